Source: an optimization exercise on an open RTL-to-GDS flow (aim: small area). Production flows keep margins and buffers that such runs may drop.
Only simulation tests tie the RTL to the original design; equivalence was not proved.
The runs stand in the order in which they began. Some may have run side by side, so a run need not build on the results above it, and the first need not be the original design.
The series may have gaps, and a smaller design here may also do less where the tests do not look.
The clock cells of runs 8 to 12 come from the design's own scripts or RTL, not from TritonCTS.
The clock input has no modelled driver; a real chip could not lean on it and would need a root buffer or a full tree.

==> flow/design.v <==
module RateDivider(d, r, clock, Clear_b, ParLoad, Enable, pulse, rise, fall);
	input [27:0] d, r;
	input clock;
	input Clear_b;
	input ParLoad;
	input Enable;
	output pulse;
	output rise;
	output fall;
	reg [27:0] q;  
	reg [27:0] q_next;
	always @(*)
	begin
		q_next = q;
		if (Clear_b == 1'b0)  
			q_next = 28'b0000000000000000000000000000;  
		else if (Enable == 1'b1)
		begin
			if (ParLoad == 1'b0 || q == 28'b0000000000000000000000000000)  
				q_next = d;  
			else
				q_next = q - 1'b1;  
		end
	end
	always @(posedge clock)  
		q <= q_next;
	assign pulse = (q < r) ? 1'b1 : 1'b0;
	wire pulse_next = (q_next < r) ? 1'b1 : 1'b0;
	assign rise = !pulse && pulse_next;
	assign fall = pulse && !pulse_next;
endmodule
module SevenSegDecoder(e, m);
    input [3:0] e;
    output [6:0] m;
	 wire a, b, c, d;
	 assign a = e[0];
	 assign b = e[1];
	 assign c = e[2];
	 assign d = e[3];
    assign m[0] = ~((~a | b | c | d) & (a | b | ~c | d) & (~a | ~b | c | ~d) & (~a | b | ~c | ~d));
    assign m[1] = ~((~a | ~b | ~d) & (a | ~b | ~c) & (a | ~c | ~d) & (~a | b | ~c | d));
    assign m[2] = ~(( ~b | ~c | ~d) & (a | ~c | ~d) & (a | ~b | c | d)) ;
    assign m[3] = ~((~a | ~b | ~c) & (~a | b |c) & (a | b| ~c | d)& (a | ~b |c|~d)) ;
    assign m[4] = ~((~a | d) & (~a | b | c) & (b | ~c | d)) ;
    assign m[5] = ~((~a | c | d) & (~b | c | d) & (~a | ~b | d) & (~a | b | ~c | ~d)) ;
    assign m[6] = ~((b | c | d) & (~a | ~b | ~c | d) & (a | b | ~c | ~d)) ;
endmodule
module check_touched(
	input [7:0] bird_xleft, bird_xright, bird_ytop, bird_ybottom, wall_xleft, wall_xright, wall_topy, wall_bottomy,
	output touched
);
	wire in_the_hole, touched_top_bottom;
	assign in_the_hole = (bird_xright >= wall_xleft) && (bird_xleft <= wall_xright);
	assign touched_top_bottom  = (bird_ytop <= wall_topy) || (bird_ybottom >= wall_bottomy);
	assign touched = in_the_hole && touched_top_bottom;
endmodule
module draw_rect(
	input [7:0] start_x,
	input [7:0] start_y,
	input [7:0] width,
	input [7:0] height,
	input clk,
	input resetn,
	input clk_en,
	input enable,
	output [7:0] x_out,
	output [7:0] y_out,
	output finished_draw
    );
	reg [7:0] draw_x, draw_y;
	reg finished_draw_reg;
	always @(posedge clk)
	begin
		if (resetn == 1'b0)
		begin
			draw_x <= 8'b00000000;
			draw_y <= 8'b00000000;
			finished_draw_reg <= 1'b0;
		end
		else if (clk_en == 1'b1)
		begin
			if (enable == 1'b1 && !finished_draw_reg)
			begin
				if (draw_x < width - 1)
					draw_x <= draw_x + 1;
				else if (draw_y < height - 1) 
				begin
					draw_x <= 8'b0;
					draw_y <= draw_y + 1;
				end
				else
					finished_draw_reg <= 1'b1;
			end
			else if (enable == 1'b0)
			begin
				draw_x <= 8'b00000000;
				draw_y <= 8'b00000000;
				finished_draw_reg <= 1'b0;
			end
		end
	end
	assign x_out = start_x + draw_x;
	assign y_out = start_y + draw_y;
	assign finished_draw = finished_draw_reg;
endmodule
module wall_height_generator(clk, resetn, clk_en, out);
    input clk;
    input resetn;
    input clk_en;
	 output wire [7:0] out;
	 reg [7:0] random_number;
	 reg [3:0] current;
    localparam a = 4'b0000, b = 4'b0001, c = 4'b0010, d = 4'b0011, e = 4'b0100, f = 4'b0101, g = 4'b0110, h = 4'b0111, i = 4'b1000, j = 4'b1001, k = 4'b1010;
    always@(posedge clk)
    begin: state_table
        if (resetn == 1'b0) begin
            random_number <= 8'b00100000;
            current <= a;
        end
        else if (clk_en == 1'b1)
        case(current)
            a: begin
                random_number <= 8'b00110010;
                current <= b;
            end
            b : begin 
                random_number <= 8'b00111100;
                current <= c;
            end
            c: begin
					random_number <= 8'b00101000;
                current <= d;
				end
				d: begin
				random_number <= 8'b00000110;
                current <= e;
				end
				e: begin
				random_number <= 8'b00011110;
                current <= f;
				end
				f: begin
				random_number <= 8'b00010000;
                current <= g;
				end
				g:begin
				random_number <= 8'b00001010;
                current <= h;
				end
				h:begin
				random_number <= 8'b00011010;
                current <= i;
				end
				i:begin
				random_number <= 8'b00100100;
                current <= j;
				end
				j:begin
				random_number <= 8'b00000000;
                current <= k;
				end
				k:begin
				random_number <= 8'b00110111;
                current <= a;
				end
				default: ;
        endcase
    end
	 assign out = random_number;
endmodule
module control_bird(clk, resetn, clk_en, flag, press_key, touched, current_out);
        input clk;
        input resetn;
        input clk_en;
        input press_key;
        input touched;
        input flag;  
        output [4:0] current_out;
        reg [3:0] afterDraw, current;
        localparam B_START = 5'b00000, B_RAISING = 5'b00001, B_FALLING = 5'b00010, B_STOP = 5'b00011, B_DRAW = 5'b00100, B_DEL = 5'b01111, B_UPDATE = 5'b01110, B_UPDATE_VY = 5'b01011; 
			reg [19:0]counter;
        always@(posedge clk)
        begin: state_table
                if (resetn == 1'b0) begin
                        afterDraw <= B_START;
                        current <= B_START;
                        counter <= 20'b00000000000000000000;
                end
                else if (clk_en == 1'b1)
                case(current)
                        B_START: begin
                                afterDraw <= press_key ? B_RAISING : B_START;
                                current <= B_DRAW;
                        end
                        B_RAISING: begin
                                if (touched) afterDraw <= B_STOP;
                                else afterDraw  <= flag ? B_FALLING : B_RAISING;
                                current <= B_DRAW;
                        end
                        B_FALLING: begin
                                if (touched) afterDraw <= B_STOP;
                                else begin 
										  afterDraw  <= press_key ? B_RAISING : B_FALLING;
										  end
                                current <= B_DRAW;
                        end
                        B_STOP: begin
									current <= B_START;
                        end
								B_DRAW: begin
									if(counter < 20'b00000000000000001000)
										counter <= counter + 1'b1;
									else
									begin
										counter <= 1'b0;
										current <= B_DEL;
									end
								end
                        B_DEL: current <= B_UPDATE;
								B_UPDATE: current <= B_UPDATE_VY;
								B_UPDATE_VY: current <= afterDraw;
                        default current <= B_START;
                endcase
        end
	assign current_out = current;
endmodule
module control_wall(go, touched, clk, resetn, clk_en, current_out);
    input go;
    input touched;
    input clk;
    input resetn;
    input clk_en;
    output [4:0] current_out;
    localparam W_READY = 5'b00101, W_MOVE = 5'b00110, W_STOP = 5'b00111, W_DRAW = 5'b01000, W_DEL = 5'b01001, W_UPDATE = 5'b01010, W_DRAW_B = 5'b01101, W_DEL_B = 5'b01100;
    reg [3:0] afterDraw, current;
    always@(posedge clk)
    begin: state_table
        if (resetn == 1'b0) begin
            afterDraw <= W_READY;
            current <= W_READY;
        end
        else if (clk_en == 1'b1)
        case(current)
            W_READY: begin
                afterDraw <= go ? W_MOVE : W_READY;  
                current <= W_DRAW;
            end
            W_MOVE : begin 
                afterDraw <= touched ? W_STOP : W_MOVE;  
                current <= W_DRAW;
            end
            W_STOP: begin
					current <= W_READY;
            end
				W_DRAW: current <= W_DEL;
            W_DEL: current <= W_DRAW_B;
				W_DRAW_B: current <= W_DEL_B;
				W_DEL_B: current <= W_UPDATE;
				W_UPDATE: current <=  afterDraw;
            default current <= W_READY;
        endcase
    end
	 assign current_out = current;
endmodule
module control(clk, resetn, clk_en, touched, flag, collision, go, cur_state_out, bird_curr, wall_curr);
	input clk;
	input resetn;
	input clk_en;
	input touched;
	input flag;
	input collision;
	input go;
	output [4:0] cur_state_out;
	output [4:0] bird_curr, wall_curr;
	reg [3:0] cur_par_state;
	reg gogo;
	wire [4:0] bird_state_out, wall_state_out;
	always@(posedge clk)
	begin
		if (resetn == 1'b0) gogo <= 1'b0;
		else if (clk_en == 1'b1 && go == 1'b0) gogo <= 1'b1;
	end
	control_bird bird_controller(
		.clk(clk),
		.resetn(resetn),
		.clk_en(clk_en && cur_par_state == 4'b0001),
		.flag(flag),
		.press_key(gogo),
		.touched(collision),
		.current_out(bird_state_out));
	control_wall wall_controller(
		.go(gogo),
		.touched(collision),
		.clk(clk),
		.resetn(resetn),
		.clk_en(clk_en && cur_par_state == 4'b0000),
		.current_out(wall_state_out));
	always@(posedge clk)
        begin: state_table
        if (resetn == 1'b0)
			cur_par_state <= 4'b0000;
        else if (clk_en == 1'b1)
        case(cur_par_state)
			4'b0000: begin
				cur_par_state <= 4'b0001;
			end
			4'b0001: begin 
				cur_par_state <= 4'b0000;
			end
			default: ;
        endcase
        end
	assign bird_curr = bird_state_out;
	assign wall_curr = wall_state_out;
	assign cur_state_out = cur_par_state == 4'b0000 ? bird_state_out : wall_state_out;
endmodule
module datapath_bird(input clk, input resetn, input clk_en, input jump, input [4:0] cur_state, input collision, output [7:0] y_out);
	localparam BIRD_VY_SPEED = 8'b00000100;  
	localparam BIRD_VY_JUMP = 8'b00001010;  
	localparam GRAVITY = 8'b0000001000;
	localparam BIRD_Y_START = 8'b01000000;
	localparam BIRD_VY_START = 8'b00001000;
	localparam UPDATE_BIRD_Y = 5'b01110;
	localparam UPDATE_BIRD_VY = 5'b01011;
	reg [7:0] bird_vy; 
	reg [7:0] bird_y;
	reg raising, stopped;
	wire pulse_y, pulse_vy, tick_y, tick_vy;
	RateDivider rd0(
		.d(28'b0000000000000000000001111111),
		.r(28'b000000000000000000000000010),
		.clock(clk),
		.Clear_b(resetn),
		.ParLoad(1'b1),
		.Enable(clk_en && cur_state == UPDATE_BIRD_Y),
		.pulse(pulse_y),
		.rise(tick_y),
		.fall()
	);
	RateDivider rd1(
		.d(28'b0000000000000000000000111111),
		.r(28'b000000000000000000000000010),
		.clock(clk),
		.Clear_b(resetn),
		.ParLoad(1'b1),
		.Enable(clk_en && cur_state == UPDATE_BIRD_VY),
		.pulse(pulse_vy),
		.rise(tick_vy),
		.fall()
	);
	reg [20:0] counter;
	always @(posedge clk)
	begin
		if (resetn == 1'b0)
		begin
			bird_y <= BIRD_Y_START;
			counter <= 1'b0;
		end
		else if (tick_y == 1'b1)
		begin
		if(collision && counter == 1'b0)
			counter <= 1'b1;
		else if (counter > 1'b0 && counter < 10'b0001000000)
			counter <= counter + 1'b1;
		else if (counter >= 10'b0001000000)
		begin
			bird_y <= BIRD_Y_START;
			counter <= 1'b0;
		end
		else if(raising && !stopped && bird_y >= bird_vy)
			bird_y <= bird_y - bird_vy; 
		else if(!raising && !stopped)
			bird_y <= bird_y + bird_vy;
		end
	end
	always @(posedge clk)
	begin
		if (resetn == 1'b0)
		begin
			bird_vy <= BIRD_VY_START;
			raising <= 1'b1;
			stopped <= 1'b0;
		end
		else if (tick_vy == 1'b1)
		begin
		if(collision)
			bird_vy <= BIRD_VY_START;
		else if(!raising && jump)
		begin
			raising <= 1'b1;
			bird_vy <= 8'b00001000;
			stopped <= 1'b0;
		end
		else if(raising && bird_y < bird_vy) begin  
			bird_vy <= 1'b0;
			raising <= 1'b0;
		end
		else if(!raising && bird_y + bird_vy > 8'b01101100) begin  
			bird_vy <= 1'b0;
			stopped <= 1'b1;
		end
		else if (raising && bird_vy - 1'b1 > 1'b0) 
			bird_vy <= bird_vy - 3'b001;
		else if (raising && bird_vy - 1'b1 == 1'b0)
			raising <= 1'b0;
		else if (!raising)  
			bird_vy <= bird_vy + 1'b1;
		end
	end
	assign y_out = bird_y;
endmodule
module datapath_wall(input clk, input resetn, input clk_en, input [4:0] cur_state, output [7:0] x_out, input collision, output [7:0] y_out, output [7:0] score_out);
	localparam WALL_X_SPEED = 8'b00000001; 
	localparam WALL_HEIGHT = 8'b01111000; 
	localparam WALL_START = 1'b0; 
	localparam WALL_RESET = 8'b10100000; 
	localparam HOLE_Y = 8'b00100000;
	wire [7:0] wall_top_hole_y;
	reg [7:0] wall_x;
	reg [7:0] hole_y;
	reg [7:0] score;
	localparam UPDATE_WALL = 5'b01010;
	wire pulse_x, tick_x;
	RateDivider rd2(
		.d(28'b0000000000000000000000001111),
		.r(28'b000000000000000000000000010),
		.clock(clk),
		.Clear_b(resetn),
		.ParLoad(1'b1),
		.Enable(clk_en && cur_state == UPDATE_WALL),
		.pulse(pulse_x),
		.rise(tick_x),
		.fall()
	);
	reg [20:0] counter;
	always @(posedge clk)
	begin
		if (resetn == 1'b0)
		begin
			wall_x <= WALL_RESET;
			hole_y <= HOLE_Y;
			score <= 1'b0;
			counter <= 1'b0;
		end
		else if (tick_x == 1'b1)
		begin
		if(collision && counter == 1'b0)
			counter <= 1'b1;
		else if (counter > 1'b0 && counter < 10'b0001000000)
			counter <= counter + 1'b1;
		else if (counter >= 10'b0001000000)
		begin
			wall_x <= WALL_RESET;
			score <= 1'b0;
			counter <= 1'b0;
		end
		else if(WALL_X_SPEED < wall_x)
			wall_x <= wall_x - WALL_X_SPEED;
		else
		begin
			wall_x <= WALL_RESET;
			hole_y <= wall_top_hole_y;
			score <= score + 1'b1;
		end
		end
  	end
	assign x_out = wall_x;
	assign y_out = hole_y;
	assign score_out = score;
	wall_height_generator whg(
		.clk(clk),
		.resetn(resetn),
		.clk_en(tick_x),
		.out(wall_top_hole_y)
	);
endmodule
module datapath(
		input clk,
		input resetn,
		input clk_en,
		input [4:0] cur_state,
		input jump,
		output [7:0] x_out,
		output [7:0] y_out,
		output [2:0] colour_out,
		output [7:0] score_out,
		output collision,
		output finished_draw,
		output plot
	);
	localparam DRAW_BIRD = 5'b00100;
	localparam DEL_BIRD = 5'b01111;
	localparam UPDATE_BIRD_Y = 5'b10101;
	localparam DRAW_WALL_TOP = 5'b01101;
	localparam DEL_WALL_TOP = 5'b01100;
	localparam UPDATE_WALL = 5'b01010;
	localparam DRAW_WALL_BOT = 5'b01000;
	localparam DEL_WALL_BOT = 5'b01001; 
	localparam UPDATE_BIRD_VY = 5'b01011;
	localparam BIRD_W = 8'b00000100;
	localparam BIRD_LEFT_X = 8'b00001000;
	localparam BIRD_RIGHT_X = 8'b00001100;  
	localparam BIRD_COLOUR = 3'b010;
	localparam WALL_HEIGHT = 8'b01111000;
	localparam WALL_TOP_Y = 8'b00000000;
	localparam WALL_BOT_Y = 8'b01111000;  
	localparam HOLE_HEIGHT = 8'b00110010;  
	localparam WALL_W = 8'b00001010;  
	localparam WALL_COLOUR = 3'b100;
	localparam BLACK = 3'b000;
	wire [7:0] bird_top_y, bird_bot_y, wall_left_x, wall_right_x, wall_top_hole_y, wall_bot_hole_y, wall_top_h, wall_bot_h;
	wire [7:0] draw_x, draw_y, draw_w, draw_h, draw_x_out, draw_y_out;
	wire draw_enable;
	reg [4:0] prev_state, draw_reset;
	assign bird_bot_y = bird_top_y + BIRD_W;
	assign wall_right_x = wall_left_x + WALL_W > 8'b10100000 ? 8'b10100000 - wall_left_x : wall_left_x + WALL_W;
	assign wall_bot_hole_y = wall_top_hole_y + HOLE_HEIGHT;
	assign wall_top_h = wall_top_hole_y - WALL_TOP_Y;
	assign wall_bot_h = WALL_BOT_Y - wall_bot_hole_y;
	assign draw_x = cur_state == DRAW_WALL_TOP || cur_state == DRAW_WALL_BOT ? wall_left_x : 
						 cur_state == DEL_WALL_TOP || cur_state == DEL_WALL_BOT ? wall_right_x :
						 cur_state == DRAW_BIRD || cur_state == DEL_BIRD ? BIRD_LEFT_X : 
						 8'b00000000;  
	assign draw_y = cur_state == DRAW_WALL_BOT || cur_state == DEL_WALL_BOT ? wall_bot_hole_y : 
						 cur_state == DRAW_WALL_TOP || cur_state == DEL_WALL_TOP ? WALL_TOP_Y : 
						 cur_state == DRAW_BIRD || cur_state == DEL_BIRD ? bird_top_y : 
						 8'b00000000;  
	assign draw_w = cur_state == DRAW_WALL_TOP || cur_state == DRAW_WALL_BOT ? 8'b00000001 : 
						 cur_state == DEL_WALL_TOP || cur_state == DEL_WALL_BOT ? 8'b00000011 :
						 cur_state == DRAW_BIRD || cur_state == DEL_BIRD ? BIRD_W : 
						 8'b00000000;  
	assign draw_h = cur_state == DRAW_WALL_BOT || cur_state == DEL_WALL_BOT ? wall_bot_h : 
						 cur_state == DRAW_WALL_TOP || cur_state == DEL_WALL_TOP ? wall_top_h : 
						 cur_state == DRAW_BIRD || cur_state == DEL_BIRD ? BIRD_W : 
						 8'b00000000;  
	assign draw_enable = (cur_state == DRAW_WALL_TOP || cur_state == DRAW_WALL_BOT || cur_state == DEL_WALL_TOP || cur_state == DEL_WALL_BOT || cur_state == DRAW_BIRD || cur_state == DEL_BIRD) && draw_reset == 3'b100;
	assign x_out = prev_state == cur_state ? draw_x_out : 8'b00000000;
	assign y_out = prev_state == cur_state ? draw_y_out : 8'b00000000;
	assign plot = draw_enable && !finished_draw;
	assign colour_out = cur_state == DEL_WALL_TOP || cur_state == DEL_WALL_BOT || cur_state == DEL_BIRD ? BLACK : 
						 cur_state == DRAW_WALL_TOP || cur_state == DRAW_WALL_BOT ? 3'b010 : 
						 cur_state == DRAW_BIRD ? 3'b100 : 
						 3'b000;  
	always @(posedge clk)
	begin
		if (resetn == 1'b0)
		begin
			draw_reset <= 5'b00000;
			prev_state <= 5'b00000;
		end
		else if (clk_en == 1'b1)
		begin
		if(prev_state != cur_state)
		begin
			draw_reset <= 3'b000;
			prev_state <= cur_state;
		end
		else if(draw_reset == 3'b011)
			draw_reset <= 3'b100;
		else if(draw_reset == 3'b010)
			draw_reset <= 3'b011;
		else if(draw_reset == 3'b001)
			draw_reset <= 3'b010;
		else if(draw_reset == 3'b000)
			draw_reset <= 3'b001;
		end
	end
	datapath_bird db (
		.clk(clk),
		.resetn(resetn),
		.clk_en(clk_en),
		.jump(jump),
		.cur_state(cur_state),
		.collision(collision),
		.y_out(bird_top_y)
	);
	datapath_wall dw (
		.clk(clk), 
		.resetn(resetn),
		.clk_en(clk_en),
		.cur_state(cur_state),
		.x_out(wall_left_x),
		.collision(collision),
		.y_out(wall_top_hole_y),
		.score_out(score_out)
	);
	check_touched ct(
		.bird_xleft(BIRD_LEFT_X),  
		.bird_xright(BIRD_RIGHT_X),  
		.bird_ytop(bird_top_y),  
		.bird_ybottom(bird_bot_y),  
		.wall_xleft(wall_left_x),  
		.wall_xright(wall_right_x),  
		.wall_topy(wall_top_hole_y),  
		.wall_bottomy(wall_bot_hole_y),  
		.touched(collision)
	);
	draw_rect dr(
		.start_x(draw_x),
		.start_y(draw_y),
		.width(draw_w),
		.height(draw_h),
		.clk(clk),
		.resetn(resetn),
		.clk_en(clk_en),
		.enable(draw_enable),
		.x_out(draw_x_out),
		.y_out(draw_y_out),
		.finished_draw(finished_draw)
    	);
endmodule
module jumpy_hawk(
		CLOCK_50,						 
        	SW,
		LEDR,
		KEY,
		HEX0,
		VGA_X,
		VGA_Y,
		VGA_COLOUR,
		VGA_PLOT
);
	input [17:0] SW;
	input CLOCK_50;
	input [3:0] KEY;
	output [6:0] HEX0;
	output [9:0] LEDR;
	output [7:0] VGA_X;
	output [7:0] VGA_Y;
	output [2:0] VGA_COLOUR;
	output VGA_PLOT;
	wire [7:0] x, y, score;
	wire [2:0] colour;
	wire collision, finished_draw, plot;
	wire [4:0] cur_state;
	wire pulse1, pulse2, fall1, rise2;
	wire reset, start;
	assign reset = KEY[0];
	assign start = KEY[1];
	reg temp1;
	always @(posedge CLOCK_50)
	begin
		if (reset == 1'b0)
			temp1 <= 1'b0;
		else if(SW[17])
			temp1 <= 1'b1;
	end
	RateDivider rd0(
		.d(28'b0000000000000000000111111111),
		.r(28'b000000000000000000000001000),
		.clock(CLOCK_50),
		.Clear_b(reset),
		.ParLoad(start),
		.Enable(1'b1),
		.pulse(pulse1),
		.rise(),
		.fall(fall1)
	);
	RateDivider rd1(
		.d(28'b000000000000000000000000011),
		.r(28'b000000000000000000000000010),
		.clock(CLOCK_50),
		.Clear_b(reset),
		.ParLoad(start),
		.Enable(1'b1),
		.pulse(pulse2),
		.rise(rise2),
		.fall()
	);
	control C(
		.clk(CLOCK_50),
		.resetn(reset),
		.clk_en(fall1 & temp1),
		.go(SW[1]),
		.touched(SW[4]),
		.flag(SW[2]),
		.collision(collision),
		.bird_curr(),
		.wall_curr(),
		.cur_state_out(cur_state)
	);
	datapath D0(
		.clk(CLOCK_50),
		.resetn(reset),
		.clk_en(rise2),
		.cur_state(cur_state),
		.jump(!KEY[2]),
		.x_out(x),
		.y_out(y),
		.colour_out(colour),
		.score_out(score),
		.collision(collision),
		.finished_draw(finished_draw),
		.plot(plot)
	);
	assign VGA_X = x;
	assign VGA_Y = y;
	assign VGA_COLOUR = colour;
	assign VGA_PLOT = plot;
	assign LEDR[7:0] = score;
	assign LEDR[8] = collision;
	assign LEDR[9] = finished_draw;
	SevenSegDecoder decode0(
	.e(score[3:0]),
	.m(HEX0)
    );
endmodule
==> flow/run.sh <==
#!/bin/bash
# synth_recipe.tcl (not shown) runs the flow's synth.tcl, then flattens the netlist and writes it again
# the make line also repeats each setting of config.mk as NAME=value (left out here)
make -C /OpenROAD-flow-scripts/flow DESIGN_CONFIG=/design/flow/config.mk WORK_HOME=/design/flow/orfs CLKGATE_MAP_FILE= SYNTH_SCRIPT=/design/flow/synth_recipe.tcl finish
==> flow/config.mk <==
export PLATFORM = sky130hd
export DESIGN_NAME = jumpy_hawk
export DESIGN_NICKNAME = jumpy_hawk
export VERILOG_FILES = /design/flow/design.v
export SDC_FILE = /design/flow/constraint.sdc
export NUM_CORES = 4
export LEC_CHECK = 0
export CAP_MARGIN = 20
export CORE_MARGIN = 2
export CORE_UTILIZATION = 40
export SLEW_MARGIN = 20
==> flow/constraint.sdc <==
create_clock -name core_clock -period 10.0 [get_ports {CLOCK_50}]
set_input_delay 2.0000 -clock core_clock [delete_from_list [all_inputs] [get_ports {CLOCK_50}]]
set_output_delay 2.0000 -clock core_clock [all_outputs]
set_load 0.01 [all_outputs]
==> run summary, run 1 <==
hold buffers post-CTS=0; Worst path most repeated cell=sky130_fd_sc_hd__xor2_1; nets@finish=2,463; data required time of the critical path=8000 ps; EDFF count, synth=0; critical path class=reg -> out; antenna violations before repair=0; run status=no timing/DRC/antenna violations; Max Transition Viols Final=0; number of DRC violations after detailed-routing iteration 0=1,235; num rows=a little under 80; Yosys top cell by area=sky130_fd_sc_hd__dfxtp_1; most frequent cell after synthesis=sky130_fd_sc_hd__nor2_1; top fanout value on the critical path=10; crit path cell chain=ha_1 > o21ai_0 > xor2_1 > a31oi_1 > o21ai_1 > mux2i_1 > xor2_1 > nand3_1 > o21ai_0 > a32oi_1 > o32ai_1 > ha_1 > a21o_1 > a21oi_1 > o21bai_1 > a21oi_1 > xor2_1 > xnor2_1 > nor2_1 > clkdlybuf4s50_1; Critical Path Slowest Stage Cell=sky130_fd_sc_hd__clkdlybuf4s50_1; Worst setup EP type=output pin; placed standard-cell area=0.01938 mm²; setup repair after global routing missed its margin=false; Pre-antenna DRT Iters=7; transition time of the tightest slew-check pin=around 1100 ps; Cell Area, Synth=0.01865 mm²; max_cap viols=0; area growth from synthesis to layout=10.19%; DRT antenna net count=0; warnings from Yosys=10; footprint of the flip-flops and latches=0.005826 mm²; Post-synth top flop=sky130_fd_sc_hd__dfxtp_1; fraction of the yosys area taken by sequential cells=0.3123; setup slack after placement=2224 ps; via count of the first global-routing pass=16,000; setup fix buffers added after clock tree synthesis=0; mean area per synthesized cell=7.847 µm²; total negative setup slack=0 ps; post-DP HPWL=33,200 µm; Worst Clk Skew=approximately 17 ps; final worst path period share=0.7665; All-Layer GR Usage=0.1931; total die area=0.04837 mm²; width of the die=219.9 µm; combined area of the multi-input logic cells=0.01197 mm²; overall via count from detail_route=17,020; H-Tree Level Count=2; wire length of the first global-routing pass=78,410 µm; total CTS buffers=36; CTS clock-pin slew for the worst setup and hold paths=60 ps; clock sink count=291; PostCTS Resize Cnt=0; area share of the largest cell type after synthesis=0.3123; n_diodes=0; min cycle time layout=7665 ps; height of the die=219.9 µm; CTS tree=built; total count of hold-check failures in the final report=0; worst min-delay path class=reg -> reg; last weighted congestion value of the routability-driven placer=around 0.86; top cells by instance count after synthesis=sky130_fd_sc_hd__nor2_1 (325), sky130_fd_sc_hd__dfxtp_1 (291), sky130_fd_sc_hd__nand2_1 (185), sky130_fd_sc_hd__a21oi_1 (142), sky130_fd_sc_hd__xnor2_1 (115); delay contributed by the slowest stage of the critical path=580 ps; Max Clock Freq=130.5 MHz; I/O pin total=60; category of the worst setup path launch point=flip-flop; Overflow after GRT=0; fraction of layout cells with a size suffix above 1=0.05312; Wirelength per Cell=15.90 µm; worst-case clock buffer depth=3; Arr. time, crit path=5660 ps; smallest setup slack after layout=2335 ps; Starting Density=0.4032; standard cell core area=0.04626 mm²; gate count after technology mapping=2,377; number of unique standard cell types used by synthesis=100; clock tree root buffer cell=sky130_fd_sc_hd__clkbuf_16; fraction of registers with async set/reset=0; Max transition margin=0.2750; design area=0.02055 mm²; top cell family by delay on the critical path=compound AO/OA/AOI/OAI gates; buffer and inverter count on the worst path=1; mean number of vias per cell=5.713; count of state elements after synthesis=291; filler cell count in the final layout=roughly 4,600; clock latency at the later pin of the worst-skew pair=550 ps; wire length reported by the detailed router=between 40,000 and 50,000 µm; largest cells by area after synthesis=sky130_fd_sc_hd__dfxtp_1 (31%), sky130_fd_sc_hd__nor2_1 (6.5%), sky130_fd_sc_hd__ha_1 (6.0%); count of port buffers added during placement=42; largest net degree at the start of global routing=59; # setup viols final=0; DRC=0
## kinds of logic after synthesis
family / count (synthesis) / synth area share
fa+ha+maj: 94 / 0.06467
mux: 47 / 0.02569
flops: 291 / 0.3123
other cells: 1 / 0.0002011
compound gates: 506 / 0.1788
buf+inv: 213 / 0.04763
simple gates: 1055 / 0.2909
xor+xnor: 170 / 0.07983
## worst reg2reg max path: cells and delay by family (launching register included)
family | cells | cell delay [ps]
mux | 1 | 150
buf+inv | 2 | 400
flops | 1 | 380
compound gates | 4 | 1440
simple gates | 7 | 3830
## path summary, 6_finish.rpt
kind / depth (start not counted) / slack [ps] / start / endpoint
max: 20 / 2340 / D0.dw.wall_x[2]$_SDFFE_PN0P_ / VGA_X[7]
min: 2 / 440 / D0.dw.counter[16]$_SDFFE_PN0P_ / D0.dw.counter[16]$_SDFFE_PN0P_
min reg2reg: 2 / 440 / D0.dw.counter[16]$_SDFFE_PN0P_ / D0.dw.counter[16]$_SDFFE_PN0P_
max reg2reg: 14 / 3690 / rd1.q[7]$_DFF_P_ / D0.dw.hole_y[1]$_SDFFE_PN0P_
## through the flow
stage / cells / utilization / hold WS, ps
finish: 2979 / 0.4443 / 443.3
global route: 2979 / 0.4443 / 465.6
CTS: 2979 / 0.4440 / 449.4
detailed placement: 2915 / 0.4190 / 442.5
global placement: 2915 / 0.4190 / 432.0
floorplan: 2377 / - / 416.9
## final cells by class
class	instances	share of cell area
Clock buffer	54	0.05108
Clock inverter	10	0.005236
Timing Repair Buffer	54	0.02460
Tap cell	607	0.03695
Inverter	90	0.01650
Multi-Input combinational cell	1873	0.5822
Sequential cell	291	0.2835
## placed cells by master (no fill, tap or decap), types with 10 or more instances in the layout
cell / instances
sky130_fd_sc_hd__a31oi_1: 34
sky130_fd_sc_hd__nor2_1: 325
sky130_fd_sc_hd__dfxtp_1: 291
sky130_fd_sc_hd__and3_1: 26
sky130_fd_sc_hd__mux2i_1: 40
sky130_fd_sc_hd__nand3_1: 74
sky130_fd_sc_hd__ha_1: 90
sky130_fd_sc_hd__xor2_1: 55
sky130_fd_sc_hd__o211ai_1: 12
sky130_fd_sc_hd__inv_1: 88
sky130_fd_sc_hd__clkbuf_16: 37
sky130_fd_sc_hd__a211oi_1: 12
sky130_fd_sc_hd__a21o_1: 15
sky130_fd_sc_hd__nand2_1: 185
sky130_fd_sc_hd__nand3b_1: 12
sky130_fd_sc_hd__buf_4: 12
sky130_fd_sc_hd__nor4_1: 73
sky130_fd_sc_hd__or4_1: 18
sky130_fd_sc_hd__clkdlybuf4s50_1: 41
sky130_fd_sc_hd__and2_1: 36
sky130_fd_sc_hd__a21oi_1: 141
sky130_fd_sc_hd__o22ai_1: 13
sky130_fd_sc_hd__clkbuf_1: 11
sky130_fd_sc_hd__nor3_1: 105
sky130_fd_sc_hd__o21a_1: 16
sky130_fd_sc_hd__xnor2_1: 115
sky130_fd_sc_hd__nor3b_1: 12
sky130_fd_sc_hd__or3_1: 34
sky130_fd_sc_hd__o21bai_1: 10
sky130_fd_sc_hd__nor2b_1: 26
sky130_fd_sc_hd__nand4_1: 34
sky130_fd_sc_hd__a41oi_1: 18
sky130_fd_sc_hd__o21ai_0: 103
sky130_fd_sc_hd__nand2b_1: 26
sky130_fd_sc_hd__o31ai_1: 16
## layer usage
metal	vias to the layer above	share of wire	GRT usage
li1	8500	-	-
met1	8067	0.47	0.2544
met2	376	0.46	0.3189
met3	76	0.050	0.03589
met4	0	0.024	0.05951
met5	-	0	0
Power of run 1 is not shown: the default activity estimate is doubtful for this run.
==> run 2, diff against run 1 <==
==> flow/design.v (replaced) <==
module jumpy_hawk(
		CLOCK_50,
		SW,
		LEDR,
		KEY,
		HEX0,
		VGA_X,
		VGA_Y,
		VGA_COLOUR,
		VGA_PLOT
);
	input [17:0] SW;
	input CLOCK_50;
	input [3:0] KEY;
	output [6:0] HEX0;
	output [9:0] LEDR;
	output [7:0] VGA_X;
	output [7:0] VGA_Y;
	output [2:0] VGA_COLOUR;
	output VGA_PLOT;
	wire rst = !KEY[0];
	wire run = KEY[1];
	function [7:0] hole_of;
		input [3:0] i;
		case (i)
			4'd0: hole_of = 8'd32;
			4'd1: hole_of = 8'd50;
			4'd2: hole_of = 8'd60;
			4'd3: hole_of = 8'd40;
			4'd4: hole_of = 8'd6;
			4'd5: hole_of = 8'd30;
			4'd6: hole_of = 8'd16;
			4'd7: hole_of = 8'd10;
			4'd8: hole_of = 8'd26;
			4'd9: hole_of = 8'd36;
			4'd10: hole_of = 8'd0;
			default: hole_of = 8'd55;
		endcase
	endfunction
	reg en;
	reg [8:0] q;
	always @(posedge CLOCK_50)
		if (rst) begin
			en <= 1'b0;
			q <= 9'd0;
		end else begin
			if (SW[17]) en <= 1'b1;
			q <= run ? q - 1'b1 : 9'd511;
		end
	wire ctl = en && q[8:3] == 6'd0 && (q[2:0] == 3'd0 || !run);
	wire dtick = run && q[1:0] == 2'd2;
	localparam B_DEC = 4'd0, B_D8 = 4'd9, B_DEL = 4'd10, B_UPD = 4'd11, B_UPDVY = 4'd12;
	localparam A_START = 2'd0, A_RAISING = 2'd1, A_FALLING = 2'd2, A_STOP = 2'd3;
	localparam W_DEC = 3'd0, W_DRAW = 3'd1, W_DEL = 3'd2, W_DRAW_B = 3'd3, W_DEL_B = 3'd4, W_UPD = 3'd5;
	localparam WA_READY = 2'd0, WA_MOVE = 2'd1, WA_STOP = 2'd2;
	reg gogo, par;
	reg [3:0] bpos;
	reg [1:0] bad;
	reg [2:0] wpos;
	reg [1:0] wad;
	wire coll;
	always @(posedge CLOCK_50)
		if (rst) begin
			gogo <= 1'b0;
			par <= 1'b0;
			bpos <= B_DEC;
			bad <= A_START;
			wpos <= W_DEC;
			wad <= WA_READY;
		end else if (ctl) begin
			if (!SW[1]) gogo <= 1'b1;
			par <= !par;
			if (par) begin
				if (bpos == B_DEC) begin
					case (bad)
						A_START: bad <= gogo ? A_RAISING : A_START;
						A_RAISING: bad <= coll ? A_STOP : (SW[2] ? A_FALLING : A_RAISING);
						A_FALLING: bad <= coll ? A_STOP : (gogo ? A_RAISING : A_FALLING);
						default: bad <= A_START;
					endcase
					if (bad != A_STOP) bpos <= 4'd1;
				end else
					bpos <= (bpos == B_UPDVY) ? B_DEC : bpos + 1'b1;
			end else begin
				if (wpos == W_DEC) begin
					case (wad)
						WA_READY: wad <= gogo ? WA_MOVE : WA_READY;
						WA_MOVE: wad <= coll ? WA_STOP : WA_MOVE;
						default: wad <= WA_READY;
					endcase
					if (wad == WA_READY || wad == WA_MOVE) wpos <= W_DRAW;
				end else
					wpos <= (wpos == W_UPD) ? W_DEC : wpos + 1'b1;
			end
		end
	wire b_draw = !par && bpos != B_DEC && bpos <= B_D8;
	wire b_del = !par && bpos == B_DEL;
	wire b_upd = !par && bpos == B_UPD;
	wire b_updvy = !par && bpos == B_UPDVY;
	wire w_draw_bot = par && wpos == W_DRAW;
	wire w_del_bot = par && wpos == W_DEL;
	wire w_draw_top = par && wpos == W_DRAW_B;
	wire w_del_top = par && wpos == W_DEL_B;
	wire w_upd = par && wpos == W_UPD;
	wire is_bird = b_draw || b_del;
	wire is_wall = w_draw_bot || w_del_bot || w_draw_top || w_del_top;
	wire is_draw = is_bird || is_wall;
	reg [2:0] n;
	always @(posedge CLOCK_50)
		if (rst) n <= 3'd1;
		else if (ctl) n <= 3'd0;
		else if (dtick && n != 3'd5) n <= n + 1'b1;
	wire changed = n == 3'd0;
	wire denable = is_draw && (n == 3'd0 || n == 3'd5);
	reg [7:0] bird_y, vy;
	reg raising, stopped;
	reg [6:0] ry, cb;
	reg [5:0] rv;
	wire tick_y = dtick && b_upd && ry == 7'd2;
	wire tick_vy = dtick && b_updvy && rv == 6'd2;
	wire jump = !KEY[2];
	wire [7:0] bird_y_plus = bird_y + vy;
	always @(posedge CLOCK_50)
		if (rst) begin
			ry <= 7'd0;
			rv <= 6'd0;
		end else begin
			if (dtick && b_upd) ry <= ry - 1'b1;
			if (dtick && b_updvy) rv <= rv - 1'b1;
		end
	always @(posedge CLOCK_50)
		if (rst) begin
			bird_y <= 8'd64;
			cb <= 7'd0;
		end else if (tick_y) begin
			if (coll && cb == 7'd0)
				cb <= 7'd1;
			else if (cb != 7'd0 && !cb[6])
				cb <= cb + 1'b1;
			else if (cb[6]) begin
				bird_y <= 8'd64;
				cb <= 7'd0;
			end else if (raising && !stopped && bird_y >= vy)
				bird_y <= bird_y - vy;
			else if (!raising && !stopped)
				bird_y <= bird_y_plus;
		end
	always @(posedge CLOCK_50)
		if (rst) begin
			vy <= 8'd8;
			raising <= 1'b1;
			stopped <= 1'b0;
		end else if (tick_vy) begin
			if (coll)
				vy <= 8'd8;
			else if (!raising && jump) begin
				raising <= 1'b1;
				vy <= 8'd8;
				stopped <= 1'b0;
			end else if (raising && bird_y < vy) begin
				vy <= 8'd0;
				raising <= 1'b0;
			end else if (!raising && bird_y_plus > 8'd108) begin
				vy <= 8'd0;
				stopped <= 1'b1;
			end else if (raising && vy != 8'd1)
				vy <= vy - 1'b1;
			else if (raising)
				raising <= 1'b0;
			else
				vy <= vy + 1'b1;
		end
	reg [7:0] wall_x, score;
	reg [3:0] hole_i, gen;
	reg [6:0] cw;
	reg [3:0] rx;
	wire tick_x = dtick && w_upd && rx == 4'd2;
	always @(posedge CLOCK_50)
		if (rst) rx <= 4'd0;
		else if (dtick && w_upd) rx <= rx - 1'b1;
	always @(posedge CLOCK_50)
		if (rst) begin
			wall_x <= 8'd160;
			hole_i <= 4'd0;
			score <= 8'd0;
			cw <= 7'd0;
			gen <= 4'd0;
		end else if (tick_x) begin
			gen <= (gen == 4'd11) ? 4'd1 : gen + 1'b1;
			if (coll && cw == 7'd0)
				cw <= 7'd1;
			else if (cw != 7'd0 && !cw[6])
				cw <= cw + 1'b1;
			else if (cw[6]) begin
				wall_x <= 8'd160;
				score <= 8'd0;
				cw <= 7'd0;
			end else if (wall_x > 8'd1)
				wall_x <= wall_x - 1'b1;
			else begin
				wall_x <= 8'd160;
				hole_i <= gen;
				score <= score + 1'b1;
			end
		end
	wire [7:0] hole = hole_of(hole_i);
	wire [7:0] hole_bot = hole + 8'd50;
	wire [7:0] wall_right = (wall_x > 8'd150) ? 8'd160 - wall_x : wall_x + 8'd10;
	wire [7:0] bird_bot = bird_y + 8'd4;
	assign coll = wall_x <= 8'd12 && (bird_y <= hole || bird_bot >= hole_bot);
	reg [1:0] dx;
	reg [7:0] dy;
	reg fin;
	wire w_del = w_del_bot || w_del_top;
	wire dx_more = is_bird ? dx != 2'd3 : (w_del && dx == 2'd0) || (w_del && dx == 2'd1);
	wire [7:0] hb = 8'd69 - hole;
	wire [7:0] ht = hole - 1'b1;
	wire dy_more = is_bird ? dy < 8'd3 :
		(w_draw_bot || w_del_bot) ? dy < hb :
		(hole == 8'd0 || dy < ht);
	always @(posedge CLOCK_50)
		if (rst) begin
			dx <= 2'd0;
			dy <= 8'd0;
			fin <= 1'b0;
		end else if (dtick) begin
			if (denable && !fin) begin
				if (dx_more)
					dx <= dx + 1'b1;
				else if (dy_more) begin
					dx <= 2'd0;
					dy <= dy + 1'b1;
				end else
					fin <= 1'b1;
			end else if (!denable) begin
				dx <= 2'd0;
				dy <= 8'd0;
				fin <= 1'b0;
			end
		end
	wire [7:0] sx = is_bird ? 8'd8 : w_del ? wall_right : wall_x;
	wire [7:0] sy = is_bird ? bird_y : (w_draw_bot || w_del_bot) ? hole_bot : 8'd0;
	wire vis = !changed && is_draw;
	assign VGA_X = vis ? sx + dx : 8'd0;
	assign VGA_Y = vis ? sy + dy : 8'd0;
	assign VGA_COLOUR = b_draw ? 3'b100 : (w_draw_bot || w_draw_top) ? 3'b010 : 3'b000;
	assign VGA_PLOT = denable && !fin;
	assign LEDR[7:0] = score;
	assign LEDR[8] = coll;
	assign LEDR[9] = fin;
	wire a = score[0], b = score[1], c = score[2], d = score[3];
	assign HEX0[0] = ~((~a | b | c | d) & (a | b | ~c | d) & (~a | ~b | c | ~d) & (~a | b | ~c | ~d));
	assign HEX0[1] = ~((~a | ~b | ~d) & (a | ~b | ~c) & (a | ~c | ~d) & (~a | b | ~c | d));
	assign HEX0[2] = ~((~b | ~c | ~d) & (a | ~c | ~d) & (a | ~b | c | d));
	assign HEX0[3] = ~((~a | ~b | ~c) & (~a | b | c) & (a | b | ~c | d) & (a | ~b | c | ~d));
	assign HEX0[4] = ~((~a | d) & (~a | b | c) & (b | ~c | d));
	assign HEX0[5] = ~((~a | c | d) & (~b | c | d) & (~a | ~b | d) & (~a | b | ~c | ~d));
	assign HEX0[6] = ~((b | c | d) & (~a | ~b | ~c | d) & (a | b | ~c | ~d));
endmodule
==> run 2 against run 1 <==
Hold slack better by 24 ps. Wire length down 57%. First-iteration DRC count is 62% lower. Sequential share of layout area decreased by 5.7 points. Clock skew shrank 6.0 ps. Core utilization is 1.3 points higher. Highest routed layer unchanged. Non-clock buffer count decreased by 9. Register-to-register slack improved by 2200 ps. Die area shrank 51%. Via count decreased by 54%. Worst setup slack improved by 1100 ps.
==> run summary, run 2 <==
run status=no timing/DRC/antenna violations; total CTS buffers=17; r2r endpoint=dy[5]$_SDFFE_PN0P_; mean number of vias per cell=5.408; number of unique standard cell types used by synthesis=96; Overflow after GRT=0; Arr. time, crit path=4550 ps; H-Tree Level Count=4; # setup viols final=0; top fanout value on the critical path=16; last weighted congestion value of the routability-driven placer=0.8098; critical path class=reg -> out; Max transition margin=0.4247; DRT antenna net count=0; top cells by instance count after synthesis=sky130_fd_sc_hd__nor2_1 (139), sky130_fd_sc_hd__dfxtp_1 (116), sky130_fd_sc_hd__ha_1 (101), sky130_fd_sc_hd__a21oi_1 (83), sky130_fd_sc_hd__nand2_1 (79); wire length reported by the detailed router=a little over 20,000 µm; Starting Density=0.4048; top cell family by delay on the critical path=simple AND/OR/NAND/NOR gates; post-synthesis simple-gate area fraction=0.2418; reg2reg start=hole[1]$_DFF_P_; height of the die=154.7 µm; Cell Area, Synth=0.009081 mm²; CTS clock-pin slew for the worst setup and hold paths=60 ps; All-Layer GR Usage=0.1747; largest net degree at the start of global routing=40; clock latency at the later pin of the worst-skew pair=420 ps; worst min-delay path class=reg -> reg; nets@finish=between 1,000 and 1,500; crit path cell chain=inv_1 > ha_1 > nor3b_2 > nor2_1 > and2_1 > nand2_1 > o21ai_0 > ha_1 > a21o_1 > a21o_1 > a21o_1 > a21oi_1 > o21ai_0 > xnor2_1 > nor2_1 > clkdlybuf4s50_1; combined area of the multi-input logic cells=0.006160 mm²; Largest register FFs=9; worst-case clock buffer depth=2; total negative setup slack=0 ps; most common cell after layout, fill and taps aside=sky130_fd_sc_hd__nor2_1; DRC=0; gate count after technology mapping=1,130; EDFF count, synth=0; share of the synthesized netlist area taken by xor and xnor gates=0.06834; register bank with the most flops=q; clock sink count=116; max_cap viols=0; Min-Delay Startpoint=q[0]$_SDFF_PN0_; largest cells by area after synthesis=sky130_fd_sc_hd__dfxtp_1 (26%), sky130_fd_sc_hd__ha_1 (14%), sky130_fd_sc_hd__nor2_1 (5.7%); num rows=between 50 and 60; Pre-antenna DRT Iters=5; Worst Clk Skew=11.20 ps; critical path launch point=bpos[0]$_SDFFE_PN0P_; final worst path period share=0.6550; filler cell count in the final layout=2,215; combinational family with the most area after synthesis=simple AND/OR/NAND/NOR gates; post-DP HPWL=15,040 µm; mux share of post-synthesis cell area=0.02632; setup fix buffers added after clock tree synthesis=0; total count of hold-check failures in the final report=0; footprint of the flip-flops and latches=0.002322 mm²; fraction of registers with async set/reset=0; Worst R2R Setup Slack=slightly below 6000 ps; antenna violations before repair=0; mean area per synthesized cell=8.036 µm²; Critical Path Slowest Stage Cell=sky130_fd_sc_hd__and2_1; area growth from synthesis to layout=12.92%; clock tree root buffer cell=sky130_fd_sc_hd__clkbuf_16; Wirelength per Cell=around 14 µm; Synth Area in Compound Gates=0.1934; total die area=0.02392 mm²; via count of the first global-routing pass=7,187; I/O pin total=60; fraction of the yosys area taken by sequential cells=0.2557; overall via count from detail_route=7,760; Max Clock Freq=152.7 MHz; buffer and inverter count on the worst path=2; delay contributed by the slowest stage of the critical path=650 ps; Worst path most repeated cell=sky130_fd_sc_hd__a21o_1; count of state elements after synthesis=between 100 and 150; Yosys top cell by area=sky130_fd_sc_hd__dfxtp_1; CTS tree=built; number of DRC violations after detailed-routing iteration 0=about 470; wire length of the first global-routing pass=34,740 µm; area share of the largest cell type after synthesis=0.2557; width of the die=154.7 µm; Max Transition Viols Final=0; warnings from Yosys=1; commonest cells after routing, fill and taps aside=sky130_fd_sc_hd__nor2_1 (139), sky130_fd_sc_hd__dfxtp_1 (116), sky130_fd_sc_hd__ha_1 (101); most frequent cell after synthesis=sky130_fd_sc_hd__nor2_1; standard cell core area=0.02243 mm²; area share of fa/ha/maj cells after synthesis=0.1480; category of the worst setup path launch point=flip-flop; number of instances on the worst hold path=1; data required time of the critical path=about 8000 ps; PostCTS Resize Cnt=0; endpoint of the worst hold-timing path=q[0]$_SDFF_PN0_; r2r worst-path depth=14; Post-synth top flop=sky130_fd_sc_hd__dfxtp_1; setup repair after global routing missed its margin=false; count of port buffers added during placement=42; Worst setup EP type=output pin; transition time of the tightest slew-check pin=863.0 ps; fraction of layout cells with a size suffix above 1=0.06609; n_diodes=0; hold buffers post-CTS=0; min cycle time layout=~6600 ps
[run 2: routing by layer]
layer,GRT usage,up-vias,share of wire
li1,-,3994,-
met1,0.2455,3630,0.52
met2,0.2770,126,0.44
met3,0.03390,10,0.037
met4,0.04056,0,0.0070
met5,0,-,0
[run 2: how the worst max path moves through the flow]
| stage | endpoint | slack, ps | cells past startpoint |
|---|---|---|---|
| floorplan | VGA_X[7] | 4890 | 13 |
| global placement | VGA_Y[7] | 3900 | 16 |
| detailed placement | VGA_Y[7] | 3870 | 16 |
| CTS | VGA_Y[7] | 3400 | 16 |
| global route | VGA_Y[7] | 3050 | 16 |
| finish | VGA_Y[7] | 3450 | 16 |
[run 2: area by class of cell]
class | instances | share of cell area
clock buffer | 18 | 0.04283
clock inverter | 14 | 0.02391
inverter | 77 | 0.02818
multi-input combinational | 880 | 0.6007
sequential | 116 | 0.2265
tap | 285 | 0.03477
timing repair buffer | 45 | 0.04319
[run 2: logic make-up after synthesis]
kind of cell	Yosys count
compound gates	264
xor+xnor	70
fa+ha+maj	105
buf+inv	134
flops	116
mux	23
other cells	1
simple gates	417
[run 2: worst reg2reg max path: cells and delay by family, from the launching register on]
kind,cells,cell delay (ps)
AO/OA/AOI/OAI,8,1770
adder cells (fa/ha/maj),2,470
AND/OR/NAND/NOR,3,1190
flip-flops,1,450
buffers and inverters,1,190
[run 2: through the flow]
stage / setup WS [ps] / area, µm² / util / hold WS, ps / std cells
final: 3450 / 10250 / 0.4571 / 467.0 / 1435
after global routing: 3054 / 10250 / 0.4571 / 497.3 / 1435
after CTS: 3404 / 10250 / 0.4571 / 467.4 / 1435
after detailed placement: 3870 / 9570 / 0.4266 / 458.2 / 1403
after global placement: 3901 / 9570 / 0.4266 / 453.4 / 1403
after floorplan: 4890 / 9081 / - / 436.1 / 1130
Power of run 2 is not shown: the default activity estimate is doubtful for this run.
==> run 3, diff against run 2 <==
==> flow/design.v (replaced) <==
module jumpy_hawk(
		CLOCK_50,
		SW,
		LEDR,
		KEY,
		HEX0,
		VGA_X,
		VGA_Y,
		VGA_COLOUR,
		VGA_PLOT
);
	input [17:0] SW;
	input CLOCK_50;
	input [3:0] KEY;
	output [6:0] HEX0;
	output [9:0] LEDR;
	output [7:0] VGA_X;
	output [7:0] VGA_Y;
	output [2:0] VGA_COLOUR;
	output VGA_PLOT;
	wire rst = !KEY[0];
	wire run = KEY[1];
	reg en;
	reg [1:0] L;
	reg [6:0] H;
	always @(posedge CLOCK_50)
		if (rst) begin
			en <= 1'b0;
			L <= 2'd0;
			H <= 7'd64;
		end else begin
			if (SW[17]) en <= 1'b1;
			L <= run ? L - 1'b1 : 2'd3;
			if (!run) H <= 7'd0;
			else if (L == 2'd0) H <= {H[5:0], H[6] ^ H[5] ^ (H[5:0] == 6'd0)};
		end
	wire h0 = H == 7'd64;
	wire ctl = en && (h0 || H == 7'd96) && ((h0 && L == 2'd0) || !run);
	wire dtick = run && L == 2'd2;
	localparam K_START = 2'd0, K_GO = 2'd1, K_STOP = 2'd2;
	reg gogo, par;
	reg [3:0] bpos;
	reg [1:0] bk;
	reg [2:0] wpos;
	reg [1:0] wk;
	wire coll;
	always @(posedge CLOCK_50)
		if (rst) begin
			gogo <= 1'b0;
			par <= 1'b0;
			bpos <= 4'd0;
			bk <= K_START;
			wpos <= 3'd0;
			wk <= K_START;
		end else if (ctl) begin
			if (!SW[1]) gogo <= 1'b1;
			par <= !par;
			if (par) begin
				if (bpos == 4'd0) begin
					bk <= (bk == K_START) ? (gogo ? K_GO : K_START) :
						(bk == K_GO && !coll) ? K_GO :
						(bk == K_GO) ? K_STOP : K_START;
					if (bk != K_STOP) bpos <= 4'd1;
				end else
					bpos <= (bpos == 4'd12) ? 4'd0 : bpos + 1'b1;
			end else begin
				if (wpos == 3'd0) begin
					wk <= (wk == K_START) ? (gogo ? K_GO : K_START) :
						(wk == K_GO && !coll) ? K_GO :
						(wk == K_GO) ? K_STOP : K_START;
					if (wk != K_STOP) wpos <= 3'd1;
				end else
					wpos <= (wpos == 3'd5) ? 3'd0 : wpos + 1'b1;
			end
		end
	wire b_draw = !par && bpos != 4'd0 && bpos <= 4'd9;
	wire b_del = !par && bpos == 4'd10;
	wire b_upd = !par && bpos == 4'd11;
	wire b_updvy = !par && bpos == 4'd12;
	wire w_draw_bot = par && wpos == 3'd1;
	wire w_del_bot = par && wpos == 3'd2;
	wire w_draw_top = par && wpos == 3'd3;
	wire w_del_top = par && wpos == 3'd4;
	wire w_upd = par && wpos == 3'd5;
	wire is_bird = b_draw || b_del;
	wire w_bot = w_draw_bot || w_del_bot;
	wire w_del = w_del_bot || w_del_top;
	wire is_wall = w_bot || w_draw_top || w_del_top;
	wire is_draw = is_bird || is_wall;
	reg [2:0] n;
	always @(posedge CLOCK_50)
		if (rst) n <= 3'd1;
		else if (ctl) n <= 3'd0;
		else if (dtick && n != 3'd5) n <= n + 1'b1;
	wire changed = n == 3'd0;
	wire denable = is_draw && (n == 3'd0 || n == 3'd5);
	reg [7:0] bird_y, vy;
	reg raising, stopped;
	reg [6:0] ry, cb;
	reg [5:0] rv;
	wire tick_y = dtick && b_upd && ry == 7'd96;
	wire tick_vy = dtick && b_updvy && rv == 6'd48;
	wire jump = !KEY[2];
	wire [8:0] ysum;
	wire [7:0] bsum = ysum[7:0];
	wire ge = ysum[8];
	wire [7:0] xsum;
	always @(posedge CLOCK_50)
		if (rst) begin
			ry <= 7'd0;
			rv <= 6'd0;
		end else begin
			if (dtick && b_upd) ry <= {ry[5:0], ry[6] ^ ry[5] ^ (ry[5:0] == 6'd0)};
			if (dtick && b_updvy) rv <= {rv[4:0], rv[5] ^ rv[4] ^ (rv[4:0] == 5'd0)};
		end
	wire cb_idle = cb == 7'd0;
	wire cb_last = cb == 7'd9;
	always @(posedge CLOCK_50)
		if (rst) begin
			bird_y <= 8'd64;
			cb <= 7'd0;
		end else if (tick_y) begin
			if (coll && cb_idle)
				cb <= 7'd1;
			else if (!cb_idle && !cb_last)
				cb <= {cb[5:0], cb[6] ^ cb[5]};
			else if (cb_last) begin
				bird_y <= 8'd64;
				cb <= 7'd0;
			end else if (!stopped && (!raising || ge))
				bird_y <= bsum;
		end
	always @(posedge CLOCK_50)
		if (rst) begin
			vy <= 8'd8;
			raising <= 1'b1;
			stopped <= 1'b0;
		end else if (tick_vy) begin
			if (coll)
				vy <= 8'd8;
			else if (!raising && jump) begin
				raising <= 1'b1;
				vy <= 8'd8;
				stopped <= 1'b0;
			end else if (raising && !ge) begin
				vy <= 8'd0;
				raising <= 1'b0;
			end else if (!raising && bsum > 8'd108) begin
				vy <= 8'd0;
				stopped <= 1'b1;
			end else if (raising && vy == 8'd1)
				raising <= 1'b0;
			else
				vy <= xsum;    
		end
	reg [7:0] wall_x, score;
	reg [3:0] hole_i, gen;
	reg [6:0] cw;
	reg [3:0] rx;
	wire tick_x = dtick && w_upd && rx == 4'd12;
	wire cw_idle = cw == 7'd0;
	wire cw_last = cw == 7'd9;
	always @(posedge CLOCK_50)
		if (rst) rx <= 4'd0;
		else if (dtick && w_upd) rx <= {rx[2:0], rx[3] ^ rx[2] ^ (rx[2:0] == 3'd0)};
	always @(posedge CLOCK_50)
		if (rst) begin
			wall_x <= 8'd160;
			hole_i <= 4'd0;
			score <= 8'd0;
			cw <= 7'd0;
			gen <= 4'd0;
		end else if (tick_x) begin
			gen <= (gen == 4'd11) ? 4'd1 : gen + 1'b1;
			if (coll && cw_idle)
				cw <= 7'd1;
			else if (!cw_idle && !cw_last)
				cw <= {cw[5:0], cw[6] ^ cw[5]};
			else if (cw_last) begin
				wall_x <= 8'd160;
				score <= 8'd0;
				cw <= 7'd0;
			end else if (wall_x > 8'd1)
				wall_x <= xsum;    
			else begin
				wall_x <= 8'd160;
				hole_i <= gen;
				score <= score + 1'b1;
			end
		end
	wire [5:0] hole =
		hole_i == 4'd0 ? 6'd32 :
		hole_i == 4'd1 ? 6'd50 :
		hole_i == 4'd2 ? 6'd60 :
		hole_i == 4'd3 ? 6'd40 :
		hole_i == 4'd4 ? 6'd6 :
		hole_i == 4'd5 ? 6'd30 :
		hole_i == 4'd6 ? 6'd16 :
		hole_i == 4'd7 ? 6'd10 :
		hole_i == 4'd8 ? 6'd26 :
		hole_i == 4'd9 ? 6'd36 :
		hole_i == 4'd10 ? 6'd0 : 6'd55;
	wire [7:0] hole_bot = {2'b00, hole} + 8'd50;
	assign coll = wall_x <= 8'd12 &&
		(bird_y <= {2'b00, hole} || (bird_y >= {2'b00, hole} + 8'd46 && bird_y <= 8'd251));
	reg [1:0] dx;
	reg [7:0] dy;
	reg fin;
	wire b_upds = b_upd || b_updvy;
	wire [7:0] ya = !par ? bird_y : w_bot ? hole_bot : 8'd0;
	wire [7:0] yb = b_upds ? vy ^ {8{raising}} : dy;
	assign ysum = {1'b0, ya} + {1'b0, yb} + (b_upds && raising);
	wire dx_more = is_bird ? dx != 2'd3 : w_del && !dx[1];
	wire dy_more = is_bird ? dy < 8'd3 :
		w_bot ? ysum < 9'd119 :
		(hole == 6'd0 || dy < {2'b00, hole} - 8'd1);
	always @(posedge CLOCK_50)
		if (rst)
			fin <= 1'b0;
		else if (dtick) begin
			if (denable && !fin) begin
				if (!dx_more && !dy_more)
					fin <= 1'b1;
			end else if (!denable)
				fin <= 1'b0;
		end
	always @(posedge CLOCK_50)
		if (dtick) begin
			if (denable && !fin) begin
				if (dx_more)
					dx <= dx + 1'b1;
				else if (dy_more) begin
					dx <= 2'd0;
					dy <= dy + 1'b1;
				end
			end else if (!denable) begin
				dx <= 2'd0;
				dy <= 8'd0;
			end
		end
	wire inv = w_del && wall_x > 8'd150;
	wire [7:0] xa = !par ? vy : wall_x ^ {8{inv}};
	wire [7:0] xb =
		!par ? {8{raising}} :
		w_upd ? 8'hff :
		inv ? {6'b101000, dx} :
		w_del ? {4'b0000, 1'b1, dx[1], !dx[1], dx[0]} :
		{6'b000000, dx};
	wire xc = !par ? !raising : inv;
	assign xsum = xa + xb + xc;
	wire vis = !changed && is_draw;
	assign VGA_X = !vis ? 8'd0 : is_bird ? {6'b000010, dx} : xsum;
	assign VGA_Y = vis ? ysum[7:0] : 8'd0;
	assign VGA_COLOUR = b_draw ? 3'b100 : (w_draw_bot || w_draw_top) ? 3'b010 : 3'b000;
	assign VGA_PLOT = denable && !fin;
	assign LEDR[7:0] = score;
	assign LEDR[8] = coll;
	assign LEDR[9] = fin;
	wire a = score[0], b = score[1], c = score[2], d = score[3];
	assign HEX0[0] = ~((~a | b | c | d) & (a | b | ~c | d) & (~a | ~b | c | ~d) & (~a | b | ~c | ~d));
	assign HEX0[1] = ~((~a | ~b | ~d) & (a | ~b | ~c) & (a | ~c | ~d) & (~a | b | ~c | d));
	assign HEX0[2] = ~((~b | ~c | ~d) & (a | ~c | ~d) & (a | ~b | c | d));
	assign HEX0[3] = ~((~a | ~b | ~c) & (~a | b | c) & (a | b | ~c | d) & (a | ~b | c | ~d));
	assign HEX0[4] = ~((~a | d) & (~a | b | c) & (b | ~c | d));
	assign HEX0[5] = ~((~a | c | d) & (~b | c | d) & (~a | ~b | d) & (~a | b | ~c | ~d));
	assign HEX0[6] = ~((b | c | d) & (~a | ~b | ~c | d) & (a | b | ~c | ~d));
endmodule
==> flow/flow/run.sh (new file) <==
#!/bin/bash
# Layout flow: the standard synthesis, its combinational logic re-mapped
# by ABC for area (flip-flops untouched, equivalence checked), then the
# standard ORFS layout with small port buffers and a small clock tree.
set -euo pipefail
HERE=$(pwd)
F=$HERE/flow
R=$HERE/orfs/results/$FLOW_PLATFORM/jumpy_hawk/base
LIB=$FLOW_HOME/platforms/$FLOW_PLATFORM/lib/sky130_fd_sc_hd__tt_025C_1v80.lib

bash standard.sh synth > $HERE/synth_std.log 2>&1

cp $R/1_2_yosys.v $HERE/std.v
LIB=$LIB NETLIST_IN=$HERE/std.v NETLIST_OUT=$HERE/new.v ABC_SCRIPT=$F/abc_area.scr \
  yosys -c $F/remap.tcl > $HERE/remap.log 2>&1
ln -sf $LIB $HERE/lib.lib
yosys $F/equiv.ys > $HERE/equiv.log 2>&1
rm -f $HERE/lib.lib
cp $HERE/new.v $R/1_2_yosys.v
rm -f $R/1_synth.odb $R/1_synth.sdc

source $F/settings.sh
bash standard.sh finish > $HERE/finish.log 2>&1
==> flow/flow/abc_area.scr (new file) <==
strash
&get -n
&fraig -x
&put
scorr
dc2
dretime
strash
&get -n
&dch -f
&nf -a -R 1000
&put
==> flow/flow/equiv.ys (new file) <==
read_liberty -ignore_miss_func lib.lib
read_verilog std.v
rename jumpy_hawk gold
read_verilog new.v
rename jumpy_hawk gate
flatten -noscopeinfo gold gate
rename -hide w:_*
opt_clean
equiv_make gold gate eq
hierarchy -top eq
equiv_simple
equiv_induct
equiv_status -assert
==> flow/flow/remap.tcl (new file) <==
yosys -import
# Re-map the standard synthesis's combinational logic for area. The
# flip-flops stay as they are (same instances, names and cells); only the
# logic between them is rebuilt by ABC with an area-oriented script.
read_liberty -ignore_miss_func $::env(LIB)
read_verilog $::env(NETLIST_IN)
hierarchy -top jumpy_hawk
blackbox sky130_fd_sc_hd__*df*
flatten -noscopeinfo
yosys rename -hide w:*.*
opt_clean -purge
abc -script $::env(ABC_SCRIPT) -liberty $::env(LIB) -dont_use sky130_fd_sc_hd__lpflow_bleeder_1 -dont_use sky130_fd_sc_hd__lpflow_clkbufkapwr_1 -dont_use sky130_fd_sc_hd__lpflow_clkbufkapwr_16 -dont_use sky130_fd_sc_hd__lpflow_clkbufkapwr_2 -dont_use sky130_fd_sc_hd__lpflow_clkbufkapwr_4 -dont_use sky130_fd_sc_hd__lpflow_clkbufkapwr_8 -dont_use sky130_fd_sc_hd__lpflow_clkinvkapwr_1 -dont_use sky130_fd_sc_hd__lpflow_clkinvkapwr_16 -dont_use sky130_fd_sc_hd__lpflow_clkinvkapwr_2 -dont_use sky130_fd_sc_hd__lpflow_clkinvkapwr_4 -dont_use sky130_fd_sc_hd__lpflow_clkinvkapwr_8 -dont_use sky130_fd_sc_hd__lpflow_decapkapwr_12 -dont_use sky130_fd_sc_hd__lpflow_decapkapwr_3 -dont_use sky130_fd_sc_hd__lpflow_decapkapwr_4 -dont_use sky130_fd_sc_hd__lpflow_decapkapwr_6 -dont_use sky130_fd_sc_hd__lpflow_decapkapwr_8 -dont_use sky130_fd_sc_hd__lpflow_inputiso0n_1 -dont_use sky130_fd_sc_hd__lpflow_inputiso0p_1 -dont_use sky130_fd_sc_hd__lpflow_inputiso1n_1 -dont_use sky130_fd_sc_hd__lpflow_inputiso1p_1 -dont_use sky130_fd_sc_hd__lpflow_inputisolatch_1 -dont_use sky130_fd_sc_hd__lpflow_isobufsrc_1 -dont_use sky130_fd_sc_hd__lpflow_isobufsrc_16 -dont_use sky130_fd_sc_hd__lpflow_isobufsrc_2 -dont_use sky130_fd_sc_hd__lpflow_isobufsrc_4 -dont_use sky130_fd_sc_hd__lpflow_isobufsrc_8 -dont_use sky130_fd_sc_hd__lpflow_isobufsrckapwr_16 -dont_use sky130_fd_sc_hd__lpflow_lsbuf_lh_hl_isowell_tap_1 -dont_use sky130_fd_sc_hd__lpflow_lsbuf_lh_hl_isowell_tap_2 -dont_use sky130_fd_sc_hd__lpflow_lsbuf_lh_hl_isowell_tap_4 -dont_use sky130_fd_sc_hd__lpflow_lsbuf_lh_isowell_4 -dont_use sky130_fd_sc_hd__lpflow_lsbuf_lh_isowell_tap_1 -dont_use sky130_fd_sc_hd__lpflow_lsbuf_lh_isowell_tap_2 -dont_use sky130_fd_sc_hd__lpflow_lsbuf_lh_isowell_tap_4 -dont_use sky130_fd_sc_hd__probe_p_8 -dont_use sky130_fd_sc_hd__probec_p_8  -D 10000
setundef -zero
splitnets
opt_clean -purge
hilomap -singleton -hicell sky130_fd_sc_hd__conb_1 HI -locell sky130_fd_sc_hd__conb_1 LO
insbuf -buf sky130_fd_sc_hd__buf_4 A X
opt_clean -purge
stat -liberty $::env(LIB)
write_verilog -noattr -noexpr -nohex -nodec -selected $::env(NETLIST_OUT)
==> flow/flow/settings.sh (new file) <==
export BUFFER_PORTS_ARGS="-buffer_cell sky130_fd_sc_hd__buf_1"
export CTS_ARGS="-sink_clustering_enable -repair_clock_nets -buf_list sky130_fd_sc_hd__clkbuf_8 -sink_clustering_size 16 -dont_use_dummy_load"
==> flow/standard.sh (new file) <==
#!/bin/bash
# synth_recipe.tcl (not shown) runs the flow's synth.tcl, then flattens the netlist and writes it again
# the make line also repeats each setting of config.mk as NAME=value (left out here)
make -C /OpenROAD-flow-scripts/flow DESIGN_CONFIG=/design/flow/config.mk WORK_HOME=/design/flow/orfs CLKGATE_MAP_FILE= SYNTH_SCRIPT=/design/flow/synth_recipe.tcl "${@:-finish}"
removed: flow/run.sh
==> run 3 against run 2 <==
Clock skew rose by 25 ps. Core utilization down 1.6 points. Fmax down 15%. Global-route usage increased by 2.6 points. Count of clock-buffer cells in the layout down 9. Wire length decreased by 23%. Non-clock buffer count shrank 1. Sequential share of layout area grew 12 points. Critical path type unchanged. Largest cell class unchanged.
==> run summary, run 3 <==
number of DRC violations after detailed-routing iteration 0=400; last weighted congestion value of the routability-driven placer=0.8434; setup repair after global routing missed its margin=false; # setup viols final=0; Worst R2R Setup Slack=approximately 3300 ps; height of the die=128.6 µm; total CTS buffers=9; warnings from Yosys=1; total negative setup slack=0 ps; wire length reported by the detailed router=15,870 µm; critical path class=reg -> out; r2r worst-path depth=22; Critical Path Slowest Stage Cell=sky130_fd_sc_hd__dfxtp_1; Worst Clk Skew=36.41 ps; Cell Area, Synth=between 0.006 and 0.007 mm²; critical path launch point=par$_SDFFE_PN0P_; Worst setup EP type=output pin; worst-case clock buffer depth=2; Max Transition Viols Final=0; final worst path period share=0.7710; Overflow after GRT=0; buffer and inverter count on the worst path=5; transition time of the tightest slew-check pin=976.5 ps; r2r endpoint=bird_y[4]$_SDFFE_PN0P_; top cell family by delay on the critical path=compound AO/OA/AOI/OAI gates; Wirelength per Cell=14.89 µm; delay contributed by the slowest stage of the critical path=around 700 ps; critical path depth=20; CTS tree=built; antenna violations before repair=0; clock sink count=between 100 and 150; worst min-delay path class=reg -> reg; Max Clock Freq=129.7 MHz; PostCTS Resize Cnt=0; mean area per synthesized cell=approximately 7.5 µm²; width of the die=approximately 130 µm; commonest cells after routing, fill and taps aside=sky130_fd_sc_hd__nor2_1 (137), sky130_fd_sc_hd__nand2_1 (111), sky130_fd_sc_hd__dfxtp_1 (100); reg2reg start=par$_SDFFE_PN0P_; via count of the first global-routing pass=5,172; DRC=0; filler cell count in the final layout=1,607; most common cell after layout, fill and taps aside=sky130_fd_sc_hd__nor2_1; All-Layer GR Usage=0.2006; H-Tree Level Count=3; max_cap viols=0; num rows=between 40 and 50; Arr. time, crit path=5710 ps; mean number of vias per cell=roughly 5.6; run status=no timing/DRC/antenna violations; area growth from synthesis to layout=7.934%; I/O pin total=60; gate count after technology mapping=831; total count of hold-check failures in the final report=0; hold buffers post-CTS=0; category of the worst setup path launch point=flip-flop; clock tree root buffer cell=sky130_fd_sc_hd__clkbuf_8; total die area=0.01655 mm²; data required time of the critical path=about 8000 ps; Max transition margin=0.3430; wire length of the first global-routing pass=26,670 µm; overall via count from detail_route=5,965; CTS clock-pin slew for the worst setup and hold paths=roughly 110 ps; DRT antenna net count=0; nets@finish=roughly 900; CP endpoint=VGA_Y[7]; n_diodes=0; clock latency at the later pin of the worst-skew pair=400 ps; standard cell core area=about 0.015 mm²; Starting Density=0.4087; Pre-antenna DRT Iters=6; post-DP HPWL=11,400 µm; min cycle time layout=7710 ps; largest net degree at the start of global routing=76; top fanout value on the critical path=17; fraction of layout cells with a size suffix above 1=0.01481; crit path cell chain=clkinv_1 > nor2_1 > o21ai_0 > a21o_1 > o2bb2ai_1 > clkinv_1 > maj3_1 > maj3_1 > o21a_1 > a21oi_1 > clkinv_1 > maj3_1 > clkinv_1 > o21ai_0 > a21boi_0 > nand2b_1 > o21ai_0 > xor2_1 > nor2_1 > buf_1; Min-Delay Startpoint=stopped$_SDFFE_PN0P_; count of port buffers added during placement=just over 40; Worst path most repeated cell=sky130_fd_sc_hd__clkinv_1; setup fix buffers added after clock tree synthesis=0
-- run 3: changes by cell type in the layout (fill, tap and decap cells not counted), sizes merged, moves of 26 or more --
| cell | before | now |
|---|---|---|
| buf | 3 | 43 |
| clkdlybuf4s50 | 42 | 0 |
| clkinv | 4 | 30 |
| ha | 101 | 0 |
| inv | 80 | 0 |
| nand2 | 80 | 111 |
| o21ai | 53 | 94 |
-- run 3: final cells by class --
class | count | area (µm²) | area share
repair buffers | 44 | 177.7 | 0.02649
well taps | 188 | 235.2 | 0.03507
flip-flops and latches | 110 | 2302 | 0.3433
clock buffers | 9 | 123.9 | 0.01847
inverters | 30 | 112.6 | 0.01679
multi-input cells | 685 | 3755 | 0.5599
-- run 3: worst min-delay path, delay by kind of cell, from the launching register on --
family	cells	cell delay (ps)
simple gates	1	50
compound gates	1	50
flops	1	340
-- run 3: stage by stage --
step | util | instance area [µm²] | worst slack, ps | hold slack [ps] | std cells
2_1_floorplan | - | 6213 | 3916 | 421.4 | 831
5_1_grt | 0.4412 | 6706 | 1717 | 507.2 | 1066
6_report | 0.4412 | 6706 | 2290 | 467.9 | 1066
4_1_cts | 0.4411 | 6705 | 2313 | 468.8 | 1066
3_3_place_gp | 0.4329 | 6581 | 2859 | 443.1 | 1057
3_5_place_dp | 0.4329 | 6581 | 2793 | 443.8 | 1057
-- run 3: how the worst min path moves through the flow --
stage               slack (ps)                    to  depth (start not counted)
floorplan                  420  stopped$_SDFFE_PN0P_                          2
global placement           440  stopped$_SDFFE_PN0P_                          2
detailed placement         440  stopped$_SDFFE_PN0P_                          2
CTS                        470  stopped$_SDFFE_PN0P_                          2
global route               510    cb[6]$_SDFFE_PN0P_                          2
finish                     470  stopped$_SDFFE_PN0P_                          2
-- run 3: layer usage --
metal,vias up,global-route usage,wire length [µm]
met5,-,0,0
met4,0,0.05754,299
met3,22,0.04158,753
met2,142,0.2966,6836
met1,2729,0.2950,7984
li1,3072,-,-
Power of run 3 is not shown: the default activity estimate is doubtful for this run.
==> run 4, diff against run 3 <==
--- a/flow/design.v
+++ b/flow/design.v
@@ -132,26 +132,26 @@
 		end
 	always @(posedge CLOCK_50)
 		if (rst) begin
-			vy <= 8'd8;
+			vy <= 8'hf8;
 			raising <= 1'b1;
 			stopped <= 1'b0;
 		end else if (tick_vy) begin
 			if (coll)
-				vy <= 8'd8;
+				vy <= raising ? 8'hf8 : 8'h07;
 			else if (!raising && jump) begin
 				raising <= 1'b1;
-				vy <= 8'd8;
+				vy <= 8'hf8;
 				stopped <= 1'b0;
 			end else if (raising && !ge) begin
-				vy <= 8'd0;
+				vy <= 8'hff;
 				raising <= 1'b0;
 			end else if (!raising && bsum > 8'd108) begin
-				vy <= 8'd0;
+				vy <= 8'hff;
 				stopped <= 1'b1;
-			end else if (raising && vy == 8'd1)
-				raising <= 1'b0;
-			else
+			end else begin
+				if (raising && vy == 8'hff) raising <= 1'b0;
 				vy <= xsum;    
+			end
 		end
 	reg [7:0] wall_x, score;
 	reg [3:0] hole_i, gen;
@@ -208,8 +208,8 @@
 	reg fin;
 	wire b_upds = b_upd || b_updvy;
 	wire [7:0] ya = !par ? bird_y : w_bot ? hole_bot : 8'd0;
-	wire [7:0] yb = b_upds ? vy ^ {8{raising}} : dy;
-	assign ysum = {1'b0, ya} + {1'b0, yb} + (b_upds && raising);
+	wire [7:0] yb = b_upds ? vy : dy;
+	assign ysum = {1'b0, ya} + {1'b0, yb} + (b_upds && !raising);
 	wire dx_more = is_bird ? dx != 2'd3 : w_del && !dx[1];
 	wire dy_more = is_bird ? dy < 8'd3 :
 		w_bot ? ysum < 9'd119 :
@@ -241,12 +241,12 @@
 	wire inv = w_del && wall_x > 8'd150;
 	wire [7:0] xa = !par ? vy : wall_x ^ {8{inv}};
 	wire [7:0] xb =
-		!par ? {8{raising}} :
+		!par ? 8'h00 :
 		w_upd ? 8'hff :
 		inv ? {6'b101000, dx} :
 		w_del ? {4'b0000, 1'b1, dx[1], !dx[1], dx[0]} :
 		{6'b000000, dx};
-	wire xc = !par ? !raising : inv;
+	wire xc = !par || inv;
 	assign xsum = xa + xb + xc;
 	wire vis = !changed && is_draw;
 	assign VGA_X = !vis ? 8'd0 : is_bird ? {6'b000010, dx} : xsum;
==> flow/flow/abc_area.scr (replaced) <==
strash
&get -n
&deepsyn -T 60
&put
dc2
&get -n
&deepsyn -T 60 -S 3
&dch -f
&nf -a -R 1000
&put
--- a/flow/flow/remap.tcl
+++ b/flow/flow/remap.tcl
@@ -14,7 +14,7 @@
 splitnets
 opt_clean -purge
 hilomap -singleton -hicell sky130_fd_sc_hd__conb_1 HI -locell sky130_fd_sc_hd__conb_1 LO
-insbuf -buf sky130_fd_sc_hd__buf_4 A X
+insbuf -buf sky130_fd_sc_hd__buf_1 A X
 opt_clean -purge
 stat -liberty $::env(LIB)
 write_verilog -noattr -noexpr -nohex -nodec -selected $::env(NETLIST_OUT)
==> run 4 against run 3 <==
Critical path depth fell by 2. Core utilization rose by 0.73 points. Register-to-register slack worse by 280 ps. Non-clock buffer count stayed put. Synthesized cell count fell by 17%. Wire length fell by 6.3%. Sequential share of layout area is 2.4 points higher. Hold slack improved by 2.8 ps. Count of clock-buffer cells in the layout unchanged. Global-route usage rose by 0.25 points. Design area down 6.5%. Cell count down 14%. Highest routed layer unchanged.
==> run summary, run 4 <==
run status=no timing/DRC/antenna violations; endpoint of the worst hold-timing path=cb[4]$_SDFFE_PN0P_; mean area per synthesized cell=8.339 µm²; final cell count without fillers=919; hold buffers post-CTS=0; wire length reported by the detailed router=14,880 µm; filler cell count in the final layout=1,439; total die area=0.01540 mm²; setup fix buffers added after clock tree synthesis=0; reg2reg start=par$_SDFFE_PN0P_; design area=roughly 0.0063 mm²; top fanout value on the critical path=20; CTS clock-pin slew for the worst setup and hold paths=110 ps; standard cell core area=~0.014 mm²; clock latency at the later pin of the worst-skew pair=400 ps; DRT antenna net count=0; clock tree root buffer cell=sky130_fd_sc_hd__clkbuf_8; data required time of the critical path=roughly 8000 ps; worst-case clock buffer depth=2; placed insts=a little over 900; Max Transition Viols Final=0; antenna violations before repair=0; length of routed wiring on met1=a little under 7000 µm; nets@finish=between 700 and 800; total CTS buffers=9; gate count after technology mapping=slightly below 700; top layer in use=met4; transition time of the tightest slew-check pin=887.4 ps; total count of hold-check failures in the final report=0; number of DRC violations after detailed-routing iteration 0=around 370; placed standard-cell area=0.006150 mm²; Overflow after GRT=0; n_diodes=0; max_cap viols=0; wire length of the first global-routing pass=24,630 µm; H-Tree Level Count=3; Cell Area, Synth=0.005771 mm²; overall via count from detail_route=between 5,000 and 6,000; setup repair after global routing missed its margin=false; mean number of vias per cell=~5.8; number of instances on the worst hold path=2; total negative setup slack=0 ps; Worst Clk Skew=just over 40 ps; Worst R2R Setup Slack=slightly above 3000 ps; last weighted congestion value of the routability-driven placer=0.8689; height of the die=about 120 µm; Min-Delay Startpoint=cb[4]$_SDFFE_PN0P_; r2r worst-path depth=20; final worst path period share=0.8582; category of the worst setup path launch point=flip-flop; critical path class=reg -> out; clock sink count=between 100 and 150; r2r endpoint=dy[1]$_SDFFCE_PN0P_; met2 wirelength from detailed routing=slightly below 7000 µm; Hold Slack=470.7 ps; count of port buffers added during placement=between 40 and 50; most common cell after layout, fill and taps aside=sky130_fd_sc_hd__dfxtp_1; DRC=0; Arr. time, crit path=6580 ps; CTS tree=built; min cycle time layout=8582 ps; area growth from synthesis to layout=8.716%; Max transition margin=0.4022; commonest cells after routing, fill and taps aside=sky130_fd_sc_hd__dfxtp_1 (100), sky130_fd_sc_hd__nor2_1 (85), sky130_fd_sc_hd__nand2_1 (60); largest net degree at the start of global routing=44; Starting Density=0.4125; width of the die=124.1 µm; via count of the first global-routing pass=about 5,000; warnings from Yosys=1; PostCTS Resize Cnt=0; All-Layer GR Usage=0.2031; worst min-delay path class=reg -> reg; Wirelength per Cell=about 16 µm; # setup viols final=0; num rows=43; amount of wire on met3 after detailed routing=726 µm; Pre-antenna DRT Iters=5; post-DP HPWL=10,980 µm; combined area of the multi-input logic cells=0.003359 mm²; I/O pin total=60; Worst setup EP type=output pin; fraction of layout cells with a size suffix above 1=0.01624; Max Clock Freq=116.5 MHz; footprint of the flip-flops and latches=0.002302 mm²
run 4: final cells by class:
cell class,count,area share
multi-input cells,553,0.5355
flip-flops and latches,110,0.3670
well taps,180,0.03590
repair buffers,44,0.02812
clock buffers,9,0.01974
inverters,23,0.01376
run 4: critical path: stages, from the launching register on:
cell	delay, ps
sky130_fd_sc_hd__dfxtp_1	780
sky130_fd_sc_hd__clkinv_1	610
sky130_fd_sc_hd__nor2_1	320
sky130_fd_sc_hd__nand2_1	100
sky130_fd_sc_hd__o21ai_0	350
sky130_fd_sc_hd__a22oi_1	240
sky130_fd_sc_hd__o21ai_0	390
sky130_fd_sc_hd__nor2_1	70
sky130_fd_sc_hd__o21ai_0	280
sky130_fd_sc_hd__clkinv_1	110
sky130_fd_sc_hd__maj3_1	400
sky130_fd_sc_hd__maj3_1	410
sky130_fd_sc_hd__maj3_1	410
sky130_fd_sc_hd__maj3_1	410
sky130_fd_sc_hd__maj3_1	430
sky130_fd_sc_hd__xor2_1	280
sky130_fd_sc_hd__a21oi_1	70
sky130_fd_sc_hd__a311oi_1	320
sky130_fd_sc_hd__buf_1	220
run 4: worst max-delay path by stage:
| stage | from | endpoint |
|---|---|---|
| after floorplan | bpos[0]$_SDFFE_PN0P_ | VGA_Y[7] |
| after global placement | par$_SDFFE_PN0P_ | VGA_Y[7] |
| after detailed placement | par$_SDFFE_PN0P_ | VGA_Y[7] |
| after CTS | par$_SDFFE_PN0P_ | VGA_Y[7] |
| after global routing | par$_SDFFE_PN0P_ | VGA_Y[7] |
| final | par$_SDFFE_PN0P_ | VGA_Y[7] |
run 4: metrics by stage:
stage,setup slack (ps),utilization
after CTS,1448,0.4485
after global routing,865.1,0.4485
after global placement,1925,0.4396
after detailed placement,1907,0.4396
final,1418,0.4485
after floorplan,2675,-
run 4: layer usage:
metal | vias up | track usage
li1 | 2658 | -
met1 | 2504 | 0.2634
met2 | 121 | 0.3282
met3 | 32 | 0.04762
met4 | 0 | 0.07584
met5 | - | 0
Power of run 4 is not shown: the default activity estimate is doubtful for this run.
==> run 5, diff against run 4 <==
==> flow/flow/abc_area.scr (replaced) <==
strash
&get -n
&fraig -x
&put
scorr
dc2
dretime
strash
&get -n
&dch -f
&nf -a -R 1000
&put
==> flow/flow/settings.sh (replaced) <==
export BUFFER_PORTS_ARGS="-buffer_cell sky130_fd_sc_hd__buf_1"
export CTS_ARGS="-sink_clustering_enable -repair_clock_nets -buf_list sky130_fd_sc_hd__clkbuf_16 -sink_clustering_size 40 -sink_clustering_max_diameter 200 -dont_use_dummy_load"
==> run 5 against run 4 <==
Non-clock buffer count increased by 3. Clock skew decreased by 13 ps. Synthesized cell count increased by 21%. Critical path depth decreased by 4. Wire length increased by 6.0%. Still clean on timing, DRC and antenna. Die area increased by 6.4%. Cell count increased by 17%. Count of clock-buffer cells in the layout unchanged.
==> run summary, run 5 <==
run status=no timing/DRC/antenna violations; height of the die=128.0 µm; Max Clock Freq=~140 MHz; CTS tree=built; Starting Density=0.4078; final worst path period share=0.6976; Pre-antenna DRT Iters=5; n_diodes=0; fraction of layout cells with a size suffix above 1=0.02027; # setup viols final=0; PostCTS Resize Cnt=0; Worst path most repeated cell=sky130_fd_sc_hd__nor2_1; number of DRC violations after detailed-routing iteration 0=484; Min-Delay Startpoint=cb[6]$_SDFFE_PN0P_; Max transition margin=0.3242; mean number of vias per cell=5.590; wire length reported by the detailed router=about 16,000 µm; footprint of the flip-flops and latches=0.002302 mm²; Critical Path Slowest Stage Cell=sky130_fd_sc_hd__clkinv_1; r2r endpoint=bird_y[6]$_SDFFE_PN1P_; combined area of the multi-input logic cells=0.003762 mm²; critical path class=reg -> out; clock tree root buffer cell=sky130_fd_sc_hd__clkbuf_16; setup repair after global routing missed its margin=false; crit path cell chain=clkinv_1 > nor2_1 > nand2_1 > o2bb2ai_1 > nor2_1 > o31a_1 > maj3_1 > nor2b_1 > o311ai_0 > a32o_1 > maj3_1 > xnor2_1 > nor2_1 > buf_1; setup fix buffers added after clock tree synthesis=0; max_cap viols=0; r2r worst-path depth=17; total CTS buffers=9; Worst Clk Skew=27.48 ps; Worst setup EP type=output pin; most common cell after layout, fill and taps aside=sky130_fd_sc_hd__nor2_1; category of the worst setup path launch point=flip-flop; overall via count from detail_route=6,015; last weighted congestion value of the routability-driven placer=between 0.8 and 0.9; I/O pin total=60; DRT antenna net count=0; Arr. time, crit path=~5000 ps; nets@finish=913; min cycle time layout=6976 ps; transition time of the tightest slew-check pin=between 1000 and 1500 ps; Overflow after GRT=0; DRC=0; commonest cells after routing, fill and taps aside=sky130_fd_sc_hd__nor2_1 (153), sky130_fd_sc_hd__nand2_1 (112), sky130_fd_sc_hd__dfxtp_1 (100); H-Tree Level Count=3; wire length of the first global-routing pass=about 26,000 µm; post-DP HPWL=11,600 µm; worst min-delay path class=reg -> reg; reg2reg start=par$_SDFFE_PN0P_; Wirelength per Cell=14.65 µm; area growth from synthesis to layout=10.53%; warnings from Yosys=1; top fanout value on the critical path=20; width of the die=128.0 µm; endpoint of the worst hold-timing path=cb[6]$_SDFFE_PN0P_; clock sink count=between 100 and 150; worst-case clock buffer depth=2; CTS clock-pin slew for the worst setup and hold paths=roughly 70 ps; total die area=0.01639 mm²; count of port buffers added during placement=41; Max Transition Viols Final=0; standard cell core area=0.01509 mm²; hold buffers post-CTS=0; filler cell count in the final layout=1,598; total negative setup slack=0 ps; gate count after technology mapping=838; via count of the first global-routing pass=~5,300; mean area per synthesized cell=7.343 µm²; antenna violations before repair=0; All-Layer GR Usage=0.1957; buffer and inverter count on the worst path=2; largest net degree at the start of global routing=75; data required time of the critical path=8000 ps; Cell Area, Synth=around 0.0062 mm²; top cell family by delay on the critical path=simple AND/OR/NAND/NOR gates; delay contributed by the slowest stage of the critical path=650 ps; num rows=45; Worst R2R Setup Slack=4400 ps; number of instances on the worst hold path=2; total count of hold-check failures in the final report=0; clock latency at the later pin of the worst-skew pair=360 ps
==> run 5: cell count changes in the layout (fill, tap and decap cells not counted), sizes merged, moves of 5 or more <==
cell	previous run	this run
a211oi	4	9
a21boi	2	10
a21oi	40	78
a22o	40	3
and2	19	9
maj3	7	2
nand2	60	112
nand3	12	19
nand4	4	10
nor2	85	153
o21a	3	8
o21ai	53	91
xnor2	23	15
==> run 5: final cells by class <==
cell class / instances / area share
multi-input combinational: 701 / 0.5532
sequential: 110 / 0.3385
tap: 188 / 0.03458
clock buffer: 9 / 0.03311
timing repair buffer: 47 / 0.02907
inverter: 21 / 0.01159
==> run 5: worst max path at each step <==
stage,start,end,slack [ps],cells after the start
2_1_floorplan,bpos[0]$_SDFFE_PN0P_,VGA_Y[7],4110,14
3_3_place_gp,par$_SDFFE_PN0P_,VGA_Y[7],3440,14
3_5_place_dp,par$_SDFFE_PN0P_,VGA_Y[7],3490,14
4_1_cts,par$_SDFFE_PN0P_,VGA_Y[7],3070,14
5_1_grt,par$_SDFFE_PN0P_,VGA_Y[7],2580,14
6_report,par$_SDFFE_PN0P_,VGA_Y[7],3020,14
==> run 5: tightest hold or removal path, stage by stage, from the launching register on <==
cell	delay [ps]
sky130_fd_sc_hd__dfxtp_1	330
sky130_fd_sc_hd__clkinv_1	50
sky130_fd_sc_hd__a21oi_1	50
==> run 5: through the flow <==
step                  util  setup slack (ps)  cell area [µm²]  cells  hold slack, ps
floorplan                -              4106             6153    838           437.1
global placement    0.4355              3438             6571   1066           453.7
detailed placement  0.4355              3488             6571   1066           458.5
CTS                 0.4504              3067             6797   1075           467.9
global route        0.4507              2579             6802   1076           483.9
finish              0.4507              3024             6802   1076           466.3
==> run 5: metal layers <==
metal / GRT usage / routed length [µm] / share of wire / vias up
met1: 0.2674 / 7607 / 0.48 / 2750
met4: 0.05107 / 254 / 0.016 / 0
met2: 0.3168 / 7230 / 0.46 / 136
met5: 0 / 0 / 0 / -
met3: 0.03965 / 675 / 0.043 / 16
li1: - / - / - / 3113
Power of run 5 is not shown: the default activity estimate is doubtful for this run.
==> run 6, diff against run 5 <==
--- a/flow/design.v
+++ b/flow/design.v
@@ -44,11 +44,13 @@
 	reg [2:0] wpos;
 	reg [1:0] wk;
 	wire coll;
+	wire b_dec = bpos == 4'd3;
+	wire w_dec = wpos == 3'd0;
 	always @(posedge CLOCK_50)
 		if (rst) begin
 			gogo <= 1'b0;
 			par <= 1'b0;
-			bpos <= 4'd0;
+			bpos <= 4'd3;
 			bk <= K_START;
 			wpos <= 3'd0;
 			wk <= K_START;
@@ -56,36 +58,36 @@
 			if (!SW[1]) gogo <= 1'b1;
 			par <= !par;
 			if (par) begin
-				if (bpos == 4'd0) begin
+				if (b_dec) begin
 					bk <= (bk == K_START) ? (gogo ? K_GO : K_START) :
 						(bk == K_GO && !coll) ? K_GO :
 						(bk == K_GO) ? K_STOP : K_START;
-					if (bk != K_STOP) bpos <= 4'd1;
+					if (bk != K_STOP) bpos <= 4'd7;
 				end else
-					bpos <= (bpos == 4'd12) ? 4'd0 : bpos + 1'b1;
+					bpos <= bpos + 1'b1;
 			end else begin
-				if (wpos == 3'd0) begin
+				if (w_dec) begin
 					wk <= (wk == K_START) ? (gogo ? K_GO : K_START) :
 						(wk == K_GO && !coll) ? K_GO :
 						(wk == K_GO) ? K_STOP : K_START;
-					if (wk != K_STOP) wpos <= 3'd1;
+					if (wk != K_STOP) wpos <= 3'd4;
 				end else
-					wpos <= (wpos == 3'd5) ? 3'd0 : wpos + 1'b1;
-			end
-		end
-	wire b_draw = !par && bpos != 4'd0 && bpos <= 4'd9;
-	wire b_del = !par && bpos == 4'd10;
-	wire b_upd = !par && bpos == 4'd11;
-	wire b_updvy = !par && bpos == 4'd12;
-	wire w_draw_bot = par && wpos == 3'd1;
-	wire w_del_bot = par && wpos == 3'd2;
-	wire w_draw_top = par && wpos == 3'd3;
-	wire w_del_top = par && wpos == 3'd4;
-	wire w_upd = par && wpos == 3'd5;
+					wpos <= (wpos == 3'd7) ? 3'd2 : (wpos == 3'd2) ? 3'd0 : wpos + 1'b1;
+			end
+		end
+	wire b_draw = !par && bpos >= 4'd7;
+	wire b_del = !par && bpos == 4'd0;
+	wire b_upd = !par && bpos == 4'd1;
+	wire b_updvy = !par && bpos == 4'd2;
+	wire is_wall = par && wpos[2];
+	wire w_draw_bot = is_wall && wpos[1:0] == 2'd0;
+	wire w_del_bot = is_wall && wpos[1:0] == 2'd1;
+	wire w_draw_top = is_wall && wpos[1:0] == 2'd2;
+	wire w_del_top = is_wall && wpos[1:0] == 2'd3;
+	wire w_upd = par && wpos == 3'd2;
 	wire is_bird = b_draw || b_del;
-	wire w_bot = w_draw_bot || w_del_bot;
-	wire w_del = w_del_bot || w_del_top;
-	wire is_wall = w_bot || w_draw_top || w_del_top;
+	wire w_bot = is_wall && !wpos[1];
+	wire w_del = is_wall && wpos[0];
 	wire is_draw = is_bird || is_wall;
 	reg [2:0] n;
 	always @(posedge CLOCK_50)
==> flow/flow/run.sh (replaced) <==
#!/bin/bash
# Layout flow: the standard synthesis, its combinational logic re-mapped
# by ABC for area (flip-flops untouched), four ABC runs with different seeds
# in parallel and the smallest kept (its equivalence with the standard
# netlist checked), then the standard ORFS layout with small port buffers
# and a small clock tree.
set -euo pipefail
HERE=$(pwd)
F=$HERE/flow
R=$HERE/orfs/results/$FLOW_PLATFORM/jumpy_hawk/base
LIB=$FLOW_HOME/platforms/$FLOW_PLATFORM/lib/sky130_fd_sc_hd__tt_025C_1v80.lib

bash standard.sh synth > $HERE/synth_std.log 2>&1
cp $R/1_2_yosys.v $HERE/std.v

pids=()
for k in 0 1 2 3; do
  sed -e "s/SEED1/$k/" -e "s/SEED2/$((k + 4))/" $F/abc_template.scr > $HERE/abc_$k.scr
  LIB=$LIB NETLIST_IN=$HERE/std.v NETLIST_OUT=$HERE/new_$k.v ABC_SCRIPT=$HERE/abc_$k.scr \
    yosys -c $F/remap.tcl > $HERE/remap_$k.log 2>&1 &
  pids+=($!)
done
for p in "${pids[@]}"; do wait $p || true; done
best=$(for k in 0 1 2 3; do
  a=$(grep "Chip area" $HERE/remap_$k.log | awk '{print $NF}' || true)
  if [ -n "$a" ] && [ -s $HERE/new_$k.v ]; then echo "$a $k"; fi
done | sort -g | head -1 | awk '{print $2}')
echo "chosen remap: $best" > $HERE/choice.log
grep "Chip area" $HERE/remap_*.log >> $HERE/choice.log
cp $HERE/new_$best.v $HERE/new.v

ln -sf $LIB $HERE/lib.lib
yosys $F/equiv.ys > $HERE/equiv.log 2>&1
rm -f $HERE/lib.lib
cp $HERE/new.v $R/1_2_yosys.v
rm -f $R/1_synth.odb $R/1_synth.sdc

source $F/settings.sh
bash standard.sh finish > $HERE/finish.log 2>&1
==> flow/flow/abc_template.scr (new file) <==
strash
&get -n
&deepsyn -T 60 -S SEED1
&put
dc2
&get -n
&deepsyn -T 60 -S SEED2
&dch -f
&nf -a -R 1000
&put
==> flow/flow/settings.sh (replaced) <==
export BUFFER_PORTS_ARGS="-buffer_cell sky130_fd_sc_hd__buf_1"
export CTS_ARGS="-sink_clustering_enable -repair_clock_nets -buf_list sky130_fd_sc_hd__clkbuf_8 -sink_clustering_size 16 -dont_use_dummy_load"
removed: flow/flow/abc_area.scr
==> run 6 against run 5 <==
Register-to-register slack worse by 700 ps. Die area fell by 8.1%. Wire length down 7.5%. Fmax fell by 12%. Core utilization decreased by 0.49 points. Via count fell by 12%. Hold slack improved by 10 ps.
==> run summary, run 6 <==
H-Tree Level Count=3; placed insts=920; transition time of the tightest slew-check pin=804.3 ps; area growth from synthesis to layout=9.319%; Pre-antenna DRT Iters=4; reg2reg start=hole_i[2]$_SDFFE_PN0P_; Worst Clk Skew=35.66 ps; clock sink count=between 100 and 150; number of instances on the worst hold path=1; worst-case clock buffer depth=2; standard cell core area=0.01383 mm²; Cell Area, Synth=0.005639 mm²; run status=no timing/DRC/antenna violations; core utilization of the finished layout=0.4458; critical path class=reg -> out; data required time of the critical path=8000 ps; nets@finish=774; total die area=0.01506 mm²; width of the die=122.7 µm; r2r worst-path depth=23; total negative setup slack=0 ps; most common cell after layout, fill and taps aside=sky130_fd_sc_hd__nor2_1; mean number of vias per cell=5.678; I/O pin total=60; DRT antenna net count=0; largest net degree at the start of global routing=27; clock tree root buffer cell=sky130_fd_sc_hd__clkbuf_8; height of the die=between 100 and 150 µm; smallest setup slack after layout=2035 ps; max_cap viols=0; # setup viols final=0; Worst R2R Setup Slack=3700 ps; top fanout value on the critical path=10; clock latency at the later pin of the worst-skew pair=390 ps; final cell count without fillers=929; via count of the first global-routing pass=between 4,000 and 5,000; Max Transition Viols Final=0; count of port buffers added during placement=41; fraction of layout cells with a size suffix above 1=0.02003; num rows=43; Critical Path Slowest Stage Cell=sky130_fd_sc_hd__o21bai_1; top cell family by delay on the critical path=adder cells; setup slack after placement=2535 ps; gate count after technology mapping=699; Max Clock Freq=125.5 MHz; setup repair after global routing missed its margin=false; warnings from Yosys=1; crit path cell chain=nor2b_1 > a21oi_1 > o21bai_1 > nand2_1 > o21ai_0 > mux2i_1 > nand2_1 > nor2_1 > a21oi_1 > xor2_1 > a31oi_1 > maj3_1 > maj3_1 > maj3_1 > maj3_1 > maj3_1 > xnor2_1 > xnor2_1 > nor2b_1 > buf_1; delay contributed by the slowest stage of the critical path=around 600 ps; n_diodes=0; mean area per synthesized cell=around 8.1 µm²; wire length reported by the detailed router=14,580 µm; CTS tree=built; Starting Density=0.4078; hold buffers post-CTS=0; filler cell count in the final layout=1,435; combined area of the multi-input logic cells=0.003236 mm²; buffer and inverter count on the worst path=1; total CTS buffers=9; Wirelength per Cell=between 15 and 20 µm; post-DP HPWL=approximately 11,000 µm; PostCTS Resize Cnt=0; All-Layer GR Usage=0.2051; overall via count from detail_route=5,275; total count of hold-check failures in the final report=0; Worst path most repeated cell=sky130_fd_sc_hd__maj3_1; CTS clock-pin slew for the worst setup and hold paths=90 ps; antenna violations before repair=0; Arr. time, crit path=5970 ps; commonest cells after routing, fill and taps aside=sky130_fd_sc_hd__nor2_1 (101), sky130_fd_sc_hd__dfxtp_1 (100), sky130_fd_sc_hd__nand2_1 (75); final worst path period share=0.7965; last weighted congestion value of the routability-driven placer=0.8802; Max transition margin=0.4597; Overflow after GRT=0; footprint of the flip-flops and latches=~0.0023 mm²; min cycle time layout=7965 ps; r2r endpoint=vy[6]$_SDFFE_PN1P_; category of the worst setup path launch point=flip-flop; worst min-delay path class=reg -> reg; number of DRC violations after detailed-routing iteration 0=376; Worst setup EP type=output pin; Min-Delay Startpoint=score[6]$_SDFFE_PN0P_; wire length of the first global-routing pass=24,450 µm; setup fix buffers added after clock tree synthesis=0; DRC=0; endpoint of the worst hold-timing path=score[6]$_SDFFE_PN0P_
[run 6: how the worst max path moves through the flow]
| stage | slack (ps) | depth (start not counted) | startpoint | end |
|---|---|---|---|---|
| finish | 2030 | 20 | hole_i[2]$_SDFFE_PN0P_ | VGA_Y[7] |
| CTS | 2080 | 20 | hole_i[2]$_SDFFE_PN0P_ | VGA_Y[7] |
| floorplan | 3230 | 19 | hole_i[2]$_SDFFE_PN0P_ | VGA_Y[7] |
| global placement | 2590 | 20 | hole_i[2]$_SDFFE_PN0P_ | VGA_Y[7] |
| detailed placement | 2540 | 20 | hole_i[2]$_SDFFE_PN0P_ | VGA_Y[7] |
| global route | 1580 | 20 | hole_i[2]$_SDFFE_PN0P_ | VGA_Y[7] |
[run 6: per-stage QoR]
| step | instance area, µm² | hold WS, ps |
|---|---|---|
| 2_1_floorplan | 5639 | 440.6 |
| 3_3_place_gp | 6041 | 454.7 |
| 3_5_place_dp | 6041 | 461.0 |
| 4_1_cts | 6165 | 481.2 |
| 5_1_grt | 6165 | 514.3 |
| 6_report | 6165 | 476.7 |
[run 6: worst reg2reg max path: cells and delay by family (launching register included)]
kind	cells	cell delay [ps]
and+or+nand+nor	6	860
AOI/OAI and AO/OA	8	2020
xor gates and xnor gates	3	580
DFF	1	430
muxes	1	200
adders and majority gates	5	2070
[run 6: area by class of cell]
cell class                 count  area share
clock buffer                   9     0.02009
inverter                      21     0.01279
multi-input combinational    562      0.5249
sequential                   110      0.3735
tap                          180     0.03653
timing repair buffer          47     0.03227
[run 6: metal layers]
layer | part of all wire | wire length (µm) | GRT usage | up-vias
met5 | 0 | 0 | 0 | -
met4 | 0.014 | 207 | 0.05460 | 0
met3 | 0.047 | 682 | 0.04368 | 15
met2 | 0.46 | 6763 | 0.3353 | 124
met1 | 0.48 | 6926 | 0.2739 | 2474
li1 | - | - | - | 2662
Power of run 6 is not shown: the default activity estimate is doubtful for this run.
==> run 7, diff against run 6 <==
==> flow/config.mk (replaced) <==
export PLATFORM = sky130hd
export DESIGN_NAME = jumpy_hawk
export DESIGN_NICKNAME = jumpy_hawk
export VERILOG_FILES = /design/flow/design.v
export SDC_FILE = /design/flow/constraint.sdc
export NUM_CORES = 4
export LEC_CHECK = 0
export CAP_MARGIN = 10
export CORE_MARGIN = 2
export CORE_UTILIZATION = 65
export GPL_TIMING_DRIVEN = 0
export SLEW_MARGIN = 10
==> run 7 against run 6 <==
Still clean on timing, DRC and antenna. Wire length is 4.5% lower. Global-route usage increased by 8.3 points. Synthesized cell count stayed put. Critical path depth down 1. First-iteration DRC count is 4.5% higher. Flip-flop and latch count did not move. Sequential share of layout area rose by 0.66 points. Synthesized area unchanged. Hold slack better by 2.4 ps. Die area decreased by 37%. Critical endpoint unchanged. Highest routed layer unchanged.
==> run summary, run 7 <==
PostCTS Resize Cnt=0; total die area=between 0.009 and 0.01 mm²; mean area per synthesized cell=approximately 8 µm²; delay contributed by the slowest stage of the critical path=560 ps; fraction of layout cells with a size suffix above 1=0.01469; wire length of the first global-routing pass=22,690 µm; height of the die=97.15 µm; I/O pin total=60; clock sink count=110; H-Tree Level Count=3; standard cell core area=0.008299 mm²; clock latency at the later pin of the worst-skew pair=370 ps; hold buffers post-CTS=0; count of port buffers added during placement=between 40 and 50; Worst path most repeated cell=sky130_fd_sc_hd__maj3_1; total count of hold-check failures in the final report=0; final worst path period share=0.7883; data required time of the critical path=8000 ps; Min-Delay Startpoint=stopped$_SDFFE_PN0P_; Wirelength per Cell=16.31 µm; DRC=0; n_diodes=0; overall via count from detail_route=5,401; Max transition margin=0.2175; Starting Density=0.6795; antenna violations before repair=0; Cell Area, Synth=0.005639 mm²; area growth from synthesis to layout=7.433%; nets@finish=774; top cell family by delay on the critical path=adder cells; Worst setup EP type=output pin; Max Transition Viols Final=0; setup repair after global routing missed its margin=false; last weighted congestion value of the routability-driven placer=0.8856; Critical Path Slowest Stage Cell=sky130_fd_sc_hd__o21bai_1; critical path launch point=hole_i[2]$_SDFFE_PN0P_; mean number of vias per cell=6.324; Max Clock Freq=126.9 MHz; total CTS buffers=9; clock tree root buffer cell=sky130_fd_sc_hd__clkbuf_8; r2r worst-path depth=20; run status=no timing/DRC/antenna violations; Arr. time, crit path=between 5000 and 6000 ps; num rows=33; width of the die=97.15 µm; max_cap viols=0; setup fix buffers added after clock tree synthesis=0; commonest cells after routing, fill and taps aside=sky130_fd_sc_hd__nor2_1 (101), sky130_fd_sc_hd__dfxtp_1 (100), sky130_fd_sc_hd__nand2_1 (75); CTS tree=built; number of DRC violations after detailed-routing iteration 0=393; Worst Clk Skew=approximately 28 ps; total negative setup slack=0 ps; reg2reg start=hole_i[2]$_SDFFE_PN0P_; buffer and inverter count on the worst path=1; gate count after technology mapping=around 700; min cycle time layout=7883 ps; Overflow after GRT=0; top fanout value on the critical path=10; post-DP HPWL=10,300 µm; Pre-antenna DRT Iters=5; # setup viols final=0; most common cell after layout, fill and taps aside=sky130_fd_sc_hd__nor2_1; via count of the first global-routing pass=4,882; transition time of the tightest slew-check pin=1174 ps; warnings from Yosys=1; worst min-delay path class=reg -> reg; wire length reported by the detailed router=13,930 µm; worst-case clock buffer depth=2; category of the worst setup path launch point=flip-flop; number of instances on the worst hold path=2; crit path cell chain=nor2b_1 > a21oi_1 > o21bai_1 > nand2_1 > o21ai_0 > mux2i_1 > or2_0 > o2bb2ai_1 > nand2b_1 > a31oi_1 > maj3_1 > maj3_1 > maj3_1 > maj3_1 > maj3_1 > xnor2_1 > xnor2_1 > nor2b_1 > buf_1; All-Layer GR Usage=0.2883; largest net degree at the start of global routing=28; CTS clock-pin slew for the worst setup and hold paths=80 ps; DRT antenna net count=0; critical path depth=19; critical path class=reg -> out
==> run 7: metal layers <==
metal,routed length [µm],vias up,part of all wire,global-route usage
met2,6482,192,0.47,0.4760
met3,747,34,0.054,0.04604
li1,-,2671,-,-
met4,469,0,0.034,0.1311
met5,0,-,0,0
met1,6225,2504,0.45,0.3717
==> run 7: layout make-up <==
class,instances,area [µm²]
timing repair buffer,41,153.9
sequential,110,2302
clock buffer,9,123.9
fill,687,2241
inverter,21,78.83
multi-input combinational,562,3246
buffer,6,22.52
tap,105,131.4
==> run 7: metrics by stage <==
stage	util	worst slack, ps	cell area (µm²)	hold WS, ps	cells
after global placement	0.7139	2637	5924	458.7	845
after CTS	0.7288	2200	6048	478.5	854
after global routing	0.7300	1628	6058	512.7	854
after detailed placement	0.7139	2597	5924	460.0	845
after floorplan	-	3235	5639	440.6	699
final	0.7300	2117	6058	479.2	854
==> run 7: final timing paths <==
check,slack (ps),endpoint
worst max-delay path,2120,VGA_Y[7]
worst min-delay path,480,stopped$_SDFFE_PN0P_
worst min register to register,480,stopped$_SDFFE_PN0P_
worst max register to register,3750,dy[1]$_SDFFCE_PN0P_
==> run 7: tightest hold or removal path, delay by kind of cell, from the launching register on <==
kind / cells / cell delay, ps
flip-flops: 1 / 340
AND/OR/NAND/NOR: 2 / 120
Power of run 7 is not shown: the default activity estimate is doubtful for this run.
==> run 8, diff against run 7 <==
==> flow/flow/clock_tree.tcl (new file) <==
# Runs after ORFS's CTS (POST_CTS_TCL): replaces the clock tree it built with
# one level of four clkbuf_16, each driving the flip-flops of one quarter of
# the design (k-means on their positions), all four fed by the clock port.
set block [ord::get_db_block]
set db [ord::get_db]
set clk_port_net [$block findNet CLOCK_50]

# the flip-flop clock pins, and the buffers CTS added
set sinks {}
set old_bufs {}
foreach inst [$block getInsts] {
  set mname [[$inst getMaster] getName]
  set ck [$inst findITerm CLK]
  if {$ck ne "NULL" && [string match "sky130_fd_sc_hd__*df*" $mname]} {
    lappend sinks $inst
  }
  if {[string match "sky130_fd_sc_hd__clkbuf_*" $mname]} {
    set a [$inst findITerm A]
    set n [$a getNet]
    if {$n ne "NULL" && ([$n getName] eq "CLOCK_50" || [string match "clknet*" [$n getName]])} {
      lappend old_bufs $inst
    }
  }
}
puts "clock_tree: [llength $sinks] sinks, removing [llength $old_bufs] CTS buffers"

set old_nets {}
foreach inst $old_bufs {
  set n [[$inst findITerm X] getNet]
  if {$n ne "NULL"} { lappend old_nets $n }
}
foreach inst $sinks {
  [$inst findITerm CLK] disconnect
}
foreach inst $old_bufs {
  foreach it [$inst getITerms] {
    if {[$it getNet] ne "NULL" && [[$it getMTerm] getSigType] ne "POWER" && [[$it getMTerm] getSigType] ne "GROUND"} {
      $it disconnect
    }
  }
  odb::dbInst_destroy $inst
}
foreach n [lsort -unique $old_nets] {
  if {[$n getName] ne "CLOCK_50"} { odb::dbNet_destroy $n }
}

# k-means on the flip-flop positions
set K 4
set xs {}
set ys {}
foreach inst $sinks {
  set loc [$inst getLocation]
  lappend xs [lindex $loc 0]
  lappend ys [lindex $loc 1]
}
set n [llength $sinks]
set xmin [tcl::mathfunc::min {*}$xs]; set xmax [tcl::mathfunc::max {*}$xs]
set ymin [tcl::mathfunc::min {*}$ys]; set ymax [tcl::mathfunc::max {*}$ys]
set cx [list [expr {$xmin + ($xmax-$xmin)/4}] [expr {$xmin + 3*($xmax-$xmin)/4}] [expr {$xmin + ($xmax-$xmin)/4}] [expr {$xmin + 3*($xmax-$xmin)/4}]]
set cy [list [expr {$ymin + ($ymax-$ymin)/4}] [expr {$ymin + ($ymax-$ymin)/4}] [expr {$ymin + 3*($ymax-$ymin)/4}] [expr {$ymin + 3*($ymax-$ymin)/4}]]
set assign {}
for {set it 0} {$it < 50} {incr it} {
  set assign {}
  for {set i 0} {$i < $n} {incr i} {
    set best 0; set bd 1e30
    for {set k 0} {$k < $K} {incr k} {
      set d [expr {abs([lindex $xs $i] - [lindex $cx $k]) + abs([lindex $ys $i] - [lindex $cy $k])}]
      if {$d < $bd} { set bd $d; set best $k }
    }
    lappend assign $best
  }
  for {set k 0} {$k < $K} {incr k} {
    set sx 0.0; set sy 0.0; set c 0
    for {set i 0} {$i < $n} {incr i} {
      if {[lindex $assign $i] == $k} {
        set sx [expr {$sx + [lindex $xs $i]}]; set sy [expr {$sy + [lindex $ys $i]}]; incr c
      }
    }
    if {$c > 0} {
      lset cx $k [expr {$sx / $c}]; lset cy $k [expr {$sy / $c}]
    }
  }
}

set master [$db findMaster sky130_fd_sc_hd__clkbuf_16]
for {set k 0} {$k < $K} {incr k} {
  set buf [odb::dbInst_create $block $master clkleaf_$k]
  $buf setLocation [expr {int([lindex $cx $k])}] [expr {int([lindex $cy $k])}]
  $buf setPlacementStatus PLACED
  set net [odb::dbNet_create $block clknet_leaf_$k]
  $net setSigType CLOCK
  [$buf findITerm A] connect $clk_port_net
  [$buf findITerm X] connect $net
  set c 0
  for {set i 0} {$i < $n} {incr i} {
    if {[lindex $assign $i] == $k} {
      [[lindex $sinks $i] findITerm CLK] connect $net
      incr c
    }
  }
  puts "clock_tree: clkleaf_$k at [expr {int([lindex $cx $k])}] [expr {int([lindex $cy $k])}] drives $c flip-flops"
}
global_connect
set_placement_padding -global -left $::env(CELL_PAD_IN_SITES_DETAIL_PLACEMENT) -right $::env(CELL_PAD_IN_SITES_DETAIL_PLACEMENT)
detailed_placement
check_placement -verbose
estimate_parasitics -placement
report_clock_skew
report_check_types -max_slew -max_capacitance -violators
==> flow/flow/settings.sh (replaced) <==
export BUFFER_PORTS_ARGS="-buffer_cell sky130_fd_sc_hd__buf_1"
export CTS_ARGS="-sink_clustering_enable -repair_clock_nets -buf_list sky130_fd_sc_hd__clkbuf_8 -dont_use_dummy_load"
export POST_CTS_TCL=$HERE/flow/clock_tree.tcl
--- a/flow/config.mk
+++ b/flow/config.mk
@@ -5,8 +5,8 @@
 export SDC_FILE = /design/flow/constraint.sdc
 export NUM_CORES = 4
 export LEC_CHECK = 0
-export CAP_MARGIN = 10
+export CAP_MARGIN = 0
 export CORE_MARGIN = 2
 export CORE_UTILIZATION = 65
 export GPL_TIMING_DRIVEN = 0
-export SLEW_MARGIN = 10
+export SLEW_MARGIN = 0
==> run 8 against run 7 <==
Core utilization is 0.41 points lower. Critical path depth rose by 1. Hold slack improved by 5.4 ps. Design area decreased by 0.56%. Fmax up 2.2%. Synthesized area unchanged. Critical path type unchanged. Register-to-register slack got worse by 60 ps. Via count fell by 0.57%.
==> run summary, run 8 <==
filler cell count in the final layout=697; category of the worst setup path launch point=flip-flop; antenna violations before repair=0; DRT antenna net count=0; Overflow after GRT=0; standard cell core area=0.008299 mm²; largest net degree at the start of global routing=32; setup repair after global routing missed its margin=false; max_cap viols=0; mean area per synthesized cell=8.067 µm²; # setup viols final=0; GR Util met1=0.3644; via count of the first global-routing pass=around 4,900; Max transition margin=0.1182; global routing met3 resource utilization=0.04388; data required time of the critical path=~8000 ps; width of the die=~100 µm; commonest cells after routing, fill and taps aside=sky130_fd_sc_hd__nor2_1 (101), sky130_fd_sc_hd__dfxtp_1 (100), sky130_fd_sc_hd__nand2_1 (75); All-Layer GR Usage=0.2845; number of DRC violations after detailed-routing iteration 0=334; min cycle time layout=7713 ps; worst min-delay path class=reg -> reg; last weighted congestion value of the routability-driven placer=0.8856; Worst setup EP type=output pin; critical path class=reg -> out; wire length reported by the detailed router=13,750 µm; Max Transition Viols Final=0; run status=no timing/DRC/antenna violations; Starting Density=0.6795; Worst Clk Skew=14.71 ps; setup slack after placement=2597 ps; total count of hold-check failures in the final report=0; transition time of the tightest slew-check pin=1315 ps; mean number of vias per cell=around 6.3; clock latency at the later pin of the worst-skew pair=170 ps; clock sink count=110; overall via count from detail_route=between 5,000 and 6,000; I/O pin total=60; count of port buffers added during placement=41; height of the die=around 100 µm; top fanout value on the critical path=10; smallest setup slack after layout=2287 ps; Max Clock Freq=129.6 MHz; top cell family by delay on the critical path=adder cells; Cell Area, Synth=~0.0056 mm²; Pre-antenna DRT Iters=5; crit path cell chain=nor2b_1 > a21oi_1 > o21bai_1 > nand2_1 > o21ai_0 > mux2i_1 > nand2_1 > nor2_1 > a21oi_1 > xor2_1 > a31oi_1 > maj3_1 > maj3_1 > maj3_1 > maj3_1 > maj3_1 > xnor2_1 > xnor2_1 > nor2b_1 > buf_1; post-DP HPWL=10,300 µm; DRC=0; nets@finish=between 700 and 800; most utilized layer in the global route result=met2; Arr. time, crit path=~5700 ps; final worst path period share=0.7713; total die area=0.009437 mm²; CTS clock-pin slew for the worst setup and hold paths=approximately 110 ps; delay contributed by the slowest stage of the critical path=570 ps; total negative setup slack=0 ps; n_diodes=0; num rows=33; Wirelength per Cell=between 15 and 20 µm; Worst path most repeated cell=sky130_fd_sc_hd__maj3_1; wire length of the first global-routing pass=22,620 µm; Critical Path Slowest Stage Cell=sky130_fd_sc_hd__o21bai_1; buffer and inverter count on the worst path=1; gate count after technology mapping=699; area growth from synthesis to layout=6.834%; GR Layer Usage met2=0.4829; warnings from Yosys=1; most common cell after layout, fill and taps aside=sky130_fd_sc_hd__nor2_1; fraction of layout cells with a size suffix above 1=0.005376; core utilization of the finished layout=0.7259
[run 8: layer usage]
metal,share of wire,wire (µm)
met1,0.43,5981
met2,0.48,6544
met5,0,0
met3,0.057,783
met4,0.032,441
[run 8: path summary, 6_finish.rpt]
check | start | end | slack [ps] | cells after the start
worst min-delay path | wall_x[7]$_SDFFE_PN1P_ | wall_x[7]$_SDFFE_PN1P_ | 480 | 2
worst min register to register | wall_x[7]$_SDFFE_PN1P_ | wall_x[7]$_SDFFE_PN1P_ | 480 | 2
worst max-delay path | hole_i[2]$_SDFFE_PN0P_ | VGA_Y[7] | 2290 | 20
worst max register to register | hole_i[2]$_SDFFE_PN0P_ | dy[2]$_SDFFCE_PN0P_ | 3690 | 21
[run 8: worst register-to-register path, cell delays in order (launching register included)]
cell and delay, ps:
sky130_fd_sc_hd__dfxtp_1 430, sky130_fd_sc_hd__nor2b_1 240, sky130_fd_sc_hd__a21oi_1 180, sky130_fd_sc_hd__o21bai_1 570, sky130_fd_sc_hd__nand2_1 100, sky130_fd_sc_hd__o21ai_0 140
sky130_fd_sc_hd__mux2i_1 210, sky130_fd_sc_hd__nand2_1 210, sky130_fd_sc_hd__nor2_1 70, sky130_fd_sc_hd__a21oi_1 200, sky130_fd_sc_hd__xor2_1 250, sky130_fd_sc_hd__a31oi_1 160
sky130_fd_sc_hd__maj3_1 420, sky130_fd_sc_hd__maj3_1 410, sky130_fd_sc_hd__maj3_1 410, sky130_fd_sc_hd__maj3_1 410, sky130_fd_sc_hd__xnor2_1 330, sky130_fd_sc_hd__o41ai_1 150
sky130_fd_sc_hd__o21ai_0 220, sky130_fd_sc_hd__o21ai_0 110, sky130_fd_sc_hd__o21ai_0 310, sky130_fd_sc_hd__and3_1 460
[run 8: layout make-up]
type | instances | area [µm²] | area share
Tap cell | 105 | 131.4 | 0.02181
Multi-Input combinational cell | 562 | 3236 | 0.5371
Buffer | 10 | 122.6 | 0.02035
Inverter | 21 | 78.83 | 0.01308
Sequential cell | 110 | 2302 | 0.3821
Timing Repair Buffer | 41 | 153.9 | 0.02555
[run 8: through the flow]
stage / hold slack (ps) / instance area, µm² / std cells
2_1_floorplan: 440.6 / 5639 / 699
3_3_place_gp: 458.7 / 5924 / 845
3_5_place_dp: 460.0 / 5924 / 845
5_1_grt: 523.1 / 6025 / 849
6_report: 484.6 / 6025 / 849
Power of run 8 is not shown: the default activity estimate is doubtful for this run.
==> run 9, diff against run 8 <==
==> flow/flow/settings.sh (replaced) <==
export BUFFER_PORTS_ARGS="-buffer_cell sky130_fd_sc_hd__buf_1"
export CTS_ARGS="-sink_clustering_enable -repair_clock_nets -buf_list sky130_fd_sc_hd__clkbuf_8 -dont_use_dummy_load"
export POST_CTS_TCL=$HERE/flow/clock_tree.tcl
export REMOVE_ABC_BUFFERS=1
==> run 9 against run 8 <==
Die area unchanged. Hold slack worse by 0.71 ps. Synthesized area did not move. Worst setup slack improved by 2.7 ps. Synthesized cell count is the same. Via count is essentially flat. Wire length down 0.33%. Largest cell class unchanged.
==> run summary, run 9 <==
fraction of layout cells with a size suffix above 1=0.005420; clock sink count=110; final worst path period share=0.7711; critical path depth=20; Worst Clk Skew=approximately 22 ps; setup repair after global routing missed its margin=false; max_cap viols=0; Cell Area, Synth=0.005639 mm²; top fanout value on the critical path=10; min cycle time layout=7711 ps; wire length of the first global-routing pass=22,920 µm; commonest cells after routing, fill and taps aside=sky130_fd_sc_hd__nor2_1 (101), sky130_fd_sc_hd__dfxtp_1 (100), sky130_fd_sc_hd__nand2_1 (75); CP endpoint=VGA_Y[7]; antenna violations before repair=0; I/O pin total=60; total count of hold-check failures in the final report=0; via count of the first global-routing pass=4,827; DRT antenna net count=0; delay contributed by the slowest stage of the critical path=590 ps; CTS clock-pin slew for the worst setup and hold paths=90 ps; Wirelength per Cell=16.26 µm; run status=no timing/DRC/antenna violations; combined area of the multi-input logic cells=approximately 0.0032 mm²; number of DRC violations after detailed-routing iteration 0=308; clock latency at the later pin of the worst-skew pair=170 ps; mean number of vias per cell=about 6.4; num rows=33; total die area=between 0.009 and 0.01 mm²; warnings from Yosys=1; Max Transition Viols Final=0; height of the die=97.15 µm; gate count after technology mapping=699; n_diodes=0; worst min-delay path class=reg -> reg; Overflow after GRT=0; Max transition margin=0.1032; category of the worst setup path launch point=flip-flop; placed standard-cell area=0.005902 mm²; Starting Density=0.6795; area growth from synthesis to layout=6.435%; largest net degree at the start of global routing=35; most common cell after layout, fill and taps aside=sky130_fd_sc_hd__nor2_1; final cell count without fillers=843; # setup viols final=0; critical path class=reg -> out; Worst path most repeated cell=sky130_fd_sc_hd__maj3_1; last weighted congestion value of the routability-driven placer=0.8824; post-DP HPWL=roughly 10,000 µm; reg2reg start=hole_i[2]$_SDFFE_PN0P_; overall via count from detail_route=roughly 5,400; top cell family by delay on the critical path=adder cells; All-Layer GR Usage=0.2894; nets@finish=between 700 and 800; Pre-antenna DRT Iters=7; total negative setup slack=0 ps; footprint of the flip-flops and latches=approximately 0.0023 mm²; transition time of the tightest slew-check pin=1337 ps; placed insts=839; Max Clock Freq=about 130 MHz; wire length reported by the detailed router=13,710 µm; buffer and inverter count on the worst path=1; mean area per synthesized cell=8.067 µm²; filler cell count in the final layout=roughly 690; critical path launch point=hole_i[2]$_SDFFE_PN0P_; DRC=0; count of port buffers added during placement=around 40; design area=approximately 0.0060 mm²; crit path cell chain=nor2b_1 > a21oi_1 > o21bai_1 > nand2_1 > o21ai_0 > mux2i_1 > nand2_1 > nor2_1 > a21oi_1 > xor2_1 > a31oi_1 > maj3_1 > maj3_1 > maj3_1 > maj3_1 > maj3_1 > xnor2_1 > xnor2_1 > nor2b_1 > buf_1; Arr. time, crit path=about 5700 ps; width of the die=97.15 µm; Critical Path Slowest Stage Cell=sky130_fd_sc_hd__o21bai_1; Worst setup EP type=output pin; data required time of the critical path=approximately 8000 ps; standard cell core area=0.008299 mm²; r2r endpoint=dy[5]$_SDFFCE_PN0P_; r2r worst-path depth=21; Worst R2R Setup Slack=roughly 3700 ps
## run 9: tightest hold or removal path, delay by kind of cell, from the launching register on
kind | cells | cell delay, ps
and+or+nand+nor | 2 | 110
DFF | 1 | 340
## run 9: worst min path at each step
stage	depth (start not counted)	startpoint	slack, ps	to
after floorplan	2	wall_x[7]$_SDFFE_PN1P_	440	wall_x[7]$_SDFFE_PN1P_
after global placement	1	score[6]$_SDFFE_PN0P_	460	score[6]$_SDFFE_PN0P_
after detailed placement	2	stopped$_SDFFE_PN0P_	460	stopped$_SDFFE_PN0P_
after global routing	1	score[6]$_SDFFE_PN0P_	520	score[6]$_SDFFE_PN0P_
final	2	stopped$_SDFFE_PN0P_	480	stopped$_SDFFE_PN0P_
## run 9: layer usage
layer  track usage  part of all wire
met1        0.3867              0.44
met2        0.4989              0.49
met3       0.03813             0.055
met4       0.06934             0.015
met5             0                 0
## run 9: per-stage QoR
step	hold slack [ps]	utilization	setup slack (ps)
after floorplan	440.6	-	3235
final	483.8	0.7232	2289
after global routing	516.9	0.7232	1812
after detailed placement	459.0	0.7111	2556
after global placement	458.0	0.7111	2630
## run 9: cell type report
class                           instances  share of cell area
Multi-Input combinational cell        562              0.5391
Sequential cell                       110              0.3836
Timing Repair Buffer                   41             0.02564
Tap cell                              105             0.02189
Buffer                                  4             0.01668
Inverter                               21             0.01313
Power of run 9 is not shown: the default activity estimate is doubtful for this run.
==> run 10, diff against run 9 <==
==> flow/flow/run.sh (replaced) <==
#!/bin/bash
# Layout flow: the standard synthesis, its combinational logic re-mapped
# by ABC for area (flip-flops untouched), eight ABC runs with different seeds
# (four at a time) and the smallest kept (its equivalence with the standard
# netlist checked), then the standard ORFS layout with small port buffers
# and a small clock tree.
set -euo pipefail
HERE=$(pwd)
F=$HERE/flow
R=$HERE/orfs/results/$FLOW_PLATFORM/jumpy_hawk/base
LIB=$FLOW_HOME/platforms/$FLOW_PLATFORM/lib/sky130_fd_sc_hd__tt_025C_1v80.lib

bash standard.sh synth > $HERE/synth_std.log 2>&1
cp $R/1_2_yosys.v $HERE/std.v

# two waves of four ABC runs (NUM_CORES is 4): two deepsyn rounds, then
# three shorter ones, each with its own seeds
for k in 0 1 2 3 4 5 6 7; do
  if [ $k -lt 4 ]; then
    sed -e "s/SEED1/$k/" -e "s/SEED2/$((k + 4))/" $F/abc_template.scr > $HERE/abc_$k.scr
  else
    sed -e "s/SEED1/$((k + 4))/" -e "s/SEED2/$((k + 8))/" -e "s/SEED3/$((k + 12))/" $F/abc_template2.scr > $HERE/abc_$k.scr
  fi
done
for wave in "0 1 2 3" "4 5 6 7"; do
  pids=()
  for k in $wave; do
    LIB=$LIB NETLIST_IN=$HERE/std.v NETLIST_OUT=$HERE/new_$k.v ABC_SCRIPT=$HERE/abc_$k.scr \
      yosys -c $F/remap.tcl > $HERE/remap_$k.log 2>&1 &
    pids+=($!)
  done
  for p in "${pids[@]}"; do wait $p || true; done
done
best=$(for k in 0 1 2 3 4 5 6 7; do
  a=$(grep "Chip area" $HERE/remap_$k.log | awk '{print $NF}' || true)
  if [ -n "$a" ] && [ -s $HERE/new_$k.v ]; then echo "$a $k"; fi
done | sort -g | head -1 | awk '{print $2}')
echo "chosen remap: $best" > $HERE/choice.log
grep "Chip area" $HERE/remap_*.log >> $HERE/choice.log
cp $HERE/new_$best.v $HERE/new.v

ln -sf $LIB $HERE/lib.lib
yosys $F/equiv.ys > $HERE/equiv.log 2>&1
rm -f $HERE/lib.lib
cp $HERE/new.v $R/1_2_yosys.v
rm -f $R/1_synth.odb $R/1_synth.sdc

source $F/settings.sh
bash standard.sh finish > $HERE/finish.log 2>&1
==> flow/flow/abc_template2.scr (new file) <==
strash
&get -n
&deepsyn -T 40 -S SEED1
&put
dc2
&get -n
&deepsyn -T 40 -S SEED2
&put
dc2
&get -n
&deepsyn -T 40 -S SEED3
&dch -f
&nf -a -R 1000
&put
==> run 10 against run 9 <==
Still clean on timing, DRC and antenna. Hold slack better by 13 ps. Fmax is 2.2% higher. Register-to-register slack worse by 100 ps. Design area is 0.60% lower. Synthesized area is 0.73% lower. Flip-flop and latch count stayed put. Die area is 0.71% lower. Via count is 2.3% lower. Clock skew is 11 ps lower. Highest routed layer unchanged.
==> run summary, run 10 <==
Max Clock Freq=132.6 MHz; data required time of the critical path=around 8000 ps; critical path class=reg -> out; last weighted congestion value of the routability-driven placer=0.9260; setup repair after global routing missed its margin=false; max_cap viols=0; commonest cells after routing, fill and taps aside=sky130_fd_sc_hd__nor2_1 (104), sky130_fd_sc_hd__dfxtp_1 (100), sky130_fd_sc_hd__nand2_1 (69); number of DRC violations after detailed-routing iteration 0=443; # setup viols final=0; clock latency at the later pin of the worst-skew pair=170 ps; height of the die=96.80 µm; filler cell count in the final layout=664; Cell Area, Synth=0.005598 mm²; total count of hold-check failures in the final report=0; antenna violations before repair=0; transition time of the tightest slew-check pin=1070 ps; All-Layer GR Usage=0.2886; fraction of layout cells with a size suffix above 1=0.007013; mean number of vias per cell=roughly 6.4; top fanout value on the critical path=7; n_diodes=0; wire length reported by the detailed router=13,800 µm; Max Transition Viols Final=0; post-DP HPWL=around 10,000 µm; final worst path period share=0.7543; DRT antenna net count=0; min cycle time layout=about 7500 ps; count of port buffers added during placement=41; Arr. time, crit path=about 5500 ps; Worst setup EP type=output pin; via count of the first global-routing pass=4,732; nets@finish=738; gate count after technology mapping=~670; standard cell core area=~0.0083 mm²; total negative setup slack=0 ps; largest net degree at the start of global routing=30; num rows=33; Worst Clk Skew=10.63 ps; Starting Density=0.6745; width of the die=96.80 µm; most common cell after layout, fill and taps aside=sky130_fd_sc_hd__nor2_1; mean area per synthesized cell=roughly 8.3 µm²; category of the worst setup path launch point=flip-flop; design area=0.005966 mm²; Pre-antenna DRT Iters=5; area growth from synthesis to layout=6.571%; warnings from Yosys=1; Overflow after GRT=0; I/O pin total=60; worst min-delay path class=reg -> reg; DRC=0; clock sink count=110; Wirelength per Cell=16.87 µm; wire length of the first global-routing pass=~23,000 µm; run status=no timing/DRC/antenna violations; overall via count from detail_route=5,246; placed standard-cell area=0.005866 mm²; total die area=0.009370 mm²; CTS clock-pin slew for the worst setup and hold paths=100 ps; Max transition margin=0.2809
-- run 10: final cells by class --
cell class	count	area (µm²)	area share
multi-input combinational	544	3226	0.5407
buffer	4	100.1	0.01678
tap	105	131.4	0.02202
timing repair buffer	41	153.9	0.02580
sequential	110	2302	0.3859
inverter	14	52.55	0.008809
-- run 10: stage by stage --
step	setup slack [ps]	hold slack [ps]	utilization	std cells
floorplan	3644	427.8	-	668
global placement	2816	449.7	0.7062	814
detailed placement	2768	468.0	0.7068	814
finish	2457	496.6	0.7188	818
global route	2097	514.4	0.7188	818
-- run 10: worst max-delay path, stage by stage, from the launching register on --
cell,delay (ps)
sky130_fd_sc_hd__dfxtp_1,480
sky130_fd_sc_hd__nand2b_1,210
sky130_fd_sc_hd__nand2_1,120
sky130_fd_sc_hd__nand3b_1,90
sky130_fd_sc_hd__o21ai_0,290
sky130_fd_sc_hd__nor2_1,330
sky130_fd_sc_hd__a21oi_1,180
sky130_fd_sc_hd__o31ai_1,790
sky130_fd_sc_hd__a22oi_1,240
sky130_fd_sc_hd__maj3_1,450
sky130_fd_sc_hd__maj3_1,410
sky130_fd_sc_hd__maj3_1,420
sky130_fd_sc_hd__maj3_1,410
sky130_fd_sc_hd__maj3_1,430
sky130_fd_sc_hd__xnor2_1,300
sky130_fd_sc_hd__nor2_1,90
sky130_fd_sc_hd__buf_1,140
-- run 10: layer usage --
metal,up-vias,global-route usage,wire length [µm]
li1,2569,-,-
met1,2473,0.3957,6148
met2,181,0.4824,6567
met3,23,0.04552,841
met4,0,0.06501,240
met5,-,0,0
-- run 10: final timing paths --
kind,start,end,slack [ps],cells past startpoint
hold / removal,cb[4]$_SDFFE_PN0P_,cb[4]$_SDFFE_PN0P_,500,2
setup / recovery,hole_i[0]$_SDFFE_PN0P_,VGA_Y[7],2460,16
hold reg to reg,cb[4]$_SDFFE_PN0P_,cb[4]$_SDFFE_PN0P_,500,2
setup reg to reg,hole_i[0]$_SDFFE_PN0P_,score[7]$_SDFFE_PN0P_,3610,22
Power of run 10 is not shown: the default activity estimate is doubtful for this run.
==> run 11, diff against run 10 <==
==> flow/flow/run.sh (replaced) <==
#!/bin/bash
# Layout flow: the standard synthesis, its combinational logic re-mapped
# by ABC for area (flip-flops untouched), twelve ABC runs with different seeds
# (four at a time) and the smallest kept (its equivalence with the standard
# netlist checked), then the standard ORFS layout with small port buffers
# and a small clock tree.
set -euo pipefail
HERE=$(pwd)
F=$HERE/flow
R=$HERE/orfs/results/$FLOW_PLATFORM/jumpy_hawk/base
LIB=$FLOW_HOME/platforms/$FLOW_PLATFORM/lib/sky130_fd_sc_hd__tt_025C_1v80.lib

bash standard.sh synth > $HERE/synth_std.log 2>&1
cp $R/1_2_yosys.v $HERE/std.v

# three waves of four ABC runs (NUM_CORES is 4), each three deepsyn rounds
# with its own seeds
seeds=("8 12 16" "11 15 19" "9 13 17" "10 14 18" "20 32 44" "21 33 45"
       "22 34 46" "23 35 47" "24 36 48" "25 37 49" "26 38 50" "27 39 51")
for k in 0 1 2 3 4 5 6 7 8 9 10 11; do
  set -- ${seeds[$k]}
  sed -e "s/SEED1/$1/" -e "s/SEED2/$2/" -e "s/SEED3/$3/" $F/abc_template2.scr > $HERE/abc_$k.scr
done
for wave in "0 1 2 3" "4 5 6 7" "8 9 10 11"; do
  pids=()
  for k in $wave; do
    LIB=$LIB NETLIST_IN=$HERE/std.v NETLIST_OUT=$HERE/new_$k.v ABC_SCRIPT=$HERE/abc_$k.scr \
      yosys -c $F/remap.tcl > $HERE/remap_$k.log 2>&1 &
    pids+=($!)
  done
  for p in "${pids[@]}"; do wait $p || true; done
done
best=$(for k in 0 1 2 3 4 5 6 7 8 9 10 11; do
  a=$(grep "Chip area" $HERE/remap_$k.log | awk '{print $NF}' || true)
  if [ -n "$a" ] && [ -s $HERE/new_$k.v ]; then echo "$a $k"; fi
done | sort -g | head -1 | awk '{print $2}')
echo "chosen remap: $best" > $HERE/choice.log
grep "Chip area" $HERE/remap_*.log >> $HERE/choice.log
cp $HERE/new_$best.v $HERE/new.v

ln -sf $LIB $HERE/lib.lib
yosys $F/equiv.ys > $HERE/equiv.log 2>&1
rm -f $HERE/lib.lib
cp $HERE/new.v $R/1_2_yosys.v
rm -f $R/1_synth.odb $R/1_synth.sdc

source $F/settings.sh
bash standard.sh finish > $HERE/finish.log 2>&1
removed: flow/flow/abc_template.scr
==> run 11 against run 10 <==
Via count stayed put. Worst setup slack unchanged. Hold slack unchanged. Fmax unchanged. Clock skew unchanged. Flip-flop and latch count stayed put. Cell count unchanged.
==> run summary, run 11 <==
run status=no timing/DRC/antenna violations; num rows=33; Max transition margin=0.2809; fraction of layout cells with a size suffix above 1=0.007013; worst min-delay path class=reg -> reg; n_diodes=0; width of the die=between 90 and 100 µm; core utilization of the finished layout=0.7188; data required time of the critical path=approximately 8000 ps; total die area=0.009370 mm²; clock sink count=110; mean area per synthesized cell=between 8 and 9 µm²; largest net degree at the start of global routing=30; max_cap viols=0; CTS clock-pin slew for the worst setup and hold paths=100 ps; filler cell count in the final layout=roughly 660; final worst path period share=0.7543; Starting Density=0.6745; DRC=0; clock latency at the later pin of the worst-skew pair=between 150 and 200 ps; via count of the first global-routing pass=4,732; All-Layer GR Usage=0.2886; wire length reported by the detailed router=13,800 µm; warnings from Yosys=1; combined area of the multi-input logic cells=0.003226 mm²; commonest cells after routing, fill and taps aside=sky130_fd_sc_hd__nor2_1 (104), sky130_fd_sc_hd__dfxtp_1 (100), sky130_fd_sc_hd__nand2_1 (69); overall via count from detail_route=5,246; gate count after technology mapping=674; Max Transition Viols Final=0; Max Clock Freq=between 100 and 150 MHz; post-DP HPWL=between 10,000 and 15,000 µm; final cell count without fillers=around 800; transition time of the tightest slew-check pin=1070 ps; DRT antenna net count=0; critical path class=reg -> out; Overflow after GRT=0; total negative setup slack=0 ps; footprint of the flip-flops and latches=0.002302 mm²; total count of hold-check failures in the final report=0; # setup viols final=0; wire length of the first global-routing pass=22,860 µm; most common cell after layout, fill and taps aside=sky130_fd_sc_hd__nor2_1; placed insts=around 810; category of the worst setup path launch point=flip-flop; Cell Area, Synth=0.005598 mm²; setup repair after global routing missed its margin=false; Arr. time, crit path=~5500 ps; min cycle time layout=7543 ps; Worst Clk Skew=10.63 ps; Pre-antenna DRT Iters=5; number of DRC violations after detailed-routing iteration 0=443; Worst setup EP type=output pin; top fanout value on the critical path=7; I/O pin total=60; last weighted congestion value of the routability-driven placer=approximately 0.9; height of the die=96.80 µm; standard cell core area=0.008299 mm²; antenna violations before repair=0; Hold Slack=496.6 ps; Wirelength per Cell=between 15 and 20 µm; count of port buffers added during placement=between 40 and 50; mean number of vias per cell=between 6 and 7; area growth from synthesis to layout=6.571%; nets@finish=738
## run 11: critical path, cell delays in order, from the launching register on
cell	delay (ps)
sky130_fd_sc_hd__dfxtp_1	480
sky130_fd_sc_hd__nand2b_1	210
sky130_fd_sc_hd__nand2_1	120
sky130_fd_sc_hd__nand3b_1	90
sky130_fd_sc_hd__o21ai_0	290
sky130_fd_sc_hd__nor2_1	330
sky130_fd_sc_hd__a21oi_1	180
sky130_fd_sc_hd__o31ai_1	790
sky130_fd_sc_hd__a22oi_1	240
sky130_fd_sc_hd__maj3_1	450
sky130_fd_sc_hd__maj3_1	410
sky130_fd_sc_hd__maj3_1	420
sky130_fd_sc_hd__maj3_1	410
sky130_fd_sc_hd__maj3_1	430
sky130_fd_sc_hd__xnor2_1	300
sky130_fd_sc_hd__nor2_1	90
sky130_fd_sc_hd__buf_1	140
## run 11: routing by layer
metal	part of all wire	vias to the layer above	GRT usage
met2	0.48	181	0.4824
met5	0	-	0
met3	0.061	23	0.04552
met1	0.45	2473	0.3957
met4	0.017	0	0.06501
li1	-	2569	-
## run 11: metrics by stage
step | worst slack, ps | area (µm²)
after floorplan | 3644 | 5575
after global placement | 2816 | 5861
after detailed placement | 2768 | 5866
after global routing | 2097 | 5966
final | 2457 | 5966
## run 11: layout make-up
type	count	share of cell area
Buffer	4	0.01678
Timing Repair Buffer	41	0.02580
Tap cell	105	0.02202
Multi-Input combinational cell	544	0.5407
Inverter	14	0.008809
Sequential cell	110	0.3859
## run 11: path summary, 6_finish.rpt
check | startpoint | end | slack, ps | depth (start not counted)
worst max-delay path | hole_i[0]$_SDFFE_PN0P_ | VGA_Y[7] | 2460 | 16
worst min-delay path | cb[4]$_SDFFE_PN0P_ | cb[4]$_SDFFE_PN0P_ | 500 | 2
worst max register to register | hole_i[0]$_SDFFE_PN0P_ | score[7]$_SDFFE_PN0P_ | 3610 | 22
worst min register to register | cb[4]$_SDFFE_PN0P_ | cb[4]$_SDFFE_PN0P_ | 500 | 2
Power of run 11 is not shown: the default activity estimate is doubtful for this run.
==> run 12, diff against run 11 <==
--- a/flow/design.v
+++ b/flow/design.v
@@ -91,11 +91,11 @@
 	wire is_draw = is_bird || is_wall;
 	reg [2:0] n;
 	always @(posedge CLOCK_50)
-		if (rst) n <= 3'd1;
-		else if (ctl) n <= 3'd0;
-		else if (dtick && n != 3'd5) n <= n + 1'b1;
-	wire changed = n == 3'd0;
-	wire denable = is_draw && (n == 3'd0 || n == 3'd5);
+		if (rst) n <= 3'b001;
+		else if (ctl) n <= 3'b000;
+		else if (dtick && n != 3'b100) n <= {n[1:0], !n[2]};
+	wire changed = n == 3'b000;
+	wire denable = is_draw && n[1:0] == 2'b00;
 	reg [7:0] bird_y, vy;
 	reg raising, stopped;
 	reg [6:0] ry, cb;
@@ -116,20 +116,19 @@
 			if (dtick && b_updvy) rv <= {rv[4:0], rv[5] ^ rv[4] ^ (rv[4:0] == 5'd0)};
 		end
 	wire cb_idle = cb == 7'd0;
-	wire cb_last = cb == 7'd9;
-	always @(posedge CLOCK_50)
-		if (rst) begin
+	wire cb_last = cb == 7'h40;
+	always @(posedge CLOCK_50)
+		if (rst)
+			cb <= 7'd0;
+		else if (tick_y && (!cb_idle || coll))
+			cb <= {cb[5:0], cb[6] ^ cb[1] ^ cb[2] ^ (!cb[0] && !cb[2])};
+	always @(posedge CLOCK_50)
+		if (rst)
 			bird_y <= 8'd64;
-			cb <= 7'd0;
-		end else if (tick_y) begin
-			if (coll && cb_idle)
-				cb <= 7'd1;
-			else if (!cb_idle && !cb_last)
-				cb <= {cb[5:0], cb[6] ^ cb[5]};
-			else if (cb_last) begin
+		else if (tick_y) begin
+			if (cb_last)
 				bird_y <= 8'd64;
-				cb <= 7'd0;
-			end else if (!stopped && (!raising || ge))
+			else if (cb_idle && !coll && !stopped && (!raising || ge))
 				bird_y <= bsum;
 		end
 	always @(posedge CLOCK_50)
@@ -155,39 +154,41 @@
 				vy <= xsum;    
 			end
 		end
-	reg [7:0] wall_x, score;
+	reg [7:0] w, score;
 	reg [3:0] hole_i, gen;
 	reg [6:0] cw;
 	reg [3:0] rx;
 	wire tick_x = dtick && w_upd && rx == 4'd12;
 	wire cw_idle = cw == 7'd0;
-	wire cw_last = cw == 7'd9;
+	wire cw_last = cw == 7'h40;
 	always @(posedge CLOCK_50)
 		if (rst) rx <= 4'd0;
 		else if (dtick && w_upd) rx <= {rx[2:0], rx[3] ^ rx[2] ^ (rx[2:0] == 3'd0)};
 	always @(posedge CLOCK_50)
-		if (rst) begin
-			wall_x <= 8'd160;
+		if (rst)
+			cw <= 7'd0;
+		else if (tick_x && (!cw_idle || coll))
+			cw <= {cw[5:0], cw[6] ^ cw[1] ^ cw[2] ^ (!cw[0] && !cw[2])};
+	wire wrap = w == 8'd159;
+	always @(posedge CLOCK_50)
+		if (rst) begin
+			w <= 8'd0;
 			hole_i <= 4'd0;
 			score <= 8'd0;
-			cw <= 7'd0;
 			gen <= 4'd0;
 		end else if (tick_x) begin
 			gen <= (gen == 4'd11) ? 4'd1 : gen + 1'b1;
-			if (coll && cw_idle)
-				cw <= 7'd1;
-			else if (!cw_idle && !cw_last)
-				cw <= {cw[5:0], cw[6] ^ cw[5]};
-			else if (cw_last) begin
-				wall_x <= 8'd160;
+			if (cw_last) begin
+				w <= 8'd0;
 				score <= 8'd0;
-				cw <= 7'd0;
-			end else if (wall_x > 8'd1)
-				wall_x <= xsum;    
-			else begin
-				wall_x <= 8'd160;
-				hole_i <= gen;
-				score <= score + 1'b1;
+			end else if (cw_idle && !coll) begin
+				if (!wrap)
+					w <= xsum;    
+				else begin
+					w <= 8'd0;
+					hole_i <= gen;
+					score <= score + 1'b1;
+				end
 			end
 		end
 	wire [5:0] hole =
@@ -203,7 +204,7 @@
 		hole_i == 4'd9 ? 6'd36 :
 		hole_i == 4'd10 ? 6'd0 : 6'd55;
 	wire [7:0] hole_bot = {2'b00, hole} + 8'd50;
-	assign coll = wall_x <= 8'd12 &&
+	assign coll = w >= 8'd148 &&
 		(bird_y <= {2'b00, hole} || (bird_y >= {2'b00, hole} + 8'd46 && bird_y <= 8'd251));
 	reg [1:0] dx;
 	reg [7:0] dy;
@@ -240,16 +241,14 @@
 				dy <= 8'd0;
 			end
 		end
-	wire inv = w_del && wall_x > 8'd150;
-	wire [7:0] xa = !par ? vy : wall_x ^ {8{inv}};
+	wire special = w_del && w < 8'd10;
+	wire [7:0] xa = !par ? vy : (special || w_upd) ? w : ~w;
 	wire [7:0] xb =
-		!par ? 8'h00 :
-		w_upd ? 8'hff :
-		inv ? {6'b101000, dx} :
-		w_del ? {4'b0000, 1'b1, dx[1], !dx[1], dx[0]} :
-		{6'b000000, dx};
-	wire xc = !par || inv;
-	assign xsum = xa + xb + xc;
+		(!par || w_upd) ? 8'h00 :
+		special ? {6'b000000, dx} :
+		w_del ? {5'b10101, dx[1], !dx[1], dx[0]} :
+		{6'b101000, dx};
+	assign xsum = xa + xb + !special;
 	wire vis = !changed && is_draw;
 	assign VGA_X = !vis ? 8'd0 : is_bird ? {6'b000010, dx} : xsum;
 	assign VGA_Y = vis ? ysum[7:0] : 8'd0;
==> run 12 against run 11 <==
Still clean on timing, DRC and antenna. Flip-flop and latch count is the same. Critical path depth grew 1. Clock skew is 5.3 ps higher. Register-to-register slack improved by 110 ps. Core utilization rose by 0.075 points. Synthesized area grew 0.11%.
==> run summary, run 12 <==
run status=no timing/DRC/antenna violations; mean number of vias per cell=6.340; area growth from synthesis to layout=6.564%; r2r worst-path depth=15; Cell Area, Synth=0.005604 mm²; clock sink count=between 100 and 150; wire length of the first global-routing pass=22,410 µm; # setup viols final=0; Max Transition Viols Final=0; fraction of layout cells with a size suffix above 1=0.006954; Critical Path Slowest Stage Cell=sky130_fd_sc_hd__dfxtp_1; width of the die=96.86 µm; n_diodes=0; antenna violations before repair=0; via count of the first global-routing pass=4,765; commonest cells after routing, fill and taps aside=sky130_fd_sc_hd__dfxtp_1 (100), sky130_fd_sc_hd__nor2_1 (94), sky130_fd_sc_hd__nand2_1 (72); total die area=0.009381 mm²; CTS clock-pin slew for the worst setup and hold paths=110 ps; last weighted congestion value of the routability-driven placer=between 0.9 and 1; data required time of the critical path=about 8000 ps; category of the worst setup path launch point=flip-flop; delay contributed by the slowest stage of the critical path=~950 ps; Worst R2R Setup Slack=3720 ps; clock latency at the later pin of the worst-skew pair=170 ps; Arr. time, crit path=5770 ps; All-Layer GR Usage=0.2819; final cell count without fillers=around 800; final worst path period share=0.7767; min cycle time layout=7767 ps; Wirelength per Cell=between 15 and 20 µm; count of port buffers added during placement=41; r2r endpoint=bird_y[3]$_SDFFE_PN0P_; reg2reg start=par$_SDFFE_PN0P_; post-DP HPWL=9978 µm; max_cap viols=0; worst min-delay path class=reg -> reg; buffer and inverter count on the worst path=2; Worst setup EP type=output pin; Overflow after GRT=0; placed insts=820; height of the die=96.86 µm; largest net degree at the start of global routing=33; most common cell after layout, fill and taps aside=sky130_fd_sc_hd__dfxtp_1; top cell family by delay on the critical path=compound AO/OA/AOI/OAI gates; Pre-antenna DRT Iters=5; Starting Density=0.6753; I/O pin total=60; endpoint of the worst hold-timing path=stopped$_SDFFE_PN0P_; nets@finish=744; wire length reported by the detailed router=13,500 µm; DRT antenna net count=0; total count of hold-check failures in the final report=0; overall via count from detail_route=~5,200; setup repair after global routing missed its margin=false; Min-Delay Startpoint=stopped$_SDFFE_PN0P_; number of instances on the worst hold path=2; crit path cell chain=clkinv_1 > a311oi_1 > nor2_1 > nand2_1 > o21ai_0 > xor2_1 > maj3_1 > nand2_1 > o21ai_0 > mux2_1 > and2_0 > xor2_1 > o21ai_0 > o32ai_1 > xor2_1 > nor2_1 > buf_1; warnings from Yosys=1; DRC=0; total negative setup slack=0 ps; number of DRC violations after detailed-routing iteration 0=413; mean area per synthesized cell=8.241 µm²; top fanout value on the critical path=24; Worst Clk Skew=between 15 and 20 ps; Max Clock Freq=128.7 MHz; Max transition margin=0.1077; transition time of the tightest slew-check pin=1330 ps; gate count after technology mapping=between 600 and 700; num rows=33; standard cell core area=~0.0083 mm²; critical path class=reg -> out
-- run 12: metal layers --
layer | vias to the layer above | track usage | wire length [µm]
met4 | 0 | 0.07259 | 157
li1 | 2587 | - | -
met1 | 2447 | 0.3912 | 6210
met2 | 174 | 0.4706 | 6376
met5 | - | 0 | 0
met3 | 16 | 0.03251 | 752
-- run 12: how the worst max path moves through the flow --
stage | slack, ps | to | start | cells past startpoint
global route | 1790 | VGA_X[7] | par$_SDFFE_PN0P_ | 17
global placement | 2300 | VGA_Y[7] | par$_SDFFE_PN0P_ | 13
floorplan | 3100 | VGA_Y[7] | par$_SDFFE_PN0P_ | 12
detailed placement | 2690 | VGA_X[7] | par$_SDFFE_PN0P_ | 17
finish | 2230 | VGA_X[7] | par$_SDFFE_PN0P_ | 17
-- run 12: stage by stage --
stage / utilization / hold slack (ps) / setup WS (ps) / instance area [µm²]
3_3_place_gp: 0.7069 / 440.0 / 2299 / 5867
6_report: 0.7196 / 457.1 / 2233 / 5972
2_1_floorplan: - / 415.9 / 3098 / 5582
5_1_grt: 0.7196 / 479.0 / 1793 / 5972
3_5_place_dp: 0.7075 / 444.4 / 2685 / 5872
-- run 12: layout make-up --
cell class,instances,area (µm²)
multi-input combinational,547,3221
fill,677,2327
sequential,110,2302
timing repair buffer,41,153.9
tap,105,131.4
buffer,4,100.1
inverter,17,63.81
-- run 12: worst reg2reg max path, stage by stage (launching register included) --
cell and delay, ps:
sky130_fd_sc_hd__dfxtp_1 630, sky130_fd_sc_hd__nor3b_2 890, sky130_fd_sc_hd__o21ai_0 260, sky130_fd_sc_hd__o21ai_0 310, sky130_fd_sc_hd__clkinv_1 120, sky130_fd_sc_hd__maj3_1 400, sky130_fd_sc_hd__maj3_1 410, sky130_fd_sc_hd__maj3_1 410
sky130_fd_sc_hd__maj3_1 400, sky130_fd_sc_hd__maj3_1 400, sky130_fd_sc_hd__maj3_1 410, sky130_fd_sc_hd__o21ai_0 270, sky130_fd_sc_hd__nor2b_1 140, sky130_fd_sc_hd__or3_1 380, sky130_fd_sc_hd__or3b_1 530, sky130_fd_sc_hd__o21ai_0 220
Power of run 12 is not shown: the default activity estimate is doubtful for this run.

separate check: timing with driven ports:
The flow's constraints put no driver on any port. The routed layouts listed below were extracted and timed again, unchanged, in two steps.
Step 1: set_driving_cell puts a clkbuf_16 on CLOCK_50 and a buf_2 on each other input, an assumption about the parent block.
Step 2 times the ports against the registers' clock, not the clock port: input delays grow and output delays shrink by t, the midpoint of the rising clock arrivals with the driver on.
Three values: ideal ports, drivers, drivers and shift; two values: the first two.
run | shift t [ns] | setup slack, ns | hold WS [ns] | latest minus earliest clock arrival (ns)
run 1 | 0.597 | 2.335 / 2.278 / 2.632 | 0.443 / 0.443 / 0.443 | 0.017 / 0.017
run 2 | 0.459 | 3.450 / 3.408 / 3.866 | 0.467 / 0.467 / 0.467 | 0.012 / 0.011
run 3 | 0.414 | 2.290 / 2.253 / 2.667 | 0.468 / 0.468 / 0.468 | 0.036 / 0.036
run 4 | 0.413 | 1.418 / 1.385 / 1.798 | 0.471 / 0.471 / 0.471 | 0.041 / 0.041
run 5 | 0.391 | 3.024 / 2.981 / 3.372 | 0.466 / 0.466 / 0.466 | 0.029 / 0.029
run 6 | 0.410 | 2.035 / 2.000 / 2.410 | 0.477 / 0.477 / 0.477 | 0.036 / 0.035
run 7 | 0.395 | 2.117 / 2.078 / 2.474 | 0.479 / 0.479 / 0.479 | 0.028 / 0.027
run 8 | 0.239 | 2.287 / 2.207 / 2.446 | 0.485 / 0.485 / 0.485 | 0.015 / 0.015
run 9 | 0.245 | 2.289 / 2.207 / 2.452 | 0.484 / 0.484 / 0.484 | 0.022 / 0.023
run 10 | 0.246 | 2.457 / 2.373 / 2.619 | 0.497 / 0.497 / 0.497 | 0.011 / 0.010
run 11 | 0.246 | 2.457 / 2.373 / 2.619 | 0.497 / 0.497 / 0.497 | 0.011 / 0.010
run 12 | 0.244 | 2.233 / 2.150 / 2.394 | 0.457 / 0.457 / 0.457 | 0.016 / 0.017
After both steps setup and hold are still met in every run listed.
